From an optimization exercise on the open Yosys and OpenROAD flow, aimed at small area; shortcuts taken in it are not production practice.
Function was checked by simulation only, so behaviour that the tests miss may differ from the original.
Runs are listed by start time; runs that overlapped did not see each other's results, and the first one shown may already differ from the original design.
Some runs may be left out. An edit can pass the tests and still lose a function that they never use.
Power and IR drop assume default switching activity.

**design/flow/constraint.sdc**
```tcl
create_clock -name core_clock -period 12.5 [get_ports {clk}]
set_input_delay 2.5000 -clock core_clock [delete_from_list [all_inputs] [get_ports {clk}]]
set_output_delay 2.5000 -clock core_clock [all_outputs]
set_load 0.01 [all_outputs]
```
**design/flow/design.v**
```verilog
`timescale 1ns / 1ps
module Data_memory(mux_ans_dm,RW_dm,ans_ex,B_Bypass,RW_ex,mem_en_ex,mem_rw_ex,mem_mux_sel_ex,clk,reset,ans_dm);
output [7:0] mux_ans_dm;
output reg [4:0] RW_dm;
reg mem_mux_sel_dm;
reg [7:0] ans_reg;
input [7:0] ans_ex,B_Bypass;
input [4:0] RW_ex;
input mem_en_ex,mem_rw_ex,mem_mux_sel_ex,clk,reset;
input [7:0] ans_dm;	 
assign mux_ans_dm=(mem_mux_sel_dm==0)?ans_reg:ans_dm;
always@(posedge clk)	 
begin
		if(reset==1)	 
		begin
			ans_reg<=ans_ex;
			mem_mux_sel_dm<=mem_mux_sel_ex;
			RW_dm<=RW_ex;
		end
		else	 
		begin
			ans_reg<=8'b00000000;
			mem_mux_sel_dm<=0;
			RW_dm<=5'b00000;
		end
end		
endmodule
`timescale 1ns / 1ps
module progcount_im_block(ins,ins_pm,current_address,jmp_loc,pc_mux_sel,stall,stall_pm,reset,clk,mux1,ins_temp);
output [19:0]ins;
output [19:0]ins_pm;
output [7:0]current_address;
reg [7:0] address_hold,next_address;
reg [19:0] reg1;
input [7:0]jmp_loc;
input pc_mux_sel,stall,stall_pm,reset,clk;
wire [7:0]current_address_temp,increment_address;
output [7:0]mux1;	 
input [19:0] ins_temp;	 
assign current_address_temp=(stall==0)?next_address:address_hold;
assign current_address=(pc_mux_sel==0)?current_address_temp:jmp_loc;
assign ins=(stall_pm==1)?reg1:ins_temp;
assign mux1=(reset==1)?current_address:8'b00000000;
assign ins_pm=(reset==1)?ins:20'b00000000000000000000;
assign increment_address = mux1 + 8'b00000001;
always@(posedge clk)   
begin
		if(reset==1)  
		begin
			next_address<=increment_address;
			address_hold<=mux1;
			reg1<=ins;
		end
		else  
		begin
				next_address<=8'b00000000; 
				address_hold<=8'b00000000;
				reg1<=20'b00000000000000000000;
		end
end
endmodule
`timescale 1ns / 1ps
module dependency_check_block(mux_sel_a,mux_sel_b,imm_sel,imm,mem_en_dec,mem_rw_dec,mem_mux_sel_dec,RW_dec,op_dec,ins,clk,reset);
output reg [7:0]imm;
output reg [4:0]op_dec;
output [4:0]RW_dec;
output [1:0]mux_sel_a,mux_sel_b;
output imm_sel,mem_rw_dec,mem_mux_sel_dec,mem_en_dec;
input [19:0]ins;
input clk,reset;
wire ld_st,temp_imm,temp1,temp2,temp3,temp4,temp5,temp7,temp8,temp9,temp10,nor1,comp1,comp2,comp3,comp4,comp5,comp6,D1,D2,D3,D4;
wire [14:0] extend,temp6;
reg [4:0] reg1,reg2,reg3,reg4,reg5,r1;
reg Q1,Q2,Q3,Q4;
and(ld_st,ins[19],~ins[18],ins[17],~ins[16]);  
and(temp_imm,~ins[19],ins[18]);					  
and(temp1,ins[19],~ins[18],ins[17],~ins[16],~ins[15],~Q4);	
and(temp2,ins[19],ins[18],ins[17]);
and(temp3,ins[19],ins[18],~ins[17],~ins[16],~ins[15]);
nor(nor1,temp2,temp3,Q4);	
assign temp6 = ins[14:0]&extend;  
assign extend[14:0]=(nor1==1)?15'b111111111111111:15'b000000000000000;	 
and(temp4,ins[15],~Q1);    
and(temp5,ld_st,~Q2);	  
and(mem_mux_sel_dec,~Q1,Q2);	 
assign comp1=(reg2==reg1)?1:0;
assign comp2=(reg3==reg1)?1:0;
assign comp3=(reg4==reg1)?1:0;
assign comp4=(reg2==reg5)?1:0;
assign comp5=(reg3==reg5)?1:0;
assign comp6=(reg4==reg5)?1:0;
and(temp7,~comp1,comp2);
and(temp8,~comp1,~comp2,comp3);
and(temp9,~comp4,comp5);
and(temp10,~comp4,~comp5,comp6);
assign mux_sel_a=((comp1==1'b1)?2'b01:((temp7==1'b1)?2'b10:((temp8==1'b1)?2'b11:2'b00)));
assign mux_sel_b=((comp4==1'b1)?2'b01:((temp9==1'b1)?2'b10:((temp10==1'b1)?2'b11:2'b00)));
assign D1=temp4;
assign D2=temp5;
assign D3=temp_imm;
assign D4=temp1;
assign mem_en_dec=Q2;
assign mem_rw_dec=Q1;
assign imm_sel=Q3;
assign RW_dec=r1;
always@(posedge clk) 
begin
		if(reset==1)	 
		begin
				Q1<=D1;		 
				Q2<=D2;		 
				Q3<=D3;		 
				Q4<=D4;		 
				imm[4:0]<=ins[4:0];		 
				imm[7:5]<=3'b000;			 
				op_dec<=ins[19:15];		 
				reg1<=temp6[9:5];			 
				r1<=temp6[14:10];			 
				reg2<=r1;					 
				reg3<=reg2;					 
				reg4<=reg3;					 
				reg5<=temp6[4:0];			 
		end
		else		 
		begin
				Q1<=0;
				Q2<=0;
				Q3<=0;
				Q4<=0;
				imm[7:0]<=8'b00000000;
				op_dec<=5'b00000;
				reg1<=5'b00000;
				r1<=5'b00000;
				reg2<=5'b00000;
				reg3<=5'b00000;
				reg4<=5'b00000;
				reg5<=5'b00000;
		end
end
endmodule  
`timescale 1ns / 1ps
module StallControl_Block(stall,stall_pm,ins_pm,clk,reset);
output stall;
output reg stall_pm;
input [19:0]ins_pm;	 
input clk,reset;
wire jump_out,ld_out,hlt_out;
reg Q_temp1,Q_temp2,Q_temp3;
and(jump_out,ins_pm[17],ins_pm[18],ins_pm[19],~(Q_temp2));		 
and(ld_out,ins_pm[19],~(ins_pm[18]),ins_pm[17],~(ins_pm[16]),~(ins_pm[15]),~(Q_temp3));	 
and(hlt_out,ins_pm[19],~(ins_pm[18]),~(ins_pm[17]),~(ins_pm[16]),ins_pm[15]);		 
or(stall,jump_out,ld_out,hlt_out);	 
always@(posedge clk) 
begin
		if(reset==1)	 
		begin
				Q_temp1<=jump_out;  
				Q_temp2<=Q_temp1;  
				Q_temp3<=ld_out;  
				stall_pm<=stall;  
		end
		else	 
		begin
				Q_temp1<=0;
				Q_temp2<=0;
				Q_temp3<=0;
				stall_pm<=0;
		end
end
endmodule  
`timescale 1ns / 1ps
module Register_bank(A,B,ins,RW_dm,ans_ex,mux_ans_dm,ans_wb,imm,mux_sel_a,mux_sel_b,imm_sel,clk,reset);
output [7:0] A,B;
reg [7:0] reg_A,reg_B;
reg [255:0] membyte;	 
input [19:0] ins;
input [4:0] RW_dm;
input [7:0] ans_ex,mux_ans_dm,ans_wb,imm;
input [1:0] mux_sel_a,mux_sel_b;
input imm_sel,clk,reset;
integer i;
wire [4:0] RA,RB;
wire [7:0] temp_B;
assign A=(mux_sel_a==2'b00)?reg_A:(mux_sel_a==2'b01)?ans_ex:(mux_sel_a==2'b10)?mux_ans_dm:ans_wb;
assign temp_B=(mux_sel_b==2'b00)?reg_B:(mux_sel_b==2'b01)?ans_ex:(mux_sel_b==2'b10)?mux_ans_dm:ans_wb;
assign B=(imm_sel==0)?temp_B:imm;
assign RA=ins[9:5];
assign RB=ins[4:0];
always@(posedge clk)	 
begin
		if(reset==1)	 
		begin
				reg_A<=membyte[RA*8 +: 8];	 
				reg_B<=membyte[RB*8 +: 8];	 
				membyte[RW_dm*8 +: 8]<=mux_ans_dm;	 
		end
		else	 
		begin
				reg_A<=0;
				reg_B<=0;
				for(i=0;i<32;i=i+1)
					membyte[i*8 +: 8]<=i[7:0];	 
		end
end										
endmodule  
`timescale 1ns / 1ps
module JumpControl_Block(pc_mux_sel,jmp_loc,ins,clk,interrupt,current_address,flag_ex,reset);
output [7:0] jmp_loc;
output pc_mux_sel;
input [19:0] ins;
input [7:0] current_address;
input [3:0] flag_ex;
input clk,reset,interrupt;
wire JC,JNC,JZ,JNZ,JMP,RET,temp1,temp2,temp3,temp4;
wire [7:0]mux1,mux2;
wire [3:0]mux3,mux4;
reg out_reg1;
reg [7:0]out_reg2;
reg [3:0]out_reg3;
and(JC,~ins[15],~ins[16],ins[17],ins[18],ins[19]);		 
and(JNC,ins[15],~ins[16],ins[17],ins[18],ins[19]);		 
and(JZ,~ins[15],ins[16],ins[17],ins[18],ins[19]);		 
and(JNZ,ins[15],ins[16],ins[17],ins[18],ins[19]);		 
and(JMP,~ins[15],~ins[16],~ins[17],ins[18],ins[19]);	 
and(RET,~ins[15],~ins[16],~ins[17],~ins[18],ins[19]);	 
and(temp1,JC,mux4[0]);
and(temp2,JNC,~mux4[0]);
and(temp3,JZ,mux4[1]);
and(temp4,JNZ,~mux4[1]);
or(pc_mux_sel,temp1,temp2,temp3,RET,temp4,JMP,out_reg1);
assign mux1=(out_reg1==1)?8'hf0:ins[7:0];
assign mux2=(interrupt==1)?current_address:out_reg2;
assign mux3=(interrupt==1)?flag_ex:out_reg3;
assign mux4=(RET==1)?out_reg3:flag_ex;
assign jmp_loc=(RET==1)?out_reg2:mux1;
always@(posedge clk)  
begin
	if(reset==1)	 
   begin
		out_reg1<=interrupt;  
		out_reg2<=mux2;	 
		out_reg3<=mux3;	 
	end
	else	 
	begin
		out_reg1<=0;
		out_reg2<=0;
		out_reg3<=0;
	end
end
endmodule
`timescale 1ns / 1ps
module write_back_block(mux_ans_dm,clk,reset,ans_wb);
input [7:0]mux_ans_dm;
input clk,reset;
output reg [7:0]ans_wb;
always@(posedge clk)	 
begin
		if(reset==1'b1)		 
			ans_wb<=mux_ans_dm;
		else						 
			ans_wb<=8'b00000000;
end
endmodule  
`timescale 1ns / 1ps
module microprocessor(ans_ex, data_out, B_Bypass, mem_en_ex, mem_rw_ex, mem_mux_sel_ex, RW_ex,A, B, data_in, op_dec, clk, mem_en_dec, mem_rw_dec, mem_mux_sel_dec, RW_dec, reset, flag_ex);
output reg [7:0] ans_ex, data_out, B_Bypass;
output [3:0] flag_ex;
output reg mem_en_ex, mem_rw_ex, mem_mux_sel_ex;
output reg [4:0] RW_ex;
input [7:0] A, B, data_in;
input [4:0] op_dec, RW_dec;
input clk, mem_en_dec, mem_rw_dec, mem_mux_sel_dec, reset;
wire [7:0] a0, a1, a2, a3, a4, a5, a6, a7, a8, a9, a10, a11, a12, a13, a14, a15, a16, a17, a18, a19, a20, a21, a22, a23, a24, a25, a26, a27;
wire [3:0] f0, f1, f2, f3, f4, f5, f6, f7, f8, f9, f10, f11, f12, f13, f14, f15, f17, f16, f18, f19, f20, f21, f22, f23, f24, f25, f26, f27;
wire [6:0] cin1, cin2;
wire [7:0] ans_temp, B2, ans_t, B_temp;	
wire [7:0] data_out_buff, data_out_temp;	
wire [4:0] RW_dec_temp;	
wire mem_en_dec_temp, mem_rw_dec_temp, mem_mux_sel_dec_temp;
reg [3:0] flag_temp;
assign ans_temp = (op_dec==5'b00000) ? a0: 
						(op_dec==5'b00001) ? a1: 
						(op_dec==5'b00010) ? a2: 
						(op_dec==5'b00100) ? a3: 
						(op_dec==5'b00101) ? a4: 
						(op_dec==5'b00110) ? a5: 
						(op_dec==5'b00111) ? a6: 
						(op_dec==5'b01000) ? a7: 
						(op_dec==5'b01001) ? a8: 
						(op_dec==5'b01010) ? a9: 
						(op_dec==5'b01100) ? a10: 
						(op_dec==5'b01101) ? a11: 
						(op_dec==5'b01110) ? a12: 
						(op_dec==5'b01111) ? a13: 
						(op_dec==5'b10000) ? a14: 
						(op_dec==5'b10001) ? a15: 
						(op_dec==5'b10100) ? a16: 
						(op_dec==5'b10101) ? a17: 
						(op_dec==5'b10110) ? a18: 
						(op_dec==5'b10111) ? a19: 
						(op_dec==5'b11000) ? a20: 
						(op_dec==5'b11001) ? a21: 
						(op_dec==5'b11010) ? a22: 
						(op_dec==5'b11011) ? a23: 
						(op_dec==5'b11100) ? a24: 
						(op_dec==5'b11101) ? a25: 
						(op_dec==5'b11110) ? a26: 
						(op_dec==5'b11111) ? a27: 0;
assign flag_ex = (op_dec==5'b00000) ? f0: 
					  (op_dec==5'b00001) ? f1:
					  (op_dec==5'b00010) ? f2 : 
					  (op_dec==5'b00100) ? f3 : 
					  (op_dec==5'b00101) ? f4 : 
					  (op_dec==5'b00110) ? f5 : 
					  (op_dec==5'b00111) ? f6 : 
					  (op_dec==5'b01000) ? f7 : 
					  (op_dec==5'b01001) ? f8 : 
					  (op_dec==5'b01010) ? f9 : 
					  (op_dec==5'b01100) ? f10 : 
					  (op_dec==5'b01101) ? f11 : 
					  (op_dec==5'b01110) ? f12 : 
					  (op_dec==5'b01111) ? f13 : 
					  (op_dec==5'b10000) ? f14: 
					  (op_dec==5'b10001) ? f15 : 
					  (op_dec==5'b10100) ? f16 : 
					  (op_dec==5'b10101) ? f17 : 
					  (op_dec==5'b10110) ? f18 : 
					  (op_dec==5'b10111) ? f19 : 
					  (op_dec==5'b11000) ? f20 : 
					  (op_dec==5'b11001) ? f21 : 
					  (op_dec==5'b11010) ? f22 : 
					  (op_dec==5'b11011) ? f23 : 
					  (op_dec==5'b11100) ? f24 : 
					  (op_dec==5'b11101) ? f25 : 
					  (op_dec==5'b11110) ? f26 : 
					  (op_dec==5'b11111) ? f27 : 0;
assign {cin1[0], a0[0]} = A[0] + B[0];
assign {cin1[1], a0[1]} = A[1] + B[1] + cin1[0];
assign {cin1[2], a0[2]} = A[2] + B[2] + cin1[1];
assign {cin1[3], a0[3]} = A[3]+ B[3] + cin1[2];
assign {cin1[4], a0[4]} = A[4]+ B[4] + cin1[3];
assign {cin1[5], a0[5]} = A[5]+ B[5] + cin1[4];
assign {cin1[6], a0[6]} = A[6]+ B[6] + cin1[5];
assign {f0[0], a0[7]} = A[7] + B[7] + cin1[6];								 
assign f0[1] = ~(a0[0]|a0[1]|a0[2]|a0[3]|a0[4]|a0[5]|a0[6]|a0[7]);	 
assign f0[2]= f0[0] ^ cin1[6];													 
assign f0[3] = a0[0]^a0[1]^a0[2]^a0[3]^a0[4]^a0[5]^a0[6]^a0[7];		 
assign B2=~B+1'b1;
assign {cin2[0], a1[0]} = A[0] + B2[0];
assign {cin2[1], a1[1]} = A[1] + B2[1] + cin2[0];
assign {cin2[2], a1[2]} = A[2] + B2[2] + cin2[1];
assign {cin2[3], a1[3]} = A[3]+ B2[3] + cin2[2];
assign {cin2[4], a1[4]} = A[4]+ B2[4] + cin2[3];
assign {cin2[5], a1[5]} = A[5]+ B2[5] + cin2[4];
assign {cin2[6], a1[6]} = A[6]+ B2[6] + cin2[5];
assign {f1[0], a1[7]} = A[7] + B2[7] + cin2[6];								 
assign f1[1] = ~(a1[0]|a1[1]|a1[2]|a1[3]|a1[4]|a1[5]|a1[6]|a1[7]);	 
assign f1[2]= f1[0] ^ cin2[6];													 
assign f1[3] = a1[0]^a1[1]^a1[2]^a1[3]^a1[4]^a1[5]^a1[6]^a1[7];		 
assign a2 = B;
assign f2[0] = 0;																		 
assign f2[1] = ~(a2[0]|a2[1]|a2[2]|a2[3]|a2[4]|a2[5]|a2[6]|a2[7]);	 
assign f2[2] = 0;																		 
assign f2[3] = a2[0]^a2[1]^a2[2]^a2[3]^a2[4]^a2[5]^a2[6]^a2[7];		 
assign a3 = A&B;
assign f3[0] = 0;																		 
assign f3[1] = ~(a3[0]|a3[1]|a3[2]|a3[3]|a3[4]|a3[5]|a3[6]|a3[7]);	 
assign f3[2] = 0;																		 
assign f3[3] = a3[0]^a3[1]^a3[2]^a3[3]^a3[4]^a3[5]^a3[6]^a3[7];		 
assign a4 = A|B;
assign f4[0] = 0;																		 
assign f4[1] = ~(a4[0]|a4[1]|a4[2]|a4[3]|a4[4]|a4[5]|a4[6]|a4[7]);	 
assign f4[2] = 0;																		 
assign f4[3] = a4[0]^a4[1]^a4[2]^a4[3]^a4[4]^a4[5]^a4[6]^a4[7];		 
assign a5 = A^B;
assign f5[0] = 0;																		 
assign f5[1] = ~(a5[0]|a5[1]|a5[2]|a5[3]|a5[4]|a5[5]|a5[6]|a5[7]);	 
assign f5[2] = 0;																		 
assign f5[3] = a5[0]^a5[1]^a5[2]^a5[3]^a5[4]^a5[5]^a5[6]^a5[7];		 
assign a6 = ~B;
assign f6[0] = 0;																		 
assign f6[1] = ~(a6[0]|a6[1]|a6[2]|a6[3]|a6[4]|a6[5]|a6[6]|a6[7]);	 
assign f6[2] = 0;																		 
assign f6[3] = a6[0]^a6[1]^a6[2]^a6[3]^a6[4]^a6[5]^a6[6]^a6[7];		 
assign a7 = a0;
assign f7 = f0;
assign a8 = a1;
assign f8 = f1;
assign a9 = a2;
assign f9 = f2;
assign a10 = a3;
assign f10 = f3;
assign a11 = a4;
assign f11 = f4;
assign a12 = a5;
assign f12 = f5;
assign a13 = a6;
assign f13 = f6;
assign a14 = ans_ex;
assign f14 = 0;
assign a15 = ans_ex;
assign f15 = 0;
assign a16 = A;
assign f16 = flag_temp;
assign a17 = A;
assign f17 = flag_temp;
assign a18 = data_in;
assign f18[0] = 0;																				 
assign f18[1] = ~(a18[0]|a18[1]|a18[2]|a18[3]|a18[4]|a18[5]|a18[6]|a18[7]);	 
assign f18[2] = 0;																				 
assign f18[3] = a18[0]^a18[1]^a18[2]^a18[3]^a18[4]^a18[5]^a18[6]^a18[7];		 
assign a19 = ans_ex;
assign f19 = flag_temp;
assign a20 = ans_ex;
assign f20 = flag_temp;
assign a21 = A<<B;
assign f21[0] = 0;																					 
assign f21[1] = ~(a21[0]|a21[1]|a21[2]|a21[3]|a21[4]|a21[5]|a21[6]|a21[7]);		 
assign f21[2] = 0;																					 
assign f21[3] = a21[0]^a21[1]^a21[2]^a21[3]^a21[4]^a21[5]^a21[6]^a21[7];			 
assign a22 = A>>B;
assign f22[0] = 0;																					 
assign f22[1] = ~(a22[0]|a22[1]|a22[2]|a22[3]|a22[4]|a22[5]|a22[6]|a22[7]);		 
assign f22[2] = 0;																					 
assign f22[3] = a22[0]^a22[1]^a22[2]^a22[3]^a22[4]^a22[5]^a22[6]^a22[7];			 
assign a23 = (B[3:0] == 4'b0000) ?A:
				 (B[3:0] == 4'b0001) ?{A[7],A[7],A[6:1]}:
				 (B[3:0] == 4'b0010) ?{A[7],A[7],A[7],A[6:2]}:
				 (B[3:0] == 4'b0011) ?{A[7],A[7],A[7],A[7],A[6:3]}:
				 (B[3:0] == 4'b0100) ?{A[7],A[7],A[7],A[7],A[7],A[6:4]}:
				 (B[3:0] == 4'b0101) ?{A[7],A[7],A[7],A[7],A[7],A[7],A[6:5]}:
				 (B[3:0] == 4'b0110) ?{A[7],A[7],A[7],A[7],A[7],A[7],A[7],A[6]}:{A[7],A[7],A[7],A[7],A[7],A[7],A[7],A[7]};
assign f23[0] = 0;																					 
assign f23[1] = ~(a23[0]|a23[1]|a23[2]|a23[3]|a23[4]|a23[5]|a23[6]|a23[7]);		 
assign f23[2] = 0;																					 
assign f23[3] = a23[0]^a23[1]^a23[2]^a23[3]^a23[4]^a23[5]^a23[6]^a23[7];			 
assign a24 = ans_ex;
assign f24 = flag_temp;
assign a25 = ans_ex;
assign f25 = flag_temp;
assign a26 = ans_ex;
assign f26 = flag_temp;
assign a27 = ans_ex;
assign f27 = flag_temp;
assign data_out_buff = (op_dec==5'b10111 ? A : data_out);	
assign ans_t = (reset == 1) ? ans_temp : 0;
assign B_temp = (reset == 1) ? B : 0;
assign data_out_temp = (reset == 1) ? data_out_buff : 0;
assign mem_en_dec_temp = (reset == 1) ? mem_en_dec : 0;
assign mem_rw_dec_temp = (reset == 1) ? mem_rw_dec : 0;
assign mem_mux_sel_dec_temp = (reset == 1) ? mem_mux_sel_dec : 0;
assign RW_dec_temp = (reset == 1) ? RW_dec : 0;
always@(posedge clk)  
begin
		flag_temp <= flag_ex;
		ans_ex <= ans_t;
		B_Bypass <= B_temp;
		data_out <= data_out_temp;
		mem_en_ex <= mem_en_dec_temp;
		mem_rw_ex <= mem_rw_dec_temp;
		mem_mux_sel_ex <= mem_mux_sel_dec_temp;
		RW_ex <= RW_dec_temp;
end
endmodule  
`timescale 1ns / 1ps
module main_module(data_out,ins,A,B,current_address,ans_ex,mux_ans_dm,ans_wb,data_in,clk,interrupt,reset,
	imem_addr,imem_rdata,dmem_en,dmem_we,dmem_addr,dmem_wdata,dmem_rdata);
output [19:0] ins;
output [7:0] A,B,current_address,ans_ex,mux_ans_dm,ans_wb,data_out;
input [7:0] data_in;
input clk,interrupt,reset;
output [7:0] imem_addr;
input [19:0] imem_rdata;
output dmem_en,dmem_we;
output [7:0] dmem_addr,dmem_wdata;
input [7:0] dmem_rdata;
wire [19:0]ins_pm;
wire [7:0] B_Bypass,imm,mux_ans_dm,jmp_loc,current_address;
wire [4:0]op_dec,RW_dec,RW_dm,RW_ex;
wire [3:0]flag_ex;
wire [1:0]mux_sel_a,mux_sel_b;
wire mem_en_ex,mem_rw_ex,mem_mux_sel_ex,clk,reset,imm_sel,interrupt,pc_mux_sel,stall,stall_pm,mem_en_dec,mem_rw_dec,mem_mux_sel_dec;
Data_memory dm(mux_ans_dm,RW_dm,ans_ex,B_Bypass,RW_ex,mem_en_ex,mem_rw_ex,mem_mux_sel_ex,clk,reset,dmem_rdata);
progcount_im_block pi(ins,ins_pm,current_address,jmp_loc,pc_mux_sel,stall,stall_pm,reset,clk,imem_addr,imem_rdata);
microprocessor mi(ans_ex, data_out, B_Bypass, mem_en_ex, mem_rw_ex, mem_mux_sel_ex, RW_ex,A, B, data_in, op_dec, clk, mem_en_dec, mem_rw_dec, mem_mux_sel_dec, RW_dec, reset, flag_ex);
dependency_check_block db(mux_sel_a,mux_sel_b,imm_sel,imm,mem_en_dec,mem_rw_dec,mem_mux_sel_dec,RW_dec,op_dec,ins,clk,reset);
StallControl_Block sb(stall,stall_pm,ins_pm,clk,reset);
Register_bank rb(A,B,ins,RW_dm,ans_ex,mux_ans_dm,ans_wb,imm,mux_sel_a,mux_sel_b,imm_sel,clk,reset);
JumpControl_Block jb(pc_mux_sel,jmp_loc,ins,clk,interrupt,current_address,flag_ex,reset);
write_back_block wb(mux_ans_dm,clk,reset,ans_wb);
assign dmem_en=mem_en_ex;
assign dmem_we=mem_rw_ex;
assign dmem_addr=ans_ex;
assign dmem_wdata=B_Bypass;
endmodule  
```
**design/flow/config.mk**
```make
export PLATFORM = sky130hd
export DESIGN_NAME = main_module
export DESIGN_NICKNAME = main_module
export VERILOG_FILES = /design/flow/design.v
export SDC_FILE = /design/flow/constraint.sdc
export NUM_CORES = 4
export LEC_CHECK = 0
export CAP_MARGIN = 20
export CORE_MARGIN = 8
export CORE_UTILIZATION = 30
export SLEW_MARGIN = 20
```
**design/flow/run.sh**
```bash
#!/bin/bash
# synth_recipe.tcl (not shown) runs the flow's synth.tcl, then flattens the netlist and writes it again
# the make line also repeats each setting of config.mk as NAME=value (left out here)
make -C /OpenROAD-flow-scripts/flow DESIGN_CONFIG=/design/flow/config.mk WORK_HOME=/design/flow/orfs CLKGATE_MAP_FILE= SYNTH_SCRIPT=/design/flow/synth_recipe.tcl finish
```
==> results of run 1 <==
## layout make-up
cell class / instances / share of cell area (%)
sequential: 407 / 29.50
timing repair buffer: 241 / 7.917
multi-input combinational: 2429 / 50.42
tap: 1040 / 4.710
clock inverter: 20 / 1.110
clock buffer: 70 / 5.335
inverter: 70 / 1.005
## power groups by stage
stage	sequential [mW]	combinational (mW)	clock (mW)
5_1_grt	1.40	1.53	1.64
6_report	1.40	1.45	1.56
3_5_place_dp	1.43	1.38	0
4_1_cts	1.40	1.39	1.58
3_3_place_gp	1.43	1.39	0
2_1_floorplan	1.40	0.834	0
## synthesized netlist by cell type, drive strengths merged (14+ instances only)
cell / instances
nor3: 47
or3: 15
and2: 50
buf: 69
xor2: 22
a311oi: 102
nor4: 21
a221oi: 14
nor2: 372
nand2: 773
ha: 21
a211oi: 194
mux2i: 57
and3: 114
a21oi: 91
clkbuf: 217
o21ai: 127
a31oi: 44
inv: 65
nand3: 101
xnor2: 24
o211ai: 33
o311ai: 42
dfxtp: 407
## worst max-delay path, delay by kind of cell
family                   cells  cell delay [ns]
buffers and inverters        8             1.47
adder cells (fa/ha/maj)      8             2.32
AO/OA/AOI/OAI                7             1.56
multiplexers                 2             0.49
AND/OR/NAND/NOR              6             1.19
XOR/XNOR                     1             0.18
## cells in the final DEF, fill, tap and decap left out, types with 17 or more instances in the layout
| master | synthesis | layout |
|---|---|---|
| a311oi_1 | 101 | 100 |
| ha_1 | 21 | 21 |
| mux2i_4 | 1 | 17 |
| nor2_1 | 371 | 359 |
| dfxtp_1 | 407 | 405 |
| and2_1 | 50 | 50 |
| o211ai_1 | 33 | 33 |
| inv_1 | 60 | 56 |
| a211oi_1 | 194 | 193 |
| o21ai_0 | 121 | 119 |
| o311ai_0 | 33 | 32 |
| clkbuf_16 | 0 | 48 |
| and3_1 | 114 | 114 |
| nor3_1 | 43 | 41 |
| a31oi_1 | 44 | 44 |
| a21oi_1 | 90 | 90 |
| clkdlybuf4s50_1 | 0 | 132 |
| mux2i_1 | 51 | 35 |
| buf_4 | 10 | 101 |
| nand3_1 | 100 | 100 |
| xor2_1 | 22 | 22 |
| nor4_1 | 21 | 19 |
| clkbuf_8 | 0 | 19 |
| nand2_1 | 773 | 773 |
| xnor2_1 | 23 | 23 |
## worst paths after layout
path / slack [ns] / end / startpoint
worst max-delay path: 0.28 / imem_addr[4] / dmem_rdata[0]
worst min-delay path: 0.42 / sb.Q_temp3$_SDFF_PN0_ / sb.Q_temp3$_SDFF_PN0_
worst max register to register: 4.06 / pi.next_address[6]$_SDFF_PN0_ / db.reg3[0]$_SDFF_PN0_
worst min register to register: 0.42 / sb.Q_temp3$_SDFF_PN0_ / sb.Q_temp3$_SDFF_PN0_
## what timing repair did
action | CTS | global route
hold endpoints to repair | 0 | 0
buffers inserted | 0 | 2
endpoints found under the setup margin | 12 | 16
pin swaps | 0 | 4
gates resized for setup | 3 | 23
## per-layer routing
layer / wire [µm] / vias up
li1: - / 11260
met1: 40610 / 11460
met2: 41820 / 1245
met3: 9044 / 256
met4: 4120 / 2
met5: 13 / -
## through the flow
| stage | worst slack (ns) | std cells | instance area [µm²] | hold slack [ns] | utilization, % |
|---|---|---|---|---|---|
| 4_1_cts | 0.04476 | 4273 | 27470 | 0.4197 | 35.64 |
| 3_3_place_gp | 0.03111 | 4183 | 25670 | 0.4033 | 33.30 |
| 3_5_place_dp | -0.09327 | 4183 | 25680 | 0.4054 | 33.31 |
| 5_1_grt | -0.06816 | 4277 | 27630 | 0.4363 | 35.84 |
| 2_1_floorplan | 1.055 | 3192 | 23220 | 0.3840 | - |
| 6_report | 0.2788 | 4277 | 27630 | 0.4225 | 35.84 |
## kinds of logic (layout without fill, tap and decap cells)
logic type      count (synthesis)  count (layout)  synth area share (%)
xor+xnor                       46              46                 1.768
compound gates                740             740                 22.76
buf+inv                       356             401                 6.241
simple gates                 1541            1541                 28.71
fa+ha+maj                      34              34                 2.253
mux                            68              68                 3.174
flops                         407             407                 35.10
==> metrics.md, run 1 <==
| Metric | Value |
|---|---|
| CP max stage cell | clkdlybuf4s50_1 |
| WP data arrival | roughly 9.7 ns |
| Ys Warns | 8 |
| Sw Ratio | 36.38% |
| Clock-pin slew on the worst setup and hold paths | around 0.060 ns |
| Final wirelength | ~96000 µm |
| Via/cell ratio | 5.664 |
| M3 GR Usage | 3.974% |
| Die H | 294.2 µm |
| Overflow left after global routing | 0 |
| CTS Buf Count | 48 |
| Clock share of power | a little over a third |
| Largest net degree at the start of global routing | ~120 |
| Maximum vdd drop | around 0.12 mV |
| Slowest stage delay, CP | 0.53 ns |
| WL per Instance | ~22 µm |
| Die Wd | about 290 µm |
| First-pass GRT wire length | about 140000 µm |
| Distinct cells, synth | 87 |
| Max Cap Viol | 0 |
| NetSw | around 1.6 mW |
| Vias in the first global route | 22340 |
| Largest register by flop count | rb.membyte |
| Setup TNS Final | 0 ns |
| Layout cells sized above 1 | approximately 8.7% |
| Largest area contributor in the netlist | dfxtp_1 |
| Regs by FF count | rb.membyte: 256 flops, pi.reg1: 20 flops |
| Number of top-level pins | ~140 |
| Synth Cell Area | ~23000 µm² |
| Multi-input logic area | ~14000 µm² |
| Comb pwr share | between 30 and 40% |
| Clock Latency Late Sink | ~0.62 ns |
| Mapped Cells | about 3200 |
| Area contributors post-synth | dfxtp_1, nand2_1, a211oi_1, nor2_1, a311oi_1 |
| Layout Area Growth over Synthesis | 19.00% |
| Fmax | approximately 80 MHz |
| CP endpoint kind | primary output |
| Reg power frac | between 30% and 40% |
| Detail Route Antenna Nets | 0 |
| Starting Density | ~30% |
| Syn avg cell area | 7.273 µm² |
| Global placement routability congestion | 0.9939 |
| Via Count | roughly 24000 |
| Clock root cell | clkbuf_16 |
| Floorplan row count | 102 |
| CTS max path bufs | 3 |
| Unrepaired setup endpoints after global routing | true |
| Final count of hold timing violations | 0 |
| Post-layout min period | around 12 ns |
| Antenna diodes | 0 |
| Status | no timing/DRC/antenna violations |
| Area of the core | between 70000 and 80000 µm² |
| NumNets Final | around 3300 |
| Yosys reg bits | around 400 |
| 1st-iter DRT viols | approximately 2900 |
| CP Max Fanout | 9 |
| DRC violations left | 0 |
| IO buf count | 140 |
| Tot Pwr | around 4.4 mW |
| Pins over their slew limit | 0 |
| Filler Cell Count | just over 8000 |
| Initial antenna violation count | 3 |
| TritonCTS clock tree | done |
| Worst-Margin Slew | 1.171 ns |
| Req. time, crit path | around 10 ns |
| Synth async-reset ratio | 0% |
| # H-tree levels | 2 |
| PwrDens | between 150 and 200 nW/µm² |
| Setup Skew | 0.03584 ns |
| Hold crit path type | reg -> reg |
| Int Pwr | roughly 2.8 mW |
| DIE AREA | 86540 µm² |
| Synth top area share | a little over a third |
| Gr usage total | between 20% and 30% |
| Max FFs per register | around 260 |
| Layer carrying the most global-route usage | met2 |
| Met2 Use GR | about a third |
| CP most frequent cell | fa_1 |
| CP Class | in -> out |
| Critical Path Start Type | input port |
| Met1 Track Usage GR | between 20% and 30% |
| Hold Path Depth | 1 |
| Worst reg2reg path depth | 37 |
| Max_slew headroom | a little over a fifth |
| Sequential share of the synthesized area | approximately a third |
| CTS Hold Bufs | 0 |
| Router iterations before antenna repair | 6 |
| Fin crit share | roughly 100% |
| Final setup viols | 0 |
| Dpl hpwl | 63130 µm |
| Dominant synthesized flop cell | dfxtp_1 |
| Lkg Pwr | 10.05 nW |
| Number of flops mapped to enable cells by yosys | 0 |
| Clk sinks | approximately 410 |
| Reg area | between 8000 and 9000 µm² |
==> run 2, diff against run 1 <==
==> design/flow/design.v (replaced) <==
`timescale 1ns / 1ps
module rf_a22o(input a1, input a2, input b1, input b2, output x);
assign x = (a1 & a2) | (b1 & b2);
endmodule
module rf_a22oi(input a1, input a2, input b1, input b2, output y);
assign y = ~((a1 & a2) | (b1 & b2));
endmodule
module rf_a222oi(input a1, input a2, input b1, input b2, input c1, input c2, output y);
assign y = ~((a1 & a2) | (b1 & b2) | (c1 & c2));
endmodule
module rf_rdbit(input [31:0] d, input [31:0] s, output q);
wire [10:0] y;
genvar k;
generate
	for (k = 0; k < 10; k = k + 1) begin : g
		rf_a222oi u(.a1(d[3*k]), .a2(s[3*k]), .b1(d[3*k+1]), .b2(s[3*k+1]), .c1(d[3*k+2]), .c2(s[3*k+2]), .y(y[k]));
	end
endgenerate
rf_a22oi ul(.a1(d[30]), .a2(s[30]), .b1(d[31]), .b2(s[31]), .y(y[10]));
assign q = ~&y;
endmodule
module regfile(clk, reset, waddr, wdata, ra, rb, qa, qb);
input clk, reset;
input [4:0] waddr, ra, rb;
input [7:0] wdata;
output [7:0] qa, qb;
reg [255:0] bank;
wire [255:0] bank_d;
wire [31:0] en  = {32{~reset}} | (32'b1 << waddr);
wire [31:0] enn = ~en;
wire [7:0] wd0 = wdata & {8{reset}};     
wire [7:0] wd1 = wdata | {8{~reset}};    
genvar r, b;
generate
	for (r = 0; r < 32; r = r + 1) begin : row
		for (b = 0; b < 8; b = b + 1) begin : bt
			wire wd = ((r >> b) & 1) ? wd1[b] : wd0[b];
			rf_a22o u(.a1(en[r]), .a2(wd), .b1(enn[r]), .b2(bank[r*8+b]), .x(bank_d[r*8+b]));
		end
	end
endgenerate
always @(posedge clk)
	bank <= bank_d;
wire [31:0] sa = 32'b1 << ra;
wire [31:0] sb = 32'b1 << rb;
generate
	for (b = 0; b < 8; b = b + 1) begin : rd
		wire [31:0] col;
		for (r = 0; r < 32; r = r + 1) begin : c
			assign col[r] = bank[r*8+b];
		end
		rf_rdbit ua(.d(col), .s(sa), .q(qa[b]));
		rf_rdbit ub(.d(col), .s(sb), .q(qb[b]));
	end
endgenerate
endmodule
`timescale 1ns / 1ps
module main_module(data_out,ins,A,B,current_address,ans_ex,mux_ans_dm,ans_wb,data_in,clk,interrupt,reset,
	imem_addr,imem_rdata,dmem_en,dmem_we,dmem_addr,dmem_wdata,dmem_rdata);
output [19:0] ins;
output [7:0] A,B,current_address,ans_ex,mux_ans_dm,ans_wb,data_out;
input [7:0] data_in;
input clk,interrupt,reset;
output [7:0] imem_addr;
input [19:0] imem_rdata;
output dmem_en,dmem_we;
output [7:0] dmem_addr,dmem_wdata;
input [7:0] dmem_rdata;
reg        rd;                  
reg  [7:0] hold;                
reg [19:0] ins_hold;            
reg        stall_pm, qt1, qt2;
reg        Q1, Q2, Q3, Q4;      
reg  [4:0] op_dec;
reg  [4:0] RA_reg, RB_reg, RW_reg;
reg        nm;                  
reg  [4:0] reg2, reg3, reg4;    
reg        out_reg1;
reg  [7:0] out_reg2;
reg  [1:0] flag_temp;
reg  [7:0] ans_ex_r, B_Bypass, data_out_r;
reg        mem_en_ex, mem_rw_ex;
reg  [7:0] ans_reg;
reg        msel_dm;
reg  [7:0] ans_wb_r;
wire [4:0] op = ins[19:15];
assign ins = stall_pm ? ins_hold : imem_rdata;
wire op_jcc = (op[4:2] == 3'b111);
wire op_ld  = (op == 5'b10100);
wire op_hlt = (op == 5'b10001);
wire op_ret = (op == 5'b10000);
wire op_jmp = (op == 5'b11000);
wire jump_out = op_jcc & ~qt2;
wire ld_out   = op_ld & ~Q4;
wire stall    = reset & (jump_out | ld_out | op_hlt);
wire c_flag, z_flag;
wire cond = op[1] ? z_flag : c_flag;
wire pc_mux_sel = (op_jcc & (cond ^ op[0])) | op_ret | op_jmp | out_reg1;
wire [7:0] jmp_loc = op_ret ? out_reg2 : (out_reg1 ? 8'hf0 : ins[7:0]);
wire [7:0] cur_tmp = hold + {7'b0, rd & ~stall};
assign current_address = pc_mux_sel ? jmp_loc : cur_tmp;
assign imem_addr = reset ? current_address : 8'b0;
wire nor1 = ~(op_jcc | op_jmp | Q4);
always @(posedge clk) begin
	rd <= reset;
	hold <= imem_addr;
	ins_hold <= ins;
	stall_pm <= stall;
	qt1 <= reset & jump_out;
	qt2 <= reset & qt1;
	Q1 <= reset & ins[15] & ~Q1;
	Q2 <= reset & (op[4:1] == 4'b1010) & ~Q2;
	Q3 <= reset & (op[4:3] == 2'b01);
	Q4 <= reset & ld_out;
	op_dec <= reset ? op : 5'b0;
	RA_reg <= ins[9:5];
	RB_reg <= ins[4:0];
	RW_reg <= ins[14:10];
	nm <= reset & nor1;
	out_reg1 <= reset & interrupt;
	if (!reset)
		out_reg2 <= 8'b0;
	else if (interrupt)
		out_reg2 <= current_address;
end
wire [4:0] reg1 = RA_reg & {5{nm}};
wire [4:0] reg5 = RB_reg & {5{nm}};
wire [4:0] r1   = RW_reg & {5{nm}};
wire [7:0] bankA, bankB;
regfile rf(.clk(clk), .reset(reset), .waddr(reg4), .wdata(ans_wb_r), .ra(RA_reg), .rb(RB_reg), .qa(bankA), .qb(bankB));
assign A = (reg2 == reg1) ? ans_ex_r :
           (reg3 == reg1) ? mux_ans_dm :
           (reg4 == reg1) ? ans_wb_r : bankA;
wire [7:0] tB = (reg2 == reg5) ? ans_ex_r :
                (reg3 == reg5) ? mux_ans_dm :
                (reg4 == reg5) ? ans_wb_r : bankB;
assign B = Q3 ? {3'b0, RB_reg} : tB;
wire [4:0] o = op_dec;
wire sub = o[0];
wire [8:0] sum = {1'b0, A} + {1'b0, B ^ {8{sub}}} + {8'b0, sub};
wire b_nz = |B;
wire rev = ~o[1];
wire ars = o[1] & o[0];
wire [7:0] xa = rev ? {A[0],A[1],A[2],A[3],A[4],A[5],A[6],A[7]} : A;
wire fill = ars & A[7];
wire big = ars ? B[3] : (|B[7:3]);
wire [15:0] sx = {{8{fill}}, xa} >> B[2:0];
wire [7:0] y = big ? {8{fill}} : sx[7:0];
wire [7:0] sh = rev ? {y[0],y[1],y[2],y[3],y[4],y[5],y[6],y[7]} : y;
reg [7:0] res;
reg zen, hold_f, cy;
always @* begin
	res = 8'b0; zen = 1'b0; hold_f = 1'b0; cy = 1'b0;
	if (!o[4]) begin
		zen = 1'b1;
		case (o[2:0])
			3'b000: begin res = sum[7:0]; cy = sum[8]; end
			3'b001: begin res = sum[7:0]; cy = sum[8] & b_nz; end
			3'b010: res = B;
			3'b011: zen = 1'b0;
			3'b100: res = A & B;
			3'b101: res = A | B;
			3'b110: res = A ^ B;
			3'b111: res = ~B;
		endcase
	end else if (!o[3]) begin
		case (o[2:0])
			3'b000, 3'b001: res = ans_ex_r;
			3'b100, 3'b101: begin res = A; hold_f = 1'b1; end
			3'b110: begin res = data_in; zen = 1'b1; end
			3'b111: begin res = ans_ex_r; hold_f = 1'b1; end
			default: ;
		endcase
	end else begin
		case (o[2:0])
			3'b000: begin res = ans_ex_r; hold_f = 1'b1; end
			3'b001, 3'b010, 3'b011: begin res = sh; zen = 1'b1; end
			default: begin res = ans_ex_r; hold_f = 1'b1; end
		endcase
	end
end
assign c_flag = hold_f ? flag_temp[0] : cy;
assign z_flag = hold_f ? flag_temp[1] : (zen & ~(|res));
always @(posedge clk) begin
	flag_temp <= {z_flag, c_flag};
	ans_ex_r <= reset ? res : 8'b0;
	B_Bypass <= B;
	data_out_r <= reset ? ((o == 5'b10111) ? A : data_out_r) : 8'b0;
	mem_en_ex <= reset & Q2;
	mem_rw_ex <= Q1;
	reg2 <= reset ? r1 : 5'b0;
	reg3 <= reset ? reg2 : 5'b0;
	reg4 <= reset ? reg3 : 5'b0;
	ans_reg <= reset ? ans_ex_r : 8'b0;
	msel_dm <= reset & mem_en_ex & ~mem_rw_ex;
	ans_wb_r <= reset ? mux_ans_dm : 8'b0;
end
assign mux_ans_dm = msel_dm ? dmem_rdata : ans_reg;
assign ans_ex = ans_ex_r;
assign ans_wb = ans_wb_r;
assign data_out = data_out_r;
assign dmem_en = mem_en_ex;
assign dmem_we = mem_rw_ex;
assign dmem_addr = ans_ex_r;
assign dmem_wdata = B_Bypass;
endmodule
--- a/design/flow/config.mk
+++ b/design/flow/config.mk
@@ -9,3 +9,4 @@
 export CORE_MARGIN = 8
 export CORE_UTILIZATION = 30
 export SLEW_MARGIN = 20
+export SYNTH_HIERARCHICAL = 1
==> run 2 against run 1 <==
Compared with the run above: highest routed layer is now met4; sequential power about the same; die area down 20%; via count fell by 26%; clock skew down 0.010 ns; still clean on timing, DRC and antenna; first-iteration DRC count shrank 12%; area after synthesis down 21%; non-clock buffer count shrank 88; sequential cell count is 40 lower; largest power group is now registers.
==> metrics.md, run 2 <==
| Metric | Value |
|---|---|
| Detail Route Antenna Nets | 0 |
| CP Class | reg -> out |
| Router iterations before antenna repair | 12 |
| Final setup viols | 0 |
| Layout cells sized above 1 | about a tenth |
| TritonCTS clock tree | done |
| Clock Latency Late Sink | around 0.58 ns |
| Synth async-reset ratio | 0% |
| Setup Skew | approximately 0.025 ns |
| Placed Instances | between 2000 and 3000 |
| Area contributors post-synth | dfxtp_1, a22o_1, a222oi_1, nor2_1, mux2_2 |
| Distinct cells, synth | 103 |
| 1st-iter DRT viols | between 2000 and 3000 |
| Hold crit path type | reg -> reg |
| Initial antenna violation count | 2 |
| Post-CTS setup buffers | 0 |
| NumNets Final | between 2000 and 2500 |
| Synth top area share | around two fifths |
| Fin crit share | around 90% |
| Overflow left after global routing | 0 |
| Mapped Cells | around 1900 |
| Via Count | 17960 |
| Lkg Pwr | ~8.0 nW |
| Via/cell ratio | ~6.4 |
| CTS Buf Count | 43 |
| Maximum vdd drop | 0.1205 mV |
| Syn avg cell area | between 9 and 10 µm² |
| CTS max path bufs | 3 |
| PwrDens | ~170 nW/µm² |
| # H-tree levels | 2 |
| Max Cap Viol | 0 |
| Fin cells | roughly 2800 |
| Vias in the first global route | ~17000 |
| Gr usage total | around 21% |
| Most common cell after layout, fill and taps aside | dfxtp_1 |
| Pins over their slew limit | 0 |
| Die Wd | 263.5 µm |
| Layout Area Growth over Synthesis | 18.86% |
| Dpl hpwl | around 55000 µm |
| Status | no timing/DRC/antenna violations |
| Top cells by count, synth | dfxtp_1, a22o_1, a222oi_1, nor2_1, nand2_1 |
| WL per Instance | 27.33 µm |
| Die H | 263.5 µm |
| CTS Hold Bufs | 0 |
| Post-layout min period | ~11 ns |
| Setup TNS Final | 0 ns |
| Most frequent cells in the layout | dfxtp_1, a22o_1, a222oi_1 |
| Count leader, synth | dfxtp_1 |
| Number of flops mapped to enable cells by yosys | 0 |
| Placement Setup Slack | around 1.4 ns |
| Clk sinks | ~370 |
| Floorplan row count | 90 |
| Max_slew headroom | between 10% and 20% |
| WP data arrival | slightly below 9 ns |
| Largest area contributor in the netlist | dfxtp_1 |
| Req. time, crit path | around 10 ns |
| Area of the core | 60470 µm² |
| Yosys reg bits | roughly 370 |
| Number of top-level pins | ~140 |
| Final count of hold timing violations | 0 |
| CP endpoint kind | primary output |
| Critical Path Start Type | flop |
| Ys Warns | 8 |
| Sequential share of the synthesized area | between 30% and 40% |
| DIE AREA | roughly 69000 µm² |
| Max FFs per register | between 200 and 300 |
| Clock-pin slew on the worst setup and hold paths | 0.06 ns |
| Final wirelength | ~76000 µm |
| IO buf count | 140 |
| Tot Pwr | roughly 3.7 mW |
| Fmax | approximately 88 MHz |
| First-pass GRT wire length | 113400 µm |
| Setup WS post-layout | approximately 1.2 ns |
| Largest register by flop count | rf.bank |
| Global placement routability congestion | roughly 1.0 |
| Dominant synthesized flop cell | dfxtp_1 |
| Synth Cell Area | 18380 µm² |
| DRC violations left | 0 |
| Starting Density | 30.40% |
| CP Max Fanout | 18 |
| Worst-Margin Slew | about 1.2 ns |
| Unrepaired setup endpoints after global routing | false |
| Final Hold Slack | between 0.3 and 0.4 ns |
| CTS-repair resized insts | 0 |
| Clock root cell | clkbuf_16 |
| Largest net degree at the start of global routing | between 90 and 100 |
run 2: cell types whose count changed after synthesis, sizes merged, moves of 100 or more:
cell	before	now
a211oi	194	12
nand2	773	85
nor2	372	141
and3	114	14
a22o	1	258
clkbuf	217	52
a222oi	0	160
run 2: Yosys stat by module, one instance, submodules excluded:
module       flip-flops and latches  times used
rf_a22oi                          0          16
regfile                         256           1
rf_rdbit                          0          16
rf_a22o                           0         256
rf_a222oi                         0         160
main_module                     111           1
run 2: worst max-delay path, stage by stage (launching register included):
cell             delay [ns]
dfxtp_1                0.62
nand2b_1               0.50
nor2_1                 0.27
a222oi_1               0.57
nand4_1                0.37
or3_1                  0.52
mux2_2                 0.30
o211ai_1               0.45
and2_1                 0.30
inv_1                  0.15
ha_1                   0.41
a21o_1                 0.19
a21oi_1                0.24
o21bai_1               0.10
a21oi_1                0.29
xnor2_1                0.16
a22oi_1                0.08
o221a_2                0.31
a2111oi_4              0.37
nor4b_2                0.10
nand4_2                0.15
mux2i_4                0.66
mux2i_1                0.36
and2_1                 0.19
clkdlybuf4s50_1        0.54
run 2: stage by stage:
step	cell area [µm²]	utilization [%]
6_report	21850	36.13
5_1_grt	21850	36.13
2_1_floorplan	18380	-
3_3_place_gp	20310	33.58
4_1_cts	21840	36.12
3_5_place_dp	20310	33.58
run 2: cells by family (layout without fill, tap and decap cells):
logic type	count (synthesis)	count (layout)	share of synthesized area (%)
adder cells (fa/ha/maj)	26	26	1.811
AND/OR/NAND/NOR	509	509	14.72
XOR/XNOR	39	39	1.858
flip-flops	367	367	39.97
multiplexers	61	61	3.676
buffers and inverters	129	271	3.819
other	0	1	0
AO/OA/AOI/OAI	743	743	34.14
run 2: cell type report:
type	count	area [µm²]
sequential	367	7348
clock inverter	23	342.8
inverter	39	148.9
fill	5997	38620
antenna	1	2.502
clock buffer	56	1195
multi-input combinational	1378	10340
timing repair buffer	153	1496
tap	782	978.4
run 2: metal layers:
layer	vias to the layer above	track usage, %	wire length, µm
li1	7873	-	-
met1	8826	26.60	31040
met2	1082	33.17	34280
met3	179	5.575	8142
met4	0	7.638	3034
met5	-	0	0
run 2: power by group:
group,switching [mW],internal [mW]
combinational,0.601,0.392
clock,0.539,0.825
sequential,0.122,1.27
total,1.26,2.49
run 2: worst paths after layout:
check	slack [ns]	cells after the start	to	startpoint
max	1.19	24	imem_addr[4]	ins_hold[9]$_DFF_P_
min	0.36	0	mem_rw_ex$_DFF_P_	Q1$_DFF_P_
max reg2reg	4.67	23	hold[0]$_DFF_P_	ins_hold[9]$_DFF_P_
min reg2reg	0.36	0	mem_rw_ex$_DFF_P_	Q1$_DFF_P_
==> run 3, diff against run 2 <==
--- a/design/flow/design.v
+++ b/design/flow/design.v
@@ -97,7 +97,16 @@
 wire cond = op[1] ? z_flag : c_flag;
 wire pc_mux_sel = (op_jcc & (cond ^ op[0])) | op_ret | op_jmp | out_reg1;
 wire [7:0] jmp_loc = op_ret ? out_reg2 : (out_reg1 ? 8'hf0 : ins[7:0]);
-wire [7:0] cur_tmp = hold + {7'b0, rd & ~stall};
+wire inc = rd & ~stall;
+wire [8:0] ic;
+assign ic[0] = inc;
+genvar n;
+generate
+	for (n = 0; n < 8; n = n + 1) begin : incr
+		assign ic[n+1] = ic[n] & hold[n];
+	end
+endgenerate
+wire [7:0] cur_tmp = hold ^ ic[7:0];
 assign current_address = pc_mux_sel ? jmp_loc : cur_tmp;
 assign imem_addr = reset ? current_address : 8'b0;
 wire nor1 = ~(op_jcc | op_jmp | Q4);
@@ -136,9 +145,45 @@
                 (reg4 == reg5) ? ans_wb_r : bankB;
 assign B = Q3 ? {3'b0, RB_reg} : tB;
 wire [4:0] o = op_dec;
-wire sub = o[0];
-wire [8:0] sum = {1'b0, A} + {1'b0, B ^ {8{sub}}} + {8'b0, sub};
+wire o_alu  = ~o[4];                        
+wire arith  = o_alu & (o[2:1] == 2'b00);    
+wire sub    = o[0];
+wire o_mem  = (o[4:1] == 4'b1010);          
+wire o_in   = (o == 5'b10110);
+wire o_sh   = (o[4:3] == 2'b11) & (o[2] == 1'b0) & (o[1:0] != 2'b00);   
+wire o_keep = (o[4:1] == 4'b1000) | (o == 5'b10111) | (o == 5'b11000) | (o[4:2] == 3'b111);
+wire hold_f = o_mem | (o == 5'b10111) | (o == 5'b11000) | (o[4:2] == 3'b111);
+wire zen    = (o_alu & (o[2:0] != 3'b011)) | o_in | o_sh;
+reg [3:0] tt;
+always @* begin
+	tt = 4'b0000;
+	if (o_alu)
+		case (o[2:0])
+			3'b000: tt = 4'b0110;    
+			3'b001: tt = 4'b1001;    
+			3'b010: tt = 4'b1010;    
+			3'b100: tt = 4'b1000;    
+			3'b101: tt = 4'b1110;    
+			3'b110: tt = 4'b0110;    
+			3'b111: tt = 4'b0101;    
+			default: tt = 4'b0000;
+		endcase
+	else if (o_mem)
+		tt = 4'b1100;                
+end
+wire [7:0] p;
+wire [8:0] cy;
+assign cy[0] = arith & sub;
+genvar k;
+generate
+	for (k = 0; k < 8; k = k + 1) begin : lu
+		alu_mux4 m(.s1(A[k]), .s0(B[k]), .d(tt), .x(p[k]));
+		assign cy[k+1] = p[k] ? cy[k] : (A[k] & arith);
+	end
+endgenerate
+wire [7:0] r_lu = p ^ cy[7:0];
 wire b_nz = |B;
+wire cy_flag = arith & cy[8] & (b_nz | ~sub);
 wire rev = ~o[1];
 wire ars = o[1] & o[0];
 wire [7:0] xa = rev ? {A[0],A[1],A[2],A[3],A[4],A[5],A[6],A[7]} : A;
@@ -147,39 +192,8 @@
 wire [15:0] sx = {{8{fill}}, xa} >> B[2:0];
 wire [7:0] y = big ? {8{fill}} : sx[7:0];
 wire [7:0] sh = rev ? {y[0],y[1],y[2],y[3],y[4],y[5],y[6],y[7]} : y;
-reg [7:0] res;
-reg zen, hold_f, cy;
-always @* begin
-	res = 8'b0; zen = 1'b0; hold_f = 1'b0; cy = 1'b0;
-	if (!o[4]) begin
-		zen = 1'b1;
-		case (o[2:0])
-			3'b000: begin res = sum[7:0]; cy = sum[8]; end
-			3'b001: begin res = sum[7:0]; cy = sum[8] & b_nz; end
-			3'b010: res = B;
-			3'b011: zen = 1'b0;
-			3'b100: res = A & B;
-			3'b101: res = A | B;
-			3'b110: res = A ^ B;
-			3'b111: res = ~B;
-		endcase
-	end else if (!o[3]) begin
-		case (o[2:0])
-			3'b000, 3'b001: res = ans_ex_r;
-			3'b100, 3'b101: begin res = A; hold_f = 1'b1; end
-			3'b110: begin res = data_in; zen = 1'b1; end
-			3'b111: begin res = ans_ex_r; hold_f = 1'b1; end
-			default: ;
-		endcase
-	end else begin
-		case (o[2:0])
-			3'b000: begin res = ans_ex_r; hold_f = 1'b1; end
-			3'b001, 3'b010, 3'b011: begin res = sh; zen = 1'b1; end
-			default: begin res = ans_ex_r; hold_f = 1'b1; end
-		endcase
-	end
-end
-assign c_flag = hold_f ? flag_temp[0] : cy;
+wire [7:0] res = r_lu | (ans_ex_r & {8{o_keep}}) | (data_in & {8{o_in}}) | (sh & {8{o_sh}});
+assign c_flag = hold_f ? flag_temp[0] : cy_flag;
 assign z_flag = hold_f ? flag_temp[1] : (zen & ~(|res));
 always @(posedge clk) begin
 	flag_temp <= {z_flag, c_flag};
@@ -204,3 +218,6 @@
 assign dmem_addr = ans_ex_r;
 assign dmem_wdata = B_Bypass;
 endmodule
+module alu_mux4(input s1, input s0, input [3:0] d, output x);
+assign x = s1 ? (s0 ? d[3] : d[2]) : (s0 ? d[1] : d[0]);
+endmodule
--- a/design/flow/config.mk
+++ b/design/flow/config.mk
@@ -7,6 +7,7 @@
 export LEC_CHECK = 0
 export CAP_MARGIN = 20
 export CORE_MARGIN = 8
-export CORE_UTILIZATION = 30
+export CORE_UTILIZATION = 50
+export CTS_BUF_LIST = sky130_fd_sc_hd__clkbuf_4
 export SLEW_MARGIN = 20
 export SYNTH_HIERARCHICAL = 1
==> run 3 against run 2 <==
Compared with the run above: count of clock-buffer cells in the layout is 77 higher; wire length shrank 7.1%; cell count shrank 12%; combinational power is 7.1% lower; via count down 1.9%; critical path depth stayed put; setup slack got worse by 0.12 ns; largest power group unchanged; fmax is 1.0% lower; critical path type unchanged; highest routed layer unchanged; power fell by 9.3%; die area decreased by 40%.
==> metrics.md, run 3 <==
| Metric | Value |
|---|---|
| Status | no timing/DRC/antenna violations |
| Post-CTS setup buffers | 0 |
| Regs by FF count | rf.bank: 256 flops, ins_hold: 15 flops |
| Via/cell ratio | just over 7 |
| Clock Latency Late Sink | around 0.83 ns |
| Placement Setup Slack | approximately 1.4 ns |
| Pins over their slew limit | 0 |
| DRC violations left | 0 |
| CTS Buf Count | 96 |
| TritonCTS clock tree | done |
| Largest register by flop count | rf.bank |
| Sequential share of the synthesized area | about two fifths |
| Detail Route Antenna Nets | 0 |
| CTS Hold Bufs | 0 |
| R2R Path Start | ins_hold[2]$_DFF_P_ |
| Clock root cell | clkbuf_4 |
| Max Cap Viol | 0 |
| WP data arrival | a little under 9 ns |
| NumNets Final | between 1500 and 2000 |
| Fin crit share | about nine tenths |
| Max FFs per register | 256 |
| Clock-pin slew on the worst setup and hold paths | 0.07 ns |
| CP Max Fanout | 17 |
| CTS max path bufs | 3 |
| Multi-input logic area | 9788 µm² |
| Post-synthesis simple-gate area fraction | 15.15% |
| Setup Skew | approximately 0.062 ns |
| Synth Cell Area | around 18000 µm² |
| Area contributors post-synth | dfxtp_1, a22o_1, a222oi_1, nor2_1, and2_1 |
| Setup WS post-layout | between 1 and 1.5 ns |
| CP Class | reg -> out |
| Overflow left after global routing | 0 |
| Yosys reg bits | 367 |
| Floorplan row count | 69 |
| Final Hold Slack | 0.3544 ns |
| Final count of hold timing violations | 0 |
| Syn avg cell area | slightly above 10 µm² |
| Synth top area share | between 40% and 50% |
| Adder-cell share of the synthesized area | less than 1% |
| WL per Instance | between 20 and 30 µm |
| Worst-Margin Slew | roughly 1.2 ns |
| Setup TNS Final | 0 ns |
| Gr usage total | approximately 33% |
| Top cells by count, synth | dfxtp_1, a22o_1, a222oi_1, nor2_1, nand2_1 |
| Reg area | roughly 7300 µm² |
| Xor/xnor cell area share of the yosys netlist | ~1.2% |
| Distinct cells, synth | 93 |
| Die Wd | 204.3 µm |
| Mux cell area share after synthesis | around 4% |
| Area of the core | roughly 35000 µm² |
| Die H | between 200 and 250 µm |
| Worst hold start | Q1$_DFF_P_ |
| Initial antenna violation count | 2 |
| Vias in the first global route | approximately 17000 |
| IO buf count | between 100 and 150 |
| Starting Density | 50.32% |
| Largest family of logic cells by synthesized area | compound AO/OA/AOI/OAI gates |
| Final wirelength | about 71000 µm |
| Lkg Pwr | 7.674 nW |
| Layout Area Growth over Synthesis | 16.14% |
| DIE AREA | roughly 42000 µm² |
| Req. time, crit path | about 10 ns |
| Synth async-reset ratio | 0% |
| Global placement routability congestion | ~1.0 |
| Number of flops mapped to enable cells by yosys | 0 |
| Largest area contributor in the netlist | dfxtp_1 |
| # H-tree levels | 3 |
| 1st-iter DRT viols | approximately 2800 |
| Filler Cell Count | 3137 |
| Largest net degree at the start of global routing | 85 |
| Fmax | between 80 and 90 MHz |
| Layout cells sized above 1 | roughly an eighth |
| First-pass GRT wire length | 104500 µm |
| Max_slew headroom | ~23% |
| Most common cell after layout, fill and taps aside | dfxtp_1 |
| Crit path launch | ins_hold[2]$_DFF_P_ |
| Most frequent cells in the layout | dfxtp_1, a22o_1, a222oi_1 |
| Router iterations before antenna repair | 12 |
| Dpl hpwl | 49730 µm |
| Mapped Cells | 1760 |
| Count leader, synth | dfxtp_1 |
| Unrepaired setup endpoints after global routing | false |
| Post-layout min period | about 11 ns |
| CP endpoint kind | primary output |
| PwrDens | around 170 nW/µm² |
| Clk sinks | 367 |
| Critical Path Start Type | flop |
| Compound-cell area share of the yosys netlist | between 30% and 40% |
| Ys Warns | 8 |
| Number of top-level pins | 141 |
| CTS-repair resized insts | 0 |
| Hold crit path type | reg -> reg |
| Final setup viols | 0 |
| Via Count | between 15000 and 20000 |
| Dominant synthesized flop cell | dfxtp_1 |
| Maximum vdd drop | around 0.11 mV |
run 3: changes by cell type after synthesis, sizes merged, moves of 16 or more:
cell / delta
a21oi: -19
nand2: -18
nor3: +17
o21ai: -24
ha: -18
a211oi: +16
run 3: worst paths after layout:
check	end	depth (start not counted)	slack, ns
hold / removal	mem_rw_ex$_DFF_P_	0	0.35
hold reg to reg	mem_rw_ex$_DFF_P_	0	0.35
setup reg to reg	hold[4]$_DFF_P_	23	4.86
setup / recovery	imem_addr[4]	24	1.08
run 3: cells by family after synthesis:
group / after synthesis
flops: 367
compound gates: 701
buf+inv: 122
fa+ha+maj: 7
xor+xnor: 25
simple gates: 483
mux: 55
run 3: layout make-up:
| type | count | area share [%] |
|---|---|---|
| Timing Repair Buffer | 156 | 7.379 |
| Antenna cell | 2 | 0.02431 |
| Tap cell | 461 | 2.802 |
| Multi-Input combinational cell | 1271 | 47.55 |
| Clock buffer | 133 | 4.850 |
| Inverter | 39 | 0.7111 |
| Sequential cell | 367 | 35.69 |
| Clock inverter | 24 | 0.9968 |
run 3: per-module statistics from Yosys (local to each module, per instance):
module       cell area, µm²  cells inside
alu_mux4              22.52             1
main_module            6912           800
regfile                6210           456
rf_a222oi             10.01             1
rf_a22o               8.758             1
rf_a22oi              12.51             1
rf_rdbit              23.77             4
run 3: power by group:
part	switching, mW	internal [mW]
clock network	0.500	0.568
registers	0.130	1.28
logic	0.538	0.384
run 3: through the flow:
| step | std cells | area [µm²] | util, % | power (mW) |
|---|---|---|---|---|
| after floorplan | 1760 | 17730 | - | 1.956 |
| after detailed placement | 2294 | 19370 | 55.01 | 2.321 |
| after CTS | 2451 | 20580 | 58.42 | 3.392 |
| after global placement | 2294 | 19370 | 55.01 | 2.322 |
| after global routing | 2453 | 20590 | 58.44 | 3.541 |
| final | 2453 | 20590 | 58.44 | 3.400 |
run 3: worst max-delay path: stages (launching register included):
cell and delay (ns):
dfxtp_1 0.80, nand3b_1 0.36, nor2_1 0.23, a222oi_1 0.60
nand4_1 0.25, or3_1 0.49, a211oi_1 0.41, nor4_4 0.14
nor2_4 0.29, inv_1 0.27, mux4_2 0.57, nand2_1 0.12
nand2_1 0.07, a21oi_1 0.19, a221oi_2 0.13, o211ai_1 0.35
a21oi_2 0.13, or4b_1 0.53, o2111ai_1 0.15, nor4_1 0.12
a31o_2 0.31, o211ai_4 0.31, nand2_1 0.30, a211oi_1 0.39
clkdlybuf4s50_1 0.61
run 3: per-layer routing:
metal	up-vias	routed length, µm	GRT usage (%)
met2	1235	31360	50.88
met1	8447	27910	40.89
met5	-	0	0
met3	262	8005	9.066
met4	0	3785	16.43
li1	7678	-	-
==> run 4, diff against run 3 <==
==> design/flow/flow/run.sh (new file) <==
#!/bin/bash
# Standard layout, except: ports are buffered with the smallest buffer, and
# clock tree synthesis uses clkbuf_4 without dummy loads.
set -euo pipefail
bash standard.sh finish \
  "BUFFER_PORTS_ARGS=-buffer_cell sky130_fd_sc_hd__buf_1" \
  "CTS_ARGS=-sink_clustering_enable -repair_clock_nets -dont_use_dummy_load -buf_list sky130_fd_sc_hd__clkbuf_4" \
  > standard.log 2>&1
==> design/flow/standard.sh (new file) <==
#!/bin/bash
# synth_recipe.tcl (not shown) runs the flow's synth.tcl, then flattens the netlist and writes it again
# the make line also repeats each setting of config.mk as NAME=value (left out here)
make -C /OpenROAD-flow-scripts/flow DESIGN_CONFIG=/design/flow/config.mk WORK_HOME=/design/flow/orfs CLKGATE_MAP_FILE= SYNTH_SCRIPT=/design/flow/synth_recipe.tcl "${@:-finish}"
--- a/design/flow/config.mk
+++ b/design/flow/config.mk
@@ -8,6 +8,5 @@
 export CAP_MARGIN = 20
 export CORE_MARGIN = 8
 export CORE_UTILIZATION = 50
-export CTS_BUF_LIST = sky130_fd_sc_hd__clkbuf_4
 export SLEW_MARGIN = 20
 export SYNTH_HIERARCHICAL = 1
removed: design/flow/run.sh
==> run 4 against run 3 <==
Compared with the run above: still clean; combinational power down 9.5%; clock power shrank 26%; area after synthesis stayed put; power decreased by 11%; largest power group unchanged.
==> metrics.md, run 4 <==
| Metric | Value |
|---|---|
| Status | no timing/DRC/antenna violations |
| Via/cell ratio | about 7.3 |
| Final setup viols | 0 |
| Synth Cell Area | 17730 µm² |
| Max Cap Viol | 0 |
| Reg power frac | about 47% |
| Final wirelength | around 70000 µm |
| CP most frequent cell | nand2_1 |
| Clock root cell | clkbuf_4 |
| IO buf count | between 100 and 150 |
| CTS max path bufs | 3 |
| Area contributors post-synth | dfxtp_1, a22o_1, a222oi_1, nor2_1, and2_1 |
| Clock Latency Late Sink | 0.79 ns |
| Post-CTS setup buffers | 0 |
| CTS-repair resized insts | 0 |
| Dpl hpwl | roughly 50000 µm |
| PwrDens | between 150 and 200 nW/µm² |
| Hold crit path type | reg -> reg |
| Yosys reg bits | 367 |
| Post-layout min period | between 10 and 15 ns |
| CP endpoint kind | primary output |
| Count leader, synth | dfxtp_1 |
| Top cells by count, synth | dfxtp_1, a22o_1, a222oi_1, nor2_1, nand2_1 |
| Sequential share of the synthesized area | approximately two fifths |
| Fmax | 91.52 MHz |
| CTS Buf Count | 98 |
| Via Count | about 17000 |
| DIE AREA | 41730 µm² |
| Worst reg2reg path depth | 23 |
| Lkg Pwr | about 7 nW |
| Router iterations before antenna repair | 14 |
| Area of the core | between 30000 and 40000 µm² |
| Placed Instances | between 2000 and 2500 |
| Max_slew headroom | ~17% |
| Worst setup path end | imem_addr[7] |
| CP Max Fanout | 17 |
| CP max stage cell | dfxtp_1 |
| Die Wd | roughly 200 µm |
| Regs by FF count | rf.bank: 256 flops, ins_hold: 15 flops |
| Placement Setup Slack | about 2.2 ns |
| Dominant synthesized flop cell | dfxtp_1 |
| Syn avg cell area | approximately 10 µm² |
| Vias in the first global route | approximately 17000 |
| Crit path cell chain | nand3b_1 > nor2_1 > a222oi_1 > nand4_1 > or3_1 > a211oi_1 > nor4_4 > nor2_4 > inv_1 > mux4_2 > nand2_1 > nand2_1 > a21oi_1 > a221oi_2 > o211ai_1 > a21oi_2 > or4b_1 > o2111ai_1 > nor4_1 > a31o_2 > o211ai_4 > a211oi_2 > a2111oi_2 > buf_1 |
| Slowest stage delay, CP | 0.79 ns |
| Final count of hold timing violations | 0 |
| Pins over their slew limit | 0 |
| Fin cells | around 2400 |
| Sw Ratio | between 30% and 40% |
| Placed Area | roughly 19000 µm² |
| Mapped Cells | ~1800 |
| Clock-pin slew on the worst setup and hold paths | ~0.060 ns |
| Largest register by flop count | rf.bank |
| NumNets Final | around 2000 |
| Initial antenna violation count | 3 |
| Critical Path Start Type | flop |
| DRC violations left | 0 |
| Tot Pwr | around 3 mW |
| Detail Route Antenna Nets | 0 |
| Filler Cell Count | ~3200 |
| Synth top area share | 41.45% |
| Setup TNS Final | 0 ns |
| Die H | slightly above 200 µm |
| 1st-iter DRT viols | between 2000 and 3000 |
| WL per Instance | between 20 and 30 µm |
| Fin crit share | approximately 87% |
| Most frequent cells in the layout | dfxtp_1, a22o_1, a222oi_1 |
| Global placement routability congestion | 0.9987 |
| First-pass GRT wire length | between 100000 and 150000 µm |
| Worst-Margin Slew | about 1.2 ns |
| WP data arrival | between 8 and 9 ns |
| Distinct cells, synth | 93 |
| Most common cell after layout, fill and taps aside | dfxtp_1 |
| Largest net degree at the start of global routing | 84 |
| Levels on crit path | 24 |
| Number of flops mapped to enable cells by yosys | 0 |
| Setup Skew | about 0.070 ns |
| Ys Warns | 8 |
| CP Class | reg -> out |
| Req. time, crit path | about 10 ns |
| Final Cell Area | ~19000 µm² |
| Starting Density | 50.32% |
| Synth async-reset ratio | 0% |
| Cell family with most CP delay | compound AO/OA/AOI/OAI gates |
| Largest area contributor in the netlist | dfxtp_1 |
| Comb pwr share | between 20 and 30% |
| R2r endpoint | hold[7]$_DFF_P_ |
| Gr usage total | 32.36% |
| Setup WS post-layout | between 1.5 and 2 ns |
| R2R Path Start | ins_hold[2]$_DFF_P_ |
| # H-tree levels | 3 |
| Max FFs per register | roughly 260 |
| Worst R2R Setup Slack | between 4 and 5 ns |
| Clock share of power | a little over a quarter |
| Bufs and invs on worst path | 2 |
| CTS Hold Bufs | 0 |
| Floorplan row count | 69 |
| Unrepaired setup endpoints after global routing | false |
| Layout cells sized above 1 | between 10% and 20% |
| Crit path launch | ins_hold[2]$_DFF_P_ |
| Maximum vdd drop | around 0.093 mV |
| Int Pwr | 1.931 mW |
| Layout Area Growth over Synthesis | 8.619% |
| Overflow left after global routing | 0 |
| Number of top-level pins | around 140 |
| NetSw | around 1.1 mW |
| Clk sinks | around 370 |
| TritonCTS clock tree | done |
-- run 4: cell families after synthesis --
group / share of synthesized area, %
AND/OR/NAND/NOR: 15.16
XOR/XNOR: 1.235
buffers and inverters: 3.346
adder cells (fa/ha/maj): 0.4941
multiplexers: 4.122
flip-flops: 41.45
AO/OA/AOI/OAI: 34.20
-- run 4: how the worst min path moves through the flow --
stage,startpoint,endpoint,slack [ns],cells past startpoint
6_report,Q1$_DFF_P_,mem_rw_ex$_DFF_P_,0.37,0
5_1_grt,Q1$_DFF_P_,mem_rw_ex$_DFF_P_,0.37,0
4_1_cts,Q1$_DFF_P_,mem_rw_ex$_DFF_P_,0.36,0
3_5_place_dp,Q1$_DFF_P_,mem_rw_ex$_DFF_P_,0.34,0
3_3_place_gp,Q1$_DFF_P_,mem_rw_ex$_DFF_P_,0.36,0
2_1_floorplan,Q1$_DFF_P_,mem_rw_ex$_DFF_P_,0.33,0
-- run 4: power groups by stage --
stage / clock (mW) / sequential [mW] / combinational [mW]
after floorplan: 0 / 1.38 / 0.576
after global placement: 0 / 1.43 / 0.815
after detailed placement: 0 / 1.43 / 0.813
after CTS: 0.815 / 1.41 / 0.817
after global routing: 0.871 / 1.42 / 0.887
final: 0.790 / 1.41 / 0.834
-- run 4: layer usage --
| metal | track usage (%) | part of all wire (%) |
|---|---|---|
| met1 | 41.64 | 40 |
| met3 | 7.783 | 10 |
| met2 | 48.59 | 44 |
| met4 | 19.65 | 6.1 |
| met5 | 0 | 0 |
-- run 4: layout make-up --
type	instances	area, µm²	share of cell area (%)
multi-input combinational	1271	9786	50.83
sequential	367	7347	38.16
clock buffer	98	735.7	3.821
timing repair buffer	154	654.4	3.399
tap	461	576.8	2.996
inverter	39	146.4	0.7603
antenna	3	7.507	0.03899
-- run 4: stage by stage --
step	hold slack (ns)	utilization [%]
2_1_floorplan	0.3314	-
4_1_cts	0.3624	54.64
5_1_grt	0.3713	54.66
3_5_place_dp	0.3420	52.55
6_report	0.3697	54.66
3_3_place_gp	0.3565	52.47
-- run 4: worst reg2reg max path, cell delays in order, from the launching register on --
cell,delay (ns)
dfxtp_1,0.79
nand3b_1,0.39
nor2_1,0.24
a222oi_1,0.56
nand4_1,0.30
or3_1,0.50
a211oi_1,0.40
nor4_4,0.14
nor2_4,0.29
inv_1,0.26
mux4_2,0.56
nand2_1,0.13
nand2_1,0.07
a21oi_1,0.20
a221oi_2,0.12
o211ai_1,0.35
a21oi_2,0.13
or4b_1,0.53
o2111ai_1,0.15
nor4_1,0.11
a31o_2,0.30
o211ai_4,0.29
a211oi_2,0.16
a2111oi_2,0.47
-- run 4: per-module statistics from Yosys (local to each module, per instance) --
module,flip-flops and latches,cell area [µm²],cells
alu_mux4,0,22.52,1
main_module,111,6912,800
regfile,256,6210,456
rf_a222oi,0,10.01,1
rf_a22o,0,8.758,1
rf_a22oi,0,12.51,1
rf_rdbit,0,23.77,4
==> run 5, diff against run 4 <==
==> design/flow/design.v (replaced) <==
`timescale 1ns / 1ps
module rf_a22o(input a1, input a2, input b1, input b2, output x);
assign x = (a1 & a2) | (b1 & b2);
endmodule
module rf_a221o(input a1, input a2, input b1, input b2, input c1, output x);
assign x = (a1 & a2) | (b1 & b2) | c1;
endmodule
module rf_mux2(input s, input a, input b, output x);
assign x = s ? b : a;
endmodule
module rf_a21oi(input a1, input a2, input b1, output y);
assign y = ~((a1 & a2) | b1);
endmodule
module rf_a22oi(input a1, input a2, input b1, input b2, output y);
assign y = ~((a1 & a2) | (b1 & b2));
endmodule
module rf_a222oi(input a1, input a2, input b1, input b2, input c1, input c2, output y);
assign y = ~((a1 & a2) | (b1 & b2) | (c1 & c2));
endmodule
module rf_rdbit36(input [35:0] d, input [35:0] s, output q);
wire [11:0] y;
genvar k;
generate
	for (k = 0; k < 12; k = k + 1) begin : g
		rf_a222oi u(.a1(d[3*k]), .a2(s[3*k]), .b1(d[3*k+1]), .b2(s[3*k+1]), .c1(d[3*k+2]), .c2(s[3*k+2]), .y(y[k]));
	end
endgenerate
assign q = ~&y;
endmodule
module rf_rdbit35(input [34:0] d, input [34:0] s, output q);
wire [11:0] y;
genvar k;
generate
	for (k = 0; k < 11; k = k + 1) begin : g
		rf_a222oi u(.a1(d[3*k]), .a2(s[3*k]), .b1(d[3*k+1]), .b2(s[3*k+1]), .c1(d[3*k+2]), .c2(s[3*k+2]), .y(y[k]));
	end
endgenerate
assign y[11] = ~((d[33] & s[33]) | (d[34] & s[34]));
assign q = ~&y;
endmodule
module regfile(clk, reset, waddr, wdata, ra, rb, fa, fb, imm_sel, f1, f2, f3, qa, qb);
input clk, reset;
input [4:0] waddr, ra, rb;
input [7:0] wdata;
input [3:0] fa, fb;         
input imm_sel;              
input [7:0] f1, f2, f3;     
output [7:0] qa, qb;
reg [255:0] bank;
wire [255:0] bank_d;
wire [31:0] en, enn;
rf_wdec uw(.a(waddr), .reset(reset), .en(en), .enn(enn));
wire [7:0] wd0 = wdata & {8{reset}};     
wire [7:0] wd1 = wdata | {8{~reset}};    
genvar r, b;
generate
	for (r = 0; r < 32; r = r + 1) begin : row
		for (b = 0; b < 8; b = b + 1) begin : bt
			wire wd = ((r >> b) & 1) ? wd1[b] : wd0[b];
			rf_a22o u(.a1(en[r]), .a2(wd), .b1(enn[r]), .b2(bank[r*8+b]), .x(bank_d[r*8+b]));
		end
	end
endgenerate
always @(posedge clk)
	bank <= bank_d;
wire [31:0] sa, sb;
rf_rdec uda(.a(ra), .e(fa[0]), .y(sa));
rf_rdec udb(.a(rb), .e(fb[0]), .y(sb));
generate
	for (b = 0; b < 8; b = b + 1) begin : rd
		wire [31:0] col;
		for (r = 0; r < 32; r = r + 1) begin : c
			assign col[r] = bank[r*8+b];
		end
		rf_rdbit35 ua(.d({f3[b], f2[b], f1[b], col}), .s({fa[3:1], sa}), .q(qa[b]));
		if (b < 5) begin : im
			rf_rdbit36 ub(.d({rb[b], f3[b], f2[b], f1[b], col}), .s({imm_sel, fb[3:1], sb}), .q(qb[b]));
		end else begin : nim
			rf_rdbit35 ub(.d({f3[b], f2[b], f1[b], col}), .s({fb[3:1], sb}), .q(qb[b]));
		end
	end
endgenerate
endmodule
module rf_rdec(input [4:0] a, input e, output [31:0] y);
wire [3:0] p = (4'b1 << a[1:0]) & {4{e}};
wire [7:0] q = 8'b1 << a[4:2];
genvar j;
generate
	for (j = 0; j < 32; j = j + 1) begin : g
		assign y[j] = p[j % 4] & q[j / 4];
	end
endgenerate
endmodule
module rf_nand2(input a, input b, output y);
assign y = ~(a & b);
endmodule
module rf_inv(input a, output y);
assign y = ~a;
endmodule
module rf_wdec(input [4:0] a, input reset, output [31:0] en, output [31:0] enn);
wire [3:0] p = (4'b1 << a[1:0]) | {4{~reset}};
wire [7:0] q = (8'b1 << a[4:2]) | {8{~reset}};
genvar j;
generate
	for (j = 0; j < 32; j = j + 1) begin : g
		rf_nand2 un(.a(p[j % 4]), .b(q[j / 4]), .y(enn[j]));
		rf_inv ui(.a(enn[j]), .y(en[j]));
	end
endgenerate
endmodule
`timescale 1ns / 1ps
module main_module(data_out,ins,A,B,current_address,ans_ex,mux_ans_dm,ans_wb,data_in,clk,interrupt,reset,
	imem_addr,imem_rdata,dmem_en,dmem_we,dmem_addr,dmem_wdata,dmem_rdata);
output [19:0] ins;
output [7:0] A,B,current_address,ans_ex,mux_ans_dm,ans_wb,data_out;
input [7:0] data_in;
input clk,interrupt,reset;
output [7:0] imem_addr;
input [19:0] imem_rdata;
output dmem_en,dmem_we;
output [7:0] dmem_addr,dmem_wdata;
input [7:0] dmem_rdata;
reg        rd;                  
reg  [7:0] hold;                
reg [19:0] ins_hold;            
reg        stall_pm, qt1, qt2;
reg        Q1, Q2, Q3, Q4;      
reg  [4:0] op_dec;
reg  [4:0] RA_reg, RB_reg, RW_reg;
reg        nm;                  
reg  [4:0] reg2, reg3, reg4;    
reg        out_reg1;
reg  [7:0] out_reg2;
reg  [1:0] flag_temp;
reg  [7:0] ans_ex_r, B_Bypass, data_out_r;
reg        mem_en_ex, mem_rw_ex;
reg  [7:0] ans_reg;
reg        msel_dm;
reg  [7:0] ans_wb_r;
wire [4:0] op = ins[19:15];
wire stall_pm_n = ~stall_pm;
generate
	for (q = 0; q < 20; q = q + 1) begin : insm
		rf_a22o u(.a1(stall_pm), .a2(ins_hold[q]), .b1(stall_pm_n), .b2(imem_rdata[q]), .x(ins[q]));
	end
endgenerate
wire op_jcc = (op[4:2] == 3'b111);
wire op_ld  = (op == 5'b10100);
wire op_hlt = (op == 5'b10001);
wire op_ret = (op == 5'b10000);
wire op_jmp = (op == 5'b11000);
wire jump_out = op_jcc & ~qt2;
wire ld_out   = op_ld & ~Q4;
wire stall    = reset & (jump_out | ld_out | op_hlt);
wire c_flag, z_flag;
wire cond = op[1] ? z_flag : c_flag;
wire pc_mux_sel = (op_jcc & (cond ^ op[0])) | op_ret | op_jmp | out_reg1;
wire j_ins = ~op_ret & ~out_reg1;
wire j_f0  = ~op_ret & out_reg1;
wire [7:0] jmp_loc;
genvar q;
generate
	for (q = 0; q < 8; q = q + 1) begin : jl
		if (q >= 4) begin : hi
			rf_a221o u(.a1(op_ret), .a2(out_reg2[q]), .b1(j_ins), .b2(ins[q]), .c1(j_f0), .x(jmp_loc[q]));
		end else begin : lo
			rf_a22o u(.a1(op_ret), .a2(out_reg2[q]), .b1(j_ins), .b2(ins[q]), .x(jmp_loc[q]));
		end
	end
endgenerate
wire inc = rd & ~stall;
wire [8:0] ic;
assign ic[0] = inc;
genvar n;
generate
	for (n = 0; n < 8; n = n + 1) begin : incr
		assign ic[n+1] = ic[n] & hold[n];
	end
endgenerate
wire [7:0] cur_tmp = hold ^ ic[7:0];
wire pc_mux_sel_n = ~pc_mux_sel;
generate
	for (q = 0; q < 8; q = q + 1) begin : curm
		rf_a22o u(.a1(pc_mux_sel), .a2(jmp_loc[q]), .b1(pc_mux_sel_n), .b2(cur_tmp[q]), .x(current_address[q]));
	end
endgenerate
assign imem_addr = reset ? current_address : 8'b0;
wire nor1 = ~(op_jcc | op_jmp | Q4);
always @(posedge clk) begin
	rd <= reset;
	hold <= imem_addr;
	ins_hold <= ins;
	stall_pm <= stall;
	qt1 <= reset & jump_out;
	qt2 <= reset & qt1;
	Q1 <= reset & ins[15] & ~Q1;
	Q2 <= reset & (op[4:1] == 4'b1010) & ~Q2;
	Q3 <= reset & (op[4:3] == 2'b01);
	Q4 <= reset & ld_out;
	op_dec <= reset ? op : 5'b0;
	RA_reg <= ins[9:5];
	RB_reg <= ins[4:0];
	RW_reg <= ins[14:10];
	nm <= reset & nor1;
	out_reg1 <= reset & interrupt;
end
wire [4:0] reg1 = RA_reg & {5{nm}};
wire [4:0] reg5 = RB_reg & {5{nm}};
wire [4:0] r1   = RW_reg & {5{nm}};
wire ca1 = (reg2 == reg1), ca2 = (reg3 == reg1), ca3 = (reg4 == reg1);
wire cb1 = (reg2 == reg5), cb2 = (reg3 == reg5), cb3 = (reg4 == reg5);
wire [3:0] fa, fb;
assign fa[1] = ca1;
assign fa[2] = ~ca1 & ca2;
assign fa[3] = ~ca1 & ~ca2 & ca3;
assign fa[0] = ~ca1 & ~ca2 & ~ca3;
assign fb[1] = ~Q3 & cb1;
assign fb[2] = ~Q3 & ~cb1 & cb2;
assign fb[3] = ~Q3 & ~cb1 & ~cb2 & cb3;
assign fb[0] = ~Q3 & ~cb1 & ~cb2 & ~cb3;
regfile rf(.clk(clk), .reset(reset), .waddr(reg4), .wdata(ans_wb_r),
	.ra(RA_reg), .rb(RB_reg), .fa(fa), .fb(fb), .imm_sel(Q3),
	.f1(ans_ex_r), .f2(mux_ans_dm), .f3(ans_wb_r), .qa(A), .qb(B));
wire [4:0] o = op_dec;
wire [7:0] res;
alu ua(.o(op_dec), .A(A), .B(B), .ans_ex_r(ans_ex_r), .data_in(data_in), .flag_temp(flag_temp), .res(res), .c_flag(c_flag), .z_flag(z_flag));
always @(posedge clk) begin
	flag_temp <= {z_flag, c_flag};
	ans_ex_r <= reset ? res : 8'b0;
	B_Bypass <= B;
	mem_en_ex <= reset & Q2;
	mem_rw_ex <= Q1;
	reg2 <= reset ? r1 : 5'b0;
	reg3 <= reset ? reg2 : 5'b0;
	reg4 <= reset ? reg3 : 5'b0;
	ans_reg <= reset ? ans_ex_r : 8'b0;
	msel_dm <= reset & mem_en_ex & ~mem_rw_ex;
	ans_wb_r <= reset ? mux_ans_dm : 8'b0;
end
wire do_ld  = reset & (o == 5'b10111);
wire do_kp  = reset & ~(o == 5'b10111);
wire or_ld  = reset & interrupt;
wire or_kp  = reset & ~interrupt;
wire msel_n = ~msel_dm;
wire [7:0] data_out_d, out_reg2_d;
generate
	for (q = 0; q < 8; q = q + 1) begin : pm
		rf_a22o ud(.a1(do_ld), .a2(A[q]), .b1(do_kp), .b2(data_out_r[q]), .x(data_out_d[q]));
		rf_a22o uo(.a1(or_ld), .a2(current_address[q]), .b1(or_kp), .b2(out_reg2[q]), .x(out_reg2_d[q]));
		rf_a22o um(.a1(msel_dm), .a2(dmem_rdata[q]), .b1(msel_n), .b2(ans_reg[q]), .x(mux_ans_dm[q]));
	end
endgenerate
always @(posedge clk) begin
	data_out_r <= data_out_d;
	out_reg2 <= out_reg2_d;
end
assign ans_ex = ans_ex_r;
assign ans_wb = ans_wb_r;
assign data_out = data_out_r;
assign dmem_en = mem_en_ex;
assign dmem_we = mem_rw_ex;
assign dmem_addr = ans_ex_r;
assign dmem_wdata = B_Bypass;
endmodule
module alu_mux4(input s1, input s0, input [3:0] d, output x);
assign x = s1 ? (s0 ? d[3] : d[2]) : (s0 ? d[1] : d[0]);
endmodule
module alu(input [4:0] o, input [7:0] A, input [7:0] B, input [7:0] ans_ex_r, input [7:0] data_in, input [1:0] flag_temp, output [7:0] res, output c_flag, output z_flag);
wire o_alu  = ~o[4];                        
wire arith  = o_alu & (o[2:1] == 2'b00);    
wire sub    = o[0];
wire o_mem  = (o[4:1] == 4'b1010);          
wire o_in   = (o == 5'b10110);
wire o_sh   = (o[4:3] == 2'b11) & (o[2] == 1'b0) & (o[1:0] != 2'b00);   
wire o_keep = (o[4:1] == 4'b1000) | (o == 5'b10111) | (o == 5'b11000) | (o[4:2] == 3'b111);
wire hold_f = o_mem | (o == 5'b10111) | (o == 5'b11000) | (o[4:2] == 3'b111);
wire zen    = (o_alu & (o[2:0] != 3'b011)) | o_in | o_sh;
reg [3:0] tt;
always @* begin
	tt = 4'b0000;
	if (o_alu)
		case (o[2:0])
			3'b000: tt = 4'b0110;    
			3'b001: tt = 4'b1001;    
			3'b010: tt = 4'b1010;    
			3'b100: tt = 4'b1000;    
			3'b101: tt = 4'b1110;    
			3'b110: tt = 4'b0110;    
			3'b111: tt = 4'b0101;    
			default: tt = 4'b0000;
		endcase
	else if (o_mem)
		tt = 4'b1100;                
end
wire [7:0] p;
wire [8:0] cy;
wire [7:0] ga = A & {8{arith}};
assign cy[0] = arith & sub;
genvar k;
generate
	for (k = 0; k < 8; k = k + 1) begin : lu
		alu_mux4 m(.s1(A[k]), .s0(B[k]), .d(tt), .x(p[k]));
		assign cy[k+1] = p[k] ? cy[k] : ga[k];
	end
endgenerate
wire [7:0] r_lu = p ^ cy[7:0];
wire b_nz = |B;
wire cy_flag = arith & cy[8] & (b_nz | ~sub);
wire o_ls = o_sh & ~o[1];
wire o_rs = o_sh & o[1];
wire ars = o[1] & o[0];
wire fill = ars & A[7];
wire big = ars ? B[3] : (|B[7:3]);
wire big2 = big | B[2];
wire [8:0] x;
wire [9:0] t1;
wire [11:0] t2;
wire [7:0] u, t3;
assign x[8] = fill;
assign t1[9:8] = {fill, fill};
assign t2[11:8] = {4{fill}};
generate
	for (k = 0; k < 8; k = k + 1) begin : sh
		assign x[k] = o_ls ? A[7-k] : A[k];
		assign t1[k] = B[0] ? x[k+1] : x[k];
		assign t2[k] = B[1] ? t1[k+2] : t1[k];
		if (k >= 4) begin : hi
			assign t3[k] = big2 ? fill : t2[k];
		end else begin : lo
			assign u[k] = B[2] ? t2[k+4] : t2[k];
			assign t3[k] = big ? fill : u[k];
		end
		wire y1, y2;
		rf_a222oi ua(.a1(o_keep), .a2(ans_ex_r[k]), .b1(o_in), .b2(data_in[k]), .c1(o_rs), .c2(t3[k]), .y(y1));
		rf_a21oi ub(.a1(o_ls), .a2(t3[7-k]), .b1(r_lu[k]), .y(y2));
		rf_nand2 uc(.a(y1), .b(y2), .y(res[k]));
	end
endgenerate
assign c_flag = hold_f ? flag_temp[0] : cy_flag;
assign z_flag = hold_f ? flag_temp[1] : (zen & ~(|res));
endmodule
==> design/flow/flow/run.sh (replaced) <==
#!/bin/bash
# Standard layout, except: ports are buffered with the smallest buffer, and
# clock tree synthesis uses larger sink clusters without dummy loads.
set -euo pipefail
bash standard.sh finish \
  "BUFFER_PORTS_ARGS=-buffer_cell sky130_fd_sc_hd__buf_1" \
  "CTS_ARGS=-sink_clustering_enable -repair_clock_nets -dont_use_dummy_load -buf_list sky130_fd_sc_hd__clkbuf_4 -sink_clustering_size 8 -sink_clustering_max_diameter 40" \
  > standard.log 2>&1
--- a/design/flow/config.mk
+++ b/design/flow/config.mk
@@ -6,7 +6,7 @@
 export NUM_CORES = 4
 export LEC_CHECK = 0
 export CAP_MARGIN = 20
-export CORE_MARGIN = 8
-export CORE_UTILIZATION = 50
+export CORE_MARGIN = 4
+export CORE_UTILIZATION = 45
 export SLEW_MARGIN = 20
 export SYNTH_HIERARCHICAL = 1
==> run 5 against run 4 <==
Compared with the run above: still clean; via count shrank 11%; wire length shrank 11%; combinational power is 32% lower; non-clock buffer count fell by 7; hold slack worse by 0.0060 ns; critical path depth is 5 higher; area after synthesis shrank 9.3%; cell area decreased by 9.3%; sequential power hardly changed; cell count fell by 10%; fmax decreased by 9.2%; synthesized cell count is 13% lower.
==> metrics.md, run 5 <==
| Metric | Value |
|---|---|
| Status | no timing/DRC/antenna violations |
| CTS Buf Count | 58 |
| Int Pwr | between 1.5 and 2 mW |
| Router iterations before antenna repair | 13 |
| Bufs and invs on worst path | 3 |
| Sequential share of the synthesized area | 45.68% |
| Sw Ratio | about a third |
| CTS Hold Bufs | 0 |
| Cell family with most CP delay | simple AND/OR/NAND/NOR gates |
| Regs by FF count | rf.bank: 256 flops, ins_hold: 20 flops |
| Gr usage total | between 30% and 40% |
| Fmax | slightly above 80 MHz |
| TritonCTS clock tree | done |
| Pins over their slew limit | 0 |
| Largest register by flop count | rf.bank |
| Clock Latency Late Sink | approximately 0.8 ns |
| Area of the core | ~35000 µm² |
| DRC violations left | 0 |
| Post-layout min period | between 10 and 15 ns |
| Count leader, synth | dfxtp_1 |
| Largest net degree at the start of global routing | 82 |
| IO buf count | 140 |
| Syn avg cell area | about 11 µm² |
| Floorplan row count | slightly below 70 |
| Vias in the first global route | roughly 14000 |
| Layout Area Growth over Synthesis | 8.612% |
| Layout cells sized above 1 | under 10% |
| Worst R2R Setup Slack | ~3.8 ns |
| NetSw | 0.8726 mW |
| Tot Pwr | roughly 2.6 mW |
| Post-CTS setup buffers | 0 |
| Req. time, crit path | approximately 10 ns |
| Distinct cells, synth | 73 |
| CP endpoint kind | primary output |
| Initial antenna violation count | 3 |
| 1st-iter DRT viols | 3355 |
| Unrepaired setup endpoints after global routing | false |
| Clock-pin slew on the worst setup and hold paths | 0.09 ns |
| Dpl hpwl | roughly 44000 µm |
| WL per Instance | 28.98 µm |
| Lkg Pwr | slightly below 7 nW |
| Met2 Use GR | between 40% and 50% |
| Setup TNS Final | 0 ns |
| Filler Cell Count | approximately 3200 |
| Yosys reg bits | about 370 |
| Critical Path Start Type | flop |
| DIE AREA | just under 40000 µm² |
| Via Count | about 16000 |
| # H-tree levels | 2 |
| CTS max path bufs | 3 |
| Final count of hold timing violations | 0 |
| Final wirelength | between 60000 and 70000 µm |
| Final Hold Slack | roughly 0.36 ns |
| CP max stage cell | nor3b_1 |
| WP data arrival | ~9.5 ns |
| Detail Route Antenna Nets | 0 |
| Dominant synthesized flop cell | dfxtp_1 |
| Clock share of power | between 20% and 30% |
| PwrDens | around 150 nW/µm² |
| Max FFs per register | between 200 and 300 |
| Largest area contributor in the netlist | dfxtp_1 |
| Synth top area share | a little under half |
| CP Class | reg -> out |
| Die Wd | 197.1 µm |
| Max_slew headroom | between 10% and 20% |
| Clock root cell | clkbuf_4 |
| Top cells by count, synth | dfxtp_1, a22o_1, a222oi_1, nor2_1, nand2_1 |
| Starting Density | between 40% and 50% |
| Slowest stage delay, CP | slightly below 1 ns |
| Synth Cell Area | about 16000 µm² |
| Overflow left after global routing | 0 |
| Synth async-reset ratio | 0% |
| Reg power frac | between 50% and 60% |
| Clk sinks | 367 |
| Mapped Cells | roughly 1500 |
| Maximum vdd drop | roughly 0.081 mV |
| Most common cell after layout, fill and taps aside | dfxtp_1 |
| Via/cell ratio | around 7.2 |
| Max Cap Viol | 0 |
| Setup Skew | between 0.05 and 0.06 ns |
| M3 GR Usage | about 8% |
| Comb pwr share | 22.2% |
| Most frequent cells in the layout | dfxtp_1, a22o_1, a222oi_1 |
| First-pass GRT wire length | slightly above 90000 µm |
| Global placement routability congestion | between 1 and 1.5 |
| Layer carrying the most global-route usage | met1 |
| Fin crit share | ~96% |
| NumNets Final | about 1700 |
| Worst-Margin Slew | about 1.3 ns |
| Number of top-level pins | approximately 140 |
| Ys Warns | 9 |
| Final setup viols | 0 |
| Number of flops mapped to enable cells by yosys | 0 |
| Die H | roughly 200 µm |
| CP Max Fanout | 30 |
| Area contributors post-synth | dfxtp_1, a22o_1, a222oi_1, nor2_1, and2_1 |
| CTS-repair resized insts | 0 |
| Hold crit path type | reg -> reg |
| CP most frequent cell | xnor2_1 |
| Met1 Track Usage GR | 43.95% |
[run 5: cell types whose count changed after synthesis, sizes merged, moves of 19 or more]
| cell | change |
|---|---|
| a22o | +69 |
| o21a | -36 |
| clkbuf | -31 |
| a222oi | +29 |
| nand3 | -29 |
| nor2 | -29 |
| nor3 | -28 |
| a211oi | -25 |
| mux2 | -20 |
| or3 | -20 |
| o21ai | -19 |
[run 5: power groups by stage]
stage               logic [mW]  registers [mW]  clock network, mW
detailed placement       0.551            1.40                  0
CTS                      0.553            1.38              0.627
global route             0.602            1.39              0.671
floorplan                0.384            1.36                  0
global placement         0.549            1.40                  0
finish                   0.567            1.38              0.607
[run 5: final cells by class]
cell class                 count  area (µm²)  area share (%)
antenna                        2       5.005         0.02865
timing repair buffer         147       579.3           3.316
clock buffer                  58       435.4           2.493
multi-input combinational   1068        8342           47.75
tap                          455       569.3           3.259
sequential                   367        7347           42.06
inverter                      50       190.2           1.089
[run 5: kinds of logic after synthesis]
family                   Yosys count  share of synthesized area [%]
adder cells (fa/ha/maj)            7                         0.5446
XOR/XNOR                          27                          1.470
AND/OR/NAND/NOR                  391                          13.19
buffers and inverters             89                          2.513
AO/OA/AOI/OAI                    620                          34.07
flip-flops                       367                          45.68
multiplexers                      23                          2.528
[run 5: final timing paths]
path / cells past startpoint / startpoint / to
setup reg to reg: 28 / nm$_DFF_P_ / out_reg2[2]$_DFF_P_
hold reg to reg: 0 / Q1$_DFF_P_ / mem_rw_ex$_DFF_P_
hold / removal: 0 / Q1$_DFF_P_ / mem_rw_ex$_DFF_P_
setup / recovery: 29 / nm$_DFF_P_ / imem_addr[3]
[run 5: modules after synthesis (local to each module, per instance), a selection]
module	flops+latches	area, µm²	copies in the design
regfile	256	5218	1
rf_a222oi	0	10.01	189
alu	0	965.9	1
alu_mux4	0	22.52	8
rf_a21oi	0	8.758	8
rf_a221o	0	10.01	4
main_module	111	3655	1
rf_rdbit35	0	33.78	11
rf_rdec	0	230.2	2
rf_a22o	0	8.758	312
[run 5: per-stage QoR]
stage	setup slack, ns	utilization [%]	cells	instance area [µm²]
final	0.4691	50.08	2147	17470
after global routing	0.1460	50.07	2146	17470
after CTS	0.6977	50.05	2145	17460
after detailed placement	1.620	48.80	2087	17020
after global placement	1.773	48.78	2087	17020
after floorplan	2.961	-	1524	16080
[run 5: layer usage]
| metal | vias up | part of all wire, % |
|---|---|---|
| li1 | 6729 | - |
| met1 | 7518 | 42 |
| met2 | 1084 | 42 |
| met3 | 176 | 12 |
| met4 | 0 | 4.4 |
| met5 | - | 0 |
==> run 6, diff against run 5 <==
==> design/flow/flow/run.sh (replaced) <==
#!/bin/bash
# Standard layout, except: ports are buffered with the smallest buffer, and
# clock tree synthesis uses larger sink clusters without dummy loads.
set -euo pipefail
bash standard.sh finish \
  "BUFFER_PORTS_ARGS=-buffer_cell sky130_fd_sc_hd__buf_1" \
  "CTS_ARGS=-sink_clustering_enable -repair_clock_nets -dont_use_dummy_load -buf_list sky130_fd_sc_hd__clkbuf_8 -sink_clustering_size 12 -sink_clustering_max_diameter 50" \
  > standard.log 2>&1
==> run 6 against run 5 <==
Compared with the run above: count of clock-buffer cells in the layout decreased by 16; global-route usage rose by 0.053 points; via count down 1.3%; setup slack improved by 0.20 ns; power up 3.8%; combinational power about the same; clock power grew 16%.
==> metrics.md, run 6 <==
| Metric | Value |
|---|---|
| Status | no timing/DRC/antenna violations |
| Ys Warns | 9 |
| R2R Path Start | nm$_DFF_P_ |
| Hold Path Depth | 0 |
| Number of flops mapped to enable cells by yosys | 0 |
| CP max stage cell | nor3b_1 |
| Worst reg2reg path depth | 28 |
| Hold path endpoint | mem_rw_ex$_DFF_P_ |
| IO buf count | 140 |
| Lkg Pwr | approximately 6.8 nW |
| R2r endpoint | out_reg2[3]$_DFF_P_ |
| Worst-Margin Slew | between 1 and 1.5 ns |
| Sequential share of the synthesized area | 45.68% |
| Post-CTS setup buffers | 0 |
| Crit path launch | nm$_DFF_P_ |
| Floorplan row count | slightly below 70 |
| CP most frequent cell | xnor2_1 |
| Setup Skew | 0.05526 ns |
| Clock-pin slew on the worst setup and hold paths | approximately 0.080 ns |
| Clk sinks | around 370 |
| First-pass GRT wire length | about 92000 µm |
| Clock root cell | clkbuf_8 |
| Max Cap Viol | 0 |
| Final setup viols | 0 |
| Vias in the first global route | between 10000 and 15000 |
| Synth async-reset ratio | 0% |
| Syn avg cell area | between 10 and 15 µm² |
| Dpl hpwl | around 44000 µm |
| Final wirelength | 62110 µm |
| Post-layout min period | approximately 12 ns |
| WP data arrival | approximately 9.3 ns |
| Yosys reg bits | 367 |
| 1st-iter DRT viols | between 3000 and 4000 |
| Clock Latency Late Sink | about 0.62 ns |
| DIE AREA | 38830 µm² |
| Bufs and invs on worst path | 3 |
| Area contributors post-synth | dfxtp_1, a22o_1, a222oi_1, nor2_1, and2_1 |
| CTS Buf Count | 42 |
| Unrepaired setup endpoints after global routing | false |
| Largest net degree at the start of global routing | between 80 and 90 |
| Number of top-level pins | 141 |
| Largest register by flop count | rf.bank |
| Synth top area share | 45.68% |
| Max_slew headroom | roughly an eighth |
| Pins over their slew limit | 0 |
| Die Wd | approximately 200 µm |
| Req. time, crit path | 10.00 ns |
| TritonCTS clock tree | done |
| Distinct cells, synth | between 70 and 80 |
| Cell family with most CP delay | simple AND/OR/NAND/NOR gates |
| Reg area | 7347 µm² |
| Largest area contributor in the netlist | dfxtp_1 |
| CTS Hold Bufs | 0 |
| Final count of hold timing violations | 0 |
| Fmax | between 80 and 90 MHz |
| Starting Density | a little under half |
| Final Cell Area | 17610 µm² |
| Die H | around 200 µm |
| Gr usage total | approximately 31% |
| DRC violations left | 0 |
| Final Hold Slack | between 0.3 and 0.4 ns |
| Hold crit path type | reg -> reg |
| Layout Area Growth over Synthesis | 9.483% |
| Regs by FF count | rf.bank: 256 flops, ins_hold: 20 flops |
| Dominant synthesized flop cell | dfxtp_1 |
| PwrDens | about 150 nW/µm² |
| Max FFs per register | ~260 |
| Mapped Cells | about 1500 |
| Synth Cell Area | between 15000 and 20000 µm² |
| Layout cells sized above 1 | 5.496% |
| Setup TNS Final | 0 ns |
| WL per Instance | 29.16 µm |
| Count leader, synth | dfxtp_1 |
| CP Max Fanout | 30 |
| Detail Route Antenna Nets | 0 |
| CP endpoint kind | primary output |
| Fin crit share | a little over nine tenths |
| Via/cell ratio | between 7 and 8 |
| Slowest stage delay, CP | between 0.9 and 1 ns |
| Initial antenna violation count | 3 |
| CTS-repair resized insts | 0 |
| Global placement routability congestion | approximately 1.0 |
| Maximum vdd drop | a little under 0.09 mV |
| Most common cell after layout, fill and taps aside | dfxtp_1 |
| Overflow left after global routing | 0 |
| # H-tree levels | 2 |
| CTS max path bufs | 3 |
| Filler Cell Count | 3200 |
| Top cells by count, synth | dfxtp_1, a22o_1, a222oi_1, nor2_1, nand2_1 |
| Worst R2R Setup Slack | around 3.8 ns |
| Most frequent cells in the layout | dfxtp_1, a22o_1, a222oi_1 |
| Placed Area | 17020 µm² |
| Multi-input logic area | 8342 µm² |
| Worst hold start | Q1$_DFF_P_ |
| CP Class | reg -> out |
| Area of the core | roughly 35000 µm² |
| Router iterations before antenna repair | 15 |
| Via Count | approximately 15000 |
| Critical Path Start Type | flop |
| NumNets Final | approximately 1700 |
## run 6: worst max-delay path by stage
stage,to,depth (start not counted)
detailed placement,imem_addr[3],29
floorplan,imem_addr[1],22
global route,imem_addr[6],28
global placement,imem_addr[1],24
CTS,imem_addr[3],29
finish,imem_addr[3],29
## run 6: worst reg2reg max path: cells and delay by family, from the launching register on
kind            cells  cell delay, ns
compound gates     10            2.39
xor+xnor            3            0.59
buf+inv             2            0.45
flops               1            0.93
mux                 3            0.75
simple gates       10            3.50
## run 6: modules after synthesis (local to each module, per instance), a selection
module	flops+latches	area, µm²
alu	0	965.9
alu_mux4	0	22.52
main_module	111	3655
regfile	256	5218
rf_a21oi	0	8.758
rf_a221o	0	10.01
rf_a222oi	0	10.01
rf_a22o	0	8.758
rf_inv	0	3.754
rf_nand2	0	3.754
rf_rdbit36	0	25.02
rf_rdec	0	230.2
rf_wdec	0	102.6
## run 6: cell type report
| cell class | count | area share [%] |
|---|---|---|
| Timing Repair Buffer | 147 | 3.290 |
| Multi-Input combinational cell | 1068 | 47.37 |
| Sequential cell | 367 | 41.73 |
| Clock buffer | 42 | 3.283 |
| Antenna cell | 1 | 0.01421 |
| Tap cell | 455 | 3.233 |
| Inverter | 50 | 1.080 |
## run 6: report_power, final
group,switching [mW],leakage (nW),internal (mW)
Sequential,0.115,3.01,1.27
Clock,0.406,0.302,0.299
Combinational,0.361,3.46,0.205
Total,0.882,6.77,1.77
## run 6: cells by family after synthesis
| kind of cell | synth area share (%) |
|---|---|
| compound gates | 34.07 |
| simple gates | 13.19 |
| flops | 45.68 |
| buf+inv | 2.513 |
| xor+xnor | 1.470 |
| mux | 2.528 |
| fa+ha+maj | 0.5446 |
## run 6: layer usage
layer / wire length (µm) / up-vias / GRT usage (%)
met3: 7690 / 162 / 7.436
met5: 0 / - / 0
met4: 2494 / 0 / 11.58
li1: - / 6683 / -
met1: 25980 / 7389 / 44.57
met2: 25950 / 1075 / 43.77
## run 6: per-stage QoR
step | util, % | total power [mW] | setup slack, ns | std cells
4_1_cts | 50.46 | 2.655 | 0.9341 | 2129
6_report | 50.48 | 2.655 | 0.6726 | 2130
2_1_floorplan | - | 1.748 | 2.961 | 1524
3_5_place_dp | 48.80 | 1.956 | 1.620 | 2087
3_3_place_gp | 48.78 | 1.952 | 1.773 | 2087
5_1_grt | 50.47 | 2.763 | 0.3357 | 2129
==> run 7, diff against run 6 <==
--- a/design/flow/design.v
+++ b/design/flow/design.v
@@ -81,13 +81,26 @@
 	end
 endgenerate
 endmodule
+module rf_nor2(input a, input b, output y);
+assign y = ~(a | b);
+endmodule
+module rf_nand3(input a, input b, input c, output y);
+assign y = ~(a & b & c);
+endmodule
 module rf_rdec(input [4:0] a, input e, output [31:0] y);
-wire [3:0] p = (4'b1 << a[1:0]) & {4{e}};
-wire [7:0] q = 8'b1 << a[4:2];
+wire [4:0] an = ~a;
+wire [3:0] pn;    
+wire [7:0] qn;    
 genvar j;
 generate
+	for (j = 0; j < 4; j = j + 1) begin : p
+		rf_nand3 u(.a(e), .b(j & 1 ? a[0] : an[0]), .c(j & 2 ? a[1] : an[1]), .y(pn[j]));
+	end
+	for (j = 0; j < 8; j = j + 1) begin : q
+		rf_nand3 u(.a(j & 1 ? a[2] : an[2]), .b(j & 2 ? a[3] : an[3]), .c(j & 4 ? a[4] : an[4]), .y(qn[j]));
+	end
 	for (j = 0; j < 32; j = j + 1) begin : g
-		assign y[j] = p[j % 4] & q[j / 4];
+		rf_nor2 u(.a(pn[j % 4]), .b(qn[j / 4]), .y(y[j]));
 	end
 endgenerate
 endmodule
==> design/flow/flow/run.sh (replaced) <==
#!/bin/bash
# Standard layout, except: ports are buffered with the smallest buffer, and
# clock tree synthesis uses larger sink clusters without dummy loads.
set -euo pipefail
bash standard.sh finish \
  "BUFFER_PORTS_ARGS=-buffer_cell sky130_fd_sc_hd__buf_1" \
  "CTS_ARGS=-sink_clustering_enable -repair_clock_nets -dont_use_dummy_load -buf_list sky130_fd_sc_hd__clkbuf_4 -sink_clustering_size 8 -sink_clustering_max_diameter 40" \
  > standard.log 2>&1
==> run 7 against run 6 <==
Compared with the run above: still clean on timing, DRC and antenna; die area decreased by 0.17%; register-to-register slack better by 0.25 ns; cell count grew 1.5%; sequential share of layout area up 0.21 points.
==> metrics.md, run 7 <==
| Metric | Value |
|---|---|
| Req. time, crit path | approximately 10 ns |
| Via Count | between 15000 and 20000 |
| Via/cell ratio | 7.172 |
| Largest net degree at the start of global routing | 85 |
| Final wirelength | about 63000 µm |
| Distinct cells, synth | 67 |
| Setup Skew | 0.08883 ns |
| Largest register by flop count | rf.bank |
| Synth async-reset ratio | 0% |
| Clock-pin slew on the worst setup and hold paths | roughly 0.090 ns |
| First-pass GRT wire length | 94460 µm |
| Layout cells sized above 1 | under 10% |
| Most common cell after layout, fill and taps aside | dfxtp_1 |
| CTS-repair resized insts | 0 |
| Synth top area share | between 40% and 50% |
| Ys Warns | 9 |
| Syn avg cell area | roughly 11 µm² |
| Critical Path Start Type | flop |
| Die H | about 200 µm |
| Initial antenna violation count | 3 |
| Mapped Cells | ~1500 |
| Dpl hpwl | between 40000 and 50000 µm |
| Fmax | about 85 MHz |
| Overflow left after global routing | 0 |
| Unrepaired setup endpoints after global routing | false |
| Regs by FF count | rf.bank: 256 flops, ins_hold: 20 flops |
| Yosys reg bits | 367 |
| Post-CTS setup buffers | 0 |
| Dominant synthesized flop cell | dfxtp_1 |
| Final count of hold timing violations | 0 |
| Area of the core | 34880 µm² |
| Count leader, synth | dfxtp_1 |
| Starting Density | a little under half |
| WL per Instance | between 20 and 30 µm |
| Vias in the first global route | between 10000 and 15000 |
| Max_slew headroom | 19.05% |
| IO buf count | 140 |
| WP data arrival | about 9.3 ns |
| Floorplan row count | between 60 and 70 |
| CTS max path bufs | 3 |
| # H-tree levels | 2 |
| Sequential share of the synthesized area | 45.76% |
| CP Class | reg -> out |
| Clock Latency Late Sink | 0.83 ns |
| Fin crit share | between 90% and 100% |
| PwrDens | 146.5 nW/µm² |
| Largest area contributor in the netlist | dfxtp_1 |
| CP endpoint kind | primary output |
| Die Wd | 196.9 µm |
| Detail Route Antenna Nets | 0 |
| Worst-Margin Slew | 1.214 ns |
| Synth Cell Area | between 15000 and 20000 µm² |
| Top cells by count, synth | dfxtp_1, a22o_1, a222oi_1, nor2_1, nand2_1 |
| Max FFs per register | ~260 |
| Maximum vdd drop | 0.07938 mV |
| Number of flops mapped to enable cells by yosys | 0 |
| Global placement routability congestion | 1.005 |
| Lkg Pwr | 6.799 nW |
| Setup TNS Final | 0 ns |
| NumNets Final | between 1500 and 2000 |
| Clock root cell | clkbuf_4 |
| CP Max Fanout | 32 |
| Area contributors post-synth | dfxtp_1, a22o_1, a222oi_1, and2_1, nor2_1 |
| Final core occ | between 50% and 60% |
| DRC violations left | 0 |
| Status | no timing/DRC/antenna violations |
| TritonCTS clock tree | done |
| Layout Area Growth over Synthesis | 9.134% |
| Most frequent cells in the layout | dfxtp_1, a22o_1, a222oi_1 |
| Post-layout min period | 11.75 ns |
| CTS Hold Bufs | 0 |
| 1st-iter DRT viols | roughly 3000 |
| Pins over their slew limit | 0 |
| Clk sinks | between 300 and 400 |
| Max Cap Viol | 0 |
| Placed Area | 17090 µm² |
| DIE AREA | 38760 µm² |
| CTS Buf Count | 57 |
| Hold crit path type | reg -> reg |
| Gr usage total | a little under a third |
| Number of top-level pins | 141 |
| Final setup viols | 0 |
| Final Cell Area | 17520 µm² |
| Router iterations before antenna repair | 14 |
run 7: cell count changes in the layout (fill, tap and decap cells not counted), moves of 8 or more:
cell      previous run  this run
nand3_1             14        38
and4bb_2             0         8
clkbuf_8            42         0
buf_4                7        16
clkbuf_4             0        57
run 7: layout make-up:
type / count / area (µm²)
Fill cell: 3304 / 17360
Multi-Input combinational cell: 1071 / 8314
Sequential cell: 367 / 7347
Timing Repair Buffer: 156 / 646.9
Tap cell: 455 / 569.3
Clock buffer: 57 / 427.9
Inverter: 56 / 212.7
Antenna cell: 1 / 2.502
run 7: power by group:
part	switching, mW	internal, mW
sequential	0.119	1.27
clock	0.400	0.207
combinational	0.364	0.208
run 7: metal layers:
metal / vias to the layer above / GRT usage [%] / part of all wire [%]
li1: 6769 / - / -
met1: 7506 / 42.15 / 41
met2: 1044 / 47.50 / 43
met3: 190 / 8.410 / 11
met4: 4 / 13.30 / 5.2
met5: - / 0 / 0.041
run 7: critical path, stage by stage, from the launching register on:
cell      delay [ns]
dfxtp_1         0.95
nand2_1         0.14
xnor2_1         0.16
or3_1           0.39
nor3b_1         0.19
nand3_1         0.54
nor2_1          0.33
a222oi_1        0.77
nand4_1         0.32
or4_1           0.82
mux4_2          0.60
a22oi_1         0.26
o211ai_1        0.26
a222oi_1        0.37
nand2_1         0.14
nor4_1          0.29
nand3_1         0.11
a21oi_1         0.15
a21o_1          0.11
mux2i_1         0.09
xnor2_1         0.14
a311o_1         0.51
inv_1           0.28
a22o_1          0.23
and2_1          0.16
buf_1           0.17
run 7: worst paths after layout:
| path | startpoint | end | slack [ns] | depth (start not counted) |
|---|---|---|---|---|
| setup / recovery | nm$_DFF_P_ | imem_addr[1] | 0.75 | 25 |
| hold / removal | Q1$_DFF_P_ | mem_rw_ex$_DFF_P_ | 0.35 | 0 |
| setup reg to reg | nm$_DFF_P_ | out_reg2[6]$_DFF_P_ | 4.03 | 24 |
| hold reg to reg | Q1$_DFF_P_ | mem_rw_ex$_DFF_P_ | 0.35 | 0 |
run 7: stage by stage:
step | std cells | total power [mW] | hold slack, ns | worst slack [ns]
2_1_floorplan | 1527 | 1.747 | 0.3314 | 2.961
5_1_grt | 2163 | 2.679 | 0.3675 | 0.03468
3_5_place_dp | 2105 | 1.967 | 0.3435 | 1.680
4_1_cts | 2162 | 2.569 | 0.3580 | 0.9884
3_3_place_gp | 2105 | 1.965 | 0.3374 | 1.673
6_report | 2163 | 2.567 | 0.3534 | 0.7455
run 7: cell families after synthesis:
family          count (synthesis)  share of synthesized area (%)
simple gates                  394                          12.96
fa+ha+maj                       7                         0.5455
mux                            23                          2.533
compound gates                617                          34.10
flops                         367                          45.76
xor+xnor                       30                          1.637
buf+inv                        89                          2.463
run 7: Yosys stat by module, one instance, submodules excluded, excerpt:
module / area [µm²] / times used / cells
alu_mux4: 22.52 / 8 / 1
rf_nor2: 3.754 / 64 / 1
alu: 965.9 / 1 / 140
rf_rdec: 18.77 / 2 / 5
main_module: 3689 / 1 / 332
rf_a21oi: 8.758 / 8 / 1
rf_inv: 3.754 / 32 / 1
rf_a22o: 8.758 / 312 / 1
rf_nand2: 3.754 / 40 / 1
rf_a222oi: 10.01 / 189 / 1
regfile: 5218 / 1 / 270
rf_a221o: 10.01 / 4 / 1
==> run 8, diff against run 7 <==
==> design/flow/flow/run.sh (replaced) <==
#!/bin/bash
# Standard layout, except: ports are buffered with the smallest buffer, and
# clock tree synthesis uses larger sink clusters without dummy loads.
set -euo pipefail
bash standard.sh finish \
  "BUFFER_PORTS_ARGS=-buffer_cell sky130_fd_sc_hd__buf_1" \
  "CTS_ARGS=-sink_clustering_enable -repair_clock_nets -dont_use_dummy_load -buf_list sky130_fd_sc_hd__clkbuf_4 -sink_clustering_size 10 -sink_clustering_max_diameter 45" \
  > standard.log 2>&1
==> run 8 against run 7 <==
Compared with the run above: utilization is 0.17 points lower; fmax grew 0.69%; still clean on timing, DRC and antenna; area after synthesis stayed put; wire length is essentially flat.
==> metrics.md, run 8 <==
| Metric | Value |
|---|---|
| Vias in the first global route | around 15000 |
| Levels on crit path | 29 |
| IO buf count | 140 |
| Final setup viols | 0 |
| Fin crit share | between 90% and 100% |
| Setup WS post-layout | roughly 0.83 ns |
| Comb pwr share | 22.6% |
| Gr usage total | 31.30% |
| Filler Cell Count | between 3000 and 4000 |
| TritonCTS clock tree | done |
| CTS-repair resized insts | 0 |
| Slowest stage delay, CP | just over 0.9 ns |
| Worst R2R Setup Slack | 4.14 ns |
| Fmax | 85.66 MHz |
| Clk sinks | 367 |
| DRC violations left | 0 |
| CP endpoint kind | primary output |
| Final core occ | about half |
| Largest register by flop count | rf.bank |
| Clock root cell | clkbuf_4 |
| Max_slew headroom | about 18% |
| Placed Area | roughly 17000 µm² |
| Synth async-reset ratio | 0% |
| Dpl hpwl | 45580 µm |
| Hold path endpoint | mem_rw_ex$_DFF_P_ |
| Lkg Pwr | 6.762 nW |
| Final Cell Area | between 15000 and 20000 µm² |
| Ys Warns | 9 |
| Cell family with most CP delay | simple AND/OR/NAND/NOR gates |
| Req. time, crit path | approximately 10 ns |
| NetSw | slightly below 0.9 mW |
| Clock share of power | a little under a quarter |
| Synth Cell Area | roughly 16000 µm² |
| Clock Latency Late Sink | between 0.8 and 0.9 ns |
| Max FFs per register | ~260 |
| Hold Path Depth | 0 |
| Crit path launch | nm$_DFF_P_ |
| Via/cell ratio | approximately 7 |
| Largest net degree at the start of global routing | 85 |
| Setup TNS Final | 0 ns |
| Distinct cells, synth | 67 |
| Syn avg cell area | ~11 µm² |
| Reg power frac | 54.8% |
| Most common cell after layout, fill and taps aside | dfxtp_1 |
| Setup Skew | about 0.11 ns |
| Router iterations before antenna repair | 14 |
| Unrepaired setup endpoints after global routing | false |
| Pins over their slew limit | 0 |
| Floorplan row count | 68 |
| Top cells by count, synth | dfxtp_1, a22o_1, a222oi_1, nor2_1, nand2_1 |
| Initial antenna violation count | 4 |
| WL per Instance | about 30 µm |
| Placement Setup Slack | 1.680 ns |
| # H-tree levels | 2 |
| R2R Path Start | nm$_DFF_P_ |
| Area contributors post-synth | dfxtp_1, a22o_1, a222oi_1, and2_1, nor2_1 |
| Critical Path Start Type | flop |
| Starting Density | between 40% and 50% |
| Synth top area share | a little under half |
| Mapped Cells | 1527 |
| Die Wd | a little under 200 µm |
| Area of the core | ~35000 µm² |
| Sequential share of the synthesized area | 45.76% |
| Bufs and invs on worst path | 3 |
| CP max stage cell | dfxtp_1 |
| Layout cells sized above 1 | under 10% |
| First-pass GRT wire length | approximately 94000 µm |
| Largest area contributor in the netlist | dfxtp_1 |
| Clock-pin slew on the worst setup and hold paths | ~0.09 ns |
| Number of top-level pins | between 100 and 150 |
| PwrDens | 145.1 nW/µm² |
| Most frequent cells in the layout | dfxtp_1, a22o_1, a222oi_1 |
| CTS max path bufs | 3 |
| Post-layout min period | about 12 ns |
| Max Cap Viol | 0 |
| Int Pwr | roughly 1.7 mW |
| Layout Area Growth over Synthesis | 8.776% |
| Regs by FF count | rf.bank: 256 flops, ins_hold: 20 flops |
| Worst-Margin Slew | 1.226 ns |
| DIE AREA | 38760 µm² |
| R2r endpoint | out_reg2[7]$_DFF_P_ |
| CTS Hold Bufs | 0 |
| Number of flops mapped to enable cells by yosys | 0 |
| Sw Ratio | between 30% and 40% |
| Global placement routability congestion | roughly 1 |
| Status | no timing/DRC/antenna violations |
| CP Class | reg -> out |
| CP Max Fanout | 32 |
| Dominant synthesized flop cell | dfxtp_1 |
| Maximum vdd drop | 0.08900 mV |
| Final wirelength | between 60000 and 70000 µm |
| Detail Route Antenna Nets | 0 |
| Worst hold start | Q1$_DFF_P_ |
| NumNets Final | ~1700 |
| 1st-iter DRT viols | about 3200 |
| Die H | 196.9 µm |
| Final count of hold timing violations | 0 |
| Overflow left after global routing | 0 |
| Yosys reg bits | 367 |
| Post-CTS setup buffers | 0 |
| Worst reg2reg path depth | 28 |
| Hold crit path type | reg -> reg |
| Via Count | around 15000 |
| WP data arrival | 9.17 ns |
| CTS Buf Count | slightly below 50 |
| Count leader, synth | dfxtp_1 |
==> run 8: cell counts after synthesis <==
No cell type changed its count.
==> run 8: per-layer routing <==
metal	vias to the layer above	global-route usage, %	routed length [µm]
met5	-	0	77
met1	7487	42.64	25860
met2	1050	47.31	26980
met4	8	13.25	3336
li1	6739	-	-
met3	201	8.103	6952
==> run 8: how the worst max path moves through the flow <==
stage / to / slack, ns
after floorplan: imem_addr[1] / 2.96
after global placement: imem_addr[4] / 1.67
after detailed placement: imem_addr[5] / 1.68
after CTS: imem_addr[1] / 1.03
after global routing: imem_addr[2] / 0.06
final: imem_addr[1] / 0.83
==> run 8: Yosys stat by module, one instance, submodules excluded, a selection <==
module | times used | cells
alu | 1 | 140
rf_wdec | 1 | 19
rf_rdbit36 | 5 | 4
rf_rdec | 2 | 5
rf_a222oi | 189 | 1
rf_nand3 | 24 | 1
rf_inv | 32 | 1
==> run 8: cell families (layout without fill, tap and decap cells) <==
kind of cell,count (synthesis),in the layout,share of synthesized area (%)
AOI/OAI and AO/OA,617,617,34.10
buffers and inverters,89,261,2.463
other,0,2,0
xor gates and xnor gates,30,30,1.637
adders and majority gates,7,7,0.5455
DFF,367,367,45.76
and+or+nand+nor,394,394,12.96
muxes,23,23,2.533
==> run 8: area by class of cell <==
cell class / count / area (µm²) / share of cell area (%)
antenna: 2 / 5.005 / 0.02866
clock buffer: 49 / 367.9 / 2.106
inverter: 56 / 212.7 / 1.218
multi-input combinational: 1071 / 8314 / 47.61
sequential: 367 / 7347 / 42.07
tap: 455 / 569.3 / 3.260
timing repair buffer: 156 / 646.9 / 3.704
==> run 8: metrics by stage <==
stage                     hold WS, ns  cells  power, mW
final                          0.3534   2156      2.533
after global routing           0.3675   2155      2.646
after CTS                      0.3579   2154      2.534
after detailed placement       0.3435   2105      1.967
after global placement         0.3374   2105      1.965
after floorplan                0.3314   1527      1.747
==> run 8: power groups by stage <==
| stage | Clock (mW) | Sequential, mW | Combinational (mW) |
|---|---|---|---|
| finish | 0.573 | 1.39 | 0.573 |
| global route | 0.636 | 1.40 | 0.611 |
| CTS | 0.591 | 1.38 | 0.560 |
| detailed placement | 0 | 1.41 | 0.559 |
| global placement | 0 | 1.41 | 0.556 |
| floorplan | 0 | 1.36 | 0.384 |
==> run 9, diff against run 8 <==
--- a/design/flow/design.v
+++ b/design/flow/design.v
@@ -81,26 +81,13 @@
 	end
 endgenerate
 endmodule
-module rf_nor2(input a, input b, output y);
-assign y = ~(a | b);
-endmodule
-module rf_nand3(input a, input b, input c, output y);
-assign y = ~(a & b & c);
-endmodule
 module rf_rdec(input [4:0] a, input e, output [31:0] y);
-wire [4:0] an = ~a;
-wire [3:0] pn;    
-wire [7:0] qn;    
+wire [3:0] p = (4'b1 << a[1:0]) & {4{e}};
+wire [7:0] q = 8'b1 << a[4:2];
 genvar j;
 generate
-	for (j = 0; j < 4; j = j + 1) begin : p
-		rf_nand3 u(.a(e), .b(j & 1 ? a[0] : an[0]), .c(j & 2 ? a[1] : an[1]), .y(pn[j]));
-	end
-	for (j = 0; j < 8; j = j + 1) begin : q
-		rf_nand3 u(.a(j & 1 ? a[2] : an[2]), .b(j & 2 ? a[3] : an[3]), .c(j & 4 ? a[4] : an[4]), .y(qn[j]));
-	end
 	for (j = 0; j < 32; j = j + 1) begin : g
-		rf_nor2 u(.a(pn[j % 4]), .b(qn[j / 4]), .y(y[j]));
+		assign y[j] = p[j % 4] & q[j / 4];
 	end
 endgenerate
 endmodule
@@ -181,23 +168,8 @@
 		end
 	end
 endgenerate
-wire inc = rd & ~stall;
-wire [8:0] ic;
-assign ic[0] = inc;
-genvar n;
-generate
-	for (n = 0; n < 8; n = n + 1) begin : incr
-		assign ic[n+1] = ic[n] & hold[n];
-	end
-endgenerate
-wire [7:0] cur_tmp = hold ^ ic[7:0];
-wire pc_mux_sel_n = ~pc_mux_sel;
-generate
-	for (q = 0; q < 8; q = q + 1) begin : curm
-		rf_a22o u(.a1(pc_mux_sel), .a2(jmp_loc[q]), .b1(pc_mux_sel_n), .b2(cur_tmp[q]), .x(current_address[q]));
-	end
-endgenerate
-assign imem_addr = reset ? current_address : 8'b0;
+pc_next upc(.hold(hold), .inc(rd & ~stall), .pc_mux_sel(pc_mux_sel), .jmp_loc(jmp_loc), .reset(reset),
+	.current_address(current_address), .imem_addr(imem_addr));
 wire nor1 = ~(op_jcc | op_jmp | Q4);
 always @(posedge clk) begin
 	rd <= reset;
@@ -220,17 +192,9 @@
 wire [4:0] reg1 = RA_reg & {5{nm}};
 wire [4:0] reg5 = RB_reg & {5{nm}};
 wire [4:0] r1   = RW_reg & {5{nm}};
-wire ca1 = (reg2 == reg1), ca2 = (reg3 == reg1), ca3 = (reg4 == reg1);
-wire cb1 = (reg2 == reg5), cb2 = (reg3 == reg5), cb3 = (reg4 == reg5);
 wire [3:0] fa, fb;
-assign fa[1] = ca1;
-assign fa[2] = ~ca1 & ca2;
-assign fa[3] = ~ca1 & ~ca2 & ca3;
-assign fa[0] = ~ca1 & ~ca2 & ~ca3;
-assign fb[1] = ~Q3 & cb1;
-assign fb[2] = ~Q3 & ~cb1 & cb2;
-assign fb[3] = ~Q3 & ~cb1 & ~cb2 & cb3;
-assign fb[0] = ~Q3 & ~cb1 & ~cb2 & ~cb3;
+fwd_sel ufa(.src(reg1), .d1(reg2), .d2(reg3), .d3(reg4), .imm(1'b0), .f(fa));
+fwd_sel ufb(.src(reg5), .d1(reg2), .d2(reg3), .d3(reg4), .imm(Q3), .f(fb));
 regfile rf(.clk(clk), .reset(reset), .waddr(reg4), .wdata(ans_wb_r),
 	.ra(RA_reg), .rb(RB_reg), .fa(fa), .fb(fb), .imm_sel(Q3),
 	.f1(ans_ex_r), .f2(mux_ans_dm), .f3(ans_wb_r), .qa(A), .qb(B));
@@ -352,3 +316,29 @@
 assign c_flag = hold_f ? flag_temp[0] : cy_flag;
 assign z_flag = hold_f ? flag_temp[1] : (zen & ~(|res));
 endmodule
+module fwd_sel(input [4:0] src, input [4:0] d1, input [4:0] d2, input [4:0] d3, input imm, output [3:0] f);
+wire c1 = (d1 == src), c2 = (d2 == src), c3 = (d3 == src);
+assign f[1] = ~imm & c1;
+assign f[2] = ~imm & ~c1 & c2;
+assign f[3] = ~imm & ~c1 & ~c2 & c3;
+assign f[0] = ~imm & ~c1 & ~c2 & ~c3;
+endmodule
+module pc_next(input [7:0] hold, input inc, input pc_mux_sel, input [7:0] jmp_loc, input reset,
+	output [7:0] current_address, output [7:0] imem_addr);
+wire [8:0] ic;
+assign ic[0] = inc;
+genvar n;
+generate
+	for (n = 0; n < 8; n = n + 1) begin : incr
+		assign ic[n+1] = ic[n] & hold[n];
+	end
+endgenerate
+wire [7:0] cur_tmp = hold ^ ic[7:0];
+wire pc_mux_sel_n = ~pc_mux_sel;
+generate
+	for (n = 0; n < 8; n = n + 1) begin : curm
+		rf_a22o u(.a1(pc_mux_sel), .a2(jmp_loc[n]), .b1(pc_mux_sel_n), .b2(cur_tmp[n]), .x(current_address[n]));
+	end
+endgenerate
+assign imem_addr = reset ? current_address : 8'b0;
+endmodule
==> design/flow/flow/run.sh (replaced) <==
#!/bin/bash
# Standard layout, except: ports are buffered with the smallest buffer, and
# clock tree synthesis uses larger sink clusters without dummy loads.
set -euo pipefail
bash standard.sh finish \
  "BUFFER_PORTS_ARGS=-buffer_cell sky130_fd_sc_hd__buf_1" \
  "CTS_ARGS=-sink_clustering_enable -repair_clock_nets -dont_use_dummy_load -buf_list sky130_fd_sc_hd__clkbuf_4 -sink_clustering_size 8 -sink_clustering_max_diameter 40" \
  > standard.log 2>&1
==> run 9 against run 8 <==
Compared with the run above: critical path depth increased by 1; via count down 2.3%; largest power group unchanged; largest cell class unchanged; critical path type unchanged; global-route usage is 0.81 points lower.
==> metrics.md, run 9 <==
| Metric | Value |
|---|---|
| Status | no timing/DRC/antenna violations |
| Worst-Margin Slew | roughly 1.2 ns |
| CP Class | reg -> out |
| Setup TNS Final | 0 ns |
| CP Max Fanout | 15 |
| IO buf count | 140 |
| Cell family with most CP delay | simple AND/OR/NAND/NOR gates |
| Number of flops mapped to enable cells by yosys | 0 |
| Final core occ | between 50% and 60% |
| Critical Path Start Type | flop |
| PwrDens | 142.9 nW/µm² |
| CTS Hold Bufs | 0 |
| Maximum vdd drop | roughly 0.080 mV |
| Starting Density | 45.81% |
| Ys Warns | 9 |
| Sequential share of the synthesized area | between 40 and 50% |
| Layout Area Growth over Synthesis | 9.300% |
| CP max stage cell | or4b_1 |
| # H-tree levels | 2 |
| Initial antenna violation count | 6 |
| NumNets Final | ~1700 |
| Die Wd | ~200 µm |
| Largest register by flop count | rf.bank |
| Setup Skew | 0.06495 ns |
| Max Cap Viol | 0 |
| Clock-pin slew on the worst setup and hold paths | ~0.080 ns |
| Fmax | 87.88 MHz |
| First-pass GRT wire length | between 90000 and 100000 µm |
| Regs by FF count | rf.bank: 256 flops, ins_hold: 19 flops |
| Hold crit path type | reg -> reg |
| Pins over their slew limit | 0 |
| Max FFs per register | roughly 260 |
| Final count of hold timing violations | 0 |
| Dominant synthesized flop cell | dfxtp_1 |
| Via Count | 15130 |
| Via/cell ratio | 7.156 |
| CTS-repair resized insts | 0 |
| Top cells by count, synth | dfxtp_1, a22o_1, a222oi_1, nor2_1, and2_1 |
| Count leader, synth | dfxtp_1 |
| Mapped Cells | between 1000 and 1500 |
| Slowest stage delay, CP | ~0.65 ns |
| Largest area contributor in the netlist | dfxtp_1 |
| 1st-iter DRT viols | 2589 |
| Gr usage total | 30.49% |
| Met1 Track Usage GR | about two fifths |
| WL per Instance | about 29 µm |
| Req. time, crit path | roughly 10 ns |
| Xor/xnor cell area share of the yosys netlist | 2.319% |
| Synth top area share | between 40 and 50% |
| Floorplan row count | 68 |
| Met2 Use GR | around 45% |
| DRC violations left | 0 |
| Fin crit share | 91.03% |
| Final wirelength | about 60000 µm |
| DIE AREA | around 38000 µm² |
| WP data arrival | slightly below 9 ns |
| Most common cell after layout, fill and taps aside | dfxtp_1 |
| Post-synthesis simple-gate area fraction | 13.13% |
| CTS max path bufs | 3 |
| Clk sinks | 367 |
| Bufs and invs on worst path | 3 |
| Synth Cell Area | 15860 µm² |
| Max_slew headroom | 17.02% |
| Tot Pwr | between 2 and 2.5 mW |
| Area of the core | roughly 35000 µm² |
| Dpl hpwl | approximately 44000 µm |
| CP endpoint kind | primary output |
| Yosys reg bits | around 370 |
| Post-layout min period | between 10 and 15 ns |
| Router iterations before antenna repair | 17 |
| Compound-cell area share of the yosys netlist | about 33% |
| Layout cells sized above 1 | between 6 and 7% |
| Most frequent cells in the layout | dfxtp_1, a22o_1, a222oi_1 |
| Lkg Pwr | between 6 and 7 nW |
| Area contributors post-synth | dfxtp_1, a22o_1, a222oi_1, and2_1, nor2_1 |
| Post-CTS setup buffers | 0 |
| Largest family of logic cells by synthesized area | compound AO/OA/AOI/OAI gates |
| Die H | between 150 and 200 µm |
| Syn avg cell area | ~11 µm² |
| Detail Route Antenna Nets | 0 |
| Overflow left after global routing | 0 |
| Layer carrying the most global-route usage | met2 |
| Mux cell area share after synthesis | under 10% |
| Adder-cell share of the synthesized area | less than 1% |
| Synth async-reset ratio | 0% |
| Largest net degree at the start of global routing | 52 |
| M3 GR Usage | 8.209% |
| CTS Buf Count | 58 |
| Number of top-level pins | ~140 |
| Final setup viols | 0 |
| Clock root cell | clkbuf_4 |
| Unrepaired setup endpoints after global routing | false |
| Distinct cells, synth | just under 70 |
| Global placement routability congestion | between 1 and 1.5 |
| TritonCTS clock tree | done |
| Vias in the first global route | roughly 14000 |
| Clock Latency Late Sink | about 0.83 ns |
[run 9: cell type report]
class | count | area, µm²
inverters | 47 | 178.9
fillers | 3201 | 17290
diodes | 5 | 12.51
flip-flops and latches | 367 | 7347
repair buffers | 147 | 584.3
clock buffers | 58 | 435.4
well taps | 455 | 569.3
multi-input cells | 1035 | 8209
[run 9: logic make-up after synthesis]
kind of cell,Yosys count
multiplexers,22
flip-flops,367
adder cells (fa/ha/maj),7
XOR/XNOR,42
other,1
AO/OA/AOI/OAI,586
AND/OR/NAND/NOR,376
buffers and inverters,75
[run 9: worst reg2reg max path, delay by kind of cell (launching register included)]
kind	cells	cell delay (ns)
and+or+nand+nor	10	3.30
xor gates and xnor gates	3	0.45
AOI/OAI and AO/OA	11	2.45
DFF	1	0.56
muxes	3	0.91
buffers and inverters	2	0.34
[run 9: worst paths after layout]
kind                   start             endpoint  slack (ns)  depth (start not counted)
setup reg to reg  nm$_DFF_P_  out_reg2[7]$_DFF_P_        4.38                         29
hold reg to reg   Q1$_DFF_P_    mem_rw_ex$_DFF_P_        0.37                          0
setup / recovery  nm$_DFF_P_         imem_addr[7]        1.12                         30
hold / removal    Q1$_DFF_P_    mem_rw_ex$_DFF_P_        0.37                          0
[run 9: metrics by stage]
stage	area, µm²	instances	worst slack, ns	hold WS [ns]
floorplan	15870	1477	2.683	0.3314
global placement	16850	2049	1.970	0.3404
detailed placement	16870	2050	1.915	0.3501
CTS	17310	2108	1.189	0.3704
global route	17330	2111	0.5597	0.3790
finish	17340	2114	1.121	0.3696
[run 9: routing by layer]
metal	wire [µm]	part of all wire, %
met5	49	0.080
met4	3189	5.2
met3	7228	12
met2	26250	43
met1	24710	40
[run 9: Yosys stat by module (local to each module, per instance), a selection]
module,copies in the design,flops+latches,cells inside
regfile,1,256,270
main_module,1,111,216
alu,1,0,140
pc_next,1,0,17
rf_rdbit35,11,0,5
rf_rdbit36,5,0,4
rf_a22o,312,0,1
rf_nand2,40,0,1
rf_inv,32,0,1
[run 9: report_power, final]
group	internal (mW)	total, mW	leakage [nW]	switching [mW]
Clock	0.211	0.617	0.267	0.406
Combinational	0.178	0.502	3.46	0.324
Sequential	1.26	1.36	3.00	0.0980
==> run 10, diff against run 9 <==
--- a/design/flow/design.v
+++ b/design/flow/design.v
@@ -8,8 +8,8 @@
 module rf_mux2(input s, input a, input b, output x);
 assign x = s ? b : a;
 endmodule
-module rf_a21oi(input a1, input a2, input b1, output y);
-assign y = ~((a1 & a2) | b1);
+module rf_nand3b(input a_n, input b, input c, output y);
+assign y = ~(~a_n & b & c);
 endmodule
 module rf_a22oi(input a1, input a2, input b1, input b2, output y);
 assign y = ~((a1 & a2) | (b1 & b2));
@@ -193,7 +193,7 @@
 wire [4:0] reg5 = RB_reg & {5{nm}};
 wire [4:0] r1   = RW_reg & {5{nm}};
 wire [3:0] fa, fb;
-fwd_sel ufa(.src(reg1), .d1(reg2), .d2(reg3), .d3(reg4), .imm(1'b0), .f(fa));
+fwd_sel_a ufa(.src(reg1), .d1(reg2), .d2(reg3), .d3(reg4), .f(fa));
 fwd_sel ufb(.src(reg5), .d1(reg2), .d2(reg3), .d3(reg4), .imm(Q3), .f(fb));
 regfile rf(.clk(clk), .reset(reset), .waddr(reg4), .wdata(ans_wb_r),
 	.ra(RA_reg), .rb(RB_reg), .fa(fa), .fb(fb), .imm_sel(Q3),
@@ -309,8 +309,8 @@
 		end
 		wire y1, y2;
 		rf_a222oi ua(.a1(o_keep), .a2(ans_ex_r[k]), .b1(o_in), .b2(data_in[k]), .c1(o_rs), .c2(t3[k]), .y(y1));
-		rf_a21oi ub(.a1(o_ls), .a2(t3[7-k]), .b1(r_lu[k]), .y(y2));
-		rf_nand2 uc(.a(y1), .b(y2), .y(res[k]));
+		rf_nand2 ub(.a(o_ls), .b(t3[7-k]), .y(y2));
+		rf_nand3b uc(.a_n(r_lu[k]), .b(y1), .c(y2), .y(res[k]));
 	end
 endgenerate
 assign c_flag = hold_f ? flag_temp[0] : cy_flag;
@@ -342,3 +342,10 @@
 endgenerate
 assign imem_addr = reset ? current_address : 8'b0;
 endmodule
+module fwd_sel_a(input [4:0] src, input [4:0] d1, input [4:0] d2, input [4:0] d3, output [3:0] f);
+wire c1 = (d1 == src), c2 = (d2 == src), c3 = (d3 == src);
+assign f[1] = c1;
+assign f[2] = ~c1 & c2;
+assign f[3] = ~c1 & ~c2 & c3;
+assign f[0] = ~c1 & ~c2 & ~c3;
+endmodule
==> run 10 against run 9 <==
Compared with the run above: global-route usage is 0.17 points higher; wire length grew 0.16%; count of clock-buffer cells in the layout is the same; sequential share of layout area grew 0.11 points; first-iteration DRC count increased by 12%; combinational power increased by 19%; clock power increased by 0.6%; via count is 1.3% higher; critical path type unchanged; critical endpoint unchanged.
==> metrics.md, run 10 <==
| Metric | Value |
|---|---|
| CP Class | reg -> out |
| PwrDens | roughly 150 nW/µm² |
| Number of top-level pins | approximately 140 |
| Slowest stage delay, CP | 0.72 ns |
| Worst-Margin Slew | ~1.3 ns |
| Worst reg2reg path depth | 28 |
| Largest net degree at the start of global routing | 73 |
| Largest area contributor in the netlist | dfxtp_1 |
| Req. time, crit path | about 10 ns |
| Int Pwr | around 1.7 mW |
| Synth top area share | a little under half |
| Lkg Pwr | 6.695 nW |
| Setup WS post-layout | roughly 0.9 ns |
| CP max stage cell | dfxtp_1 |
| Hold path endpoint | mem_rw_ex$_DFF_P_ |
| Overflow left after global routing | 0 |
| Gr usage total | 30.66% |
| R2r endpoint | out_reg2[4]$_DFF_P_ |
| WP data arrival | 9.09 ns |
| Post-CTS setup buffers | 0 |
| Yosys reg bits | between 300 and 400 |
| Final wirelength | 61530 µm |
| Vias in the first global route | approximately 14000 |
| Sequential share of the synthesized area | approximately 46% |
| Clock root cell | clkbuf_4 |
| Router iterations before antenna repair | 17 |
| NetSw | 0.9035 mW |
| Dpl hpwl | between 40000 and 50000 µm |
| Max_slew headroom | approximately 16% |
| Top cells by count, synth | dfxtp_1, a22o_1, a222oi_1, nor2_1, and2_1 |
| Number of flops mapped to enable cells by yosys | 0 |
| Dominant synthesized flop cell | dfxtp_1 |
| Regs by FF count | rf.bank: 256 flops, ins_hold: 19 flops |
| Ys Warns | 9 |
| Via Count | roughly 15000 |
| # H-tree levels | 2 |
| Critical Path Start Type | flop |
| Hold Path Depth | 0 |
| Placement Setup Slack | around 1.8 ns |
| Synth Cell Area | approximately 16000 µm² |
| Final count of hold timing violations | 0 |
| CTS Buf Count | 58 |
| Mapped Cells | around 1500 |
| Syn avg cell area | roughly 11 µm² |
| CP Max Fanout | 14 |
| Worst R2R Setup Slack | roughly 4.2 ns |
| Most frequent cells in the layout | dfxtp_1, a22o_1, a222oi_1 |
| Status | no timing/DRC/antenna violations |
| CTS Hold Bufs | 0 |
| Die H | 195.6 µm |
| Clock share of power | 23.8% |
| Count leader, synth | dfxtp_1 |
| Maximum vdd drop | around 0.09 mV |
| Reg power frac | a little over half |
| DIE AREA | around 38000 µm² |
| Detail Route Antenna Nets | 0 |
| Clk sinks | about 370 |
| WL per Instance | 29.17 µm |
| Post-layout min period | about 12 ns |
| Initial antenna violation count | 6 |
| Comb pwr share | approximately 23% |
| Clock Latency Late Sink | 0.87 ns |
| Floorplan row count | just under 70 |
| Area of the core | 34630 µm² |
| Starting Density | between 40% and 50% |
| Layout Area Growth over Synthesis | 9.189% |
| Setup Skew | a little under 0.1 ns |
| Layout cells sized above 1 | under 10% |
| CTS max path bufs | 3 |
| Pins over their slew limit | 0 |
| Hold crit path type | reg -> reg |
| Worst hold start | Q1$_DFF_P_ |
| Unrepaired setup endpoints after global routing | false |
| TritonCTS clock tree | done |
| Sw Ratio | 34.71% |
| Fmax | approximately 86 MHz |
| CP endpoint kind | primary output |
| Filler Cell Count | ~3200 |
| First-pass GRT wire length | slightly above 90000 µm |
| R2R Path Start | ins_hold[4]$_DFF_P_ |
| Area contributors post-synth | dfxtp_1, a22o_1, a222oi_1, and2_1, nor2_1 |
| Largest register by flop count | rf.bank |
| Max FFs per register | about 260 |
| NumNets Final | roughly 1700 |
| Fin crit share | roughly 93% |
| Distinct cells, synth | 68 |
| Die Wd | 195.6 µm |
| Via/cell ratio | 7.263 |
| Final setup viols | 0 |
| 1st-iter DRT viols | between 2000 and 3000 |
| Most common cell after layout, fill and taps aside | dfxtp_1 |
| IO buf count | 140 |
| DRC violations left | 0 |
| Clock-pin slew on the worst setup and hold paths | around 0.08 ns |
| CTS-repair resized insts | 0 |
| Synth async-reset ratio | 0% |
| Max Cap Viol | 0 |
| Global placement routability congestion | approximately 1 |
| Setup TNS Final | 0 ns |
## run 10: cell count changes after synthesis
cell	before	now
conb_1	1	0
nand3b_1	0	8
nand4_1	43	42
nor3_1	9	10
buf_4	8	9
a41o_1	3	2
nor2_1	90	88
nand3_1	18	19
nor3b_1	1	2
nor3b_2	2	1
a21oi_2	8	0
## run 10: worst max-delay path by stage
| stage | startpoint | slack (ns) | depth (start not counted) | endpoint |
|---|---|---|---|---|
| 2_1_floorplan | dmem_rdata[0] | 2.69 | 21 | imem_addr[1] |
| 3_3_place_gp | dmem_rdata[0] | 1.75 | 24 | imem_addr[7] |
| 3_5_place_dp | dmem_rdata[0] | 1.76 | 24 | imem_addr[7] |
| 4_1_cts | ins_hold[4]$_DFF_P_ | 1.06 | 29 | imem_addr[7] |
| 5_1_grt | ins_hold[4]$_DFF_P_ | 0.36 | 29 | imem_addr[7] |
| 6_report | ins_hold[4]$_DFF_P_ | 0.91 | 29 | imem_addr[7] |
## run 10: through the flow
| stage | hold WS, ns | area [µm²] | instances | util [%] | power, mW |
|---|---|---|---|---|---|
| after floorplan | 0.3314 | 15840 | 1474 | - | 1.767 |
| after global placement | 0.3374 | 16830 | 2047 | 48.61 | 1.987 |
| after detailed placement | 0.3471 | 16840 | 2047 | 48.64 | 1.989 |
| after CTS | 0.3607 | 17280 | 2105 | 49.90 | 2.603 |
| after global routing | 0.3717 | 17290 | 2108 | 49.93 | 2.713 |
| final | 0.3601 | 17290 | 2109 | 49.94 | 2.603 |
## run 10: area by class of cell
cell class	count	area, µm²	share of cell area (%)
clock buffer	58	435.4	2.518
sequential	367	7347	42.49
multi-input combinational	1031	8172	47.26
antenna	4	10.01	0.05789
timing repair buffer	147	579.3	3.350
tap	455	569.3	3.292
inverter	47	178.9	1.035
## run 10: routing by layer
layer	vias to the layer above	GRT usage, %	routed length (µm)	part of all wire [%]
met5	-	0	43	0.070
met4	6	14.04	3355	5.5
met3	242	8.040	7449	12
met2	1145	45.29	25990	42
met1	7359	42.05	24690	40
li1	6565	-	-	-
## run 10: power by group through the flow
stage	combinational, mW	sequential, mW	clock (mW)
final	0.596	1.39	0.621
after floorplan	0.398	1.37	0
after CTS	0.583	1.38	0.638
after global routing	0.634	1.40	0.682
after global placement	0.578	1.41	0
after detailed placement	0.582	1.41	0
## run 10: cells by family after synthesis
kind of cell	share of synthesized area, %
AOI/OAI and AO/OA	32.66
xor gates and xnor gates	2.323
adders and majority gates	0.5530
buffers and inverters	2.102
DFF	46.39
muxes	2.497
and+or+nand+nor	13.47
## run 10: Yosys stat by module (local to each module, per instance), excerpt
| module | times used | flip-flops and latches | area (µm²) | cells inside |
|---|---|---|---|---|
| regfile | 1 | 256 | 5218 | 270 |
| rf_rdbit35 | 11 | 0 | 33.78 | 5 |
| rf_wdec | 1 | 0 | 102.6 | 19 |
| rf_inv | 32 | 0 | 3.754 | 1 |
| rf_a221o | 4 | 0 | 10.01 | 1 |
| alu_mux4 | 8 | 0 | 22.52 | 1 |
| rf_nand3b | 8 | 0 | 7.507 | 1 |
| rf_rdec | 2 | 0 | 230.2 | 47 |
| fwd_sel_a | 1 | 0 | 197.7 | 25 |
| rf_nand2 | 40 | 0 | 3.754 | 1 |
| main_module | 1 | 111 | 2861 | 215 |
## run 10: critical path, delay by kind of cell, from the launching register on
| family | cells | cell delay [ns] |
|---|---|---|
| AOI/OAI and AO/OA | 9 | 1.81 |
| DFF | 1 | 0.72 |
| xor gates and xnor gates | 3 | 0.46 |
| muxes | 3 | 1.01 |
| buffers and inverters | 3 | 0.45 |
| and+or+nand+nor | 11 | 3.82 |
==> run 11, diff against run 10 <==
--- a/design/flow/design.v
+++ b/design/flow/design.v
@@ -38,9 +38,9 @@
 assign y[11] = ~((d[33] & s[33]) | (d[34] & s[34]));
 assign q = ~&y;
 endmodule
-module regfile(clk, reset, waddr, wdata, ra, rb, fa, fb, imm_sel, f1, f2, f3, qa, qb);
+module regfile(clk, reset, waddr_n, wdata, ra, rb, fa, fb, imm_sel, f1, f2, f3, qa, qb);
 input clk, reset;
-input [4:0] waddr, ra, rb;
+input [4:0] waddr_n, ra, rb;    
 input [7:0] wdata;
 input [3:0] fa, fb;         
 input imm_sel;              
@@ -49,7 +49,7 @@
 reg [255:0] bank;
 wire [255:0] bank_d;
 wire [31:0] en, enn;
-rf_wdec uw(.a(waddr), .reset(reset), .en(en), .enn(enn));
+rf_wdec uw(.a_n(waddr_n), .reset(reset), .en(en), .enn(enn));
 wire [7:0] wd0 = wdata & {8{reset}};     
 wire [7:0] wd1 = wdata | {8{~reset}};    
 genvar r, b;
@@ -97,7 +97,8 @@
 module rf_inv(input a, output y);
 assign y = ~a;
 endmodule
-module rf_wdec(input [4:0] a, input reset, output [31:0] en, output [31:0] enn);
+module rf_wdec(input [4:0] a_n, input reset, output [31:0] en, output [31:0] enn);
+wire [4:0] a = ~a_n;
 wire [3:0] p = (4'b1 << a[1:0]) | {4{~reset}};
 wire [7:0] q = (8'b1 << a[4:2]) | {8{~reset}};
 genvar j;
@@ -125,10 +126,10 @@
 reg [19:0] ins_hold;            
 reg        stall_pm, qt1, qt2;
 reg        Q1, Q2, Q3, Q4;      
-reg  [4:0] op_dec;
+reg  [4:0] op_dec_n;             
 reg  [4:0] RA_reg, RB_reg, RW_reg;
 reg        nm;                  
-reg  [4:0] reg2, reg3, reg4;    
+reg  [4:0] reg2_n, reg3, reg4_n;  
 reg        out_reg1;
 reg  [7:0] out_reg2;
 reg  [1:0] flag_temp;
@@ -182,7 +183,7 @@
 	Q2 <= reset & (op[4:1] == 4'b1010) & ~Q2;
 	Q3 <= reset & (op[4:3] == 2'b01);
 	Q4 <= reset & ld_out;
-	op_dec <= reset ? op : 5'b0;
+	op_dec_n <= ~(op & {5{reset}});
 	RA_reg <= ins[9:5];
 	RB_reg <= ins[4:0];
 	RW_reg <= ins[14:10];
@@ -193,23 +194,23 @@
 wire [4:0] reg5 = RB_reg & {5{nm}};
 wire [4:0] r1   = RW_reg & {5{nm}};
 wire [3:0] fa, fb;
-fwd_sel_a ufa(.src(reg1), .d1(reg2), .d2(reg3), .d3(reg4), .f(fa));
-fwd_sel ufb(.src(reg5), .d1(reg2), .d2(reg3), .d3(reg4), .imm(Q3), .f(fb));
-regfile rf(.clk(clk), .reset(reset), .waddr(reg4), .wdata(ans_wb_r),
+fwd_sel_a ufa(.src(reg1), .d1_n(reg2_n), .d2(reg3), .d3_n(reg4_n), .f(fa));
+fwd_sel ufb(.src(reg5), .d1_n(reg2_n), .d2(reg3), .d3_n(reg4_n), .imm(Q3), .f(fb));
+regfile rf(.clk(clk), .reset(reset), .waddr_n(reg4_n), .wdata(ans_wb_r),
 	.ra(RA_reg), .rb(RB_reg), .fa(fa), .fb(fb), .imm_sel(Q3),
 	.f1(ans_ex_r), .f2(mux_ans_dm), .f3(ans_wb_r), .qa(A), .qb(B));
-wire [4:0] o = op_dec;
+wire [4:0] o = ~op_dec_n;
 wire [7:0] res;
-alu ua(.o(op_dec), .A(A), .B(B), .ans_ex_r(ans_ex_r), .data_in(data_in), .flag_temp(flag_temp), .res(res), .c_flag(c_flag), .z_flag(z_flag));
+alu ua(.o_n(op_dec_n), .A(A), .B(B), .ans_ex_r(ans_ex_r), .data_in(data_in), .flag_temp(flag_temp), .res(res), .c_flag(c_flag), .z_flag(z_flag));
 always @(posedge clk) begin
 	flag_temp <= {z_flag, c_flag};
 	ans_ex_r <= reset ? res : 8'b0;
 	B_Bypass <= B;
 	mem_en_ex <= reset & Q2;
 	mem_rw_ex <= Q1;
-	reg2 <= reset ? r1 : 5'b0;
-	reg3 <= reset ? reg2 : 5'b0;
-	reg4 <= reset ? reg3 : 5'b0;
+	reg2_n <= ~(r1 & {5{reset}});
+	reg3 <= ~reg2_n & {5{reset}};
+	reg4_n <= ~(reg3 & {5{reset}});
 	ans_reg <= reset ? ans_ex_r : 8'b0;
 	msel_dm <= reset & mem_en_ex & ~mem_rw_ex;
 	ans_wb_r <= reset ? mux_ans_dm : 8'b0;
@@ -242,7 +243,8 @@
 module alu_mux4(input s1, input s0, input [3:0] d, output x);
 assign x = s1 ? (s0 ? d[3] : d[2]) : (s0 ? d[1] : d[0]);
 endmodule
-module alu(input [4:0] o, input [7:0] A, input [7:0] B, input [7:0] ans_ex_r, input [7:0] data_in, input [1:0] flag_temp, output [7:0] res, output c_flag, output z_flag);
+module alu(input [4:0] o_n, input [7:0] A, input [7:0] B, input [7:0] ans_ex_r, input [7:0] data_in, input [1:0] flag_temp, output [7:0] res, output c_flag, output z_flag);
+wire [4:0] o = ~o_n;
 wire o_alu  = ~o[4];                        
 wire arith  = o_alu & (o[2:1] == 2'b00);    
 wire sub    = o[0];
@@ -316,8 +318,8 @@
 assign c_flag = hold_f ? flag_temp[0] : cy_flag;
 assign z_flag = hold_f ? flag_temp[1] : (zen & ~(|res));
 endmodule
-module fwd_sel(input [4:0] src, input [4:0] d1, input [4:0] d2, input [4:0] d3, input imm, output [3:0] f);
-wire c1 = (d1 == src), c2 = (d2 == src), c3 = (d3 == src);
+module fwd_sel(input [4:0] src, input [4:0] d1_n, input [4:0] d2, input [4:0] d3_n, input imm, output [3:0] f);
+wire c1 = (~d1_n == src), c2 = (d2 == src), c3 = (~d3_n == src);
 assign f[1] = ~imm & c1;
 assign f[2] = ~imm & ~c1 & c2;
 assign f[3] = ~imm & ~c1 & ~c2 & c3;
@@ -342,8 +344,8 @@
 endgenerate
 assign imem_addr = reset ? current_address : 8'b0;
 endmodule
-module fwd_sel_a(input [4:0] src, input [4:0] d1, input [4:0] d2, input [4:0] d3, output [3:0] f);
-wire c1 = (d1 == src), c2 = (d2 == src), c3 = (d3 == src);
+module fwd_sel_a(input [4:0] src, input [4:0] d1_n, input [4:0] d2, input [4:0] d3_n, output [3:0] f);
+wire c1 = (~d1_n == src), c2 = (d2 == src), c3 = (~d3_n == src);
 assign f[1] = c1;
 assign f[2] = ~c1 & c2;
 assign f[3] = ~c1 & ~c2 & c3;
==> run 11 against run 10 <==
Compared with the run above: area after synthesis down 0.53%; sequential power about the same; synthesized cell count down 0.68%; utilization down 0.098 points; global-route usage down 0.71 points; highest routed layer is now met4.
==> metrics.md, run 11 <==
| Metric | Value |
|---|---|
| Status | no timing/DRC/antenna violations |
| WP data arrival | 8.82 ns |
| Detail Route Antenna Nets | 0 |
| Final count of hold timing violations | 0 |
| Hold crit path type | reg -> reg |
| Multi-input logic area | 8087 µm² |
| Overflow left after global routing | 0 |
| CTS Buf Count | 59 |
| 1st-iter DRT viols | around 2900 |
| Bufs and invs on worst path | 3 |
| Layout cells sized above 1 | around 6.2% |
| Post-CTS setup buffers | 0 |
| Via/cell ratio | between 7 and 8 |
| Distinct cells, synth | between 60 and 70 |
| Worst R2R Setup Slack | between 4 and 5 ns |
| PwrDens | 153.4 nW/µm² |
| CP endpoint kind | primary output |
| Vias in the first global route | between 10000 and 15000 |
| Synth top area share | 46.64% |
| Final setup viols | 0 |
| Wire length on met3 | ~7100 µm |
| DIE AREA | approximately 38000 µm² |
| Setup Skew | just under 0.08 ns |
| Largest register by flop count | rf.bank |
| Via Count | approximately 15000 |
| Post-layout min period | approximately 11 ns |
| Setup TNS Final | 0 ns |
| Metal2 WL | roughly 25000 µm |
| Layout Area Growth over Synthesis | 9.285% |
| CP Max Fanout | 15 |
| Fmax | 88.34 MHz |
| Largest net degree at the start of global routing | between 40 and 50 |
| Placed Instances | 2037 |
| Fin cells | around 2100 |
| DR top layer | met4 |
| Max Cap Viol | 0 |
| Ys Warns | 9 |
| Max FFs per register | approximately 260 |
| CTS Hold Bufs | 0 |
| Met1 Routed Length | ~25000 µm |
| Top cells by count, synth | dfxtp_1, a22o_1, a222oi_1, nor2_1, nand2_1 |
| Global placement routability congestion | around 1 |
| Filler Cell Count | 3255 |
| DRC violations left | 0 |
| Clock Latency Late Sink | roughly 0.84 ns |
| Clock root cell | clkbuf_4 |
| Area of the core | 34540 µm² |
| CTS max path bufs | 3 |
| Mapped Cells | between 1000 and 1500 |
| IO buf count | between 100 and 150 |
| Dominant synthesized flop cell | dfxtp_1 |
| TritonCTS clock tree | done |
| Dpl hpwl | 42780 µm |
| Cell family with most CP delay | simple AND/OR/NAND/NOR gates |
| Synth Cell Area | 15750 µm² |
| Slowest stage delay, CP | 0.62 ns |
| Starting Density | between 40% and 50% |
| Area contributors post-synth | dfxtp_1, a22o_1, a222oi_1, and2_1, nor2_1 |
| Synth async-reset ratio | 0% |
| Clock-pin slew on the worst setup and hold paths | ~0.09 ns |
| Sequential share of the synthesized area | between 40% and 50% |
| Regs by FF count | rf.bank: 256 flops, ins_hold: 19 flops |
| Die H | 195.1 µm |
| Gr usage total | 29.95% |
| Req. time, crit path | roughly 10 ns |
| Final wirelength | 60290 µm |
| Number of top-level pins | 141 |
| Yosys reg bits | around 370 |
| CTS-repair resized insts | 0 |
| Unrepaired setup endpoints after global routing | false |
| Router iterations before antenna repair | 15 |
| Initial antenna violation count | 1 |
| Pins over their slew limit | 0 |
| First-pass GRT wire length | about 89000 µm |
| Floorplan row count | 68 |
| Number of flops mapped to enable cells by yosys | 0 |
| # H-tree levels | 2 |
| Maximum vdd drop | ~0.077 mV |
| Count leader, synth | dfxtp_1 |
| CP Class | reg -> out |
| Die Wd | just under 200 µm |
| Critical Path Start Type | flop |
| Most frequent cells in the layout | dfxtp_1, a22o_1, a222oi_1 |
| CP max stage cell | mux4_2 |
| WL per Instance | roughly 29 µm |
| Clk sinks | ~370 |
| Largest area contributor in the netlist | dfxtp_1 |
| Max_slew headroom | 17.57% |
| Syn avg cell area | approximately 11 µm² |
| Fin crit share | around 91% |
| Reg area | about 7300 µm² |
| NumNets Final | around 1700 |
| Most common cell after layout, fill and taps aside | dfxtp_1 |
| Lkg Pwr | 6.664 nW |
| Worst-Margin Slew | roughly 1.2 ns |
## run 11: cell count changes in the layout (fill, tap and decap cells not counted), sizes merged, moves of 6 or more
| cell | change |
|---|---|
| o21ai | -6 |
| and2 | -14 |
| nand2 | +6 |
| nand3 | +8 |
| and3 | -6 |
## run 11: final cells by class
cell class | count | share of cell area, %
timing repair buffer | 150 | 3.496
antenna | 1 | 0.01454
inverter | 44 | 0.9594
sequential | 367 | 42.68
clock buffer | 59 | 2.573
multi-input combinational | 1021 | 46.97
tap | 455 | 3.307
## run 11: worst paths after layout
check	start	to	depth (start not counted)
max	nm$_DFF_P_	imem_addr[7]	29
min	Q1$_DFF_P_	mem_rw_ex$_DFF_P_	0
max reg2reg	nm$_DFF_P_	out_reg2[3]$_DFF_P_	28
min reg2reg	Q1$_DFF_P_	mem_rw_ex$_DFF_P_	0
## run 11: logic make-up after synthesis
kind of cell / after synthesis / synth area share (%)
AND/OR/NAND/NOR: 380 / 13.19
XOR/XNOR: 42 / 2.383
multiplexers: 20 / 2.518
buffers and inverters: 76 / 2.121
flip-flops: 367 / 46.64
adder cells (fa/ha/maj): 7 / 0.5560
AO/OA/AOI/OAI: 572 / 32.59
## run 11: routing by layer
layer  up-vias  track usage (%)
met2      1068            43.56
met3       162            6.246
met4         0            10.45
met5         -                0
met1      7238            44.14
li1       6529                -
## run 11: report_power, final
group / leakage, nW / internal [mW] / switching [mW]
Sequential: 3.01 / 1.28 / 0.118
Combinational: 3.39 / 0.228 / 0.398
Clock: 0.271 / 0.214 / 0.406
## run 11: per-stage QoR
| stage | setup slack (ns) | power (mW) | hold slack [ns] | cell area [µm²] | util, % |
|---|---|---|---|---|---|
| 2_1_floorplan | 2.914 | 1.794 | 0.3314 | 15750 | - |
| 3_3_place_gp | 2.020 | 2.021 | 0.3375 | 16760 | 48.51 |
| 3_5_place_dp | 2.092 | 2.025 | 0.3491 | 16770 | 48.55 |
| 4_1_cts | 1.376 | 2.636 | 0.3683 | 17210 | 49.83 |
| 5_1_grt | 0.4833 | 2.754 | 0.3695 | 17220 | 49.84 |
| 6_report | 1.180 | 2.641 | 0.3650 | 17220 | 49.84 |
## run 11: per-module statistics from Yosys (local to each module, per instance), a selection
module,cells inside,flip-flops and latches,times used
rf_wdec,20,0,1
rf_a221o,1,0,4
rf_nand2,1,0,40
main_module,213,111,1
rf_inv,1,0,32
rf_nand3b,1,0,8
alu_mux4,1,0,8
rf_rdec,47,0,2
rf_a22o,1,0,312
rf_rdbit35,5,0,11

==> static timing again, ports no longer ideal <==
The flow's constraints put no driver on any port. The routed layouts listed below were extracted and timed again, unchanged, in two steps.
Step 1 sets driving cells, clkbuf_16 on the clock port and buf_2 on the other inputs (assumed; they add their load-dependent delay and slew).
Step 2 times the ports against the registers' clock, not the clock port: input delays grow and output delays shrink by t, the midpoint of the rising clock arrivals with the driver on.
Three values: ideal ports, drivers, drivers and shift; two values: the first two.
run	t, ns	setup slack, ns	hold slack, ns	worst register clock-pin slew, ns
run 1	0.661	0.279 / 0.241 / 0.241	0.422 / 0.422 / 0.422	0.07 / 0.07
run 2	0.629	1.194 / 1.136 / 1.332	0.361 / 0.361 / 0.361	0.07 / 0.07
run 3	0.856	1.075 / 1.026 / 1.258	0.354 / 0.354 / 0.354	0.08 / 0.08
run 4	0.808	1.573 / 1.518 / 2.102	0.370 / 0.370 / 0.370	0.06 / 0.06
run 5	0.824	0.469 / 0.422 / 1.246	0.364 / 0.364 / 0.364	0.10 / 0.10
run 6	0.639	0.673 / 0.624 / 1.264	0.362 / 0.362 / 0.362	0.08 / 0.08
run 7	0.839	0.745 / 0.697 / 1.442	0.353 / 0.353 / 0.353	0.09 / 0.09
run 8	0.858	0.826 / 0.774 / 1.466	0.353 / 0.353 / 0.353	0.12 / 0.12
run 9	0.845	1.121 / 1.069 / 1.796	0.370 / 0.370 / 0.370	0.11 / 0.11
run 10	0.869	0.915 / 0.864 / 1.657	0.360 / 0.360 / 0.360	0.10 / 0.10
run 11	0.848	1.180 / 1.130 / 1.851	0.365 / 0.365 / 0.365	0.10 / 0.10
After both steps every run listed still meets setup and hold. For run 1, which loses most, drivers alone change the setup slack by -0.038 ns; drivers and shift together by -0.038 ns.
